This design comes from an exercise in tuning for small area and a short achievable clock period on the open sky130 flow, not from production work. Where RTL was checked, it was by simulation tests only, not by an equivalence proof against the original. The runs stand in the order in which they began. Some may have run side by side, so a run need not build on the results above it, and the first need not be the original design. The series may have gaps, and a smaller design here may also do less where the tests do not look. Only the layout flow was run in run 22; the RTL was not checked for function there. Power figures rest on the tool's default switching activity, not on a simulated workload.

==> design.v <==
`timescale 1ns / 1ps
module ALU(
	input [3:0] opcode,
	input [15:0] operandA,
	input [15:0] operandB,
	output reg [15:0] ALUo,
	output reg [2:0] flags
);
	always @(opcode or operandA or operandB) begin
		case(opcode)
			4'b0001: begin ALUo = operandA & operandB; flags[0] = 0; end
			4'b0000: begin ALUo = operandA | operandB; flags[0] = 0; end
			4'b0010: begin ALUo = ~operandA; flags[0]= 0; end
			4'b0011: begin ALUo = operandA ^ operandB; flags[0] = 0; end
			4'b0100: {flags[0], ALUo} = operandA + operandB;
			4'b0101: {flags[0], ALUo} = operandA + operandB + 1'b1;
			4'b0110: {flags[0], ALUo} = operandA - operandB;
			4'b0111: {flags[0], ALUo} = operandA - operandB - 1'b1;
			4'b1000: begin ALUo = operandA << operandB[4:0]; flags[0] = 0; end
			4'b1010: begin ALUo = {operandA[15], operandA[14:0] <<< operandB[3:0]}; flags[0] = 0; end
			4'b1001: begin ALUo = operandA >> operandB[4:0]; flags[0] = 0; end
			4'b1011: begin ALUo = $signed(operandA) >>> operandB[4:0]; flags[0] = 0; end
			default: begin ALUo = operandA & operandB; flags[0] = 0; end
		endcase
	end
	always @(ALUo) begin
		flags[2] = ALUo[15];
		flags[1] = ALUo == 16'd0;
	end
endmodule
`timescale 1ns / 1ps
module PCPU(
	input clock,
	input [15:0] d_datain,
	input enable,
	input [15:0] i_datain,
	input reset,
	input [3:0] select_y,
	input start,
	output [7:0] d_addr,
	output [15:0] d_dataout,
	output d_we,
	output [7:0] i_addr,
	output reg [15:0] y,
	input show_gr
);
	reg [7:0] pc;
	reg [15:0] id_ir, ex_ir, mem_ir, wb_ir;
	reg [15:0] reg_A, reg_B, reg_C, reg_C1;
	reg [15:0] smdr, smdr1;
	reg [2:0] flags;  
	reg dw;
	wire [15:0] w_ALUo;
	wire [2:0] w_flags;
	assign d_dataout = smdr1;
	assign d_we = dw;
	assign d_addr = reg_C[7:0];
	assign i_addr = pc;
	reg state, next_state;
	always @(posedge clock) begin
		if (reset)
			state <= 1'b0;
		else
			state <= next_state;
	end
	always @(*) begin
		case (state)
			1'b0 : 
				if ((enable == 1'b1) 
				&& (start == 1'b1))
					next_state = 1'b1;
				else    
					next_state = 1'b0;
			1'b1 :
				if ((enable == 1'b0)
				|| wb_ir[15:11] == 5'b00001)
					next_state = 1'b0;
				else
					next_state = 1'b1;
		endcase
	end
	reg [15:0] gr[0:7];
	always @(posedge clock or posedge reset) begin
		if (reset) begin
			gr[0] <= 0; gr[1] <= 0; gr[2] <= 0; gr[3] <= 0;
			gr[4] <= 0; gr[5] <= 0; gr[6] <= 0; gr[7] <= 0;
		end else if (state ==1'b1) begin
			case(wb_ir[15:11])
				5'b00010, 5'b10000, 5'b10100,
				5'b01000, 5'b01001, 5'b10001,
				5'b01010, 5'b01011, 5'b10010, 
				5'b10011, 5'b01101, 5'b01110, 5'b01111,
				5'b00100, 5'b00110, 5'b00101, 5'b00111:
					gr[wb_ir[10:8]] <= reg_C1;
			endcase
		end
	end
	wire w_data_miss;
	DetectLoadDataMiss pcpu_dldm_id(
		.peek_ir(i_datain),
		.prev_ir(id_ir),
		.miss(w_data_miss)
	);
	reg pc_jump;
	always @(*) begin
		case(mem_ir[15:11])
			5'b11000,
			5'b11001: pc_jump = 1'b1;
			5'b11010: pc_jump = (flags[1] == 1'b1) ? 1'b1 : 1'b0;
			5'b11011: pc_jump = (flags[1] == 1'b0) ? 1'b1 : 1'b0;
			5'b11100: pc_jump = (flags[2] == 1'b1) ? 1'b1 : 1'b0;
			5'b11101: pc_jump = (flags[2] == 1'b0) ? 1'b1 : 1'b0;
			5'b11110: pc_jump = (flags[0] == 1'b1) ? 1'b1 : 1'b0;
			5'b11111: pc_jump = (flags[0] == 1'b0) ? 1'b1 : 1'b0;
			default: pc_jump = 1'b0;
		endcase
	end
	always @(posedge clock or posedge reset) begin
		if (reset) begin
			id_ir <= 16'b0000_0000_0000_0000;
			pc <= 8'b0000_0000;
		end else if (state ==1'b1) begin
			id_ir <= (pc_jump || w_data_miss) ? {5'b00000, 11'd0} : i_datain;
			if (pc_jump) begin
				pc <= reg_C[7:0];
			end else begin
				if (wb_ir[15:11] != 5'b00001 && !w_data_miss)
					pc <= pc + 1'b1;
			end
		end
	end
	wire [3:0] w_rgra [1:2];
	wire [2:0] w_dirty [0:2];
	DetectWBData pcpu_dwbd_ex_0(
		.gra(id_ir[10:8]),
		.prev_ir(ex_ir),
		.dirty(w_dirty[0][0])
	);
	DetectWBData pcpu_dwbd_mem_0(
		.gra(id_ir[10:8]),
		.prev_ir(mem_ir),
		.dirty(w_dirty[0][1])
	);
	DetectWBData pcpu_dwbd_wb_0(
		.gra(id_ir[10:8]),
		.prev_ir(wb_ir),
		.dirty(w_dirty[0][2])
	);
	ParseReadGR pcpu_parseRGR(
		.ir(id_ir),
		.gra1(w_rgra[1]),
		.gra2(w_rgra[2])
	);
	DetectWBData pcpu_dwbd_ex_1(
		.gra(w_rgra[1][2:0]),
		.prev_ir(ex_ir),
		.dirty(w_dirty[1][0])
	);
	DetectWBData pcpu_dwbd_mem_1(
		.gra(w_rgra[1][2:0]),
		.prev_ir(mem_ir),
		.dirty(w_dirty[1][1])
	);
	DetectWBData pcpu_dwbd_wb_1(
		.gra(w_rgra[1][2:0]),
		.prev_ir(wb_ir),
		.dirty(w_dirty[1][2])
	);
	DetectWBData pcpu_dwbd_ex_2(
		.gra(w_rgra[2][2:0]),
		.prev_ir(ex_ir),
		.dirty(w_dirty[2][0])
	);
	DetectWBData pcpu_dwbd_mem_2(
		.gra(w_rgra[2][2:0]),
		.prev_ir(mem_ir),
		.dirty(w_dirty[2][1])
	);
	DetectWBData pcpu_dwbd_wb_2(
		.gra(w_rgra[2][2:0]),
		.prev_ir(wb_ir),
		.dirty(w_dirty[2][2])
	);
	always @(posedge clock or posedge reset) begin
		if (reset) begin
			ex_ir <= 16'd0;
			reg_A <= 16'd0;
			reg_B <= 16'd0;
		end else if (state ==1'b1) begin
			ex_ir <= pc_jump ? {5'b00000, 11'd0} : id_ir;
			if (id_ir[15:11] == 5'b00011) begin
			   if (w_dirty[0][0])
					smdr <= w_ALUo;
				else if (w_dirty[0][1])
					smdr <= reg_C;
				else if (w_dirty[0][2])
					smdr <= reg_C1;
				else
					smdr <= gr[id_ir[10:8]];
			end
			if (w_rgra[1][3]) begin
				case(w_rgra[1][2:0])
					3'b000: reg_A <= 16'd0;
					3'b001: reg_A <= id_ir[3:0];
					3'b010: reg_A <= id_ir[7:4];
					3'b011: reg_A <= id_ir[7:0];
					3'b111: reg_A <= {id_ir[7:0], 8'd0};
				endcase
			end else begin
				if (w_dirty[1][0])
					reg_A <= w_ALUo;
				else if (w_dirty[1][1])
					reg_A <= mem_ir[15:11] == 5'b00010 ? d_datain : reg_C;
				else if (w_dirty[1][2])
					reg_A <= reg_C1;
				else
					reg_A <= gr[w_rgra[1][2:0]];
			end
			if (w_rgra[2][3]) begin
				case(w_rgra[2][2:0])
					3'b000: reg_B <= 16'd0;
					3'b001: reg_B <= id_ir[3:0];
					3'b010: reg_B <= id_ir[7:4];
					3'b011: reg_B <= id_ir[7:0];
					3'b111: reg_B <= {id_ir[7:0], 8'd0};
				endcase
			end else begin
				if (w_dirty[2][0])
					reg_B <= w_ALUo;
				else if (w_dirty[2][1])
					reg_B <= mem_ir[15:11] == 5'b00010 ? d_datain : reg_C;
				else if (w_dirty[2][2])
					reg_B <= reg_C1;
				else
					reg_B <= gr[w_rgra[2][2:0]];
			end
		end
	end
	wire strAfterLd =
		ex_ir[15:11] == 5'b00011 &&
		mem_ir[15:11] == 5'b00010 &&
		ex_ir[10:8] == mem_ir[10:8];
	wire updateZFNF =
		!(ex_ir[15:11] == 5'b11100 || ex_ir[15:11] == 5'b11101 ||
			ex_ir[15:11] == 5'b11010 || ex_ir[15:11] == 5'b11011 ||
			ex_ir[15:11] == 5'b11110 || ex_ir[15:11] == 5'b11111);
	wire updateCF = 
		ex_ir[15:11] == 5'b01000  || ex_ir[15:11] == 5'b01010 ||
		ex_ir[15:11] == 5'b01001 || ex_ir[15:11] == 5'b01011 ||
		ex_ir[15:11] == 5'b10001 || ex_ir[15:11] == 5'b10010;
	wire dwCondition =
		mem_ir[15:11] != 5'b00001 &&
		wb_ir[15:11] != 5'b00001 &&
		!pc_jump && ex_ir[15:11] == 5'b00011;
	always @(posedge clock or posedge reset) begin
		if (reset) begin
			mem_ir <= 16'd0;
			reg_C <= 16'd0;
			flags <= 3'd0;
			dw <= 1'b0;
		end else if (state ==1'b1) begin
			mem_ir <= pc_jump ? {5'b00000, 11'd0} : ex_ir;
			reg_C <= w_ALUo;
			if (updateZFNF) begin
				flags[2:1] <= w_flags[2:1];
				if (updateCF)
					flags[0] <= w_flags[0];
			end
			smdr1 <= strAfterLd ? d_datain : smdr;
			if (dwCondition)
				dw <= 1'b1;
			else
				dw <= 1'b0;
		end
	end
	always @(posedge clock or posedge reset) begin
		if (reset) begin
			wb_ir <= 16'd0;
		end else if (state ==1'b1) begin
			if (wb_ir[15:11] != 5'b00001)
				wb_ir <= pc_jump ? {5'b00000, 11'd0} : mem_ir;
			if (mem_ir[15:11] == 5'b00010)
				reg_C1 <= d_datain;
			else
				reg_C1 <= reg_C;
		end
	end
	reg [3:0] ALUop;
	always @(ex_ir or flags) begin
		case(ex_ir[15:11])
			5'b00010,5'b00011,5'b10000,5'b11010,5'b11011,
			5'b11100,5'b11101,5'b11110,5'b11111,5'b01000,
			5'b01001: ALUop = 4'b0100;
			5'b10001: ALUop = flags[0] == 1'b1 ? 4'b0101 : 4'b0100;
			5'b01010, 5'b01011,
			5'b01100: ALUop = 4'b0110;
			5'b10010: ALUop = flags[0] == 1'b1 ? 4'b0111 : 4'b0110;
			5'b01101: ALUop = 4'b0001;
			5'b01111: ALUop = 4'b0011;
			5'b10011: ALUop = 4'b0010;
			5'b00100: ALUop = 4'b1000;
			5'b00110: ALUop = 4'b1010;
			5'b00101: ALUop = 4'b1001;
			5'b00111: ALUop = 4'b1011;
			 default: ALUop = 4'b0000;
		endcase
	end
	ALU alu(
		.opcode(ALUop),
		.operandA(reg_A),
		.operandB(reg_B),
		.ALUo(w_ALUo),
		.flags(w_flags)
	);
	always @(*) begin
		if (show_gr == 1'b1) begin
			case (select_y[2:0])
				3'b000: y = gr[0];
				3'b001: y = gr[1];
				3'b010: y = gr[2];
				3'b011: y = gr[3];
				3'b100: y = gr[4];
				3'b101: y = gr[5];
				3'b110: y = gr[6];
				3'b111: y = gr[7];
			endcase
		end else begin
			case (select_y)
				4'd0: y = pc;     
				4'd1: y = id_ir;
				4'd2: y = ex_ir;
				4'd3: y = mem_ir;
				4'd4: y = wb_ir;
				4'd5: y = reg_A;
				4'd6: y = reg_B;
				4'd7: y = reg_C;
				4'd8: y = flags;
				4'd9: y = dw;
				4'd10: y = smdr;
				4'd11: y = smdr1;
				4'd12: y = reg_C1;
				default: y = pc;
			endcase
		end
	end
endmodule
module ParseReadGR(
	input [15:0] ir,
	output reg [3:0] gra1,
	output reg [3:0] gra2
);
	always @(*) begin
		case(ir[15:11])
			5'b00000,
			5'b00001: {gra1, gra2} = {1'b1, 3'd0, 1'b1, 3'd0};
			5'b10000: {gra1, gra2} = {1'b0, ir[10:8], 1'b1, 3'b111};
			5'b11000,5'b10100: {gra1, gra2} = {1'b1, 3'b000, 1'b1, 3'b011};
			5'b10011: {gra1, gra2} = {1'b0, ir[6:4], 1'b1, 3'b000};
			5'b01000,5'b10001,5'b01010,5'b10010,5'b01100,5'b01101,5'b01110,
			5'b01111: {gra1, gra2} = {1'b0, ir[6:4], 1'b0, ir[2:0]};
			5'b01001,5'b01011,5'b11001,5'b11010,5'b11011,5'b11100,5'b11101,5'b11110,
			5'b11111: {gra1, gra2} = {1'b0, ir[10:8], 1'b1, 3'b011};
			5'b00100, 5'b00110, 5'b00101,5'b00111,5'b00010,
			5'b00011: {gra1, gra2} = {1'b0, ir[6:4], 1'b1, 3'b001};
			default: {gra1, gra2} = {1'b1, 3'b000, 1'b1, 3'b000};
		endcase
	end
endmodule
module ParseWriteGR(
	input [15:0] ir,
	output reg [3:0] gra
);
	always @(*) begin
		case(ir[15:11])
			5'b00010,5'b10000,5'b01000,5'b01001,5'b10001,5'b01010,5'b01011,5'b10010,
			5'b01101,5'b01111,5'b01110,5'b10011,5'b00100,5'b00110,5'b00101,5'b00111:
				gra = {1'b0, ir[10:8]};
			default: gra = 4'b1000;
		endcase
	end
endmodule
module DetectLoadDataMiss(
	input [15:0] peek_ir,
	input [15:0] prev_ir,
	output miss
);
	wire nre1, nre2;
	wire [2:0] rgr1, rgr2;
	ParseReadGR l_parseRGR(
		.ir(peek_ir),
		.gra1({nre1, rgr1}),
		.gra2({nre2, rgr2})
	);
	assign miss = 
	(prev_ir[15:11] == 5'b00010 &&
		((!nre1 && prev_ir[10:8] == rgr1) ||
		 (!nre2 && prev_ir[10:8] == rgr2) 
  ) ) ?
	1'b1 : 1'b0;
endmodule
module DetectWBData(
	input [2:0] gra,
	input [15:0] prev_ir,
	output dirty
);
	wire nwe;
	wire [2:0] wgra;
	assign dirty = !nwe && gra == wgra;
	ParseWriteGR wb_parseWGR(
		.ir(prev_ir),
		.gra({nwe, wgra})
	);
endmodule
==> run.sh <==
#!/bin/bash
# synth_recipe.tcl (not shown) runs the flow's synth.tcl, then flattens the netlist and writes it again
# the make line also repeats each setting of config.mk as NAME=value (left out here)
make -C /OpenROAD-flow-scripts/flow DESIGN_CONFIG=/design/flow/config.mk WORK_HOME=/design/flow/orfs CLKGATE_MAP_FILE= SYNTH_SCRIPT=/design/flow/synth_recipe.tcl finish
==> config.mk <==
export PLATFORM = sky130hd
export DESIGN_NAME = PCPU
export DESIGN_NICKNAME = PCPU
export VERILOG_FILES = /design/flow/design.v
export SDC_FILE = /design/flow/constraint.sdc
export NUM_CORES = 4
export LEC_CHECK = 0
export CAP_MARGIN = 20
export CORE_MARGIN = 2
export CORE_UTILIZATION = 40
export SLEW_MARGIN = 20
==> constraint.sdc <==
create_clock -name core_clock -period 7.5 [get_ports {clock}]
set_input_delay 1.5000 -clock core_clock [delete_from_list [all_inputs] [get_ports {clock}]]
set_output_delay 1.5000 -clock core_clock [all_outputs]
set_load 0.01 [all_outputs]
==> results of run 1 <==
through the flow:
stage	hold slack, ns	setup WS (ns)
final	0.534	1.12
after global routing	0.565	1.17
after CTS	0.533	1.25
after detailed placement	0.522	1.24
after global placement	0.511	1.37
after floorplan	0.449	1.69
area by class of cell:
cell class,instances,area share (%)
multi-input cells,2163,57.3
flip-flops and latches,301,27.8
repair buffers,173,5.41
clock buffers,49,3.84
well taps,837,3.74
inverters,95,1.29
clock inverters,17,0.590
diodes,3,0.0268
power breakdown:
part / internal, mW / total, mW / switching (mW)
Combinational: 2.46 / 7.08 / 4.62
Sequential: 2.07 / 3.03 / 0.968
Clock: 1.09 / 1.88 / 0.792
path summary, 6_finish.rpt:
path	slack [ns]	endpoint	cells after the start	start
min reg2reg	0.53	mem_ir[3]	2	ex_ir[3]
max in group asynchronous	4.28	gr[7][2]	4	reset
max	1.12	y[4]	7	select_y[0]
min in group asynchronous	1.57	id_ir[13]	2	reset
max reg2reg	1.91	reg_B[4]	9	id_ir[13]
min	0.53	mem_ir[3]	2	ex_ir[3]
flip-flops by register name, indices dropped and copies added (netlist names):
register,flops
dw,1
ex_ir,16
flags,3
gr,128
id_ir,16
mem_ir,16
pc,8
reg_A,16
reg_B,16
reg_C,16
reg_C1,16
smdr,16
smdr1,16
state,1
wb_ir,16
layer usage:
layer  global-route usage, %  up-vias  wire length [um]
met4                    19.1        8              7300
met3                    11.2      412             15400
li1                        -    10682                 -
met2                    55.1     1963             51700
met1                    50.9    12707             48900
met5                       0        -                48
cells by family after synthesis:
| kind of cell | after synthesis | share of synthesized area [%] |
|---|---|---|
| compound gates | 887 | 24.3 |
| xor+xnor | 74 | 2.59 |
| fa+ha+maj | 58 | 2.96 |
| buf+inv | 346 | 5.45 |
| flops | 301 | 31.1 |
| mux | 340 | 18.3 |
| simple gates | 804 | 15.4 |
worst max-delay path: cells and delay by family:
family | cells | cell delay (ns)
simple gates | 2 | 0.86
buf+inv | 2 | 0.88
compound gates | 3 | 1.64
layout by cell type (no fill, tap or decap), types with 16 or more instances in the layout:
master / n
a22o_1: 22
nand2b_1: 17
clkdlybuf4s50_1: 85
dfrtp_1: 250
nand3_1: 84
xor2_1: 26
nand2_1: 239
a21o_1: 19
mux2i_1: 73
a2111oi_0: 21
mux2_2: 195
xnor2_1: 48
o2bb2ai_1: 34
a22oi_1: 57
or3_1: 20
nor3_1: 52
a221o_1: 17
edfxtp_1: 48
a221oi_1: 54
mux4_2: 67
o22ai_1: 48
buf_4: 83
o31ai_1: 16
a21oi_1: 169
nor2b_1: 20
nand4_1: 21
a31oi_1: 27
inv_1: 89
o21ai_0: 185
clkbuf_16: 39
nor2_1: 225
ha_1: 56
a211oi_1: 47
o211ai_1: 31
==> impl_results.md, run 1 <==
* Status: no timing/DRC/antenna violations
* Min-Delay Path Class: flop to flop
* TNS Setup at 0 ns
* Slowest cell delay on critical path at 0.89 ns
* Final instance area at 0.0280 mm2
* Ys Warns at 6
* Hold buffer count at CTS at 0
* Final setup vio count at 0
* Number of filler cells placed in the layout at 5991
* Area of the multi-input gates at 0.0160 mm2
* Synth cell count leaders: dfrtp_1, nand2_1, nor2_1
* Grt ovf at 0
* RSZ-0062 raised after global routing: no
* Max Slew Vio Count at 0
* I/O pin count at 90
* Post-CTS Repair Setup Buffers at 0
* Core box area at 0.0617 mm2
* P_leak at 11.0 nW
* Fin crit period at 6.38 ns
* Max cap viols at 0
* Cell count after synthesis at 2810
* Net Count, Synth at 2909
* Maximum VDD drop at 0.000186 V
* DRT iter0 DRCs at 4018
* Antenna viol nets, final at 0
* Tot GR Track Use at 37.9%
* Initial antenna violation count at 8
* Die Area at 0.0645 mm2
* Util after Layout at 45.3%
* Synth top area cells: dfrtp_1, mux2_2, mux4_2, edfxtp_1, o21ai_0
* Setup CP Type: primary input to primary output
* DR vias at 25772
* Most frequent cell after synthesis: dfrtp_1
* FF/Latch Area at 0.00777 mm2
* CP Capture Type: primary output
* Design Power at 12.0 mW
* Post-synthesis area per instance at 8.90 um2
* TritonCTS clock tree: done
* Pwr Density at 429 mW/mm2
* Post-CTS sizing at 0
* Clock transition at path regs at 0.06 ns
* Critical Path RT at 6.00 ns
* Drt wl/cell at 33.9 um
* Async S/R FF share, synth at 83.7%
* Largest net degree at the start of global routing at 140
* Final Hold Viols at 0
* CP Launch Type: primary input
* DR vias/cell at 7.08
* Clock Latency Late Sink at 0.58 ns
* Share of layout cells above drive strength 1 at 16.9%
* Synthesis-to-layout area growth at 11.9%
* Clk root buf: clkbuf_16
* Row count at 91
* Largest area contributor in the netlist: dfrtp_1
* Worst-margin pin slew at 1.25 ns
* Vias in the first global route at 24315
* I/O Buffers at 89
* Synth cell types at 92
* Skew final at 0.0226 ns
* Mapped Area at 0.0250 mm2
* Post-synth EDFFs at 48
* Max Buffers Root-to-Sink at 3
* Non-Filler Instances at 3638
* Final net count at 2870
* WL final at 123 mm
* Max FO, Critical Path at 23
* DR pass1 iterations at 7
* Dpl cells at 3569
* Max-slew headroom at 16.4%
* Crit path DAT at 4.88 ns
* Initial Utilization at 40.5%
* Global-route wire length before repair at 177 mm
* Predominant post-synthesis flop cell: dfrtp_1
* Synth top area share at 25.2%
* H-tree levels at 2
* Sink Count at 301
* Post-synthesis sequential area ratio at 31.1%
* Slowest CP cell: o22ai_1
* Post-DP HPWL at 89.9 mm
* Total CTS buffers at 37
* Placer Congestion at 1.06
* Placed Area at 0.0267 mm2
* Die Ht at 254 um
* Critical path cell sequence: buf_2 -> nor2_1 -> nand2_1 -> o22ai_1 -> a2111oi_0 -> a21oi_1 -> clkdlybuf4s50_1
* Number of synthesized register bits at 301
* Drt drc at 0
* Die width at 254 um
* Fmax at 157 MHz
* Final period util at 85.1%
==> run 2, diff against run 1 <==
==> design.v (replaced) <==
`timescale 1ns / 1ps
module ALU(
	input [4:0] op,
	input cf,
	input [15:0] operandA,
	input [15:0] operandB,
	output reg [15:0] ALUo,
	output cout
);
	wire is_sub  = op == 5'b01010 || op == 5'b01011 || op == 5'b01100 || op == 5'b10010;
	wire is_arith = op == 5'b00010 || op == 5'b00011 || op == 5'b10000 ||
		op == 5'b01000 || op == 5'b01001 || op == 5'b10001 || is_sub ||
		op[4:1] == 4'b1101 || op[4:2] == 3'b111;
	wire cin = op == 5'b10001 ? cf :
		op == 5'b10010 ? !cf : is_sub;
	wire [15:0] bx = operandB ^ {16{is_sub}};
	wire [17:0] s = {1'b0, operandA, 1'b1} + {1'b0, bx, cin};
	wire [15:0] sum = s[16:1];
	assign cout = s[17] ^ is_sub;
	wire [3:0] sh = operandB[3:0];
	wire [15:0] shl = operandA << sh;
	wire [15:0] shr = $signed({op == 5'b00111 && operandA[15], operandA}) >>> sh;
	always @(*) begin
		case (op)
			5'b01101: ALUo = operandA & operandB;
			5'b01111: ALUo = operandA ^ operandB;
			5'b10011: ALUo = ~operandA;
			5'b00100: ALUo = shl;
			5'b00110: ALUo = {operandA[15], shl[14:0]};
			5'b00101, 5'b00111: ALUo = shr;
			default: ALUo = is_arith ? sum : (operandA | operandB);
		endcase
	end
endmodule
`timescale 1ns / 1ps
module PCPU(
	input clock,
	input [15:0] d_datain,
	input enable,
	input [15:0] i_datain,
	input reset,
	input [3:0] select_y,
	input start,
	output [7:0] d_addr,
	output [15:0] d_dataout,
	output d_we,
	output [7:0] i_addr,
	output reg [15:0] y,
	input show_gr
);
	reg [7:0] pc;
	reg [15:0] id_ir;
	reg [4:0] ex_op, mem_op;
	reg [2:0] ex_r1, mem_r1, wb_r1;
	reg wb_halt, wb_we, wb_fw;	 
	reg [15:0] reg_A, reg_B, reg_C, reg_C1;
	reg [15:0] smdr, smdr1;
	reg [2:0] flags;  
	reg dw;
	reg state;
	reg [15:0] gr[0:7];
	wire run = state == 1'b1;
	assign d_dataout = smdr1;
	assign d_we = dw;
	assign d_addr = reg_C[7:0];
	assign i_addr = pc;
	always @(posedge clock) begin
		if (reset)
			state <= 1'b0;
		else if (state == 1'b0)
			state <= enable && start;
		else
			state <= enable && !wb_halt;
	end
	function fwd_op(input [4:0] op);
		fwd_op = op == 5'b00010 || op[4:2] == 3'b001 ||
			(op[4:3] == 2'b01 && op != 5'b01100) || op[4:2] == 3'b100;
	endfunction
	always @(posedge clock or posedge reset) begin
		if (reset) begin
			gr[0] <= 0; gr[1] <= 0; gr[2] <= 0; gr[3] <= 0;
			gr[4] <= 0; gr[5] <= 0; gr[6] <= 0; gr[7] <= 0;
		end else if (run && wb_we) begin
			gr[wb_r1] <= reg_C1;
		end
	end
	wire [4:0] id_op = id_ir[15:11];
	wire [2:0] id_r1 = id_ir[10:8];
	wire [4:0] pk_op = i_datain[15:11];
	wire pk_rr = pk_op == 5'b01000 || pk_op == 5'b10001 || pk_op == 5'b01010 ||
		pk_op == 5'b10010 || pk_op[4:2] == 3'b011;
	wire pk_a_r1 = pk_op == 5'b10000 || pk_op == 5'b01001 || pk_op == 5'b01011 ||
		pk_op == 5'b11001 || pk_op[4:1] == 4'b1101 || pk_op[4:2] == 3'b111;
	wire pk_a_none = pk_op[4:1] == 4'b0000 || pk_op == 5'b11000 ||
		pk_op[4:2] == 3'b101;
	wire [2:0] pk_ra = pk_a_r1 ? i_datain[10:8] : i_datain[6:4];
	wire miss = id_op == 5'b00010 &&
		((!pk_a_none && id_r1 == pk_ra) || (pk_rr && id_r1 == i_datain[2:0]));
	reg pc_jump;
	always @(*) begin
		case (mem_op)
			5'b11000, 5'b11001: pc_jump = 1'b1;
			5'b11010:  pc_jump = flags[1];
			5'b11011: pc_jump = !flags[1];
			5'b11100:  pc_jump = flags[2];
			5'b11101: pc_jump = !flags[2];
			5'b11110:  pc_jump = flags[0];
			5'b11111: pc_jump = !flags[0];
			default: pc_jump = 1'b0;
		endcase
	end
	always @(posedge clock or posedge reset) begin
		if (reset) begin
			id_ir <= 16'd0;
			pc <= 8'd0;
		end else if (run) begin
			id_ir <= (pc_jump || miss) ? 16'd0 : i_datain;
			if (pc_jump)
				pc <= reg_C[7:0];
			else if (!wb_halt && !miss)
				pc <= pc + 8'd1;
		end
	end
	wire [15:0] w_ALUo;
	wire w_cout;
	wire id_store = id_op == 5'b00011;
	wire id_rr = id_op == 5'b01000 || id_op == 5'b10001 || id_op == 5'b01010 ||
		id_op == 5'b10010 || id_op[4:2] == 3'b011;
	wire id_a_r1 = id_op == 5'b10000 || id_op == 5'b01001 || id_op == 5'b01011 ||
		id_op == 5'b11001 || id_op[4:1] == 4'b1101 || id_op[4:2] == 3'b111;
	wire id_a_none = id_op[4:1] == 4'b0000 || id_op == 5'b11000 ||
		id_op[4:2] == 3'b101;
	wire id_b_imm = id_op == 5'b11000 || id_op == 5'b10100 || id_op == 5'b01001 ||
		id_op == 5'b01011 || id_op == 5'b11001 || id_op[4:1] == 4'b1101 ||
		id_op[4:2] == 3'b111;
	wire id_b_himm = id_op == 5'b10000;
	wire id_b_val3 = id_op[4:2] == 3'b001 || id_op[4:1] == 4'b0001;
	wire [2:0] ra = id_a_r1 ? id_r1 : id_ir[6:4];
	wire [2:0] rb = id_store ? id_r1 : id_ir[2:0];
	wire ex_fw = fwd_op(ex_op);
	wire mem_fw = fwd_op(mem_op);
	wire mem_load = mem_op == 5'b00010;
	wire a_ex = ex_fw && ra == ex_r1;
	wire a_mem = mem_fw && ra == mem_r1;
	wire a_wb = wb_fw && ra == wb_r1;
	wire b_ex = ex_fw && rb == ex_r1;
	wire b_mem = mem_fw && rb == mem_r1;
	wire b_wb = wb_fw && rb == wb_r1;
	wire [15:0] fwd_a = a_ex ? w_ALUo :
		a_mem ? (mem_load ? d_datain : reg_C) :
		a_wb ? reg_C1 : gr[ra];
	wire [15:0] fwd_b = b_ex ? w_ALUo :
		b_mem ? ((mem_load && !id_store) ? d_datain : reg_C) :
		b_wb ? reg_C1 : gr[rb];
	always @(posedge clock or posedge reset) begin
		if (reset) begin
			ex_op <= 5'b00000;
			ex_r1 <= 3'd0;
			reg_A <= 16'd0;
			reg_B <= 16'd0;
		end else if (run) begin
			ex_op <= pc_jump ? 5'b00000 : id_op;
			ex_r1 <= id_r1;
			reg_A <= id_a_none ? 16'd0 : fwd_a;
			reg_B <= id_rr ? fwd_b :
				id_b_imm ? {8'd0, id_ir[7:0]} :
				id_b_himm ? {id_ir[7:0], 8'd0} :
				id_b_val3 ? {12'd0, id_ir[3:0]} : 16'd0;
		end
	end
	always @(posedge clock) begin
		if (run)
			smdr <= fwd_b;
	end
	ALU alu(
		.op(ex_op),
		.cf(flags[0]),
		.operandA(reg_A),
		.operandB(reg_B),
		.ALUo(w_ALUo),
		.cout(w_cout)
	);
	wire ex_store = ex_op == 5'b00011;
	wire strAfterLd = ex_store && mem_load && ex_r1 == mem_r1;
	wire updateZFNF = !(ex_op[4:1] == 4'b1101 || ex_op[4:2] == 3'b111);
	wire updateCF = ex_op[4:2] == 3'b010 || ex_op == 5'b10001 || ex_op == 5'b10010;
	wire dwCondition = mem_op != 5'b00001 && !wb_halt && !pc_jump && ex_store;
	always @(posedge clock or posedge reset) begin
		if (reset) begin
			mem_op <= 5'b00000;
			mem_r1 <= 3'd0;
			reg_C <= 16'd0;
			flags <= 3'd0;
			dw <= 1'b0;
		end else if (run) begin
			mem_op <= pc_jump ? 5'b00000 : ex_op;
			mem_r1 <= ex_r1;
			reg_C <= w_ALUo;
			if (updateZFNF) begin
				flags[2] <= w_ALUo[15];
				flags[1] <= w_ALUo == 16'd0;
				if (updateCF)
					flags[0] <= w_cout;
			end
			dw <= dwCondition;
		end
	end
	always @(posedge clock) begin
		if (run)
			smdr1 <= strAfterLd ? d_datain : smdr;
	end
	wire mem_we = fwd_op(mem_op) || mem_op == 5'b10100;
	always @(posedge clock or posedge reset) begin
		if (reset) begin
			wb_halt <= 1'b0;
			wb_we <= 1'b0;
			wb_fw <= 1'b0;
			wb_r1 <= 3'd0;
		end else if (run && !wb_halt) begin
			wb_halt <= !pc_jump && mem_op == 5'b00001;
			wb_we <= !pc_jump && mem_we;
			wb_fw <= !pc_jump && mem_fw;
			wb_r1 <= mem_r1;
		end
	end
	always @(posedge clock) begin
		if (run)
			reg_C1 <= mem_load ? d_datain : reg_C;
	end
	always @(*) begin
		if (show_gr)
			y = gr[select_y[2:0]];
		else
			y = {8'd0, pc};
	end
endmodule
==> impl_results.md, run 2 <==
* Largest net degree at the start of global routing at 137 (was 140)
* Tot GR Track Use at 30.1% (was 37.9%)
* Crit path DAT at 4.53 ns (was 4.88 ns)
* I/O Buffers at 88 (was 89)
* Critical path cell sequence: clkdlybuf4s50_1 -> inv_1 -> nand3_1 -> o211ai_1 -> o21ai_0 -> clkdlybuf4s50_1 (was buf_2 -> nor2_1 -> nand2_1 -> o22ai_1 -> a2111oi_0 -> a21oi_1 -> clkdlybuf4s50_1)
* Max Slew Vio Count at 0 (unchanged)
* Max FO, Critical Path at 14 (was 23)
* Worst-margin pin slew at 1.24 ns (was 1.25 ns)
* Synth top area cells: dfrtp_1, mux2_2, edfxtp_1, mux4_2, o21ai_0 (was dfrtp_1, mux2_2, mux4_2, edfxtp_1, o21ai_0)
* RR Startpoint: ex_op[0] (was id_ir[13])
* Max cap viols at 0 (unchanged)
* WHS Path Cells at 1 (was 2)
* CP Capture Type: primary output (unchanged)
* Pre-CTS setup slack at 1.56 ns (was 1.24 ns)
* Final period util at 80.5% (was 85.1%)
* Total CTS buffers at 30 (was 37)
* Ant diodes at 0 (was 3)
* Hold buffer count at CTS at 0 (unchanged)
* Crit path max-delay family: buffers and inverters (was compound AO/OA/AOI/OAI gates)
* Final worst slack at 1.47 ns (was 1.12 ns)
* Clk root buf: clkbuf_16 (unchanged)
* DRT iter0 DRCs at 2359 (was 4018)
* Post-synth EDFFs at 48 (unchanged)
* I/O pin count at 90 (unchanged)
* Post-DP HPWL at 58.2 mm (was 89.9 mm)
* Antenna viol nets, final at 0 (unchanged)
* Post-CTS Repair Setup Buffers at 0 (unchanged)
* Post-CTS sizing at 0 (unchanged)
* Min-delay src: gr[1][15] (was ex_ir[3])
* TNS Setup at 0 ns (unchanged)
* Synth cell types at 94 (was 92)
* Non-Filler Instances at 2887 (was 3638)
* Fin crit period at 6.03 ns (was 6.38 ns)
* Buffer and inverter count on the worst path at 3 (was 2)
* Slowest CP cell: nand3_1 (was o22ai_1)
* Drt drc at 0 (unchanged)
* Slowest cell delay on critical path at 0.78 ns (was 0.89 ns)
* Cell count after synthesis at 2193 (was 2810)
* CP Launch Type: primary input (unchanged)
* Most frequent cell after synthesis: dfrtp_1 (unchanged)
* Post-synthesis sequential area ratio at 34.7% (was 31.1%)
* Commonest cells after routing, fill and taps aside: dfrtp_1, mux2_2, nand2_1 (was dfrtp_1, nand2_1, nor2_1)
* Number of flip-flops in the largest register at 128 (unchanged)
* Setup CP Type: primary input to primary output (unchanged)
* Skew final at 0.0155 ns (was 0.0226 ns)
* Final setup vio count at 0 (unchanged)
* Fmax at 166 MHz (was 157 MHz)
* Maximum VDD drop at 0.000241 V (was 0.000186 V)
* Largest area contributor in the netlist: dfrtp_1 (unchanged)
* Post-synthesis area per instance at 9.36 um2 (was 8.90 um2)
* Global-route wire length before repair at 122 mm (was 177 mm)
* Synth cell count leaders: dfrtp_1, mux2_2, nand2_1 (was dfrtp_1, nand2_1, nor2_1)
* Reg with most FFs: gr (unchanged)
* Drt wl/cell at 28.2 um (was 33.9 um)
* Critical Path RT at 6.00 ns (about the same)
* RSZ-0062 raised after global routing: no (unchanged)
* Sink Count at 275 (was 301)
* Vias in the first global route at 18309 (was 24315)
* Core box area at 0.0510 mm2 (was 0.0617 mm2)
* H-tree levels at 1 (was 2)
* Die Ht at 230 um (was 254 um)
* Setup crit start: select_y[2] (was select_y[0])
* Min-Delay Path Class: flop to flop (unchanged)
* Die width at 230 um (was 254 um)
* P_leak at 9.17 nW (was 11.0 nW)
* Row count at 83 (was 91)
* Final Hold Viols at 0 (unchanged)
* Pwr Density at 421 mW/mm2 (was 429 mW/mm2)
* Final net count at 2276 (was 2870)
* Dpl cells at 2832 (was 3569)
* Clock transition at path regs at 0.06 ns (about the same)
* Net Count, Synth at 2285 (was 2909)
* Commonest non-fill, non-tap cell in the layout: dfrtp_1 (unchanged)
* Most numerous cell on the critical path: clkdlybuf4s50_1
* Stages on the worst setup path at 6 (was 7)
* Initial Utilization at 40.2% (was 40.5%)
* DR vias at 18915 (was 25772)
* WL final at 81.4 mm (was 123 mm)
* Grt ovf at 0 (unchanged)
* Predominant post-synthesis flop cell: dfrtp_1 (unchanged)
* Status: no timing/DRC/antenna violations (unchanged)
* Ys Warns at 3 (was 6)
* Placer Congestion at 0.992 (was 1.06)
* TritonCTS clock tree: done (unchanged)
* Async S/R FF share, synth at 82.2% (was 83.7%)
* Clock Latency Late Sink at 0.59 ns (was 0.58 ns)
* DR vias/cell at 6.55 (was 7.08)
* FF-to-FF path depth at 16 (was 9)
* Die Area at 0.0531 mm2 (was 0.0645 mm2)
* DR pass1 iterations at 8 (was 7)
* Max Buffers Root-to-Sink at 3 (unchanged)
* Synth top area share at 27.6% (was 25.2%)
* Number of filler cells placed in the layout at 4874 (was 5991)
* Mapped Area at 0.0205 mm2 (was 0.0250 mm2)
* Max-slew headroom at 15.0% (was 16.4%)
* Number of synthesized register bits at 275 (was 301)
* Share of layout cells above drive strength 1 at 17.8% (was 16.9%)
* Initial antenna violation count at 0 (was 8)
* Synthesis-to-layout area growth at 12.5% (was 11.9%)
## run 2: layout make-up
type / instances / area (um2) / area share, %
Multi-Input combinational cell: 1653 / 12400 / 53.6
Sequential cell: 275 / 7120 / 30.9
Timing Repair Buffer: 149 / 1350 / 5.83
Clock buffer: 41 / 896 / 3.88
Tap cell: 680 / 851 / 3.69
Inverter: 75 / 285 / 1.24
Clock inverter: 14 / 205 / 0.889
## run 2: per-stage QoR
| stage | hold WS (ns) | power, mW | area, um2 | utilization, % |
|---|---|---|---|---|
| 3_3_place_gp | 0.479 | 7.86 | 22000 | 43.1 |
| 5_1_grt | 0.513 | 10.2 | 23100 | 45.3 |
| 3_5_place_dp | 0.494 | 7.92 | 22000 | 43.1 |
| 6_report | 0.505 | 9.72 | 23100 | 45.3 |
| 2_1_floorplan | 0.461 | 5.99 | 20500 | - |
| 4_1_cts | 0.507 | 9.59 | 23100 | 45.2 |
## run 2: layer usage
layer  global-route usage (%)  vias to the layer above  share of wire [%]
li1                         -                     8293                  -
met1                     39.3                     9375                 40
met2                     49.2                     1004                 47
met3                     3.61                      243                7.8
met4                     15.2                        0                5.7
met5                        0                        -                  0
## run 2: final timing paths
kind / slack [ns] / endpoint
max reg2reg: 1.97 / flags[1]
max in group asynchronous: 4.81 / reg_B[1]
max: 1.47 / y[1]
min in group asynchronous: 1.33 / id_ir[10]
min reg2reg: 0.50 / gr[1][15]
min: 0.50 / gr[1][15]
## run 2: kinds of logic (layout without fill, tap and decap cells)
group	count (synthesis)	in the layout	synth area share, %
buf+inv	265	279	5.32
mux	297	297	18.0
xor+xnor	48	48	2.05
flops	275	275	34.7
simple gates	583	583	13.8
fa+ha+maj	51	51	3.15
compound gates	674	674	23.1
## run 2: power breakdown
part,total (mW),internal (mW),switching (mW)
clock,1.64,1.01,0.638
sequential,2.79,1.99,0.793
combinational,5.29,2.10,3.19
total,9.72,5.10,4.62
==> run 3, diff against run 2 <==
--- a/config.mk
+++ b/config.mk
@@ -8,4 +8,5 @@
 export CAP_MARGIN = 20
 export CORE_MARGIN = 2
 export CORE_UTILIZATION = 40
+export SETUP_SLACK_MARGIN = 3.5
 export SLEW_MARGIN = 20
==> impl_results.md, run 3 <==
* Synth cell types at 94 (unchanged)
* Drt drc at 0 (unchanged)
* Clock Latency Late Sink at 0.57 ns (was 0.59 ns)
* Max FO, Critical Path at 4 (was 14)
* Initial Utilization at 40.2% (unchanged)
* Die Ht at 230 um (unchanged)
* Most frequent cell after synthesis: dfrtp_1 (unchanged)
* Met3 Use GR at 4.71% (was 3.61%)
* Min-Delay Path Class: flop to flop (unchanged)
* CP Launch Type: primary input (unchanged)
* Status: no timing/DRC/antenna violations (unchanged)
* Total CTS buffers at 35 (was 30)
* H-tree levels at 2 (was 1)
* Max Slew Vio Count at 0 (unchanged)
* Buffer and inverter count on the worst path at 3 (unchanged)
* WHS Path Cells at 1 (unchanged)
* Number of filler cells placed in the layout at 4667 (was 4874)
* Reg2reg end: flags[1] (unchanged)
* Flop pwr share at 26.8% (was 28.7%)
* Predominant post-synthesis flop cell: dfrtp_1 (unchanged)
* Slowest cell delay on critical path at 0.50 ns (was 0.78 ns)
* I/O pin count at 90 (unchanged)
* Pint at 5.53 mW (was 5.10 mW)
* Post-DP HPWL at 60.6 mm (was 58.2 mm)
* Synth top area cells: dfrtp_1, mux2_2, edfxtp_1, mux4_2, o21ai_0 (unchanged)
* RSZ-0062 raised after global routing: yes (was no)
* Final Hold Viols at 0 (unchanged)
* Global-route wire length before repair at 129 mm (was 122 mm)
* Clock transition at path regs at 0.05 ns (was 0.06 ns)
* Util after Layout at 49.3% (was 45.3%)
* Share of layout cells above drive strength 1 at 28.4% (was 17.8%)
* Max Buffers Root-to-Sink at 3 (unchanged)
* DR pass1 iterations at 10 (was 8)
* WL final at 88.9 mm (was 81.4 mm)
* Placed Area at 0.0220 mm2 (about the same)
* Min-delay src: gr[1][15] (unchanged)
* Placer Congestion at 0.991 (was 0.992)
* Drt wl/cell at 29.7 um (was 28.2 um)
* Worst-margin pin slew at 1.06 ns (was 1.24 ns)
* Final period util at 60.8% (was 80.5%)
* Largest net degree at the start of global routing at 137 (unchanged)
* Die Area at 0.0531 mm2 (unchanged)
* Max cap viols at 0 (unchanged)
* Core box area at 0.0510 mm2 (unchanged)
* Final net count at 2382 (was 2276)
* Met1 Use GR at 41.0% (was 39.3%)
* Commonest non-fill, non-tap cell in the layout: dfrtp_1 (unchanged)
* DRT iter0 DRCs at 2322 (was 2359)
* Net Count, Synth at 2285 (unchanged)
* Post-synthesis sequential area ratio at 34.7% (unchanged)
* Crit path DAT at 3.06 ns (was 4.53 ns)
* Critical path cell sequence: buf_12 -> buf_12 -> mux4_2 -> nor2_2 -> a31oi_2 -> a31oi_2 -> o21ai_2 -> mux2_4 -> buf_6 (was clkdlybuf4s50_1 -> inv_1 -> nand3_1 -> o211ai_1 -> o21ai_0 -> clkdlybuf4s50_1)
* Ys Warns at 3 (unchanged)
* Number of flip-flops in the largest register at 128 (unchanged)
* Crit path max-delay family: multiplexers (was buffers and inverters)
* Net Sw Frac at 48.3% (was 47.5%)
* Antenna viol nets, final at 0 (unchanged)
* Final instance area at 0.0251 mm2 (was 0.0231 mm2)
* FF-to-FF path depth at 18 (was 16)
* Fin crit period at 4.56 ns (was 6.03 ns)
* Vias in the first global route at 19236 (was 18309)
* Post-synthesis area per instance at 9.36 um2 (unchanged)
* Slowest CP cell: mux4_2 (was nand3_1)
* Synthesis-to-layout area growth at 22.5% (was 12.5%)
* Synth top area share at 27.6% (unchanged)
* NetSw at 5.17 mW (was 4.62 mW)
* Clk root buf: clkbuf_16 (unchanged)
* CP Capture Type: primary output (unchanged)
* Ant diodes at 0 (unchanged)
* Cell count after synthesis at 2193 (unchanged)
* Comb power frac at 57.9% (was 54.4%)
* Reg with most FFs: gr (unchanged)
* Largest area contributor in the netlist: dfrtp_1 (unchanged)
* GRT Max-Usage Layer: met2 (unchanged)
* Mapped Area at 0.0205 mm2 (unchanged)
* RR Startpoint: ex_op[3] (was ex_op[0])
* Row count at 83 (unchanged)
* Skew final at 0.0338 ns (was 0.0155 ns)
* Number of synthesized register bits at 275 (unchanged)
* DR vias at 19968 (was 18915)
* Async S/R FF share, synth at 82.2% (unchanged)
* I/O Buffers at 88 (unchanged)
* Hold buffer count at CTS at 0 (unchanged)
* Hold EP: gr[1][15] (unchanged)
* Commonest cells after routing, fill and taps aside: dfrtp_1, mux2_2, nand2_1 (unchanged)
* TNS Setup at 0 ns (unchanged)
* Final setup vio count at 0 (unchanged)
* Pwr Density at 426 mW/mm2 (was 421 mW/mm2)
* Critical Path RT at 6.00 ns (about the same)
* Die width at 230 um (unchanged)
* Post-synth EDFFs at 48 (unchanged)
* P_leak at 9.99 nW (was 9.17 nW)
* Fmax at 219 MHz (was 166 MHz)
* Grt ovf at 0 (unchanged)
* Max-slew headroom at 29.6% (was 15.0%)
* Clock power frac at 15.3% (was 16.9%)
* Maximum VDD drop at 0.000181 V (was 0.000241 V)
* Setup CP Type: primary input to primary output (unchanged)
* TritonCTS clock tree: done (unchanged)
* Sink Count at 275 (unchanged)
* DR vias/cell at 6.67 (was 6.55)
* Initial antenna violation count at 0 (unchanged)
* Reg-to-reg slack, setup at 3.44 ns (was 1.97 ns)
* Tot GR Track Use at 32.6% (was 30.1%)
* GR Util met2 at 52.2% (was 49.2%)
* Design Power at 10.7 mW (was 9.72 mW)
* Synth cell count leaders: dfrtp_1, mux2_2, nand2_1 (unchanged)
[run 3: cell type report]
| class | instances | area [um2] | area share [%] |
|---|---|---|---|
| clock buffers | 47 | 981 | 3.90 |
| clock inverters | 15 | 110 | 0.438 |
| flip-flops and latches | 275 | 7140 | 28.4 |
| multi-input cells | 1654 | 13300 | 52.9 |
| inverters | 75 | 294 | 1.17 |
| repair buffers | 249 | 2450 | 9.75 |
| well taps | 680 | 851 | 3.39 |
[run 3: power groups by stage]
stage	Combinational [mW]	Sequential, mW	Clock, mW
floorplan	3.65	2.36	0
global placement	5.06	2.82	0
detailed placement	5.13	2.84	0
CTS	5.66	2.80	1.65
global route	6.53	2.91	1.72
finish	6.20	2.86	1.64
[run 3: logic make-up after synthesis]
logic type	synth area share, %
xor+xnor	2.05
flops	34.7
buf+inv	5.32
simple gates	13.8
fa+ha+maj	3.15
mux	18.0
compound gates	23.1
[run 3: routing by layer]
layer	share of wire, %	vias to the layer above
li1	-	8529
met1	38	9866
met2	46	1207
met3	7.9	366
met4	7.8	0
met5	0	-
[run 3: how the worst max path moves through the flow]
| stage | startpoint | endpoint | slack, ns | cells past startpoint |
|---|---|---|---|---|
| after floorplan | reset | state | 2.09 | 2 |
| after global placement | select_y[2] | y[1] | 1.63 | 6 |
| after detailed placement | select_y[2] | y[1] | 1.62 | 6 |
| after CTS | select_y[0] | y[6] | 2.91 | 9 |
| after global routing | select_y[0] | y[6] | 2.91 | 9 |
| final | select_y[0] | y[6] | 2.94 | 9 |
[run 3: what timing repair did]
item,in CTS,in global routing
cloned,4,0
pin swaps,44,57
gates resized for setup,222,130
buffers inserted,59,38
endpoints found under the setup margin,96,59
[run 3: stage by stage]
stage	hold slack, ns	std cells	setup slack (ns)
floorplan	0.461	2193	2.09
global placement	0.478	2831	1.63
detailed placement	0.496	2832	1.62
CTS	0.509	2957	2.91
global route	0.528	2995	2.91
finish	0.504	2995	2.94
==> run 4, diff against run 3 <==
--- a/config.mk
+++ b/config.mk
@@ -7,6 +7,6 @@
 export LEC_CHECK = 0
 export CAP_MARGIN = 20
 export CORE_MARGIN = 2
-export CORE_UTILIZATION = 40
-export SETUP_SLACK_MARGIN = 3.5
+export CORE_UTILIZATION = 60
+export SETUP_SLACK_MARGIN = 4.0
 export SLEW_MARGIN = 20
==> impl_results.md, run 4 <==
* Crit path DAT at 3.06 ns (about the same)
* H-tree levels at 1 (was 2)
* WL final at 91.1 mm (was 88.9 mm)
* Final Hold Viols at 0 (unchanged)
* Drt wl/cell at 32.0 um (was 29.7 um)
* Die Area at 0.0357 mm2 (was 0.0531 mm2)
* Maximum VDD drop at 0.000368 V (was 0.000181 V)
* Clk root buf: clkbuf_16 (unchanged)
* RSZ-0062 raised after global routing: yes (unchanged)
* Min-Delay Path Class: flop to flop (unchanged)
* Antenna viol nets, final at 0 (unchanged)
* Slowest cell delay on critical path at 0.48 ns (was 0.50 ns)
* TNS Setup at 0 ns (unchanged)
* Clock transition at path regs at 0.06 ns (was 0.05 ns)
* Fmax at 219 MHz (about the same)
* Initial Utilization at 61.0% (was 40.2%)
* Util after Layout at 78.2% (was 49.3%)
* Predominant post-synthesis flop cell: dfrtp_1 (unchanged)
* Synth cell count leaders: dfrtp_1, mux2_2, nand2_1 (unchanged)
* Clock Latency Late Sink at 0.59 ns (was 0.57 ns)
* Mapped Area at 0.0205 mm2 (unchanged)
* RR Startpoint: ex_op[2] (was ex_op[3])
* Reg with most FFs: gr (unchanged)
* WHS Path Cells at 2 (was 1)
* P_leak at 10.6 nW (was 9.99 nW)
* Number of filler cells placed in the layout at 2133 (was 4667)
* Total CTS buffers at 30 (was 35)
* Max Buffers Root-to-Sink at 3 (unchanged)
* Status: no timing/DRC/antenna violations (unchanged)
* Net Count, Synth at 2285 (unchanged)
* Drt drc at 0 (unchanged)
* Buffer and inverter count on the worst path at 3 (unchanged)
* Share of layout cells above drive strength 1 at 34.2% (was 28.4%)
* Max Slew Vio Count at 0 (unchanged)
* DR vias/cell at 7.65 (was 6.67)
* Initial antenna violation count at 4 (was 0)
* Post-synth EDFFs at 48 (unchanged)
* DR pass1 iterations at 9 (was 10)
* CP Capture Type: primary output (unchanged)
* Min-delay src: reg_C[12] (was gr[1][15])
* Commonest cells after routing, fill and taps aside: dfrtp_1, mux2_2, buf_4 (was dfrtp_1, mux2_2, nand2_1)
* I/O pin count at 90 (unchanged)
* Async S/R FF share, synth at 82.2% (unchanged)
* Pwr Density at 455 mW/mm2 (was 426 mW/mm2)
* TritonCTS clock tree: done (unchanged)
* Post-DP HPWL at 56.6 mm (was 60.6 mm)
* Final setup vio count at 0 (unchanged)
* Largest net degree at the start of global routing at 139 (was 137)
* DR vias at 21755 (was 19968)
* Crit path max-delay family: multiplexers (unchanged)
* Final net count at 2460 (was 2382)
* Skew final at 0.0163 ns (was 0.0338 ns)
* Post-synthesis area per instance at 9.36 um2 (unchanged)
* Fin crit period at 4.56 ns (about the same)
* Slowest CP cell: mux4_2 (unchanged)
* Critical path cell sequence: buf_12 -> buf_12 -> mux4_2 -> nor2_1 -> a31oi_1 -> a31oi_1 -> o21ai_2 -> mux2_4 -> buf_6 (was buf_12 -> buf_12 -> mux4_2 -> nor2_2 -> a31oi_2 -> a31oi_2 -> o21ai_2 -> mux2_4 -> buf_6)
* Number of flip-flops in the largest register at 128 (unchanged)
* DRT iter0 DRCs at 3517 (was 2322)
* Die Ht at 189 um (was 230 um)
* Cell count after synthesis at 2193 (unchanged)
* Post-synthesis sequential area ratio at 34.7% (unchanged)
* Reg2reg end: reg_B[14] (was flags[1])
* Synth cell types at 94 (unchanged)
* Largest area contributor in the netlist: dfrtp_1 (unchanged)
* Most frequent cell after synthesis: dfrtp_1 (unchanged)
* Row count at 67 (was 83)
* Synth top area share at 27.6% (unchanged)
* Synthesis-to-layout area growth at 28.2% (was 22.5%)
* Critical Path RT at 6.00 ns (about the same)
* FF-to-FF path depth at 17 (was 18)
* Number of synthesized register bits at 275 (unchanged)
* Grt ovf at 0 (unchanged)
* Final period util at 60.8% (about the same)
* Max-slew headroom at 25.3% (was 29.6%)
* Sink Count at 275 (unchanged)
* CP Launch Type: primary input (unchanged)
* Max FO, Critical Path at 5 (was 4)
* Synth top area cells: dfrtp_1, mux2_2, edfxtp_1, mux4_2, o21ai_0 (unchanged)
* Reg-to-reg slack, setup at 3.15 ns (was 3.44 ns)
* Vias in the first global route at 20222 (was 19236)
* Global-route wire length before repair at 129 mm (about the same)
* I/O Buffers at 88 (unchanged)
* Tot GR Track Use at 47.8% (was 32.6%)
* Core box area at 0.0336 mm2 (was 0.0510 mm2)
* Setup CP Type: primary input to primary output (unchanged)
* Ys Warns at 3 (unchanged)
* Hold EP: reg_C[12] (was gr[1][15])
* Placer Congestion at 1.03 (was 0.991)
* Commonest non-fill, non-tap cell in the layout: dfrtp_1 (unchanged)
* Worst-margin pin slew at 1.12 ns (was 1.06 ns)
* Die width at 189 um (was 230 um)
* Max cap viols at 0 (unchanged)
[run 4: cell counts after synthesis]
No cell type changed its count.
[run 4: layout make-up]
type                            count  area [um2]  area share (%)
Multi-Input combinational cell   1656       14100            53.4
Sequential cell                   275        7140            27.2
Timing Repair Buffer              330        3180            12.1
Clock buffer                       40         830            3.15
Tap cell                          448         561            2.13
Inverter                           75         305            1.16
Clock inverter                     16         223           0.847
Antenna cell                        3        7.51          0.0285
[run 4: kinds of logic after synthesis]
kind of cell	after synthesis	synth area share (%)
simple gates	583	13.8
flops	275	34.7
compound gates	674	23.1
fa+ha+maj	51	3.15
xor+xnor	48	2.05
buf+inv	265	5.32
mux	297	18.0
[run 4: report_power, final]
group	switching, mW	internal (mW)
combinational	4.32	3.27
sequential	0.805	2.00
clock	0.660	0.921
total	5.79	6.19
[run 4: per-stage QoR]
| stage | total power [mW] | hold slack (ns) | area [um2] | std cells | setup WS (ns) |
|---|---|---|---|---|---|
| finish | 12.0 | 0.509 | 26300 | 2843 | 2.94 |
| global route | 12.2 | 0.528 | 26300 | 2840 | 2.86 |
| CTS | 10.7 | 0.508 | 25200 | 2780 | 2.91 |
| global placement | 7.84 | 0.480 | 21800 | 2593 | 1.82 |
| floorplan | 6.13 | 0.461 | 21000 | 2193 | 2.09 |
| detailed placement | 7.95 | 0.493 | 21800 | 2593 | 1.80 |
[run 4: timing repair]
item                                    CTS  global route
resized for setup                       337           164
pin swaps                                78            58
buffers inserted                        126            58
hold buffers                              0             0
cloned                                    5             2
endpoints found under the setup margin  106           101
[run 4: worst max-delay path by stage]
stage | from | end | slack [ns] | cells past startpoint
final | select_y[0] | y[6] | 2.94 | 9
after global routing | ex_op[2] | reg_B[14] | 2.86 | 17
after CTS | select_y[0] | y[6] | 2.91 | 9
after detailed placement | select_y[1] | y[6] | 1.80 | 9
after global placement | select_y[1] | y[6] | 1.82 | 9
after floorplan | reset | state | 2.09 | 2
[run 4: tightest hold or removal path: stages, from the launching register on]
cell     delay [ns]
dfrtp_1        0.36
nand2_1        0.07
o21ai_2        0.05
[run 4: layer usage]
layer	GRT usage, %	part of all wire [%]
met5	0	0.019
met4	35.6	11
met3	13.5	15
met2	72.0	42
met1	58.8	33
==> run 5, diff against run 4 <==
--- a/design.v
+++ b/design.v
@@ -4,33 +4,52 @@
 	input cf,
 	input [15:0] operandA,
 	input [15:0] operandB,
-	output reg [15:0] ALUo,
+	input store,		 
+	input [3:0] offset,
+	output [15:0] ALUo,
 	output cout
 );
-	wire is_sub  = op == 5'b01010 || op == 5'b01011 || op == 5'b01100 || op == 5'b10010;
+	wire is_sub = op == 5'b01010 || op == 5'b01011 || op == 5'b01100 || op == 5'b10010;
 	wire is_arith = op == 5'b00010 || op == 5'b00011 || op == 5'b10000 ||
 		op == 5'b01000 || op == 5'b01001 || op == 5'b10001 || is_sub ||
 		op[4:1] == 4'b1101 || op[4:2] == 3'b111;
+	wire is_and = op == 5'b01101;
+	wire is_xor = op == 5'b01111;
+	wire is_not = op == 5'b10011;
+	wire is_sll = op == 5'b00100;
+	wire is_sla = op == 5'b00110;
+	wire is_shr = op == 5'b00101 || op == 5'b00111;
+	wire is_or = !(is_arith || is_and || is_xor || is_not || is_sll ||
+		is_sla || is_shr);
 	wire cin = op == 5'b10001 ? cf :
 		op == 5'b10010 ? !cf : is_sub;
-	wire [15:0] bx = operandB ^ {16{is_sub}};
+	wire [15:0] badd = store ? {12'd0, offset} : operandB;
+	wire [15:0] bx = badd ^ {16{is_sub}};
 	wire [17:0] s = {1'b0, operandA, 1'b1} + {1'b0, bx, cin};
 	wire [15:0] sum = s[16:1];
 	assign cout = s[17] ^ is_sub;
-	wire [3:0] sh = operandB[3:0];
-	wire [15:0] shl = operandA << sh;
-	wire [15:0] shr = $signed({op == 5'b00111 && operandA[15], operandA}) >>> sh;
-	always @(*) begin
-		case (op)
-			5'b01101: ALUo = operandA & operandB;
-			5'b01111: ALUo = operandA ^ operandB;
-			5'b10011: ALUo = ~operandA;
-			5'b00100: ALUo = shl;
-			5'b00110: ALUo = {operandA[15], shl[14:0]};
-			5'b00101, 5'b00111: ALUo = shr;
-			default: ALUo = is_arith ? sum : (operandA | operandB);
-		endcase
-	end
+	wire left = op[1:0] == 2'b00 || op[1:0] == 2'b10;	 
+	reg [15:0] arev;
+	integer i;
+	always @(*)
+		for (i = 0; i < 16; i = i + 1)
+			arev[i] = operandA[15 - i];
+	wire [15:0] sin = left ? arev : operandA;
+	wire fill = op == 5'b00111 && operandA[15];
+	wire [15:0] sr = $signed({fill, sin}) >>> operandB[3:0];
+	reg [15:0] srrev;
+	always @(*)
+		for (i = 0; i < 16; i = i + 1)
+			srrev[i] = sr[15 - i];
+	wire [15:0] shl = {is_sla ? operandA[15] : srrev[15], srrev[14:0]};
+	assign ALUo =
+		({16{is_arith}} & sum) |
+		({16{is_and}} & (operandA & operandB)) |
+		({16{is_or}} & (operandA | operandB)) |
+		({16{is_xor}} & (operandA ^ operandB)) |
+		({16{is_not}} & ~operandA) |
+		({16{is_sll || is_sla}} & shl) |
+		({16{is_shr}} & sr);
 endmodule
 `timescale 1ns / 1ps
 module PCPU(
@@ -45,7 +64,7 @@
 	output [15:0] d_dataout,
 	output d_we,
 	output [7:0] i_addr,
-	output reg [15:0] y,
+	output [15:0] y,
 	input show_gr
 );
 	reg [7:0] pc;
@@ -54,7 +73,8 @@
 	reg [2:0] ex_r1, mem_r1, wb_r1;
 	reg wb_halt, wb_we, wb_fw;	 
 	reg [15:0] reg_A, reg_B, reg_C, reg_C1;
-	reg [15:0] smdr, smdr1;
+	reg [15:0] smdr1;
+	reg [3:0] ex_off;	 
 	reg [2:0] flags;  
 	reg dw;
 	reg state;
@@ -76,6 +96,18 @@
 		fwd_op = op == 5'b00010 || op[4:2] == 3'b001 ||
 			(op[4:3] == 2'b01 && op != 5'b01100) || op[4:2] == 3'b100;
 	endfunction
+	function [7:0] dec8(input [2:0] r);
+		dec8 = 8'd1 << r;
+	endfunction
+	function [15:0] grsel(input [7:0] s, input [127:0] g);
+		integer k;
+		begin
+			grsel = 16'd0;
+			for (k = 0; k < 8; k = k + 1)
+				grsel = grsel | ({16{s[k]}} & g[16*k +: 16]);
+		end
+	endfunction
+	wire [127:0] grv = {gr[7], gr[6], gr[5], gr[4], gr[3], gr[2], gr[1], gr[0]};
 	always @(posedge clock or posedge reset) begin
 		if (reset) begin
 			gr[0] <= 0; gr[1] <= 0; gr[2] <= 0; gr[3] <= 0;
@@ -134,24 +166,33 @@
 		id_op == 5'b01011 || id_op == 5'b11001 || id_op[4:1] == 4'b1101 ||
 		id_op[4:2] == 3'b111;
 	wire id_b_himm = id_op == 5'b10000;
-	wire id_b_val3 = id_op[4:2] == 3'b001 || id_op[4:1] == 4'b0001;
+	wire id_b_val3 = id_op[4:2] == 3'b001 || id_op == 5'b00010;
 	wire [2:0] ra = id_a_r1 ? id_r1 : id_ir[6:4];
 	wire [2:0] rb = id_store ? id_r1 : id_ir[2:0];
 	wire ex_fw = fwd_op(ex_op);
 	wire mem_fw = fwd_op(mem_op);
 	wire mem_load = mem_op == 5'b00010;
 	wire a_ex = ex_fw && ra == ex_r1;
-	wire a_mem = mem_fw && ra == mem_r1;
-	wire a_wb = wb_fw && ra == wb_r1;
+	wire a_mem = !a_ex && mem_fw && ra == mem_r1;
+	wire a_wb = !a_ex && !(mem_fw && ra == mem_r1) && wb_fw && ra == wb_r1;
+	wire a_gr = !a_ex && !(mem_fw && ra == mem_r1) && !(wb_fw && ra == wb_r1);
 	wire b_ex = ex_fw && rb == ex_r1;
-	wire b_mem = mem_fw && rb == mem_r1;
-	wire b_wb = wb_fw && rb == wb_r1;
-	wire [15:0] fwd_a = a_ex ? w_ALUo :
-		a_mem ? (mem_load ? d_datain : reg_C) :
-		a_wb ? reg_C1 : gr[ra];
-	wire [15:0] fwd_b = b_ex ? w_ALUo :
-		b_mem ? ((mem_load && !id_store) ? d_datain : reg_C) :
-		b_wb ? reg_C1 : gr[rb];
+	wire b_mem = !b_ex && mem_fw && rb == mem_r1;
+	wire b_wb = !b_ex && !(mem_fw && rb == mem_r1) && wb_fw && rb == wb_r1;
+	wire b_gr = !b_ex && !(mem_fw && rb == mem_r1) && !(wb_fw && rb == wb_r1);
+	wire b_memd = b_mem && mem_load && !id_store;
+	wire [15:0] fwd_a =
+		({16{a_ex}} & w_ALUo) |
+		({16{a_mem && mem_load}} & d_datain) |
+		({16{a_mem && !mem_load}} & reg_C) |
+		({16{a_wb}} & reg_C1) |
+		grsel(dec8(ra) & {8{a_gr}}, grv);
+	wire [15:0] fwd_b =
+		({16{b_ex}} & w_ALUo) |
+		({16{b_memd}} & d_datain) |
+		({16{b_mem && !b_memd}} & reg_C) |
+		({16{b_wb}} & reg_C1) |
+		grsel(dec8(rb) & {8{b_gr}}, grv);
 	always @(posedge clock or posedge reset) begin
 		if (reset) begin
 			ex_op <= 5'b00000;
@@ -161,26 +202,28 @@
 		end else if (run) begin
 			ex_op <= pc_jump ? 5'b00000 : id_op;
 			ex_r1 <= id_r1;
-			reg_A <= id_a_none ? 16'd0 : fwd_a;
-			reg_B <= id_rr ? fwd_b :
-				id_b_imm ? {8'd0, id_ir[7:0]} :
-				id_b_himm ? {id_ir[7:0], 8'd0} :
-				id_b_val3 ? {12'd0, id_ir[3:0]} : 16'd0;
+			reg_A <= {16{!id_a_none}} & fwd_a;
+			reg_B <= ({16{id_rr || id_store}} & fwd_b) |
+				({16{id_b_imm}} & {8'd0, id_ir[7:0]}) |
+				({16{id_b_himm}} & {id_ir[7:0], 8'd0}) |
+				({16{id_b_val3}} & {12'd0, id_ir[3:0]});
 		end
 	end
 	always @(posedge clock) begin
 		if (run)
-			smdr <= fwd_b;
-	end
+			ex_off <= id_ir[3:0];
+	end
+	wire ex_store = ex_op == 5'b00011;
 	ALU alu(
 		.op(ex_op),
 		.cf(flags[0]),
 		.operandA(reg_A),
 		.operandB(reg_B),
+		.store(ex_store),
+		.offset(ex_off),
 		.ALUo(w_ALUo),
 		.cout(w_cout)
 	);
-	wire ex_store = ex_op == 5'b00011;
 	wire strAfterLd = ex_store && mem_load && ex_r1 == mem_r1;
 	wire updateZFNF = !(ex_op[4:1] == 4'b1101 || ex_op[4:2] == 3'b111);
 	wire updateCF = ex_op[4:2] == 3'b010 || ex_op == 5'b10001 || ex_op == 5'b10010;
@@ -207,7 +250,7 @@
 	end
 	always @(posedge clock) begin
 		if (run)
-			smdr1 <= strAfterLd ? d_datain : smdr;
+			smdr1 <= strAfterLd ? d_datain : reg_B;
 	end
 	wire mem_we = fwd_op(mem_op) || mem_op == 5'b10100;
 	always @(posedge clock or posedge reset) begin
@@ -227,10 +270,6 @@
 		if (run)
 			reg_C1 <= mem_load ? d_datain : reg_C;
 	end
-	always @(*) begin
-		if (show_gr)
-			y = gr[select_y[2:0]];
-		else
-			y = {8'd0, pc};
-	end
+	assign y = grsel(dec8(select_y[2:0]) & {8{show_gr}}, grv) |
+		{8'd0, pc & {8{!show_gr}}};
 endmodule
--- a/config.mk
+++ b/config.mk
@@ -7,6 +7,6 @@
 export LEC_CHECK = 0
 export CAP_MARGIN = 20
 export CORE_MARGIN = 2
-export CORE_UTILIZATION = 60
-export SETUP_SLACK_MARGIN = 4.0
+export CORE_UTILIZATION = 40
+export SETUP_SLACK_MARGIN = 3.2
 export SLEW_MARGIN = 20
==> impl_results.md, run 5 <==
* Status: no timing/DRC/antenna violations (unchanged)
* Cell count after synthesis at 1980 (was 2193)
* Initial antenna violation count at 2 (was 4)
* Max Slew Vio Count at 0 (unchanged)
* Die Area at 0.0491 mm2 (was 0.0357 mm2)
* DR vias/cell at 6.66 (was 7.65)
* Skew final at 0.0154 ns (was 0.0163 ns)
* Post-DP HPWL at 53.3 mm (was 56.6 mm)
* Comb power frac at 47.0% (was 63.4%)
* DR pass1 iterations at 19 (was 9)
* Post-synth EDFFs at 36 (was 48)
* Net Count, Synth at 2071 (was 2285)
* Placer Congestion at 1.01 (was 1.03)
* Drt drc at 0 (unchanged)
* Row count at 79 (was 67)
* Post-synthesis sequential area ratio at 35.7% (was 34.7%)
* Clock power frac at 20.5% (was 13.2%)
* Post-synthesis area per instance at 9.56 um2 (was 9.36 um2)
* Predominant post-synthesis flop cell: dfrtp_1 (unchanged)
* Util after Layout at 47.8% (was 78.2%)
* Synthesis-to-layout area growth at 17.9% (was 28.2%)
* Grt ovf at 0 (unchanged)
* Drt wl/cell at 27.9 um (was 32.0 um)
* Die width at 222 um (was 189 um)
* CP Capture Type: primary output (unchanged)
* Sink Count at 263 (was 275)
* TNS Setup at 0 ns (unchanged)
* Clock transition at path regs at 0.06 ns (about the same)
* Largest net degree at the start of global routing at 194 (was 139)
* CP Launch Type: primary input (unchanged)
* Core box area at 0.0467 mm2 (was 0.0336 mm2)
* Max cap viols at 0 (unchanged)
* H-tree levels at 1 (unchanged)
* Commonest cells after routing, fill and taps aside: dfrtp_1, nand2_1, mux2_2 (was dfrtp_1, mux2_2, buf_4)
* NetSw at 3.58 mW (was 5.79 mW)
* I/O Buffers at 88 (unchanged)
* Synth top area share at 29.9% (was 27.6%)
* Die Ht at 222 um (was 189 um)
* Final Hold Viols at 0 (unchanged)
* Number of flip-flops in the largest register at 128 (unchanged)
* Total CTS buffers at 30 (unchanged)
* Antenna viol nets, final at 0 (unchanged)
* Worst-margin pin slew at 0.985 ns (was 1.12 ns)
* Area of the multi-input gates at 0.0116 mm2 (was 0.0141 mm2)
* TritonCTS clock tree: done (unchanged)
* Min-Delay Path Class: flop to flop (unchanged)
* I/O pin count at 90 (unchanged)
* Pwr Density at 354 mW/mm2 (was 455 mW/mm2)
* Setup CP Type: primary input to primary output (unchanged)
* Synth cell types at 104 (was 94)
* WL final at 74.4 mm (was 91.1 mm)
* Most frequent cell after synthesis: dfrtp_1 (unchanged)
* Clk root buf: clkbuf_16 (unchanged)
* Number of synthesized register bits at 263 (was 275)
* Net Sw Frac at 45.3% (was 48.3%)
* Mapped Area at 0.0189 mm2 (was 0.0205 mm2)
* Max-slew headroom at 32.4% (was 25.3%)
* Global-route wire length before repair at 112 mm (was 129 mm)
* DRT iter0 DRCs at 2508 (was 3517)
* DR vias at 17762 (was 21755)
* Flop pwr share at 32.5% (was 23.4%)
* Synth cell count leaders: dfrtp_1, nand2_1, mux2_2 (was dfrtp_1, mux2_2, nand2_1)
* FF/Latch Area at 0.00677 mm2 (was 0.00714 mm2)
* Vias in the first global route at 16921 (was 20222)
* Clock Latency Late Sink at 0.60 ns (was 0.59 ns)
* Initial Utilization at 40.6% (was 61.0%)
* Crit path DAT at 2.88 ns (was 3.06 ns)
* Ant diodes at 0 (was 3)
* P_leak at 9.10 nW (was 10.6 nW)
* Synth top area cells: dfrtp_1, mux2_2, edfxtp_1, nand2_1, a22oi_1 (was dfrtp_1, mux2_2, edfxtp_1, mux4_2, o21ai_0)
* RSZ-0062 raised after global routing: yes (unchanged)
* Final setup vio count at 0 (unchanged)
* Max FO, Critical Path at 5 (unchanged)
* Ys Warns at 3 (unchanged)
* Reg with most FFs: gr (unchanged)
* Largest area contributor in the netlist: dfrtp_1 (unchanged)
* Pint at 4.32 mW (was 6.19 mW)
* Async S/R FF share, synth at 85.9% (was 82.2%)
* Max Buffers Root-to-Sink at 3 (unchanged)
* Final period util at 58.4% (was 60.8%)
* Fmax at 228 MHz (was 219 MHz)
* Commonest non-fill, non-tap cell in the layout: dfrtp_1 (unchanged)
* Share of layout cells above drive strength 1 at 23.3% (was 34.2%)
* Critical Path RT at 6.00 ns (about the same)
* Final net count at 2129 (was 2460)
* Number of filler cells placed in the layout at 4366 (was 2133)
* Tot GR Track Use at 29.5% (was 47.8%)
* Maximum VDD drop at 0.000168 V (was 0.000368 V)
* Fin crit period at 4.38 ns (was 4.56 ns)
## run 5: cell types whose count changed after synthesis, sizes merged, moves of 15 or more
cell	before	now
a21oi	115	85
a222oi	17	33
a22oi	36	96
buf	56	79
clkbuf	134	96
mux2	204	162
nand2	172	198
nor2	160	107
o21ai	156	98
o31ai	25	5
xnor2	35	20
xor2	13	31
## run 5: cell type report
type                            instances  area share, %
Clock buffer                           38           3.87
Clock inverter                         17          0.959
Timing Repair Buffer                  201           8.61
Multi-Input combinational cell       1482           51.8
Sequential cell                       263           30.3
Inverter                               60           1.04
Tap cell                              607           3.40
## run 5: cell families (layout without fill, tap and decap cells)
group | Yosys count | count (layout) | share of synthesized area (%)
AOI/OAI and AO/OA | 606 | 606 | 23.7
xor gates and xnor gates | 51 | 51 | 2.36
adders and majority gates | 50 | 50 | 3.34
buffers and inverters | 235 | 316 | 5.47
DFF | 263 | 263 | 35.7
muxes | 232 | 232 | 15.1
and+or+nand+nor | 543 | 543 | 14.3
## run 5: worst max-delay path, cell delays in order
cell and delay, ns:
buf_8 0.09, nand2b_4 0.16, buf_6 0.12, buf_6 0.10, nor2_4 0.05, buf_12 0.14, a22oi_2 0.16, nand3_1 0.09
a221o_1 0.31, buf_2 0.16
## run 5: repair_timing
item	4_1_cts	5_1_grt
pin swaps	21	22
setup endpoints to repair	52	43
endpoints found under the hold margin	0	0
resized for setup	149	41
gates cloned	0	2
setup buffers	42	20
hold buffers	0	0
## run 5: power by group through the flow
stage / Combinational, mW / Clock [mW] / Sequential, mW
2_1_floorplan: 2.50 / 0 / 2.14
3_3_place_gp: 3.32 / 0 / 2.53
3_5_place_dp: 3.34 / 0 / 2.55
4_1_cts: 3.51 / 1.64 / 2.53
5_1_grt: 3.94 / 1.70 / 2.60
6_report: 3.71 / 1.62 / 2.57
## run 5: path summary, 6_finish.rpt
path / start / endpoint / slack, ns / cells after the start
worst max register to register: ex_op[0] / flags[1] / 3.23 / 16
min in group asynchronous: reset / gr[3][14] / 1.39 / 2
worst min-delay path: dw / dw / 0.49 / 1
worst max-delay path: select_y[1] / y[4] / 3.12 / 10
max in group asynchronous: reset / pc[7] / 4.66 / 4
worst min register to register: dw / dw / 0.49 / 1
## run 5: routing by layer
metal	global-route usage, %	up-vias	part of all wire, %
met5	0	-	0.017
met4	10.5	2	4.5
met3	4.68	202	9.6
met2	45.8	1132	44
met1	41.7	8745	42
li1	-	7681	-
## run 5: per-stage QoR
step                cells  worst slack, ns  area (um2)  power, mW  hold WS (ns)
finish               2668             3.12       22300       7.90         0.493
global route         2668             3.04       22300       8.24         0.506
CTS                  2645             3.18       22000       7.67         0.497
detailed placement   2548             1.56       20200       5.90         0.484
global placement     2548             1.58       20200       5.85         0.483
floorplan            1980             2.09       18900       4.64         0.423
==> run 6, diff against run 5 <==
--- a/config.mk
+++ b/config.mk
@@ -10,3 +10,4 @@
 export CORE_UTILIZATION = 40
 export SETUP_SLACK_MARGIN = 3.2
 export SLEW_MARGIN = 20
+export TNS_END_PERCENT = 20
==> impl_results.md, run 6 <==
* Initial Utilization at 40.6% (unchanged)
* Synthesis-to-layout area growth at 15.5% (was 17.9%)
* Setup CP Type: primary input to primary output (unchanged)
* Net Sw Frac at 45.5% (was 45.3%)
* Dpl cells at 2551 (was 2548)
* Post-synthesis sequential area ratio at 35.7% (unchanged)
* Final net count at 2111 (was 2129)
* Predominant post-synthesis flop cell: dfrtp_1 (unchanged)
* Core box area at 0.0467 mm2 (unchanged)
* DR vias/cell at 6.72 (was 6.66)
* Non-Filler Instances at 2651 (was 2668)
* Drt drc at 0 (unchanged)
* Die Area at 0.0491 mm2 (unchanged)
* Tot GR Track Use at 28.7% (was 29.5%)
* Fin crit period at 4.34 ns (was 4.38 ns)
* Max Slew Vio Count at 0 (unchanged)
* Row count at 79 (unchanged)
* DR vias at 17812 (was 17762)
* Reg with most FFs: gr (unchanged)
* Pwr Density at 349 mW/mm2 (was 354 mW/mm2)
* CP Capture Type: primary output (unchanged)
* Sink Count at 263 (unchanged)
* Post-synthesis area per instance at 9.56 um2 (unchanged)
* Final setup vio count at 0 (unchanged)
* Final Hold Viols at 0 (unchanged)
* Global-route wire length before repair at 109 mm (was 112 mm)
* Flop pwr share at 33.9% (was 32.5%)
* Synth cell types at 104 (unchanged)
* NetSw at 3.47 mW (was 3.58 mW)
* Max FO, Critical Path at 16 (was 5)
* Total CTS buffers at 31 (was 30)
* Ys Warns at 3 (unchanged)
* Worst-margin pin slew at 1.03 ns (was 0.985 ns)
* Worst Hold Margin at 0.517 ns (was 0.493 ns)
* Max-slew headroom at 30.7% (was 32.4%)
* I/O pin count at 90 (unchanged)
* TritonCTS clock tree: done (unchanged)
* Number of flip-flops in the largest register at 128 (unchanged)
* Die Ht at 222 um (unchanged)
* Largest net degree at the start of global routing at 76 (was 194)
* Number of synthesized register bits at 263 (unchanged)
* Ant diodes at 0 (unchanged)
* Skew final at 0.0188 ns (was 0.0154 ns)
* Commonest non-fill, non-tap cell in the layout: dfrtp_1 (unchanged)
* Largest area contributor in the netlist: dfrtp_1 (unchanged)
* Max cap viols at 0 (unchanged)
* Clock Latency Late Sink at 0.61 ns (was 0.60 ns)
* Commonest cells after routing, fill and taps aside: dfrtp_1, nand2_1, mux2_2 (unchanged)
* Vias in the first global route at 16589 (was 16921)
* Hold buffer count at CTS at 0 (unchanged)
* Critical Path RT at 6.00 ns (about the same)
* Placer Congestion at 1.01 (about the same)
* Comb power frac at 46.5% (was 47.0%)
* Placed Area at 0.0202 mm2 (about the same)
* Maximum VDD drop at 0.000202 V (was 0.000168 V)
* Async S/R FF share, synth at 85.9% (unchanged)
* Clock power frac at 19.7% (was 20.5%)
* RSZ-0062 raised after global routing: yes (unchanged)
* Final worst slack at 3.16 ns (was 3.12 ns)
* Post-DP HPWL at 52.4 mm (was 53.3 mm)
* CP Launch Type: primary input (unchanged)
* I/O Buffers at 88 (unchanged)
* Clock transition at path regs at 0.06 ns (about the same)
* Post-synth EDFFs at 36 (unchanged)
* Pre-CTS setup slack at 1.66 ns (was 1.56 ns)
* Clk root buf: clkbuf_16 (unchanged)
* Initial antenna violation count at 0 (was 2)
* Pint at 4.16 mW (was 4.32 mW)
* Critical path cell sequence: buf_8 -> nand2b_4 -> nor2_1 -> buf_6 -> a22oi_2 -> nand2_1 -> a221oi_2 -> o21ai_1 -> clkdlybuf4s15_1 (was buf_8 -> nand2b_4 -> buf_6 -> buf_6 -> nor2_4 -> buf_12 -> a22oi_2 -> nand3_1 -> a221o_1 -> buf_2)
* Final instance area at 0.0219 mm2 (was 0.0223 mm2)
* Die width at 222 um (unchanged)
* Synth top area share at 29.9% (unchanged)
* Fmax at 230 MHz (was 228 MHz)
* Drt wl/cell at 27.5 um (was 27.9 um)
* Status: no timing/DRC/antenna violations (unchanged)
* Buffer and inverter count on the worst path at 3 (was 5)
* Design Power at 7.64 mW (was 7.90 mW)
* TNS Setup at 0 ns (unchanged)
* WL final at 72.8 mm (was 74.4 mm)
* H-tree levels at 1 (unchanged)
* Final period util at 57.9% (was 58.4%)
* DR pass1 iterations at 19 (unchanged)
* Antenna viol nets, final at 0 (unchanged)
* Min-Delay Path Class: flop to flop (unchanged)
* Mapped Area at 0.0189 mm2 (unchanged)
* Max Buffers Root-to-Sink at 3 (unchanged)
* Crit path max-delay family: buffers and inverters (unchanged)
* Crit path DAT at 2.84 ns (was 2.88 ns)
* DRT iter0 DRCs at 2443 (was 2508)
* Slowest cell delay on critical path at 0.26 ns (was 0.31 ns)
* Number of filler cells placed in the layout at 4376 (was 4366)
* Cell count after synthesis at 1980 (unchanged)
* Net Count, Synth at 2071 (unchanged)
* P_leak at 8.91 nW (was 9.10 nW)
* Synth top area cells: dfrtp_1, mux2_2, edfxtp_1, nand2_1, a22oi_1 (unchanged)
* Grt ovf at 0 (unchanged)
* Most frequent cell after synthesis: dfrtp_1 (unchanged)
* Share of layout cells above drive strength 1 at 21.5% (was 23.3%)
* Slowest CP cell: clkdlybuf4s15_1 (was a221o_1)
* Synth cell count leaders: dfrtp_1, nand2_1, mux2_2 (unchanged)
* Util after Layout at 46.9% (was 47.8%)
==> run 6: cell counts after synthesis <==
Identical to the previous run, type by type.
==> run 6: repair_timing <==
item                       4_1_cts  5_1_grt
gates resized for setup        112       36
pin swaps                       10       12
buffers inserted                18       22
setup endpoints to repair       52       52
cloned                           3        0
==> run 6: power groups by stage <==
stage	clock, mW	sequential (mW)	combinational, mW
after floorplan	0	2.14	2.50
after global placement	0	2.55	3.22
after detailed placement	0	2.56	3.28
after CTS	1.52	2.55	3.34
after global routing	1.57	2.63	3.79
final	1.50	2.59	3.55
==> run 6: final timing paths <==
check,endpoint,slack [ns],start,cells after the start
worst min register to register,dw,0.52,dw,1
worst max-delay path,y[1],3.16,select_y[0],9
max in group asynchronous,pc[7],4.93,reset,3
min in group asynchronous,gr[5][9],1.29,reset,2
worst min-delay path,dw,0.52,dw,1
worst max register to register,flags[1],3.24,ex_op[3],14
==> run 6: cell families after synthesis <==
kind of cell	Yosys count	synth area share, %
multiplexers	232	15.1
buffers and inverters	235	5.47
flip-flops	263	35.7
adder cells (fa/ha/maj)	50	3.34
AO/OA/AOI/OAI	606	23.7
AND/OR/NAND/NOR	543	14.3
XOR/XNOR	51	2.36
==> run 6: area by class of cell <==
type,count,area [um2],share of cell area [%]
multi-input combinational,1482,11400,52.3
sequential,263,6770,31.0
timing repair buffer,182,1660,7.60
clock buffer,48,900,4.12
tap,607,759,3.47
inverter,60,233,1.06
clock inverter,9,97.6,0.446
==> run 6: per-layer routing <==
| metal | global-route usage (%) | vias up | wire (um) |
|---|---|---|---|
| li1 | - | 7657 | - |
| met2 | 43.5 | 1192 | 31800 |
| met1 | 40.5 | 8797 | 30000 |
| met4 | 10.9 | 0 | 2870 |
| met5 | 0 | - | 0 |
| met3 | 5.67 | 166 | 8070 |
==> run 6: worst reg2reg max path, cell delays in order (launching register included) <==
cell	delay (ns)
dfrtp_4	0.54
nand3b_1	0.23
or3_4	0.41
buf_12	0.16
mux2i_1	0.17
xor2_1	0.18
ha_2	0.33
a21o_1	0.19
a31oi_1	0.18
nand2_1	0.14
or3_1	0.36
a31o_2	0.28
nand2b_1	0.13
or4_1	0.60
o31ai_1	0.27
==> run 7, diff against run 6 <==
--- a/design.v
+++ b/design.v
@@ -78,7 +78,8 @@
 	reg [2:0] flags;  
 	reg dw;
 	reg state;
-	reg [15:0] gr[0:7];
+	reg [15:0] gr[0:7];	 
+	reg [7:0] gr_ok;	 
 	wire run = state == 1'b1;
 	assign d_dataout = smdr1;
 	assign d_we = dw;
@@ -109,12 +110,14 @@
 	endfunction
 	wire [127:0] grv = {gr[7], gr[6], gr[5], gr[4], gr[3], gr[2], gr[1], gr[0]};
 	always @(posedge clock or posedge reset) begin
-		if (reset) begin
-			gr[0] <= 0; gr[1] <= 0; gr[2] <= 0; gr[3] <= 0;
-			gr[4] <= 0; gr[5] <= 0; gr[6] <= 0; gr[7] <= 0;
-		end else if (run && wb_we) begin
+		if (reset)
+			gr_ok <= 8'd0;
+		else if (run && wb_we)
+			gr_ok[wb_r1] <= 1'b1;
+	end
+	always @(posedge clock) begin
+		if (run && wb_we)
 			gr[wb_r1] <= reg_C1;
-		end
 	end
 	wire [4:0] id_op = id_ir[15:11];
 	wire [2:0] id_r1 = id_ir[10:8];
@@ -186,13 +189,13 @@
 		({16{a_mem && mem_load}} & d_datain) |
 		({16{a_mem && !mem_load}} & reg_C) |
 		({16{a_wb}} & reg_C1) |
-		grsel(dec8(ra) & {8{a_gr}}, grv);
+		grsel(dec8(ra) & gr_ok & {8{a_gr}}, grv);
 	wire [15:0] fwd_b =
 		({16{b_ex}} & w_ALUo) |
 		({16{b_memd}} & d_datain) |
 		({16{b_mem && !b_memd}} & reg_C) |
 		({16{b_wb}} & reg_C1) |
-		grsel(dec8(rb) & {8{b_gr}}, grv);
+		grsel(dec8(rb) & gr_ok & {8{b_gr}}, grv);
 	always @(posedge clock or posedge reset) begin
 		if (reset) begin
 			ex_op <= 5'b00000;
@@ -270,6 +273,6 @@
 		if (run)
 			reg_C1 <= mem_load ? d_datain : reg_C;
 	end
-	assign y = grsel(dec8(select_y[2:0]) & {8{show_gr}}, grv) |
+	assign y = grsel(dec8(select_y[2:0]) & gr_ok & {8{show_gr}}, grv) |
 		{8'd0, pc & {8{!show_gr}}};
 endmodule
--- a/config.mk
+++ b/config.mk
@@ -8,6 +8,7 @@
 export CAP_MARGIN = 20
 export CORE_MARGIN = 2
 export CORE_UTILIZATION = 40
+export CTS_BUF_LIST = sky130_fd_sc_hd__clkbuf_4 sky130_fd_sc_hd__clkbuf_8
 export SETUP_SLACK_MARGIN = 3.2
 export SLEW_MARGIN = 20
 export TNS_END_PERCENT = 20
==> impl_results.md, run 7 <==
* Synth cell count leaders: edfxtp_1, nand2_1, nor2_1 (was dfrtp_1, nand2_1, mux2_2)
* Synth cell types at 95 (was 104)
* Final period util at 58.9% (was 57.9%)
* Sink Count at 271 (was 263)
* Commonest cells after routing, fill and taps aside: edfxtp_1, nand2_1, nor2_1 (was dfrtp_1, nand2_1, mux2_2)
* I/O pin count at 90 (unchanged)
* Fin crit period at 4.42 ns (was 4.34 ns)
* Net Count, Synth at 1907 (was 2071)
* Min-Delay Path Class: flop to flop (unchanged)
* WL final at 74.9 mm (was 72.8 mm)
* Global-route wire length before repair at 111 mm (was 109 mm)
* Predominant post-synthesis flop cell: edfxtp_1 (was dfrtp_1)
* Commonest non-fill, non-tap cell in the layout: edfxtp_1 (was dfrtp_1)
* Grt ovf at 0 (unchanged)
* Max FO, Critical Path at 5 (was 16)
* Final instance area at 0.0216 mm2 (was 0.0219 mm2)
* Worst-margin pin slew at 1.16 ns (was 1.03 ns)
* Most frequent cell after synthesis: edfxtp_1 (was dfrtp_1)
* Slowest CP cell: and3_4 (was clkdlybuf4s15_1)
* Status: no timing/DRC/antenna violations (unchanged)
* Reg with most FFs: gr (unchanged)
* Crit path DAT at 2.92 ns (was 2.84 ns)
* DR vias/cell at 6.74 (was 6.72)
* Synth top area share at 27.5% (was 29.9%)
* Number of synthesized register bits at 271 (was 263)
* Die Area at 0.0464 mm2 (was 0.0491 mm2)
* DRT iter0 DRCs at 2791 (was 2443)
* DR pass1 iterations at 11 (was 19)
* Placer Congestion at 1.01 (about the same)
* DR top layer: met5 (was met4)
* Slowest cell delay on critical path at 0.24 ns (was 0.26 ns)
* Ys Warns at 2 (was 3)
* Skew final at 0.0329 ns (was 0.0188 ns)
* Max Slew Vio Count at 0 (unchanged)
* Vias in the first global route at 16761 (was 16589)
* Clock Latency Late Sink at 0.64 ns (was 0.61 ns)
* Most numerous cell on the critical path: buf_6
* Antenna viol nets, final at 0 (unchanged)
* Share of layout cells above drive strength 1 at 19.9% (was 21.5%)
* Drt drc at 0 (unchanged)
* P_leak at 7.80 nW (was 8.91 nW)
* Synthesis-to-layout area growth at 20.8% (was 15.5%)
* Mapped Area at 0.0179 mm2 (was 0.0189 mm2)
* Maximum VDD drop at 0.000141 V (was 0.000202 V)
* RSZ-0062 raised after global routing: yes (unchanged)
* Number of filler cells placed in the layout at 4026 (was 4376)
* Pwr Density at 341 mW/mm2 (was 349 mW/mm2)
* Met2 wire len at 32.4 mm (was 31.8 mm)
* Placed Area at 0.0194 mm2 (was 0.0202 mm2)
* Clock transition at path regs at 0.06 ns (about the same)
* Drt wl/cell at 29.0 um (was 27.5 um)
* Initial Utilization at 40.5% (was 40.6%)
* Setup CP Type: primary input to primary output (unchanged)
* TNS Setup at 0 ns (unchanged)
* Largest area contributor in the netlist: edfxtp_1 (was dfrtp_1)
* Die width at 215 um (was 222 um)
* Tot GR Track Use at 31.8% (was 28.7%)
* Final Hold Viols at 0 (unchanged)
* Die Ht at 215 um (was 222 um)
* Max Buffers Root-to-Sink at 3 (unchanged)
* Initial antenna violation count at 2 (was 0)
* Fmax at 226 MHz (was 230 MHz)
* Critical Path RT at 6.00 ns (about the same)
* Clk root buf: clkbuf_8 (was clkbuf_16)
* Met3 routed WL at 7.92 mm (was 8.07 mm)
* Design Power at 7.36 mW (was 7.64 mW)
* H-tree levels at 2 (was 1)
* Post-synth EDFFs at 164 (was 36)
* Number of flip-flops in the largest register at 128 (unchanged)
* TritonCTS clock tree: done (unchanged)
* CP Capture Type: primary output (unchanged)
* Critical path cell sequence: buf_12 -> and2_4 -> and3_4 -> buf_6 -> a22o_1 -> a221oi_2 -> nand3_2 -> buf_6 (was buf_8 -> nand2b_4 -> nor2_1 -> buf_6 -> a22oi_2 -> nand2_1 -> a221oi_2 -> o21ai_1 -> clkdlybuf4s15_1)
* Post-DP HPWL at 49.8 mm (was 52.4 mm)
* Wl on met1 at 29.3 mm (was 30.0 mm)
* Final setup vio count at 0 (unchanged)
* Core box area at 0.0442 mm2 (was 0.0467 mm2)
* DR vias at 17364 (was 17812)
* CP Launch Type: primary input (unchanged)
* Total CTS buffers at 48 (was 31)
* Post-synthesis sequential area ratio at 42.5% (was 35.7%)
* Async S/R FF share, synth at 39.1% (was 85.9%)
* Final net count at 2039 (was 2111)
* Largest net degree at the start of global routing at 75 (was 76)
* Post-synthesis area per instance at 9.87 um2 (was 9.56 um2)
* Row count at 77 (was 79)
* Cell count after synthesis at 1812 (was 1980)
* I/O Buffers at 88 (unchanged)
* Max cap viols at 0 (unchanged)
* Max-slew headroom at 22.2% (was 30.7%)
* Synth top area cells: edfxtp_1, dfrtp_1, ha_1, a22oi_1, nand2_1 (was dfrtp_1, mux2_2, edfxtp_1, nand2_1, a22oi_1)
==> run 7: per-stage QoR <==
step / cells / worst slack (ns) / hold WS (ns) / utilization (%)
2_1_floorplan: 1812 / 3.19 / 0.423 / -
3_3_place_gp: 2407 / 1.66 / 0.454 / 44.0
3_5_place_dp: 2407 / 1.66 / 0.470 / 44.0
4_1_cts: 2559 / 3.12 / 0.484 / 48.2
5_1_grt: 2577 / 3.04 / 0.512 / 48.9
6_report: 2578 / 3.08 / 0.476 / 48.9
==> run 7: power by group <==
group | total (mW) | switching (mW) | internal [mW]
clock | 1.47 | 0.681 | 0.793
combinational | 3.57 | 2.15 | 1.41
sequential | 2.32 | 0.489 | 1.84
total | 7.36 | 3.32 | 4.04
==> run 7: worst max-delay path, delay by kind of cell <==
kind	cells	cell delay [ns]
AO/OA/AOI/OAI	2	0.41
buffers and inverters	3	0.41
AND/OR/NAND/NOR	3	0.60
==> run 7: final timing paths <==
check / slack, ns / to / startpoint / cells after the start
hold reg to reg: 0.48 / wb_halt / wb_halt / 1
setup / recovery: 3.08 / y[7] / show_gr / 8
max in group asynchronous: 4.83 / reg_A[8] / reset / 3
setup reg to reg: 3.26 / flags[1] / ex_op[4] / 16
hold / removal: 0.48 / wb_halt / wb_halt / 1
min in group asynchronous: 1.31 / id_ir[2] / reset / 2
==> run 7: repair_timing <==
item / CTS / global route
pin swaps: 34 / 13
resized for setup: 164 / 30
hold buffers: 0 / 0
endpoints found under the setup margin: 59 / 45
buffers inserted: 59 / 17
cloned: 3 / 0
==> run 7: logic make-up after synthesis <==
family / share of synthesized area [%]
muxes: 6.62
AOI/OAI and AO/OA: 24.8
DFF: 42.5
xor gates and xnor gates: 2.35
adders and majority gates: 3.82
and+or+nand+nor: 15.4
buffers and inverters: 4.51
==> run 7: layout make-up <==
class                           instances  area (um2)  area share [%]
Clock buffer                           66         833            3.85
Multi-Input combinational cell       1346       10000            46.4
Timing Repair Buffer                  219        2010            9.31
Inverter                               58         220            1.02
Clock inverter                         24         168           0.776
Sequential cell                       271        7610            35.2
Tap cell                              592         741            3.43
Antenna cell                            2        5.00          0.0232
==> run 7: layer usage <==
layer / GRT usage, % / up-vias
met5: 0 / -
met2: 47.9 / 1209
li1: - / 7402
met3: 6.51 / 320
met1: 42.4 / 8431
met4: 18.9 / 2
==> run 8, diff against run 7 <==
--- a/config.mk
+++ b/config.mk
@@ -8,7 +8,6 @@
 export CAP_MARGIN = 20
 export CORE_MARGIN = 2
 export CORE_UTILIZATION = 40
-export CTS_BUF_LIST = sky130_fd_sc_hd__clkbuf_4 sky130_fd_sc_hd__clkbuf_8
 export SETUP_SLACK_MARGIN = 3.2
 export SLEW_MARGIN = 20
 export TNS_END_PERCENT = 20
==> impl_results.md, run 8 <==
* RR Startpoint: id_ir[13] (was ex_op[4])
* Commonest cells after routing, fill and taps aside: edfxtp_1, nand2_1, buf_4 (was edfxtp_1, nand2_1, nor2_1)
* Initial Utilization at 40.5% (unchanged)
* Number of flip-flops in the largest register at 128 (unchanged)
* DR pass1 iterations at 10 (was 11)
* Drt drc at 0 (unchanged)
* TritonCTS clock tree: done (unchanged)
* Most numerous cell on the critical path: buf_4 (was buf_6)
* Skew final at 0.0253 ns (was 0.0329 ns)
* Post-DP HPWL at 49.8 mm (unchanged)
* Antenna viol nets, final at 0 (unchanged)
* Largest net degree at the start of global routing at 75 (unchanged)
* Max Slew Vio Count at 0 (unchanged)
* I/O pin count at 90 (unchanged)
* Slowest CP cell: dlygate4sd2_1 (was and3_4)
* DR vias/cell at 6.82 (was 6.74)
* Vias in the first global route at 16794 (was 16761)
* Final period util at 60.1% (was 58.9%)
* Die Area at 0.0464 mm2 (unchanged)
* Max cap viols at 0 (unchanged)
* Largest area contributor in the netlist: edfxtp_1 (unchanged)
* Status: no timing/DRC/antenna violations (unchanged)
* Post-synthesis sequential area ratio at 42.5% (unchanged)
* WL final at 75.8 mm (was 74.9 mm)
* I/O Buffers at 88 (unchanged)
* Synth top area cells: edfxtp_1, dfrtp_1, ha_1, a22oi_1, nand2_1 (unchanged)
* Net Count, Synth at 1907 (unchanged)
* Non-Filler Instances at 2556 (was 2578)
* Min-delay src: wb_halt (unchanged)
* Tot GR Track Use at 32.1% (was 31.8%)
* Async S/R FF share, synth at 39.1% (unchanged)
* P_leak at 7.86 nW (was 7.80 nW)
* FF-to-FF path depth at 12 (was 16)
* Initial antenna violation count at 0 (was 2)
* Core box area at 0.0442 mm2 (unchanged)
* Min-Delay Path Class: flop to flop (unchanged)
* Final setup vio count at 0 (unchanged)
* Max FO, Critical Path at 5 (unchanged)
* Row count at 77 (unchanged)
* Synth top area share at 27.5% (unchanged)
* Die Ht at 215 um (unchanged)
* Synthesis-to-layout area growth at 21.7% (was 20.8%)
* Total CTS buffers at 34 (was 48)
* Hold buffer count at CTS at 0 (unchanged)
* Ant diodes at 0 (was 2)
* Most frequent cell after synthesis: edfxtp_1 (unchanged)
* Final Hold Viols at 0 (unchanged)
* Placer Congestion at 1.01 (unchanged)
* Setup CP Type: primary input to primary output (unchanged)
* Share of layout cells above drive strength 1 at 19.1% (was 19.9%)
* Mapped Area at 0.0179 mm2 (unchanged)
* CP Launch Type: primary input (unchanged)
* Cell count after synthesis at 1812 (unchanged)
* Buffer and inverter count on the worst path at 4 (was 3)
* Ys Warns at 2 (unchanged)
* Dpl cells at 2407 (unchanged)
* RSZ-0062 raised after global routing: yes (unchanged)
* Reg2reg end: reg_B[10] (was flags[1])
* Hold EP: wb_halt (unchanged)
* Critical Path RT at 6.00 ns (about the same)
* Reg-to-reg slack, setup at 3.18 ns (was 3.26 ns)
* Post-synthesis area per instance at 9.87 um2 (unchanged)
* Slowest cell delay on critical path at 0.34 ns (was 0.24 ns)
* Final net count at 2037 (was 2039)
* Fmax at 222 MHz (was 226 MHz)
* Maximum VDD drop at 0.000144 V (was 0.000141 V)
* Reg with most FFs: gr (unchanged)
* Fin crit period at 4.51 ns (was 4.42 ns)
* Global-route wire length before repair at 112 mm (was 111 mm)
* Synth cell types at 95 (unchanged)
* TNS Setup at 0 ns (unchanged)
* Synth cell count leaders: edfxtp_1, nand2_1, nor2_1 (unchanged)
* Crit path max-delay family: buffers and inverters (was simple AND/OR/NAND/NOR gates)
* Drt wl/cell at 29.6 um (was 29.0 um)
* Commonest non-fill, non-tap cell in the layout: edfxtp_1 (unchanged)
* DR vias at 17443 (was 17364)
* Clk root buf: clkbuf_16 (was clkbuf_8)
* CP Capture Type: primary output (unchanged)
* Post-synth EDFFs at 164 (unchanged)
* Die width at 215 um (unchanged)
* Worst-margin pin slew at 1.12 ns (was 1.16 ns)
* Grt ovf at 0 (unchanged)
* Sink Count at 271 (unchanged)
* Max Buffers Root-to-Sink at 3 (unchanged)
* Predominant post-synthesis flop cell: edfxtp_1 (unchanged)
* Crit path DAT at 3.01 ns (was 2.92 ns)
* Pwr Density at 350 mW/mm2 (was 341 mW/mm2)
* Clock transition at path regs at 0.06 ns (about the same)
* WHS Path Cells at 1 (unchanged)
* Critical path cell sequence: buf_12 -> and2_4 -> buf_4 -> and3_4 -> buf_4 -> a22oi_1 -> nand4_1 -> dlygate4sd2_1 (was buf_12 -> and2_4 -> and3_4 -> buf_6 -> a22o_1 -> a221oi_2 -> nand3_2 -> buf_6)
* Max-slew headroom at 24.8% (was 22.2%)
* Number of synthesized register bits at 271 (unchanged)
* DRT iter0 DRCs at 2752 (was 2791)
* H-tree levels at 2 (unchanged)
* Clock Latency Late Sink at 0.56 ns (was 0.64 ns)
-- run 8: cell counts after synthesis --
Identical to the previous run, type by type.
-- run 8: cell type report --
class                           count  area [um2]
Fill cell                        3979       22500
Multi-Input combinational cell   1347       10000
Sequential cell                   271        7610
Timing Repair Buffer              230        2070
Clock buffer                       43         916
Tap cell                          592         741
Inverter                           58         220
Clock inverter                     15         193
-- run 8: worst max path at each step --
| stage | startpoint | end | slack (ns) | cells after the start |
|---|---|---|---|---|
| floorplan | ex_op[0] | reg_B[15] | 3.19 | 19 |
| global placement | show_gr | y[7] | 1.66 | 7 |
| detailed placement | show_gr | y[7] | 1.66 | 7 |
| CTS | show_gr | y[0] | 3.07 | 9 |
| global route | show_gr | y[0] | 2.96 | 9 |
| finish | show_gr | y[14] | 2.99 | 8 |
-- run 8: layer usage --
layer	track usage, %	up-vias	part of all wire [%]
li1	-	7384	-
met1	42.3	8477	39
met2	48.2	1259	43
met3	6.93	323	11
met4	20.0	0	7.5
met5	0	-	0
-- run 8: kinds of logic after synthesis --
family	share of synthesized area, %
flops	42.5
simple gates	15.4
mux	6.62
compound gates	24.8
fa+ha+maj	3.82
xor+xnor	2.35
buf+inv	4.51
-- run 8: per-stage QoR --
step / worst slack, ns / area (um2) / hold slack, ns / util [%] / power, mW
finish: 2.99 / 21800 / 0.480 / 49.2 / 7.61
global route: 2.96 / 21800 / 0.510 / 49.2 / 7.92
CTS: 3.07 / 21500 / 0.483 / 48.5 / 7.31
detailed placement: 1.66 / 19400 / 0.470 / 44.0 / 5.46
global placement: 1.66 / 19400 / 0.454 / 44.0 / 5.43
floorplan: 3.19 / 17900 / 0.423 / - / 4.25
-- run 8: what timing repair did --
action,CTS,global route
buffers inserted,64,23
resized for setup,156,28
pin swaps,29,22
endpoints found under the setup margin,59,43
cloned,4,0
-- run 8: where the power goes --
| part | switching [mW] | internal [mW] |
|---|---|---|
| Clock | 0.675 | 1.01 |
| Sequential | 0.488 | 1.84 |
| Combinational | 2.16 | 1.44 |
==> run 9, diff against run 8 <==
--- a/design.v
+++ b/design.v
@@ -2,32 +2,34 @@
 module ALU(
 	input [4:0] op,
 	input cf,
+	input sub,		 
+	input cincf,		 
+	input arith,		 
+	input store,		 
+	input [3:0] offset,
 	input [15:0] operandA,
 	input [15:0] operandB,
-	input store,		 
-	input [3:0] offset,
 	output [15:0] ALUo,
+	output zero,
 	output cout
 );
-	wire is_sub = op == 5'b01010 || op == 5'b01011 || op == 5'b01100 || op == 5'b10010;
-	wire is_arith = op == 5'b00010 || op == 5'b00011 || op == 5'b10000 ||
-		op == 5'b01000 || op == 5'b01001 || op == 5'b10001 || is_sub ||
-		op[4:1] == 4'b1101 || op[4:2] == 3'b111;
 	wire is_and = op == 5'b01101;
 	wire is_xor = op == 5'b01111;
 	wire is_not = op == 5'b10011;
 	wire is_sll = op == 5'b00100;
 	wire is_sla = op == 5'b00110;
 	wire is_shr = op == 5'b00101 || op == 5'b00111;
-	wire is_or = !(is_arith || is_and || is_xor || is_not || is_sll ||
+	wire is_or = !(arith || is_and || is_xor || is_not || is_sll ||
 		is_sla || is_shr);
-	wire cin = op == 5'b10001 ? cf :
-		op == 5'b10010 ? !cf : is_sub;
+	wire cin = cincf ? cf ^ sub : sub;
 	wire [15:0] badd = store ? {12'd0, offset} : operandB;
-	wire [15:0] bx = badd ^ {16{is_sub}};
+	wire [15:0] bx = badd ^ {16{sub}};
 	wire [17:0] s = {1'b0, operandA, 1'b1} + {1'b0, bx, cin};
 	wire [15:0] sum = s[16:1];
-	assign cout = s[17] ^ is_sub;
+	assign cout = s[17] ^ sub;
+	wire [15:0] p = operandA ^ bx;
+	wire [15:0] k = operandA | bx;
+	wire sum_zero = &(p ~^ {k[14:0], cin});
 	wire left = op[1:0] == 2'b00 || op[1:0] == 2'b10;	 
 	reg [15:0] arev;
 	integer i;
@@ -42,14 +44,15 @@
 		for (i = 0; i < 16; i = i + 1)
 			srrev[i] = sr[15 - i];
 	wire [15:0] shl = {is_sla ? operandA[15] : srrev[15], srrev[14:0]};
-	assign ALUo =
-		({16{is_arith}} & sum) |
+	wire [15:0] other =
 		({16{is_and}} & (operandA & operandB)) |
 		({16{is_or}} & (operandA | operandB)) |
 		({16{is_xor}} & (operandA ^ operandB)) |
 		({16{is_not}} & ~operandA) |
 		({16{is_sll || is_sla}} & shl) |
 		({16{is_shr}} & sr);
+	assign ALUo = ({16{arith}} & sum) | other;
+	assign zero = ALUo == 16'd0;
 endmodule
 `timescale 1ns / 1ps
 module PCPU(
@@ -75,6 +78,7 @@
 	reg [15:0] reg_A, reg_B, reg_C, reg_C1;
 	reg [15:0] smdr1;
 	reg [3:0] ex_off;	 
+	reg ex_sub, ex_cincf, ex_arith, ex_store;	 
 	reg [2:0] flags;  
 	reg dw;
 	reg state;
@@ -157,7 +161,7 @@
 		end
 	end
 	wire [15:0] w_ALUo;
-	wire w_cout;
+	wire w_cout, w_zero;
 	wire id_store = id_op == 5'b00011;
 	wire id_rr = id_op == 5'b01000 || id_op == 5'b10001 || id_op == 5'b01010 ||
 		id_op == 5'b10010 || id_op[4:2] == 3'b011;
@@ -170,6 +174,12 @@
 		id_op[4:2] == 3'b111;
 	wire id_b_himm = id_op == 5'b10000;
 	wire id_b_val3 = id_op[4:2] == 3'b001 || id_op == 5'b00010;
+	wire id_sub = id_op == 5'b01010 || id_op == 5'b01011 || id_op == 5'b01100 ||
+		id_op == 5'b10010;
+	wire id_cincf = id_op == 5'b10001 || id_op == 5'b10010;
+	wire id_arith = id_op == 5'b00010 || id_op == 5'b00011 || id_op == 5'b10000 ||
+		id_op == 5'b01000 || id_op == 5'b01001 || id_op == 5'b10001 || id_sub ||
+		id_op[4:1] == 4'b1101 || id_op[4:2] == 3'b111;
 	wire [2:0] ra = id_a_r1 ? id_r1 : id_ir[6:4];
 	wire [2:0] rb = id_store ? id_r1 : id_ir[2:0];
 	wire ex_fw = fwd_op(ex_op);
@@ -199,11 +209,19 @@
 	always @(posedge clock or posedge reset) begin
 		if (reset) begin
 			ex_op <= 5'b00000;
+			ex_sub <= 1'b0;
+			ex_cincf <= 1'b0;
+			ex_arith <= 1'b0;
+			ex_store <= 1'b0;
 			ex_r1 <= 3'd0;
 			reg_A <= 16'd0;
 			reg_B <= 16'd0;
 		end else if (run) begin
 			ex_op <= pc_jump ? 5'b00000 : id_op;
+			ex_sub <= !pc_jump && id_sub;
+			ex_cincf <= !pc_jump && id_cincf;
+			ex_arith <= !pc_jump && id_arith;
+			ex_store <= !pc_jump && id_store;
 			ex_r1 <= id_r1;
 			reg_A <= {16{!id_a_none}} & fwd_a;
 			reg_B <= ({16{id_rr || id_store}} & fwd_b) |
@@ -216,15 +234,18 @@
 		if (run)
 			ex_off <= id_ir[3:0];
 	end
-	wire ex_store = ex_op == 5'b00011;
 	ALU alu(
 		.op(ex_op),
 		.cf(flags[0]),
+		.sub(ex_sub),
+		.cincf(ex_cincf),
+		.arith(ex_arith),
+		.store(ex_store),
+		.offset(ex_off),
 		.operandA(reg_A),
 		.operandB(reg_B),
-		.store(ex_store),
-		.offset(ex_off),
 		.ALUo(w_ALUo),
+		.zero(w_zero),
 		.cout(w_cout)
 	);
 	wire strAfterLd = ex_store && mem_load && ex_r1 == mem_r1;
@@ -244,7 +265,7 @@
 			reg_C <= w_ALUo;
 			if (updateZFNF) begin
 				flags[2] <= w_ALUo[15];
-				flags[1] <= w_ALUo == 16'd0;
+				flags[1] <= w_zero;
 				if (updateCF)
 					flags[0] <= w_cout;
 			end
--- a/config.mk
+++ b/config.mk
@@ -8,6 +8,7 @@
 export CAP_MARGIN = 20
 export CORE_MARGIN = 2
 export CORE_UTILIZATION = 40
+export CTS_BUF_LIST = sky130_fd_sc_hd__clkbuf_4 sky130_fd_sc_hd__clkbuf_8
 export SETUP_SLACK_MARGIN = 3.2
 export SLEW_MARGIN = 20
 export TNS_END_PERCENT = 20
==> impl_results.md, run 9 <==
* Status: no timing/DRC/antenna violations (unchanged)
* I/O Buffers at 88 (unchanged)
* Initial Utilization at 40.3% (was 40.5%)
* Post-synthesis area per instance at 9.80 um2 (was 9.87 um2)
* Predominant post-synthesis flop cell: edfxtp_1 (unchanged)
* DR pass1 iterations at 7 (was 10)
* Clock power frac at 20.8% (was 22.1%)
* H-tree levels at 2 (unchanged)
* Final setup vio count at 0 (unchanged)
* Sink Count at 275 (was 271)
* Mapped Area at 0.0182 mm2 (was 0.0179 mm2)
* Drt wl/cell at 28.5 um (was 29.6 um)
* Reg-to-reg slack, setup at 3.25 ns (was 3.18 ns)
* Number of synthesized register bits at 275 (was 271)
* Critical path cell sequence: buf_2 -> nor2b_1 -> and3_4 -> buf_12 -> a222oi_1 -> nand3_1 -> buf_2 (was buf_12 -> and2_4 -> buf_4 -> and3_4 -> buf_4 -> a22oi_1 -> nand4_1 -> dlygate4sd2_1)
* Cell count after synthesis at 1856 (was 1812)
* Clock transition at path regs at 0.06 ns (about the same)
* Die Area at 0.0472 mm2 (was 0.0464 mm2)
* Post-DP HPWL at 49.5 mm (was 49.8 mm)
* Min-Delay Path Class: flop to flop (unchanged)
* Die Ht at 217 um (was 215 um)
* Final instance area at 0.0214 mm2 (was 0.0218 mm2)
* Placer Congestion at 1.04 (was 1.01)
* Initial antenna violation count at 4 (was 0)
* Post-synth EDFFs at 164 (unchanged)
* Antenna viol nets, final at 0 (unchanged)
* Row count at 78 (was 77)
* Largest net degree at the start of global routing at 61 (was 75)
* Final net count at 2036 (was 2037)
* Max-slew headroom at 15.4% (was 24.8%)
* Largest area contributor in the netlist: edfxtp_1 (unchanged)
* Comb power frac at 45.8% (was 47.4%)
* Setup CP Type: primary input to primary output (unchanged)
* RSZ-0062 raised after global routing: yes (unchanged)
* Clk root buf: clkbuf_8 (was clkbuf_16)
* Grt ovf at 0 (unchanged)
* Maximum VDD drop at 0.000171 V (was 0.000144 V)
* Synth cell count leaders: edfxtp_1, nand2_1, nor2_1 (unchanged)
* Synth cell types at 93 (was 95)
* I/O pin count at 90 (unchanged)
* FF-to-FF path depth at 12 (unchanged)
* Max Slew Vio Count at 0 (unchanged)
* Commonest non-fill, non-tap cell in the layout: edfxtp_1 (unchanged)
* Final Hold Viols at 0 (unchanged)
* Ys Warns at 2 (unchanged)
* Non-Filler Instances at 2580 (was 2556)
* Drt drc at 0 (unchanged)
* Pwr Density at 341 mW/mm2 (was 350 mW/mm2)
* Fmax at 224 MHz (was 222 MHz)
* Critical Path RT at 6.00 ns (about the same)
* P_leak at 7.91 nW (was 7.86 nW)
* Post-synthesis sequential area ratio at 42.3% (was 42.5%)
* Slowest CP cell: a222oi_1 (was dlygate4sd2_1)
* Worst Hold Margin at 0.479 ns (was 0.480 ns)
* Net Count, Synth at 1950 (was 1907)
* Max FO, Critical Path at 7 (was 5)
* Synth top area cells: edfxtp_1, dfrtp_1, ha_1, nand2_1, a22oi_1 (was edfxtp_1, dfrtp_1, ha_1, a22oi_1, nand2_1)
* Max Buffers Root-to-Sink at 3 (unchanged)
* Global-route wire length before repair at 108 mm (was 112 mm)
* Number of flip-flops in the largest register at 128 (unchanged)
* Commonest cells after routing, fill and taps aside: edfxtp_1, nand2_1, nor2_1 (was edfxtp_1, nand2_1, buf_4)
* Flop pwr share at 33.4% (was 30.5%)
* Placed Area at 0.0196 mm2 (was 0.0194 mm2)
* Clock Latency Late Sink at 0.66 ns (was 0.56 ns)
* Synth top area share at 27.1% (was 27.5%)
* Async S/R FF share, synth at 40.0% (was 39.1%)
* DR vias/cell at 6.77 (was 6.82)
* NetSw at 3.25 mW (was 3.32 mW)
* Crit path DAT at 2.96 ns (was 3.01 ns)
* Most frequent cell after synthesis: edfxtp_1 (unchanged)
* Die width at 217 um (was 215 um)
* Slowest cell delay on critical path at 0.42 ns (was 0.34 ns)
* Share of layout cells above drive strength 1 at 17.2% (was 19.1%)
* Most numerous cell on the critical path: buf_2 (was buf_4)
* WL final at 73.4 mm (was 75.8 mm)
* DR vias at 17460 (was 17443)
* TritonCTS clock tree: done (unchanged)
* Reg with most FFs: gr (unchanged)
* WHS Path Cells at 1 (unchanged)
* Core box area at 0.0452 mm2 (was 0.0442 mm2)
* CP Capture Type: primary output (unchanged)
* Max cap viols at 0 (unchanged)
* Fin crit period at 4.46 ns (was 4.51 ns)
* Worst-margin pin slew at 1.27 ns (was 1.12 ns)
* Pint at 4.04 mW (was 4.28 mW)
* CP Launch Type: primary input (unchanged)
* Vias in the first global route at 16229 (was 16794)
* TNS Setup at 0 ns (unchanged)
* Synthesis-to-layout area growth at 17.8% (was 21.7%)
* Net Sw Frac at 44.6% (was 43.7%)
* Total CTS buffers at 49 (was 34)
* Skew final at 0.0427 ns (was 0.0253 ns)
* Final period util at 59.5% (was 60.1%)
* Dpl cells at 2436 (was 2407)
* Tot GR Track Use at 30.6% (was 32.1%)
* DRT iter0 DRCs at 2936 (was 2752)
* Util after Layout at 47.4% (was 49.2%)
run 9: critical path: cells and delay by family:
kind	cells	cell delay, ns
buffers and inverters	3	0.48
AO/OA/AOI/OAI	1	0.42
AND/OR/NAND/NOR	3	0.55
run 9: cell type report:
cell class              instances  area (um2)
flip-flops and latches        275        7720
clock buffers                  62         797
diodes                          1        2.50
multi-input cells            1362        9900
fillers                      4199       23800
inverters                      65         248
clock inverters                26         244
repair buffers                189        1760
well taps                     600         751
run 9: power by group through the flow:
| stage | sequential, mW | clock (mW) | combinational [mW] |
|---|---|---|---|
| 2_1_floorplan | 2.09 | 0 | 2.26 |
| 3_3_place_gp | 2.46 | 0 | 2.99 |
| 3_5_place_dp | 2.47 | 0 | 3.01 |
| 4_1_cts | 2.43 | 1.53 | 3.11 |
| 5_1_grt | 2.47 | 1.59 | 3.55 |
| 6_report | 2.44 | 1.51 | 3.34 |
run 9: final timing paths:
kind	start	endpoint
setup reg to reg	reg_B[1]	flags[1]
max in group asynchronous	reset	ex_sub
hold reg to reg	wb_halt	wb_halt
hold / removal	wb_halt	wb_halt
min in group asynchronous	reset	id_ir[11]
setup / recovery	select_y[1]	y[7]
run 9: metal layers:
layer,part of all wire [%],track usage [%]
met5,0.037,0
met4,5.7,15.2
met3,11,6.32
met2,44,47.0
met1,40,41.1
run 9: cell families (layout without fill, tap and decap cells):
group | Yosys count | in the layout | share of synthesized area, %
AND/OR/NAND/NOR | 547 | 548 | 15.0
XOR/XNOR | 51 | 51 | 2.45
AO/OA/AOI/OAI | 613 | 613 | 25.0
buffers and inverters | 220 | 342 | 4.86
multiplexers | 97 | 97 | 6.66
other | 0 | 1 | 0
flip-flops | 275 | 275 | 42.3
adder cells (fa/ha/maj) | 53 | 53 | 3.69
run 9: per-stage QoR:
| step | setup slack [ns] | power (mW) |
|---|---|---|
| floorplan | 3.12 | 4.35 |
| global placement | 1.75 | 5.45 |
| detailed placement | 1.66 | 5.48 |
| CTS | 3.05 | 7.07 |
| global route | 3.00 | 7.61 |
| finish | 3.04 | 7.30 |
run 9: timing repair:
| item | CTS | global route |
|---|---|---|
| buffers inserted | 36 | 17 |
| resized for setup | 119 | 21 |
| cloned | 2 | 0 |
| pin swaps | 21 | 5 |
| hold buffers | 0 | 0 |
| setup endpoints to repair | 46 | 47 |
==> run 10, diff against run 9 <==
==> design.v: back to that of run 7 <==
--- a/config.mk
+++ b/config.mk
@@ -9,6 +9,6 @@
 export CORE_MARGIN = 2
 export CORE_UTILIZATION = 40
 export CTS_BUF_LIST = sky130_fd_sc_hd__clkbuf_4 sky130_fd_sc_hd__clkbuf_8
-export SETUP_SLACK_MARGIN = 3.2
+export SETUP_SLACK_MARGIN = 2.9
 export SLEW_MARGIN = 20
 export TNS_END_PERCENT = 20
==> impl_results.md, run 10 <==
* Reg with most FFs: gr (unchanged)
* Largest net degree at the start of global routing at 82 (was 61)
* Global-route wire length before repair at 107 mm (was 108 mm)
* Post-DP HPWL at 49.1 mm (was 49.5 mm)
* Final Hold Viols at 0 (unchanged)
* Share of layout cells above drive strength 1 at 17.0% (was 17.2%)
* Clk root buf: clkbuf_8 (unchanged)
* Most frequent cell after synthesis: edfxtp_1 (unchanged)
* Max-slew headroom at 23.6% (was 15.4%)
* Commonest cells after routing, fill and taps aside: edfxtp_1, nand2_1, nor2_1 (unchanged)
* Grt ovf at 0 (unchanged)
* Number of synthesized register bits at 271 (was 275)
* Fmax at 211 MHz (was 224 MHz)
* H-tree levels at 2 (unchanged)
* Clock transition at path regs at 0.06 ns (about the same)
* Die width at 215 um (was 217 um)
* CP Launch Type: primary input (unchanged)
* Predominant post-synthesis flop cell: edfxtp_1 (unchanged)
* Buffer and inverter count on the worst path at 4 (was 3)
* Final net count at 2012 (was 2036)
* Initial Utilization at 40.5% (was 40.3%)
* Synth cell types at 95 (was 93)
* Clock Latency Late Sink at 0.66 ns (about the same)
* Final instance area at 0.0212 mm2 (was 0.0214 mm2)
* Async S/R FF share, synth at 39.1% (was 40.0%)
* Critical Path RT at 6.00 ns (about the same)
* Die Ht at 215 um (was 217 um)
* Synth cell count leaders: edfxtp_1, nand2_1, nor2_1 (unchanged)
* Final worst slack at 2.75 ns (was 3.04 ns)
* DRT iter0 DRCs at 2864 (was 2936)
* Largest area contributor in the netlist: edfxtp_1 (unchanged)
* DR vias/cell at 6.70 (was 6.77)
* Cell count after synthesis at 1812 (was 1856)
* Max cap viols at 0 (unchanged)
* Worst-margin pin slew at 1.15 ns (was 1.27 ns)
* Post-synthesis area per instance at 9.87 um2 (was 9.80 um2)
* Total CTS buffers at 46 (was 49)
* Non-Filler Instances at 2547 (was 2580)
* Fin crit period at 4.75 ns (was 4.46 ns)
* Synthesis-to-layout area growth at 18.4% (was 17.8%)
* Skew final at 0.0431 ns (was 0.0427 ns)
* Ys Warns at 2 (unchanged)
* Slowest cell delay on critical path at 0.30 ns (was 0.42 ns)
* Synth top area share at 27.5% (was 27.1%)
* Min-Delay Path Class: flop to flop (unchanged)
* Post-synth EDFFs at 164 (unchanged)
* Worst Hold Margin at 0.474 ns (was 0.479 ns)
* I/O Buffers at 88 (unchanged)
* Mapped Area at 0.0179 mm2 (was 0.0182 mm2)
* Crit path DAT at 3.25 ns (was 2.96 ns)
* Dpl cells at 2412 (was 2436)
* Core box area at 0.0442 mm2 (was 0.0452 mm2)
* TNS Setup at 0 ns (unchanged)
* Row count at 77 (was 78)
* Max FO, Critical Path at 5 (was 7)
* RSZ-0062 raised after global routing: yes (unchanged)
* Util after Layout at 47.9% (was 47.4%)
* Vias in the first global route at 16049 (was 16229)
* Max Slew Vio Count at 0 (unchanged)
* I/O pin count at 90 (unchanged)
* Status: no timing/DRC/antenna violations (unchanged)
* TritonCTS clock tree: done (unchanged)
* Final setup vio count at 0 (unchanged)
* Pre-CTS setup slack at 1.68 ns (was 1.66 ns)
* Number of flip-flops in the largest register at 128 (unchanged)
* Design Power at 7.17 mW (was 7.30 mW)
* Pwr Density at 338 mW/mm2 (was 341 mW/mm2)
* WL final at 72.4 mm (was 73.4 mm)
* Placer Congestion at 0.987 (was 1.04)
* Tot GR Track Use at 30.6% (about the same)
* Drt wl/cell at 28.4 um (was 28.5 um)
* Synth top area cells: edfxtp_1, dfrtp_1, ha_1, a22oi_1, nand2_1 (was edfxtp_1, dfrtp_1, ha_1, nand2_1, a22oi_1)
* Final period util at 63.3% (was 59.5%)
* Placed Area at 0.0195 mm2 (was 0.0196 mm2)
* P_leak at 7.60 nW (was 7.91 nW)
* Die Area at 0.0464 mm2 (was 0.0472 mm2)
* Maximum VDD drop at 0.000142 V (was 0.000171 V)
* Antenna viol nets, final at 0 (unchanged)
* Drt drc at 0 (unchanged)
* CP Capture Type: primary output (unchanged)
* Crit path max-delay family: buffers and inverters (was simple AND/OR/NAND/NOR gates)
* Commonest non-fill, non-tap cell in the layout: edfxtp_1 (unchanged)
* Critical path cell sequence: dlygate4sd2_1 -> nor2b_4 -> and3_4 -> buf_6 -> buf_4 -> a22o_1 -> a221oi_2 -> nand3_2 -> buf_2 (was buf_2 -> nor2b_1 -> and3_4 -> buf_12 -> a222oi_1 -> nand3_1 -> buf_2)
* Net Count, Synth at 1907 (was 1950)
* Initial antenna violation count at 1 (was 4)
* Ant diodes at 0 (was 1)
* DR vias at 17074 (was 17460)
* Max Buffers Root-to-Sink at 3 (unchanged)
* Sink Count at 271 (was 275)
* Slowest CP cell: dlygate4sd2_1 (was a222oi_1)
* Post-synthesis sequential area ratio at 42.5% (was 42.3%)
* Setup CP Type: primary input to primary output (unchanged)
* DR pass1 iterations at 10 (was 7)
## run 10: cell count changes after synthesis, sizes merged, moves of 9 or more
cell,change
nor4b,+9
nand2,-9
a221oi,-16
o221ai,+11
nand3,+24
clkbuf,-17
and3,-17
xnor2,-13
nor3,-14
a22oi,+12
xor2,+10
nand2b,-11
## run 10: worst paths after layout
check / startpoint / endpoint / slack [ns] / cells past startpoint
max: select_y[2] / y[7] / 2.75 / 9
min: wb_halt / wb_halt / 0.47 / 1
max reg2reg: id_ir[14] / reg_A[7] / 3.05 / 12
min reg2reg: wb_halt / wb_halt / 0.47 / 1
max in group asynchronous: reset / ex_op[3] / 4.82 / 3
min in group asynchronous: reset / id_ir[13] / 1.31 / 2
## run 10: worst reg2reg max path, stage by stage, from the launching register on
cell	delay, ns
dfrtp_1	0.59
or4b_4	0.64
a21oi_2	0.35
nor2_1	0.20
a211oi_1	0.44
o221ai_2	0.28
o211ai_4	0.39
buf_4	0.23
nor3b_2	0.05
buf_4	0.24
a22o_1	0.26
o41ai_1	0.41
o221ai_1	0.21
## run 10: layer usage
metal	part of all wire [%]	vias to the layer above	global-route usage [%]
met4	5.4	2	15.3
met3	11	245	6.79
li1	-	7335	-
met1	39	8337	40.7
met2	44	1155	47.0
met5	0.018	-	0
## run 10: cell families (layout without fill, tap and decap cells)
logic type	Yosys count	after routing	synth area share, %
adder cells (fa/ha/maj)	54	54	3.82
multiplexers	95	95	6.62
AO/OA/AOI/OAI	606	606	24.8
AND/OR/NAND/NOR	541	542	15.4
buffers and inverters	197	339	4.51
XOR/XNOR	48	48	2.35
flip-flops	271	271	42.5
## run 10: report_power, final
group,internal (mW),switching (mW)
Combinational,1.33,2.06
Sequential,1.84,0.488
Clock,0.789,0.655
Total,3.96,3.21
## run 10: area by class of cell
class	count	area [um2]
fillers	4041	23000
repair buffers	195	1810
well taps	592	741
clock buffers	67	828
multi-input cells	1345	9820
clock inverters	19	165
inverters	58	220
flip-flops and latches	271	7610
## run 10: timing repair
action | CTS | global route
hold endpoints to repair | 0 | 0
setup buffers | 37 | 11
endpoints found under the setup margin | 47 | 29
gates resized for setup | 91 | 21
cloned | 1 | 0
hold buffers | 0 | 0
pin swaps | 15 | 2
==> run 11, diff against run 10 <==
==> design.v: back to that of run 9 <==
--- a/config.mk
+++ b/config.mk
@@ -9,6 +9,6 @@
 export CORE_MARGIN = 2
 export CORE_UTILIZATION = 40
 export CTS_BUF_LIST = sky130_fd_sc_hd__clkbuf_4 sky130_fd_sc_hd__clkbuf_8
-export SETUP_SLACK_MARGIN = 2.9
+export SETUP_SLACK_MARGIN = 3.5
 export SLEW_MARGIN = 20
 export TNS_END_PERCENT = 20
==> impl_results.md, run 11 <==
* Largest area contributor in the netlist: edfxtp_1 (unchanged)
* Max Buffers Root-to-Sink at 3 (unchanged)
* Slowest CP cell: a222oi_1 (was dlygate4sd2_1)
* Async S/R FF share, synth at 40.0% (was 39.1%)
* Skew final at 0.0379 ns (was 0.0431 ns)
* Post-DP HPWL at 49.5 mm (was 49.1 mm)
* DR vias at 17512 (was 17074)
* Drt wl/cell at 28.8 um (was 28.4 um)
* Synthesis-to-layout area growth at 19.6% (was 18.4%)
* Row count at 78 (was 77)
* TritonCTS clock tree: done (unchanged)
* Worst-margin pin slew at 0.979 ns (was 1.15 ns)
* Setup CP Type: primary input to primary output (unchanged)
* DRT iter0 DRCs at 2943 (was 2864)
* Max FO, Critical Path at 6 (was 5)
* Max Slew Vio Count at 0 (unchanged)
* Initial Utilization at 40.3% (was 40.5%)
* P_leak at 8.03 nW (was 7.60 nW)
* CP Launch Type: primary input (unchanged)
* Synth cell types at 93 (was 95)
* Clock transition at path regs at 0.06 ns (about the same)
* Most frequent cell after synthesis: edfxtp_1 (unchanged)
* Hold buffer count at CTS at 0 (unchanged)
* Initial antenna violation count at 1 (unchanged)
* Antenna viol nets, final at 0 (unchanged)
* Critical Path RT at 6.00 ns (about the same)
* Slowest cell delay on critical path at 0.46 ns (was 0.30 ns)
* Drt drc at 0 (unchanged)
* Dpl cells at 2436 (was 2412)
* Worst Hold Margin at 0.480 ns (was 0.474 ns)
* Predominant post-synthesis flop cell: edfxtp_1 (unchanged)
* Number of synthesized register bits at 275 (was 271)
* Non-Filler Instances at 2592 (was 2547)
* GRT Max-Usage Layer: met2 (unchanged)
* Final net count at 2048 (was 2012)
* Synth top area share at 27.1% (was 27.5%)
* Core box area at 0.0452 mm2 (was 0.0442 mm2)
* Met1 Use GR at 41.1% (was 40.7%)
* WL final at 74.5 mm (was 72.4 mm)
* Status: no timing/DRC/antenna violations (unchanged)
* H-tree levels at 2 (unchanged)
* Pwr Density at 339 mW/mm2 (was 338 mW/mm2)
* Final period util at 58.8% (was 63.3%)
* Post-synthesis area per instance at 9.80 um2 (was 9.87 um2)
* Fmax at 227 MHz (was 211 MHz)
* Vias in the first global route at 16415 (was 16049)
* Maximum VDD drop at 0.000170 V (was 0.000142 V)
* Net Count, Synth at 1950 (was 1907)
* Die width at 217 um (was 215 um)
* CP Capture Type: primary output (unchanged)
* Share of layout cells above drive strength 1 at 19.2% (was 17.0%)
* Reg with most FFs: gr (unchanged)
* Sink Count at 275 (was 271)
* Synth top area cells: edfxtp_1, dfrtp_1, ha_1, nand2_1, a22oi_1 (was edfxtp_1, dfrtp_1, ha_1, a22oi_1, nand2_1)
* Largest net degree at the start of global routing at 61 (was 82)
* Tot GR Track Use at 30.9% (was 30.6%)
* Critical path cell sequence: buf_12 -> and2_4 -> and3_2 -> a222oi_1 -> nand3_1 -> buf_2 (was dlygate4sd2_1 -> nor2b_4 -> and3_4 -> buf_6 -> buf_4 -> a22o_1 -> a221oi_2 -> nand3_2 -> buf_2)
* GR Util met2 at 47.3% (was 47.0%)
* Grt ovf at 0 (unchanged)
* Die Ht at 217 um (was 215 um)
* Final setup vio count at 0 (unchanged)
* Die Area at 0.0472 mm2 (was 0.0464 mm2)
* Min-Delay Path Class: flop to flop (unchanged)
* Commonest cells after routing, fill and taps aside: edfxtp_1, nand2_1, nor2_1 (unchanged)
* Fin crit period at 4.41 ns (was 4.75 ns)
* Synth cell count leaders: edfxtp_1, nand2_1, nor2_1 (unchanged)
* Global-route wire length before repair at 109 mm (was 107 mm)
* TNS Setup at 0 ns (unchanged)
* Crit path DAT at 2.91 ns (was 3.25 ns)
* DR pass1 iterations at 8 (was 10)
* Placer Congestion at 1.04 (was 0.987)
* RSZ-0062 raised after global routing: yes (unchanged)
* I/O Buffers at 88 (unchanged)
* DR vias/cell at 6.76 (was 6.70)
* Cell count after synthesis at 1856 (was 1812)
* Met3 Use GR at 6.75% (was 6.79%)
* Post-synthesis sequential area ratio at 42.3% (was 42.5%)
* Clk root buf: clkbuf_8 (unchanged)
* Commonest non-fill, non-tap cell in the layout: edfxtp_1 (unchanged)
* I/O pin count at 90 (unchanged)
* Clock Latency Late Sink at 0.66 ns (about the same)
* Final Hold Viols at 0 (unchanged)
* Max-slew headroom at 34.5% (was 23.6%)
* Number of flip-flops in the largest register at 128 (unchanged)
* Ys Warns at 2 (unchanged)
* Total CTS buffers at 49 (was 46)
* Mapped Area at 0.0182 mm2 (was 0.0179 mm2)
* Post-synth EDFFs at 164 (unchanged)
* Max cap viols at 0 (unchanged)
[run 11: path summary, 6_finish.rpt]
kind,startpoint,end,slack (ns),cells after the start
worst max-delay path,show_gr,y[7],3.09,6
worst min-delay path,wb_halt,wb_halt,0.48,1
worst max register to register,id_ir[14],reg_A[15],3.49,11
worst min register to register,wb_halt,wb_halt,0.48,1
max in group asynchronous,reset,ex_sub,4.67,4
min in group asynchronous,reset,dw,1.45,3
[run 11: logic make-up after synthesis]
logic type	synth area share (%)
fa+ha+maj	3.69
xor+xnor	2.45
buf+inv	4.86
flops	42.3
mux	6.66
compound gates	25.0
simple gates	15.0
[run 11: timing repair]
item	CTS	global route
setup endpoints to repair	60	61
gates resized for setup	166	47
gates cloned	4	0
setup buffers	42	21
pin swaps	35	17
[run 11: critical path: cells and delay by family]
| kind | cells | cell delay (ns) |
|---|---|---|
| AND/OR/NAND/NOR | 3 | 0.65 |
| buffers and inverters | 2 | 0.28 |
| AO/OA/AOI/OAI | 1 | 0.46 |
[run 11: metal layers]
metal / part of all wire [%] / up-vias
met4: 6.5 / 0
met1: 39 / 8519
met5: 0 / -
met2: 43 / 1240
met3: 11 / 323
li1: - / 7430
[run 11: per-stage QoR]
stage	setup WS [ns]	utilization [%]	total power, mW	cell area, um2
2_1_floorplan	3.12	-	4.35	18200
3_3_place_gp	1.75	43.4	5.45	19600
3_5_place_dp	1.66	43.4	5.48	19600
4_1_cts	3.15	47.4	7.10	21400
5_1_grt	3.09	48.2	7.68	21800
6_report	3.09	48.2	7.37	21800
[run 11: report_power, final]
part           total (mW)  leakage (nW)  internal [mW]  switching (mW)
clock                1.51         0.538          0.838           0.677
combinational        3.42          4.61           1.36            2.06
sequential           2.44          2.89           1.88           0.559
total                7.37          8.03           4.08            3.29
[run 11: cell type report]
type	instances	area (um2)
fill	4170	23400
multi-input combinational	1364	10100
sequential	275	7730
timing repair buffer	199	1880
clock buffer	62	797
tap	600	751
inverter	65	248
clock inverter	26	244
antenna	1	2.50
==> run 12, diff against run 11 <==
==> flow/run.sh (new file) <==
#!/bin/bash
# Layout: the standard flow (standard.sh: standard synthesis, floorplan,
# placement, CTS, routing), unchanged except that the port buffers are
# made from sky130_fd_sc_hd__buf_1 rather than ORFS's default delay-buffer
# cell; every port still gets its buffer, and the resizer upsizes the ones
# timing needs. The make output goes to standard.log here; the tools' own
# logs are under orfs/logs/.
set -euo pipefail
export BUFFER_PORTS_ARGS="-buffer_cell sky130_fd_sc_hd__buf_1"
bash standard.sh > standard.log 2>&1
==> standard.sh (new file) <==
#!/bin/bash
# synth_recipe.tcl (not shown) runs the flow's synth.tcl, then flattens the netlist and writes it again
# the make line also repeats each setting of config.mk as NAME=value (left out here)
make -C /OpenROAD-flow-scripts/flow DESIGN_CONFIG=/design/flow/config.mk WORK_HOME=/design/flow/orfs CLKGATE_MAP_FILE= SYNTH_SCRIPT=/design/flow/synth_recipe.tcl "${@:-finish}"
--- a/config.mk
+++ b/config.mk
@@ -9,6 +9,6 @@
 export CORE_MARGIN = 2
 export CORE_UTILIZATION = 40
 export CTS_BUF_LIST = sky130_fd_sc_hd__clkbuf_4 sky130_fd_sc_hd__clkbuf_8
-export SETUP_SLACK_MARGIN = 3.5
+export SETUP_SLACK_MARGIN = 3.2
 export SLEW_MARGIN = 20
 export TNS_END_PERCENT = 20
removed: run.sh
==> impl_results.md, run 12 <==
* Critical path cell sequence: buf_6 -> and2_4 -> buf_12 -> and3_2 -> a21oi_1 -> nand3_1 -> buf_2 (was buf_12 -> and2_4 -> and3_2 -> a222oi_1 -> nand3_1 -> buf_2)
* Initial Utilization at 40.3% (unchanged)
* Reg-to-reg slack, setup at 3.32 ns (was 3.49 ns)
* Mapped Area at 0.0182 mm2 (unchanged)
* Min-Delay Path Class: flop to flop (unchanged)
* Skew final at 0.0277 ns (was 0.0379 ns)
* Maximum VDD drop at 0.000222 V (was 0.000170 V)
* Grt ovf at 0 (unchanged)
* Final setup vio count at 0 (unchanged)
* Post-synth EDFFs at 164 (unchanged)
* Die width at 217 um (unchanged)
* Fin crit period at 4.36 ns (was 4.41 ns)
* Synth cell count leaders: edfxtp_1, nand2_1, nor2_1 (unchanged)
* Slowest cell delay on critical path at 0.33 ns (was 0.46 ns)
* Core box area at 0.0452 mm2 (unchanged)
* Worst Hold Margin at 0.481 ns (was 0.480 ns)
* Drt drc at 0 (unchanged)
* Total CTS buffers at 50 (was 49)
* Max Slew Vio Count at 0 (unchanged)
* Synth cell types at 93 (unchanged)
* Sink Count at 275 (unchanged)
* Final instance area at 0.0210 mm2 (was 0.0218 mm2)
* Final worst slack at 3.14 ns (was 3.09 ns)
* Commonest cells after routing, fill and taps aside: edfxtp_1, nand2_1, nor2_1 (unchanged)
* Fmax at 229 MHz (was 227 MHz)
* CP Capture Type: primary output (unchanged)
* Antenna viol nets, final at 0 (unchanged)
* DRT iter0 DRCs at 2778 (was 2943)
* TritonCTS clock tree: done (unchanged)
* Initial antenna violation count at 1 (unchanged)
* Async S/R FF share, synth at 40.0% (unchanged)
* DR vias/cell at 6.78 (was 6.76)
* Global-route wire length before repair at 110 mm (was 109 mm)
* Synthesis-to-layout area growth at 15.6% (was 19.6%)
* Die Area at 0.0472 mm2 (unchanged)
* Synth top area cells: edfxtp_1, dfrtp_1, ha_1, nand2_1, a22oi_1 (unchanged)
* Util after Layout at 46.6% (was 48.2%)
* Cell count after synthesis at 1856 (unchanged)
* WL final at 74.8 mm (was 74.5 mm)
* Slowest CP cell: and3_2 (was a222oi_1)
* Area of the multi-input gates at 0.00997 mm2 (was 0.0101 mm2)
* I/O Buffers at 88 (unchanged)
* Die Ht at 217 um (unchanged)
* Row count at 78 (unchanged)
* TNS Setup at 0 ns (unchanged)
* Max FO, Critical Path at 10 (was 6)
* Drt wl/cell at 29.1 um (was 28.8 um)
* Pre-CTS setup slack at 2.33 ns (was 1.66 ns)
* Crit path DAT at 2.86 ns (was 2.91 ns)
* Placer Congestion at 0.987 (was 1.04)
* Vias in the first global route at 16595 (was 16415)
* Synth top area share at 27.1% (unchanged)
* Ant diodes at 0 (was 1)
* Net Count, Synth at 1950 (unchanged)
* Dpl cells at 2437 (was 2436)
* H-tree levels at 2 (unchanged)
* Largest area contributor in the netlist: edfxtp_1 (unchanged)
* Post-synthesis area per instance at 9.80 um2 (unchanged)
* FF/Latch Area at 0.00771 mm2 (was 0.00773 mm2)
* Clock transition at path regs at 0.06 ns (about the same)
* Number of synthesized register bits at 275 (unchanged)
* Most frequent cell after synthesis: edfxtp_1 (unchanged)
* Pwr Density at 353 mW/mm2 (was 339 mW/mm2)
* Max Buffers Root-to-Sink at 3 (unchanged)
* RSZ-0062 raised after global routing: yes (unchanged)
* Commonest non-fill, non-tap cell in the layout: edfxtp_1 (unchanged)
* Placed Area at 0.0191 mm2 (was 0.0196 mm2)
* Critical Path RT at 6.00 ns (about the same)
* Final period util at 58.1% (was 58.8%)
* Reg with most FFs: gr (unchanged)
* Number of flip-flops in the largest register at 128 (unchanged)
* Final net count at 2025 (was 2048)
* Status: no timing/DRC/antenna violations (unchanged)
* I/O pin count at 90 (unchanged)
* Setup CP Type: primary input to primary output (unchanged)
* Max-slew headroom at 25.4% (was 34.5%)
* Design Power at 7.43 mW (was 7.37 mW)
* Non-Filler Instances at 2573 (was 2592)
* Worst-margin pin slew at 1.11 ns (was 0.979 ns)
* Tot GR Track Use at 31.3% (was 30.9%)
* Final Hold Viols at 0 (unchanged)
* Largest net degree at the start of global routing at 68 (was 61)
* DR pass1 iterations at 9 (was 8)
* Clock Latency Late Sink at 0.65 ns (was 0.66 ns)
* Ys Warns at 2 (unchanged)
* Number of filler cells placed in the layout at 4226 (was 4170)
* P_leak at 7.69 nW (was 8.03 nW)
* Post-synthesis sequential area ratio at 42.3% (unchanged)
* Clk root buf: clkbuf_8 (unchanged)
* DR vias at 17436 (was 17512)
* Predominant post-synthesis flop cell: edfxtp_1 (unchanged)
* Share of layout cells above drive strength 1 at 17.1% (was 19.2%)
* CP Launch Type: primary input (unchanged)
* Post-DP HPWL at 50.3 mm (was 49.5 mm)
* Max cap viols at 0 (unchanged)
* Hold buffer count at CTS at 0 (unchanged)
==> run 12: cell counts after synthesis <==
Identical to the previous run, type by type.
==> run 12: cell type report <==
type	count	share of cell area, %
timing repair buffer	175	5.72
clock inverter	24	1.32
inverter	65	1.18
multi-input combinational	1364	47.4
clock buffer	70	4.19
sequential	275	36.7
tap	600	3.57
==> run 12: where the power goes <==
group | internal [mW] | switching, mW | leakage (nW) | total [mW]
clock | 0.974 | 0.689 | 0.613 | 1.66
sequential | 1.87 | 0.554 | 2.89 | 2.43
combinational | 1.27 | 2.07 | 4.18 | 3.34
total | 4.12 | 3.31 | 7.69 | 7.43
==> run 12: worst max-delay path, delay by kind of cell <==
kind / cells / cell delay (ns)
compound gates: 1 / 0.20
simple gates: 3 / 0.71
buf+inv: 3 / 0.45
==> run 12: final timing paths <==
check | from | endpoint | depth (start not counted)
max | show_gr | y[6] | 7
min | wb_halt | wb_halt | 1
max reg2reg | ex_store | flags[1] | 14
min reg2reg | wb_halt | wb_halt | 1
max in group asynchronous | reset | reg_B[0] | 3
min in group asynchronous | reset | id_ir[12] | 2
==> run 12: metal layers <==
| layer | vias to the layer above | track usage [%] | part of all wire, % |
|---|---|---|---|
| met4 | 2 | 17.4 | 5.9 |
| met3 | 269 | 7.70 | 12 |
| met1 | 8520 | 41.7 | 39 |
| met2 | 1248 | 46.4 | 43 |
| met5 | - | 0 | 0.019 |
| li1 | 7397 | - | - |
==> run 12: cells by family (layout without fill, tap and decap cells) <==
group | after synthesis | after routing | share of synthesized area, %
flip-flops | 275 | 275 | 42.3
XOR/XNOR | 51 | 51 | 2.45
adder cells (fa/ha/maj) | 53 | 53 | 3.69
AND/OR/NAND/NOR | 547 | 550 | 15.0
multiplexers | 97 | 97 | 6.66
AO/OA/AOI/OAI | 613 | 613 | 25.0
buffers and inverters | 220 | 334 | 4.86
==> run 12: what timing repair did <==
action / in CTS / in global routing
gates cloned: 3 / 0
endpoints found under the setup margin: 48 / 43
setup buffers: 24 / 13
pin swaps: 17 / 6
resized for setup: 57 / 31
==> run 13, diff against run 12 <==
==> run.sh (new file) <==
#!/bin/bash
# synth_recipe.tcl (not shown) runs the flow's synth.tcl, then flattens the netlist and writes it again
# the make line also repeats each setting of config.mk as NAME=value (left out here)
make -C /OpenROAD-flow-scripts/flow DESIGN_CONFIG=/design/flow/config.mk WORK_HOME=/design/flow/orfs CLKGATE_MAP_FILE= SYNTH_SCRIPT=/design/flow/synth_recipe.tcl finish
--- a/config.mk
+++ b/config.mk
@@ -8,7 +8,9 @@
 export CAP_MARGIN = 20
 export CORE_MARGIN = 2
 export CORE_UTILIZATION = 40
-export CTS_BUF_LIST = sky130_fd_sc_hd__clkbuf_4 sky130_fd_sc_hd__clkbuf_8
+export CTS_BUF_LIST = sky130_fd_sc_hd__clkbuf_16
+export CTS_CLUSTER_DIAMETER = 80
+export CTS_CLUSTER_SIZE = 24
 export SETUP_SLACK_MARGIN = 3.2
 export SLEW_MARGIN = 20
 export TNS_END_PERCENT = 20
removed: flow/run.sh
removed: standard.sh
==> impl_results.md, run 13 <==
* Status: no timing/DRC/antenna violations (unchanged)
* Grt ovf at 0 (unchanged)
* Net Count, Synth at 1950 (unchanged)
* Cell count after synthesis at 1856 (unchanged)
* Ant diodes at 0 (unchanged)
* Max cap viols at 0 (unchanged)
* TritonCTS clock tree: done (unchanged)
* Post-synth EDFFs at 164 (unchanged)
* Post-DP HPWL at 49.5 mm (was 50.3 mm)
* Synth cell count leaders: edfxtp_1, nand2_1, nor2_1 (unchanged)
* Skew final at 0.0387 ns (was 0.0277 ns)
* Largest area contributor in the netlist: edfxtp_1 (unchanged)
* RR Startpoint: ex_store (unchanged)
* Met2 wire len at 31.6 mm (was 32.1 mm)
* Die Ht at 217 um (unchanged)
* Mapped Area at 0.0182 mm2 (unchanged)
* Min-Delay Path Class: flop to flop (unchanged)
* I/O pin count at 90 (unchanged)
* Fmax at 228 MHz (was 229 MHz)
* NetSw at 3.24 mW (was 3.31 mW)
* Stages on the worst setup path at 8 (was 7)
* CP Capture Type: primary output (unchanged)
* CP Launch Type: primary input (unchanged)
* Initial Utilization at 40.3% (unchanged)
* Reg-to-reg slack, setup at 3.26 ns (was 3.32 ns)
* Predominant post-synthesis flop cell: edfxtp_1 (unchanged)
* Final Hold Viols at 0 (unchanged)
* Crit path max-delay family: buffers and inverters (was simple AND/OR/NAND/NOR gates)
* Final period util at 58.4% (was 58.1%)
* Clock power frac at 18.1% (was 22.4%)
* Final net count at 2003 (was 2025)
* Post-synthesis area per instance at 9.80 um2 (unchanged)
* Max FO, Critical Path at 6 (was 10)
* Slowest CP cell: clkdlybuf4s15_1 (was and3_2)
* Critical path cell sequence: buf_2 -> nor2_1 -> and3_4 -> buf_4 -> buf_12 -> a22oi_1 -> nand4_1 -> clkdlybuf4s15_1 (was buf_6 -> and2_4 -> buf_12 -> and3_2 -> a21oi_1 -> nand3_1 -> buf_2)
* Commonest cells after routing, fill and taps aside: edfxtp_1, nand2_1, nor2_1 (unchanged)
* Wl on met1 at 28.5 mm (was 29.4 mm)
* Placed Area at 0.0196 mm2 (was 0.0191 mm2)
* Slowest cell delay on critical path at 0.27 ns (was 0.33 ns)
* Final setup vio count at 0 (unchanged)
* Largest net degree at the start of global routing at 61 (was 68)
* Share of layout cells above drive strength 1 at 15.4% (was 17.1%)
* Die width at 217 um (unchanged)
* Critical Path RT at 6.00 ns (about the same)
* Post-synthesis sequential area ratio at 42.3% (unchanged)
* DR pass1 iterations at 6 (was 9)
* Reg2reg end: reg_B[7] (was flags[1])
* TNS Setup at 0 ns (unchanged)
* Max-slew headroom at 16.1% (was 25.4%)
* Drt wl/cell at 28.6 um (was 29.1 um)
* WL final at 72.3 mm (was 74.8 mm)
* Number of flip-flops in the largest register at 128 (unchanged)
* Net Sw Frac at 46.0% (was 44.5%)
* Maximum VDD drop at 0.000176 V (was 0.000222 V)
* Pwr Density at 334 mW/mm2 (was 353 mW/mm2)
* Synth top area share at 27.1% (unchanged)
* Clk root buf: clkbuf_16 (was clkbuf_8)
* Setup CP Type: primary input to primary output (unchanged)
* Fin crit period at 4.38 ns (was 4.36 ns)
* Util after Layout at 46.7% (was 46.6%)
* Comb power frac at 47.2% (was 44.9%)
* Max Slew Vio Count at 0 (unchanged)
* Most frequent cell after synthesis: edfxtp_1 (unchanged)
* Global-route wire length before repair at 107 mm (was 110 mm)
* Sink Count at 275 (unchanged)
* Number of synthesized register bits at 275 (unchanged)
* Max Buffers Root-to-Sink at 3 (unchanged)
* Synth top area cells: edfxtp_1, dfrtp_1, ha_1, nand2_1, a22oi_1 (unchanged)
* Worst-margin pin slew at 1.26 ns (was 1.11 ns)
* DR top layer: met4 (was met5)
* Row count at 78 (unchanged)
* Crit path DAT at 2.88 ns (was 2.86 ns)
* Met3 routed WL at 8.17 mm (was 8.85 mm)
* DRT iter0 DRCs at 3073 (was 2778)
* Reg with most FFs: gr (unchanged)
* Core box area at 0.0452 mm2 (unchanged)
* FF-to-FF path depth at 13 (was 14)
* Final instance area at 0.0211 mm2 (was 0.0210 mm2)
* Commonest non-fill, non-tap cell in the layout: edfxtp_1 (unchanged)
* Antenna viol nets, final at 0 (unchanged)
* H-tree levels at 1 (was 2)
* Area of the multi-input gates at 0.00991 mm2 (was 0.00997 mm2)
* Flop pwr share at 34.6% (was 32.7%)
* Total CTS buffers at 22 (was 50)
* Clock transition at path regs at 0.08 ns (was 0.06 ns)
* DR vias at 17185 (was 17436)
* I/O Buffers at 88 (unchanged)
* DR vias/cell at 6.81 (was 6.78)
* Async S/R FF share, synth at 40.0% (unchanged)
* Vias in the first global route at 15962 (was 16595)
* Drt drc at 0 (unchanged)
* P_leak at 7.72 nW (was 7.69 nW)
* Min-delay src: wb_halt (unchanged)
* Final worst slack at 3.12 ns (was 3.14 ns)
* Number of filler cells placed in the layout at 4203 (was 4226)
* Initial antenna violation count at 1 (unchanged)
* RSZ-0062 raised after global routing: yes (unchanged)
* Clock Latency Late Sink at 0.58 ns (was 0.65 ns)
* Placer Congestion at 1.04 (was 0.987)
* Die Area at 0.0472 mm2 (unchanged)
* FF/Latch Area at 0.00772 mm2 (was 0.00771 mm2)
* Tot GR Track Use at 30.2% (was 31.3%)
* WHS Path Cells at 1 (unchanged)
* Pint at 3.80 mW (was 4.12 mW)
* Synthesis-to-layout area growth at 15.9% (was 15.6%)
* Pre-CTS setup slack at 1.66 ns (was 2.33 ns)
* Hold EP: wb_halt (unchanged)
* Synth cell types at 93 (unchanged)
* Buffer and inverter count on the worst path at 4 (was 3)
* Ys Warns at 2 (unchanged)
run 13: cell count changes in the layout (fill, tap and decap cells not counted), moves of 4 or more:
cell and delta:
nor3_4 -4, clkinv_1 -6, buf_1 -77, clkinv_2 -8, clkbuf_16 +23, buf_4 +10, buf_12 -4, clkdlybuf4s50_1 +68
clkbuf_4 -13, bufinv_16 -6, nor3_2 +5, clkbuf_8 -57
run 13: cell families (layout without fill, tap and decap cells):
kind of cell | after synthesis | after routing | synth area share, %
AOI/OAI and AO/OA | 613 | 613 | 25.0
buffers and inverters | 220 | 288 | 4.86
and+or+nand+nor | 547 | 548 | 15.0
muxes | 97 | 97 | 6.66
DFF | 275 | 275 | 42.3
adders and majority gates | 53 | 53 | 3.69
xor gates and xnor gates | 51 | 51 | 2.45
run 13: worst max-delay path by stage:
stage,start,to,slack (ns)
2_1_floorplan,reg_B[1],flags[1],3.12
3_3_place_gp,show_gr,y[6],1.75
3_5_place_dp,show_gr,y[6],1.66
4_1_cts,ex_sub,flags[1],2.95
5_1_grt,select_y[0],y[7],3.07
6_report,select_y[1],y[13],3.12
run 13: worst register-to-register path, stage by stage, from the launching register on:
cell and delay (ns):
dfrtp_4 0.51, buf_4 0.18, mux2i_1 0.18, xnor2_1 0.15
ha_1 0.30, o21ai_0 0.24, nor2_1 0.09, or4b_2 0.71
nand2_1 0.14, xnor2_1 0.07, a211oi_1 0.69, o21ai_0 0.15
a2111oi_0 0.49, a32oi_1 0.20
run 13: through the flow:
step	instances	power, mW	hold WS, ns
4_1_cts	2509	6.82	0.486
3_5_place_dp	2436	5.48	0.471
6_report	2525	7.04	0.487
2_1_floorplan	1856	4.35	0.423
3_3_place_gp	2436	5.45	0.451
5_1_grt	2525	7.36	0.517
run 13: power by group through the flow:
stage          Combinational [mW]  Clock (mW)  Sequential [mW]
5_1_grt                      3.54        1.35             2.47
6_report                     3.33        1.28             2.44
3_3_place_gp                 2.99           0             2.46
2_1_floorplan                2.26           0             2.09
3_5_place_dp                 3.01           0             2.47
4_1_cts                      3.10        1.29             2.43
run 13: what timing repair did:
action | CTS | global route
hold endpoints to repair | 0 | 0
gates cloned | 1 | 0
pin swaps | 19 | 8
setup endpoints to repair | 46 | 49
hold buffers | 0 | 0
gates resized for setup | 108 | 32
setup buffers | 32 | 16
run 13: layer usage:
layer	GRT usage, %	vias to the layer above
met5	0	-
met4	13.5	0
met3	5.65	235
met2	46.7	1254
met1	41.1	8363
li1	-	7333
run 13: cell type report:
| class | instances | area share [%] |
|---|---|---|
| Multi-Input combinational cell | 1362 | 47.0 |
| Inverter | 65 | 1.17 |
| Sequential cell | 275 | 36.6 |
| Tap cell | 600 | 3.56 |
| Timing Repair Buffer | 183 | 7.93 |
| Clock buffer | 23 | 2.73 |
| Clock inverter | 17 | 0.991 |
==> run 14, diff against run 13 <==
--- a/config.mk
+++ b/config.mk
@@ -8,9 +8,9 @@
 export CAP_MARGIN = 20
 export CORE_MARGIN = 2
 export CORE_UTILIZATION = 40
-export CTS_BUF_LIST = sky130_fd_sc_hd__clkbuf_16
-export CTS_CLUSTER_DIAMETER = 80
-export CTS_CLUSTER_SIZE = 24
+export CTS_BUF_LIST = sky130_fd_sc_hd__clkbuf_8
+export CTS_CLUSTER_DIAMETER = 50
+export CTS_CLUSTER_SIZE = 16
 export SETUP_SLACK_MARGIN = 3.2
 export SLEW_MARGIN = 20
 export TNS_END_PERCENT = 20
==> impl_results.md, run 14 <==
* Status: no timing/DRC/antenna violations (unchanged)
* Max FO, Critical Path at 6 (unchanged)
* TritonCTS clock tree: done (unchanged)
* Post-synthesis adder-cell area fraction at 3.69% (unchanged)
* Final setup vio count at 0 (unchanged)
* Max-slew headroom at 15.9% (was 16.1%)
* Worst-margin pin slew at 1.26 ns (about the same)
* H-tree levels at 1 (unchanged)
* CP Capture Type: primary output (unchanged)
* Clock transition at path regs at 0.08 ns (about the same)
* DR vias at 17232 (was 17185)
* Flop pwr share at 35.0% (was 34.6%)
* Synth top area cells: edfxtp_1, dfrtp_1, ha_1, nand2_1, a22oi_1 (unchanged)
* Initial Utilization at 40.3% (unchanged)
* Clk root buf: clkbuf_8 (was clkbuf_16)
* Vias in the first global route at 16016 (was 15962)
* Pwr Density at 332 mW/mm2 (was 334 mW/mm2)
* DR pass1 iterations at 7 (was 6)
* Hold buffer count at CTS at 0 (unchanged)
* Number of synthesized register bits at 275 (unchanged)
* TNS Setup at 0 ns (unchanged)
* Min-delay src: wb_halt (unchanged)
* Max cap viols at 0 (unchanged)
* RSZ-0062 raised after global routing: yes (unchanged)
* DRT iter0 DRCs at 2802 (was 3073)
* Clock Latency Late Sink at 0.69 ns (was 0.58 ns)
* CP Launch Type: primary input (unchanged)
* NetSw at 3.20 mW (was 3.24 mW)
* RR Startpoint: reg_B[1] (was ex_store)
* Async S/R FF share, synth at 40.0% (unchanged)
* Global-route wire length before repair at 107 mm (about the same)
* Reg with most FFs: gr (unchanged)
* Die Area at 0.0472 mm2 (unchanged)
* Die width at 217 um (unchanged)
* Combinational family with the most area after synthesis: compound AO/OA/AOI/OAI gates (unchanged)
* Setup crit start: select_y[1] (unchanged)
* Commonest cells after routing, fill and taps aside: edfxtp_1, nand2_1, nor2_1 (unchanged)
* Drt drc at 0 (unchanged)
* Core box area at 0.0452 mm2 (unchanged)
* Antenna viol nets, final at 0 (unchanged)
* Final Hold Viols at 0 (unchanged)
* Row count at 78 (unchanged)
* FF-to-FF path depth at 12 (was 13)
* Net Count, Synth at 1950 (unchanged)
* Drt wl/cell at 28.5 um (was 28.6 um)
* Mux contribution to synthesized area at 6.66% (unchanged)
* Final period util at 58.2% (was 58.4%)
* Share of layout cells above drive strength 1 at 15.8% (was 15.4%)
* Clock power frac at 17.3% (was 18.1%)
* Post-Synth XOR/XNOR Area at 2.45% (unchanged)
* Cell count after synthesis at 1856 (unchanged)
* Grt ovf at 0 (unchanged)
* Number of filler cells placed in the layout at 4247 (was 4203)
* Maximum VDD drop at 0.000146 V (was 0.000176 V)
* Number of flip-flops in the largest register at 128 (unchanged)
* Tot GR Track Use at 30.1% (was 30.2%)
* Post-synth EDFFs at 164 (unchanged)
* Initial antenna violation count at 2 (was 1)
* Final net count at 2006 (was 2003)
* Total CTS buffers at 31 (was 22)
* Post-synthesis area per instance at 9.80 um2 (unchanged)
* Synth cell count leaders: edfxtp_1, nand2_1, nor2_1 (unchanged)
* WL final at 72.4 mm (was 72.3 mm)
* Net Sw Frac at 46.0% (about the same)
* Post-DP HPWL at 49.5 mm (unchanged)
* Commonest non-fill, non-tap cell in the layout: edfxtp_1 (unchanged)
* Pre-CTS setup slack at 1.66 ns (unchanged)
* Post-synthesis sequential area ratio at 42.3% (unchanged)
* Fmax at 229 MHz (was 228 MHz)
* Placer Congestion at 1.04 (unchanged)
* P_leak at 7.66 nW (was 7.72 nW)
* Pint at 3.75 mW (was 3.80 mW)
* Skew final at 0.0590 ns (was 0.0387 ns)
* Synthesis-to-layout area growth at 15.2% (was 15.9%)
* Die Ht at 217 um (unchanged)
* Mapped Area at 0.0182 mm2 (unchanged)
* DR vias/cell at 6.79 (was 6.81)
* WHS Path Cells at 1 (unchanged)
* Setup CP Type: primary input to primary output (unchanged)
* Post-synthesis compound-gate area fraction at 25.0% (unchanged)
* Fin crit period at 4.37 ns (was 4.38 ns)
* I/O pin count at 90 (unchanged)
* Synth top area share at 27.1% (unchanged)
* Final worst slack at 3.13 ns (was 3.12 ns)
* Ys Warns at 2 (unchanged)
* Critical Path RT at 6.00 ns (about the same)
* Largest area contributor in the netlist: edfxtp_1 (unchanged)
* Area share of and/or/nand/nor cells after synthesis at 15.0% (unchanged)
* Max Buffers Root-to-Sink at 3 (unchanged)
* Most frequent cell after synthesis: edfxtp_1 (unchanged)
* Predominant post-synthesis flop cell: edfxtp_1 (unchanged)
* Crit path DAT at 2.87 ns (was 2.88 ns)
* Comb power frac at 47.7% (was 47.2%)
* I/O Buffers at 88 (unchanged)
* Max Slew Vio Count at 0 (unchanged)
* Largest net degree at the start of global routing at 61 (unchanged)
* Min-Delay Path Class: flop to flop (unchanged)
* Sink Count at 275 (unchanged)
* Synth cell types at 93 (unchanged)
run 14: power groups by stage:
stage / sequential [mW] / clock [mW] / combinational (mW)
after detailed placement: 2.47 / 0 / 3.01
after floorplan: 2.09 / 0 / 2.26
after CTS: 2.42 / 1.23 / 3.11
after global routing: 2.46 / 1.28 / 3.53
final: 2.43 / 1.21 / 3.32
after global placement: 2.46 / 0 / 2.99
run 14: critical path, stage by stage:
cell and delay [ns]:
buf_2 0.14, nor2b_2 0.17, and3_4 0.21, buf_6 0.14
a222oi_1 0.38, nand3_1 0.15, buf_2 0.17
run 14: repair_timing:
item	4_1_cts	5_1_grt
gates resized for setup	119	23
pin swaps	24	9
setup endpoints to repair	46	46
setup buffers	28	14
cloned	0	1
endpoints found under the hold margin	0	0
run 14: logic make-up (layout without fill, tap and decap cells):
group,count (synthesis),after routing
buf+inv,220,298
other cells,0,1
compound gates,613,613
xor+xnor,51,51
fa+ha+maj,53,53
mux,97,97
flops,275,275
simple gates,547,548
run 14: per-stage QoR:
stage / hold slack, ns / area [um2] / total power, mW / cells / util, %
final: 0.482 / 21000 / 6.95 / 2536 / 46.4
after global routing: 0.515 / 21000 / 7.27 / 2536 / 46.4
after CTS: 0.485 / 20800 / 6.76 / 2520 / 46.0
after detailed placement: 0.471 / 19600 / 5.48 / 2436 / 43.4
after global placement: 0.451 / 19600 / 5.45 / 2436 / 43.4
after floorplan: 0.423 / 18200 / 4.35 / 1856 / -
run 14: path summary, 6_finish.rpt:
path	endpoint	slack, ns
max reg2reg	flags[1]	3.26
max in group asynchronous	reg_B[0]	4.67
min	wb_halt	0.48
min in group asynchronous	pc[1]	1.42
min reg2reg	wb_halt	0.48
max	y[7]	3.13
run 14: layer usage:
layer / track usage [%] / up-vias / wire length (um)
met5: 0 / - / 12
met4: 12.1 / 2 / 4020
met3: 5.95 / 274 / 7790
met2: 46.9 / 1191 / 31500
met1: 41.1 / 8425 / 29000
li1: - / 7340 / -
run 14: area by class of cell:
class	count	area, um2	share of cell area [%]
diodes	1	2.50	0.0119
clock buffers	32	440	2.10
clock inverters	24	292	1.39
inverters	65	248	1.18
multi-input cells	1362	9910	47.3
flip-flops and latches	275	7720	36.8
well taps	600	751	3.58
repair buffers	177	1610	7.66
==> run 15, diff against run 14 <==
==> flow/run.sh (new file) <==
#!/bin/bash
# Layout: the standard flow (standard.sh: standard synthesis, floorplan,
# placement, CTS, routing), unchanged except that the port buffers are
# made from sky130_fd_sc_hd__buf_1 rather than ORFS's default delay-buffer
# cell; every port still gets its buffer, and the resizer upsizes the ones
# timing needs. The make output goes to standard.log here; the tools' own
# logs are under orfs/logs/.
set -euo pipefail
export BUFFER_PORTS_ARGS="-buffer_cell sky130_fd_sc_hd__buf_1"
bash standard.sh > standard.log 2>&1
==> standard.sh (new file) <==
#!/bin/bash
# synth_recipe.tcl (not shown) runs the flow's synth.tcl, then flattens the netlist and writes it again
# the make line also repeats each setting of config.mk as NAME=value (left out here)
make -C /OpenROAD-flow-scripts/flow DESIGN_CONFIG=/design/flow/config.mk WORK_HOME=/design/flow/orfs CLKGATE_MAP_FILE= SYNTH_SCRIPT=/design/flow/synth_recipe.tcl "${@:-finish}"
--- a/config.mk
+++ b/config.mk
@@ -8,9 +8,9 @@
 export CAP_MARGIN = 20
 export CORE_MARGIN = 2
 export CORE_UTILIZATION = 40
-export CTS_BUF_LIST = sky130_fd_sc_hd__clkbuf_8
-export CTS_CLUSTER_DIAMETER = 50
-export CTS_CLUSTER_SIZE = 16
+export CTS_BUF_LIST = sky130_fd_sc_hd__clkbuf_16
+export CTS_CLUSTER_DIAMETER = 80
+export CTS_CLUSTER_SIZE = 24
 export SETUP_SLACK_MARGIN = 3.2
 export SLEW_MARGIN = 20
 export TNS_END_PERCENT = 20
removed: run.sh
==> impl_results.md, run 15 <==
* Number of filler cells placed in the layout at 4279 (was 4247)
* Setup CP Type: primary input to primary output (unchanged)
* Fin crit period at 4.36 ns (was 4.37 ns)
* Synth top area share at 27.1% (unchanged)
* Maximum VDD drop at 0.000179 V (was 0.000146 V)
* Final Hold Viols at 0 (unchanged)
* Skew final at 0.0522 ns (was 0.0590 ns)
* Antenna viol nets, final at 0 (unchanged)
* Most frequent cell after synthesis: edfxtp_1 (unchanged)
* Total CTS buffers at 20 (was 31)
* Sink Count at 275 (unchanged)
* Largest net degree at the start of global routing at 68 (was 61)
* TritonCTS clock tree: done (unchanged)
* DRT iter0 DRCs at 2970 (was 2802)
* Hold EP: wb_halt (unchanged)
* I/O pin count at 90 (unchanged)
* DR pass1 iterations at 9 (was 7)
* Cell count after synthesis at 1856 (unchanged)
* Clock Latency Late Sink at 0.58 ns (was 0.69 ns)
* Tot GR Track Use at 30.8% (was 30.1%)
* Max Slew Vio Count at 0 (unchanged)
* Row count at 78 (unchanged)
* Reg with most FFs: gr (unchanged)
* Buffer and inverter count on the worst path at 2 (was 3)
* Drt wl/cell at 29.5 um (was 28.5 um)
* CP Launch Type: primary input (unchanged)
* Predominant post-synthesis flop cell: edfxtp_1 (unchanged)
* I/O Buffers at 88 (unchanged)
* Post-synth EDFFs at 164 (unchanged)
* Clk root buf: clkbuf_16 (was clkbuf_8)
* Crit path max-delay family: simple AND/OR/NAND/NOR gates (unchanged)
* Worst-margin pin slew at 1.24 ns (was 1.26 ns)
* Final net count at 1997 (was 2006)
* RSZ-0062 raised after global routing: yes (unchanged)
* Share of layout cells above drive strength 1 at 15.0% (was 15.8%)
* Comb power frac at 48.4% (was 47.7%)
* Drt drc at 0 (unchanged)
* Max cap viols at 0 (unchanged)
* Core box area at 0.0452 mm2 (unchanged)
* Max-slew headroom at 17.0% (was 15.9%)
* Synthesis-to-layout area growth at 12.8% (was 15.2%)
* Placer Congestion at 0.987 (was 1.04)
* Flop pwr share at 35.2% (was 35.0%)
* CP Capture Type: primary output (unchanged)
* Post-DP HPWL at 50.3 mm (was 49.5 mm)
* TNS Setup at 0 ns (unchanged)
* Reg-to-reg slack, setup at 3.30 ns (was 3.26 ns)
* Clock power frac at 16.4% (was 17.3%)
* Hold buffer count at CTS at 0 (unchanged)
* H-tree levels at 1 (unchanged)
* DR vias at 17233 (was 17232)
* Die Area at 0.0472 mm2 (unchanged)
* Ant diodes at 0 (was 1)
* Commonest non-fill, non-tap cell in the layout: edfxtp_1 (unchanged)
* Max Buffers Root-to-Sink at 3 (unchanged)
* Die Ht at 217 um (unchanged)
* Net Count, Synth at 1950 (unchanged)
* Slowest CP cell: and3_2 (was a222oi_1)
* Critical path cell sequence: buf_4 -> nor2_2 -> and3_2 -> a22oi_1 -> nand4_1 -> buf_1 (was buf_2 -> nor2b_2 -> and3_4 -> buf_6 -> a222oi_1 -> nand3_1 -> buf_2)
* Util after Layout at 45.4% (was 46.4%)
* Mapped Area at 0.0182 mm2 (unchanged)
* Min-Delay Path Class: flop to flop (unchanged)
* Async S/R FF share, synth at 40.0% (unchanged)
* Stages on the worst setup path at 6 (was 7)
* Pint at 3.65 mW (was 3.75 mW)
* P_leak at 7.39 nW (was 7.66 nW)
* Number of synthesized register bits at 275 (unchanged)
* Pwr Density at 336 mW/mm2 (was 332 mW/mm2)
* Final period util at 58.1% (was 58.2%)
* Initial antenna violation count at 2 (unchanged)
* Die width at 217 um (unchanged)
* Initial Utilization at 40.3% (unchanged)
* Min-delay src: wb_halt (unchanged)
* Status: no timing/DRC/antenna violations (unchanged)
* Synth cell count leaders: edfxtp_1, nand2_1, nor2_1 (unchanged)
* Max FO, Critical Path at 7 (was 6)
* Reg2reg end: reg_B[5] (was flags[1])
* RR Startpoint: id_ir[13] (was reg_B[1])
* DR vias/cell at 6.85 (was 6.79)
* Post-synthesis area per instance at 9.80 um2 (unchanged)
* Synth cell types at 93 (unchanged)
* Number of flip-flops in the largest register at 128 (unchanged)
* Ys Warns at 2 (unchanged)
* Post-synthesis sequential area ratio at 42.3% (unchanged)
* Slowest cell delay on critical path at 0.44 ns (was 0.38 ns)
* Synth top area cells: edfxtp_1, dfrtp_1, ha_1, nand2_1, a22oi_1 (unchanged)
* Final setup vio count at 0 (unchanged)
* Net Sw Frac at 47.1% (was 46.0%)
* Global-route wire length before repair at 109 mm (was 107 mm)
* Largest area contributor in the netlist: edfxtp_1 (unchanged)
* Critical Path RT at 6.00 ns (about the same)
* Fmax at 229 MHz (about the same)
* Clock transition at path regs at 0.09 ns (was 0.08 ns)
* NetSw at 3.25 mW (was 3.20 mW)
* Commonest cells after routing, fill and taps aside: edfxtp_1, nand2_1, nor2_1 (unchanged)
* Grt ovf at 0 (unchanged)
* WHS Path Cells at 1 (unchanged)
* Vias in the first global route at 16283 (was 16016)
* WL final at 74.3 mm (was 72.4 mm)
* Crit path DAT at 2.86 ns (was 2.87 ns)
* FF-to-FF path depth at 13 (was 12)
-- run 15: cell counts after synthesis --
No cell type changed its count.
-- run 15: cell families after synthesis --
logic type / Yosys count / synth area share, %
xor+xnor: 51 / 2.45
fa+ha+maj: 53 / 3.69
buf+inv: 220 / 4.86
flops: 275 / 42.3
simple gates: 547 / 15.0
mux: 97 / 6.66
compound gates: 613 / 25.0
-- run 15: per-stage QoR --
stage	cells	power, mW	instance area [um2]	worst slack, ns	hold WS [ns]
after floorplan	1856	4.35	18200	3.12	0.423
after global placement	2437	5.39	19100	2.38	0.452
after detailed placement	2437	5.43	19100	2.33	0.464
after CTS	2493	6.62	20200	2.91	0.483
after global routing	2515	7.21	20500	3.12	0.505
final	2515	6.90	20500	3.14	0.480
-- run 15: worst max-delay path by stage --
stage,start,to,slack [ns]
global route,show_gr,y[4],3.12
CTS,ex_store,flags[1],2.91
global placement,reg_B[0],flags[1],2.38
finish,select_y[1],y[14],3.14
detailed placement,reg_B[0],flags[1],2.33
floorplan,reg_B[1],flags[1],3.12
-- run 15: routing by layer --
metal,wire length (um),part of all wire (%),track usage (%),vias to the layer above
met4,4880,6.6,16.3,4
li1,-,-,-,7320
met5,24,0.032,0,-
met2,31500,42,46.2,1286
met1,29200,39,41.3,8346
met3,8670,12,7.21,277
-- run 15: power by group through the flow --
stage               Sequential (mW)  Combinational, mW  Clock [mW]
floorplan                      2.09               2.26           0
global placement               2.43               2.95           0
detailed placement             2.44               2.99           0
CTS                            2.41               3.07        1.15
global route                   2.45               3.56        1.19
finish                         2.43               3.34        1.13
-- run 15: final cells by class --
type                    instances  area (um2)  area share (%)
inverters                      65         248            1.21
multi-input cells            1366       10000            48.8
clock inverters                14         144           0.701
clock buffers                  20         500            2.44
repair buffers                175        1160            5.64
well taps                     600         751            3.66
flip-flops and latches        275        7710            37.6
-- run 15: repair_timing --
item                                    CTS  global route
cloned                                    4             1
pin swaps                                15             8
endpoints found under the setup margin   47            50
setup buffers                            18            20
gates resized for setup                  53            34
==> run 16, diff against run 15 <==
==> config.mk (replaced) <==
export PLATFORM = sky130hd
export DESIGN_NAME = PCPU
export DESIGN_NICKNAME = PCPU
export VERILOG_FILES = /design/flow/design.v
export SDC_FILE = /design/flow/constraint.sdc
export NUM_CORES = 4
export LEC_CHECK = 0
export CAP_MARGIN = 20
export CORE_MARGIN = 2
export CORE_UTILIZATION = 55
export CTS_BUF_LIST = sky130_fd_sc_hd__clkbuf_8
export CTS_CLUSTER_DIAMETER = 50
export CTS_CLUSTER_SIZE = 16
export SETUP_SLACK_MARGIN = 3.2
export SLEW_MARGIN = 20
export TNS_END_PERCENT = 20
==> impl_results.md, run 16 <==
* RSZ-0062 raised after global routing: yes (unchanged)
* Setup CP Type: primary input to primary output (unchanged)
* Drt drc at 0 (unchanged)
* Max Slew Vio Count at 0 (unchanged)
* Reg-to-reg slack, setup at 3.26 ns (was 3.30 ns)
* Die Area at 0.0346 mm2 (was 0.0472 mm2)
* Placer Congestion at 0.974 (was 0.987)
* FF/Latch Area at 0.00772 mm2 (was 0.00771 mm2)
* Predominant post-synthesis flop cell: edfxtp_1 (unchanged)
* Min-delay src: dw (was wb_halt)
* Cell count after synthesis at 1856 (unchanged)
* Min-Delay Path Class: flop to flop (unchanged)
* Post-synthesis sequential area ratio at 42.3% (unchanged)
* Reg2reg end: reg_A[3] (was reg_B[5])
* CP Capture Type: primary output (unchanged)
* Net Count, Synth at 1950 (unchanged)
* Synthesis-to-layout area growth at 13.0% (was 12.8%)
* Number of flip-flops in the largest register at 128 (unchanged)
* Synth cell types at 93 (unchanged)
* Post-synth EDFFs at 164 (unchanged)
* Crit path DAT at 2.83 ns (was 2.86 ns)
* Mapped Area at 0.0182 mm2 (unchanged)
* Fmax at 231 MHz (was 229 MHz)
* TNS Setup at 0 ns (unchanged)
* Die width at 186 um (was 217 um)
* P_leak at 7.50 nW (was 7.39 nW)
* TritonCTS clock tree: done (unchanged)
* Critical Path RT at 6.00 ns (about the same)
* Fin crit period at 4.33 ns (was 4.36 ns)
* Clk root buf: clkbuf_8 (was clkbuf_16)
* Reg with most FFs: gr (unchanged)
* Worst-margin pin slew at 1.17 ns (was 1.24 ns)
* Vias in the first global route at 16291 (was 16283)
* I/O Buffers at 88 (unchanged)
* Max-slew headroom at 22.1% (was 17.0%)
* Share of layout cells above drive strength 1 at 16.4% (was 15.0%)
* Final period util at 57.8% (was 58.1%)
* Final Hold Viols at 0 (unchanged)
* DRT iter0 DRCs at 2983 (was 2970)
* Skew final at 0.0461 ns (was 0.0522 ns)
* Final setup vio count at 0 (unchanged)
* Number of synthesized register bits at 275 (unchanged)
* Hold EP: dw (was wb_halt)
* WHS Path Cells at 2 (was 1)
* Tot GR Track Use at 42.4% (was 30.8%)
* DR vias/cell at 7.36 (was 6.85)
* Core box area at 0.0325 mm2 (was 0.0452 mm2)
* Post-DP HPWL at 49.5 mm (was 50.3 mm)
* Die Ht at 186 um (was 217 um)
* Commonest non-fill, non-tap cell in the layout: edfxtp_1 (unchanged)
* Drt wl/cell at 30.8 um (was 29.5 um)
* Placed Area at 0.0189 mm2 (was 0.0191 mm2)
* CP Launch Type: primary input (unchanged)
* H-tree levels at 2 (was 1)
* Max cap viols at 0 (unchanged)
* Antenna viol nets, final at 0 (unchanged)
* Maximum VDD drop at 0.000209 V (was 0.000179 V)
* DR vias at 17583 (was 17233)
* Status: no timing/DRC/antenna violations (unchanged)
* I/O pin count at 90 (unchanged)
* Total CTS buffers at 35 (was 20)
* Final net count at 2013 (was 1997)
* Sink Count at 275 (unchanged)
* Area of the multi-input gates at 0.0100 mm2 (about the same)
* Initial antenna violation count at 1 (was 2)
* Grt ovf at 0 (unchanged)
* Final instance area at 0.0206 mm2 (was 0.0205 mm2)
* Largest net degree at the start of global routing at 72 (was 68)
* Max Buffers Root-to-Sink at 3 (unchanged)
* Hold buffer count at CTS at 0 (unchanged)
* Commonest cells after routing, fill and taps aside: edfxtp_1, nand2_1, nor2_1 (unchanged)
* Largest area contributor in the netlist: edfxtp_1 (unchanged)
* Async S/R FF share, synth at 40.0% (unchanged)
* Global-route wire length before repair at 107 mm (was 109 mm)
* Synth top area cells: edfxtp_1, dfrtp_1, ha_1, nand2_1, a22oi_1 (unchanged)
* Most frequent cell after synthesis: edfxtp_1 (unchanged)
* Clock transition at path regs at 0.08 ns (was 0.09 ns)
* Max FO, Critical Path at 8 (was 7)
* Clock Latency Late Sink at 0.61 ns (was 0.58 ns)
* Post-synthesis area per instance at 9.80 um2 (unchanged)
* Synth top area share at 27.1% (unchanged)
* Pwr Density at 347 mW/mm2 (was 336 mW/mm2)
* Number of filler cells placed in the layout at 2794 (was 4279)
* WL final at 73.6 mm (was 74.3 mm)
* DR pass1 iterations at 13 (was 9)
* Synth cell count leaders: edfxtp_1, nand2_1, nor2_1 (unchanged)
* Ys Warns at 2 (unchanged)
* Initial Utilization at 55.9% (was 40.3%)
* RR Startpoint: id_ir[14] (was id_ir[13])
* Row count at 66 (was 78)
* FF-to-FF path depth at 11 (was 13)
run 16: how the worst max path moves through the flow:
| stage | start | endpoint | slack (ns) | depth (start not counted) |
|---|---|---|---|---|
| 6_report | select_y[0] | y[2] | 3.17 | 6 |
| 5_1_grt | show_gr | y[5] | 3.16 | 8 |
| 3_3_place_gp | reg_B[0] | flags[1] | 2.37 | 13 |
| 4_1_cts | id_ir[11] | reg_A[3] | 3.07 | 11 |
| 3_5_place_dp | reg_B[0] | flags[1] | 2.39 | 13 |
| 2_1_floorplan | reg_B[1] | flags[1] | 3.12 | 16 |
run 16: what timing repair did:
action | 4_1_cts | 5_1_grt
endpoints found under the setup margin | 52 | 49
gates cloned | 2 | 1
setup buffers | 24 | 22
gates resized for setup | 63 | 32
pin swaps | 20 | 15
run 16: per-layer routing:
layer,global-route usage (%),part of all wire [%]
met4,20.2,6.1
met2,64.1,43
met1,56.9,38
met5,0,0
met3,10.9,13
run 16: power breakdown:
group          internal, mW  total [mW]  switching [mW]
Combinational          1.28        3.36            2.08
Sequential             1.87        2.46           0.591
Clock                 0.618        1.30           0.684
Total                  3.77        7.13            3.36
run 16: layout make-up:
type	instances	share of cell area, %
clock buffer	35	2.34
tap	442	2.69
inverter	65	1.22
multi-input combinational	1364	48.7
antenna	1	0.0122
timing repair buffer	178	5.87
clock inverter	29	1.63
sequential	275	37.6
run 16: kinds of logic after synthesis:
family / after synthesis / share of synthesized area (%)
XOR/XNOR: 51 / 2.45
AO/OA/AOI/OAI: 613 / 25.0
adder cells (fa/ha/maj): 53 / 3.69
flip-flops: 275 / 42.3
multiplexers: 97 / 6.66
buffers and inverters: 220 / 4.86
AND/OR/NAND/NOR: 547 / 15.0
run 16: per-stage QoR:
| step | setup slack [ns] | hold slack (ns) | total power [mW] | std cells | util, % |
|---|---|---|---|---|---|
| 2_1_floorplan | 3.12 | 0.423 | 4.35 | 1856 | - |
| 3_3_place_gp | 2.37 | 0.466 | 5.39 | 2275 | 58.0 |
| 3_5_place_dp | 2.39 | 0.470 | 5.44 | 2275 | 58.0 |
| 4_1_cts | 3.07 | 0.491 | 6.85 | 2365 | 62.2 |
| 5_1_grt | 3.16 | 0.519 | 7.38 | 2388 | 63.2 |
| 6_report | 3.17 | 0.492 | 7.13 | 2389 | 63.2 |
run 16: worst max-delay path, cell delays in order:
cell      delay (ns)
clkbuf_2        0.11
and2_4          0.21
and3_4          0.26
a222oi_1        0.35
nand3_1         0.20
buf_2           0.19
==> run 17, diff against run 16 <==
--- a/config.mk
+++ b/config.mk
@@ -7,10 +7,10 @@
 export LEC_CHECK = 0
 export CAP_MARGIN = 20
 export CORE_MARGIN = 2
-export CORE_UTILIZATION = 55
+export CORE_UTILIZATION = 40
 export CTS_BUF_LIST = sky130_fd_sc_hd__clkbuf_8
-export CTS_CLUSTER_DIAMETER = 50
-export CTS_CLUSTER_SIZE = 16
+export CTS_CLUSTER_DIAMETER = 60
+export CTS_CLUSTER_SIZE = 20
 export SETUP_SLACK_MARGIN = 3.2
 export SLEW_MARGIN = 20
 export TNS_END_PERCENT = 20
==> impl_results.md, run 17 <==
* Status: no timing/DRC/antenna violations (unchanged)
* Mapped Area at 0.0182 mm2 (unchanged)
* Commonest non-fill, non-tap cell in the layout: edfxtp_1 (unchanged)
* Maximum VDD drop at 0.000156 V (was 0.000209 V)
* Drt wl/cell at 29.5 um (was 30.8 um)
* Antenna viol nets, final at 0 (unchanged)
* Hold buffer count at CTS at 0 (unchanged)
* CP Launch Type: primary input (unchanged)
* Critical Path RT at 6.00 ns (about the same)
* CP Capture Type: primary output (unchanged)
* Initial Utilization at 40.3% (was 55.9%)
* Async S/R FF share, synth at 40.0% (unchanged)
* Max Buffers Root-to-Sink at 3 (unchanged)
* Synth cell types at 93 (unchanged)
* Final setup vio count at 0 (unchanged)
* Clock Latency Late Sink at 0.68 ns (was 0.61 ns)
* Drt drc at 0 (unchanged)
* DR vias at 17391 (was 17583)
* H-tree levels at 1 (was 2)
* Synth cell count leaders: edfxtp_1, nand2_1, nor2_1 (unchanged)
* DR vias/cell at 6.86 (was 7.36)
* TNS Setup at 0 ns (unchanged)
* TritonCTS clock tree: done (unchanged)
* Post-DP HPWL at 50.3 mm (was 49.5 mm)
* Hold EP: wb_halt (was dw)
* Final period util at 58.7% (was 57.8%)
* WHS Path Cells at 1 (was 2)
* Ys Warns at 2 (unchanged)
* Number of filler cells placed in the layout at 4286 (was 2794)
* Skew final at 0.0650 ns (was 0.0461 ns)
* Reg-to-reg slack, setup at 3.30 ns (was 3.26 ns)
* Number of synthesized register bits at 275 (unchanged)
* Fin crit period at 4.40 ns (was 4.33 ns)
* DR pass1 iterations at 8 (was 13)
* FF-to-FF path depth at 11 (unchanged)
* Cell count after synthesis at 1856 (unchanged)
* Largest net degree at the start of global routing at 68 (was 72)
* DRT iter0 DRCs at 3053 (was 2983)
* Max cap viols at 0 (unchanged)
* Max FO, Critical Path at 7 (was 8)
* Post-synthesis sequential area ratio at 42.3% (unchanged)
* Post-synth EDFFs at 164 (unchanged)
* Most frequent cell after synthesis: edfxtp_1 (unchanged)
* Net Count, Synth at 1950 (unchanged)
* Synthesis-to-layout area growth at 13.1% (was 13.0%)
* Reg with most FFs: gr (unchanged)
* Commonest cells after routing, fill and taps aside: edfxtp_1, nand2_1, nor2_1 (unchanged)
* Placer Congestion at 0.987 (was 0.974)
* I/O Buffers at 88 (unchanged)
* Post-synthesis area per instance at 9.80 um2 (unchanged)
* Sink Count at 275 (unchanged)
* Initial antenna violation count at 3 (was 1)
* Vias in the first global route at 16348 (was 16291)
* Grt ovf at 0 (unchanged)
* Die width at 217 um (was 186 um)
* P_leak at 7.43 nW (was 7.50 nW)
* Pwr Density at 335 mW/mm2 (was 347 mW/mm2)
* Max Slew Vio Count at 0 (unchanged)
* Die Ht at 217 um (was 186 um)
* Die Area at 0.0472 mm2 (was 0.0346 mm2)
* WL final at 74.9 mm (was 73.6 mm)
* Fmax at 227 MHz (was 231 MHz)
* Clock transition at path regs at 0.08 ns (about the same)
* RSZ-0062 raised after global routing: yes (unchanged)
* Final worst slack at 3.10 ns (was 3.17 ns)
* Max-slew headroom at 16.8% (was 22.1%)
* Synth top area share at 27.1% (unchanged)
* Setup CP Type: primary input to primary output (unchanged)
* Share of layout cells above drive strength 1 at 16.0% (was 16.4%)
* Pre-CTS setup slack at 2.33 ns (was 2.39 ns)
* Global-route wire length before repair at 109 mm (was 107 mm)
* Synth top area cells: edfxtp_1, dfrtp_1, ha_1, nand2_1, a22oi_1 (unchanged)
* Crit path DAT at 2.90 ns (was 2.83 ns)
* Core box area at 0.0452 mm2 (was 0.0325 mm2)
* Tot GR Track Use at 30.9% (was 42.4%)
* Final Hold Viols at 0 (unchanged)
* RR Startpoint: id_ir[13] (was id_ir[14])
* Min-Delay Path Class: flop to flop (unchanged)
* Number of flip-flops in the largest register at 128 (unchanged)
* Setup crit start: select_y[1] (was select_y[0])
* Predominant post-synthesis flop cell: edfxtp_1 (unchanged)
* Final net count at 2006 (was 2013)
* Clk root buf: clkbuf_8 (unchanged)
* Total CTS buffers at 28 (was 35)
* Worst-margin pin slew at 1.25 ns (was 1.17 ns)
* Largest area contributor in the netlist: edfxtp_1 (unchanged)
* I/O pin count at 90 (unchanged)
* Reg2reg end: reg_B[10] (was reg_A[3])
* Min-delay src: wb_halt (was dw)
* Row count at 78 (was 66)
-- run 17: kinds of logic (layout without fill, tap and decap cells) --
logic type               count (synthesis)  in the layout  share of synthesized area, %
AND/OR/NAND/NOR                        547            552                          15.0
other                                    0              2                             0
multiplexers                            97             97                          6.66
flip-flops                             275            275                          42.3
buffers and inverters                  220            292                          4.86
adder cells (fa/ha/maj)                 53             53                          3.69
AO/OA/AOI/OAI                          613            614                          25.0
XOR/XNOR                                51             51                          2.45
-- run 17: worst max path at each step --
stage	cells past startpoint	end
global route	6	y[7]
finish	6	y[7]
floorplan	16	flags[1]
detailed placement	13	flags[1]
global placement	13	flags[1]
CTS	11	reg_A[7]
-- run 17: worst max-delay path, stage by stage --
cell and delay (ns):
clkbuf_4 0.18, nor2b_4 0.18, and3_4 0.24, a222oi_1 0.37
nand3_1 0.23, buf_2 0.20
-- run 17: report_power, final --
group | switching (mW) | total [mW] | internal [mW]
combinational | 2.08 | 3.35 | 1.27
clock | 0.661 | 1.11 | 0.445
sequential | 0.560 | 2.43 | 1.87
-- run 17: final cells by class --
type	instances	area [um2]	area share (%)
Antenna cell	2	5.00	0.0243
Clock buffer	29	399	1.94
Clock inverter	23	259	1.26
Inverter	65	248	1.20
Multi-Input combinational cell	1367	10000	48.8
Sequential cell	275	7710	37.5
Tap cell	600	751	3.65
Timing Repair Buffer	175	1160	5.66
-- run 17: routing by layer --
metal	track usage, %	vias to the layer above	share of wire [%]
li1	-	7353	-
met1	41.5	8431	39
met2	46.4	1298	43
met3	6.54	303	12
met4	17.4	6	6.7
met5	0	-	0.035
-- run 17: repair_timing --
action / in CTS / in global routing
gates resized for setup: 51 / 43
cloned: 5 / 1
pin swaps: 18 / 13
setup buffers: 18 / 20
endpoints found under the setup margin: 47 / 52
-- run 17: metrics by stage --
stage               hold WS, ns  instances  utilization, %  cell area, um2  power, mW
floorplan                 0.423       1856               -           18200       4.35
global placement          0.452       2437            42.3           19100       5.39
detailed placement        0.464       2437            42.3           19100       5.43
CTS                       0.484       2512            44.7           20200       6.60
global route              0.505       2534            45.5           20600       7.19
finish                    0.487       2536            45.5           20600       6.89
==> run 18, diff against run 17 <==
--- a/config.mk
+++ b/config.mk
@@ -9,8 +9,8 @@
 export CORE_MARGIN = 2
 export CORE_UTILIZATION = 40
 export CTS_BUF_LIST = sky130_fd_sc_hd__clkbuf_8
-export CTS_CLUSTER_DIAMETER = 60
-export CTS_CLUSTER_SIZE = 20
-export SETUP_SLACK_MARGIN = 3.2
+export CTS_CLUSTER_DIAMETER = 50
+export CTS_CLUSTER_SIZE = 16
+export SETUP_SLACK_MARGIN = 3.1
 export SLEW_MARGIN = 20
 export TNS_END_PERCENT = 20
==> impl_results.md, run 18 <==
* Status: no timing/DRC/antenna violations (unchanged)
* Die width at 217 um (unchanged)
* Number of synthesized register bits at 275 (unchanged)
* Drt wl/cell at 29.2 um (was 29.5 um)
* Met1 Use GR at 41.5% (about the same)
* Fin crit period at 4.48 ns (was 4.40 ns)
* Initial antenna violation count at 2 (was 3)
* Final instance area at 0.0206 mm2 (about the same)
* Min-Delay Path Class: flop to flop (unchanged)
* Tot GR Track Use at 31.0% (was 30.9%)
* H-tree levels at 2 (was 1)
* Largest net degree at the start of global routing at 68 (unchanged)
* Synth top area cells: edfxtp_1, dfrtp_1, ha_1, nand2_1, a22oi_1 (unchanged)
* DR vias at 17276 (was 17391)
* Met3 Use GR at 6.99% (was 6.54%)
* Post-DP HPWL at 50.3 mm (unchanged)
* Clock Latency Late Sink at 0.66 ns (was 0.68 ns)
* Comb power frac at 46.8% (was 48.6%)
* Max Buffers Root-to-Sink at 3 (unchanged)
* RSZ-0062 raised after global routing: yes (unchanged)
* Row count at 78 (unchanged)
* Clk root buf: clkbuf_8 (unchanged)
* Fmax at 223 MHz (was 227 MHz)
* Initial Utilization at 40.3% (unchanged)
* Pwr Density at 344 mW/mm2 (was 335 mW/mm2)
* CP Capture Type: primary output (unchanged)
* Antenna viol nets, final at 0 (unchanged)
* DR pass1 iterations at 8 (unchanged)
* Die Ht at 217 um (unchanged)
* Max FO, Critical Path at 8 (was 7)
* Net Sw Frac at 46.6% (was 47.9%)
* GR Util met2 at 45.6% (was 46.4%)
* Number of flip-flops in the largest register at 128 (unchanged)
* Ys Warns at 2 (unchanged)
* DR vias/cell at 6.80 (was 6.86)
* FF/Latch Area at 0.00771 mm2 (about the same)
* Post-synthesis area per instance at 9.80 um2 (unchanged)
* Maximum VDD drop at 0.000162 V (was 0.000156 V)
* GRT Max-Usage Layer: met2 (unchanged)
* Hold buffer count at CTS at 0 (unchanged)
* I/O Buffers at 88 (unchanged)
* Sink Count at 275 (unchanged)
* Global-route wire length before repair at 109 mm (about the same)
* Setup CP Type: primary input to primary output (unchanged)
* Pint at 3.77 mW (was 3.59 mW)
* Flop pwr share at 34.3% (was 35.3%)
* Async S/R FF share, synth at 40.0% (unchanged)
* Vias in the first global route at 16400 (was 16348)
* I/O pin count at 90 (unchanged)
* Post-synth EDFFs at 164 (unchanged)
* Max-slew headroom at 20.7% (was 16.8%)
* Share of layout cells above drive strength 1 at 15.2% (was 16.0%)
* Most frequent cell after synthesis: edfxtp_1 (unchanged)
* Area of the multi-input gates at 0.00991 mm2 (was 0.0100 mm2)
* Commonest non-fill, non-tap cell in the layout: edfxtp_1 (unchanged)
* Critical Path RT at 6.00 ns (about the same)
* Final Hold Viols at 0 (unchanged)
* Post-synthesis sequential area ratio at 42.3% (unchanged)
* Worst-margin pin slew at 1.19 ns (was 1.25 ns)
* Number of filler cells placed in the layout at 4299 (was 4286)
* Core box area at 0.0452 mm2 (unchanged)
* Clock transition at path regs at 0.08 ns (about the same)
* Reg with most FFs: gr (unchanged)
* Slowest CP cell: and3_2 (was a222oi_1)
* WL final at 74.3 mm (was 74.9 mm)
* Final period util at 59.8% (was 58.7%)
* Mapped Area at 0.0182 mm2 (unchanged)
* Grt ovf at 0 (unchanged)
* Ant diodes at 0 (was 2)
* Synthesis-to-layout area growth at 13.0% (was 13.1%)
* Critical path cell sequence: buf_2 -> nor2b_2 -> and3_2 -> a22oi_1 -> nand4_1 -> buf_1 (was clkbuf_4 -> nor2b_4 -> and3_4 -> a222oi_1 -> nand3_1 -> buf_2)
* Placed Area at 0.0191 mm2 (unchanged)
* WHS Path Cells at 1 (unchanged)
* Total CTS buffers at 34 (was 28)
* NetSw at 3.30 mW (about the same)
* Max Slew Vio Count at 0 (unchanged)
* Synth cell types at 93 (unchanged)
* Drt drc at 0 (unchanged)
* Clock power frac at 18.9% (was 16.1%)
* DRT iter0 DRCs at 2866 (was 3053)
* Max cap viols at 0 (unchanged)
* Commonest cells after routing, fill and taps aside: edfxtp_1, nand2_1, nor2_1 (unchanged)
* Predominant post-synthesis flop cell: edfxtp_1 (unchanged)
* Largest area contributor in the netlist: edfxtp_1 (unchanged)
* Slowest cell delay on critical path at 0.43 ns (was 0.37 ns)
* Cell count after synthesis at 1856 (unchanged)
* Net Count, Synth at 1950 (unchanged)
* Synth cell count leaders: edfxtp_1, nand2_1, nor2_1 (unchanged)
* Final setup vio count at 0 (unchanged)
* P_leak at 7.43 nW (about the same)
* Placer Congestion at 0.987 (unchanged)
* Die Area at 0.0472 mm2 (unchanged)
* FF-to-FF path depth at 12 (was 11)
* CP Launch Type: primary input (unchanged)
* Crit path DAT at 2.98 ns (was 2.90 ns)
* Skew final at 0.0703 ns (was 0.0650 ns)
* Final net count at 2010 (was 2006)
* Reg-to-reg slack, setup at 3.26 ns (was 3.30 ns)
* TNS Setup at 0 ns (unchanged)
* Synth top area share at 27.1% (unchanged)
* TritonCTS clock tree: done (unchanged)
[run 18: final cells by class]
cell class                 instances  area share, %
clock buffer                      34           2.28
clock inverter                    28           1.74
inverter                          65           1.21
multi-input combinational       1364           48.2
sequential                       275           37.5
tap                              600           3.65
timing repair buffer             176           5.38
[run 18: power groups by stage]
stage | registers [mW] | logic (mW) | clock network [mW]
after floorplan | 2.09 | 2.26 | 0
after CTS | 2.41 | 3.06 | 1.35
after global placement | 2.43 | 2.95 | 0
final | 2.42 | 3.31 | 1.34
after detailed placement | 2.44 | 2.99 | 0
after global routing | 2.45 | 3.53 | 1.40
[run 18: worst paths after layout]
path | from | end
min in group asynchronous | reset | mem_r1[2]
min | wb_halt | wb_halt
max | select_y[1] | y[15]
max in group asynchronous | reset | reg_B[0]
max reg2reg | id_ir[12] | reg_A[1]
min reg2reg | wb_halt | wb_halt
[run 18: metal layers]
layer	vias up	wire, um
li1	7346	-
met1	8450	29700
met2	1204	31700
met3	274	8160
met4	2	4790
met5	-	12
[run 18: timing repair]
| item | CTS | global route |
|---|---|---|
| hold endpoints to repair | 0 | 0 |
| setup buffers | 13 | 26 |
| gates resized for setup | 33 | 29 |
| gates cloned | 3 | 0 |
| pin swaps | 5 | 7 |
| setup endpoints to repair | 41 | 48 |
[run 18: worst max-delay path: cells and delay by family]
kind	cells	cell delay [ns]
AO/OA/AOI/OAI	1	0.14
buffers and inverters	2	0.36
AND/OR/NAND/NOR	3	0.97
[run 18: logic make-up after synthesis]
group	count (synthesis)	synth area share, %
AND/OR/NAND/NOR	547	15.0
adder cells (fa/ha/maj)	53	3.69
multiplexers	97	6.66
buffers and inverters	220	4.86
XOR/XNOR	51	2.45
flip-flops	275	42.3
AO/OA/AOI/OAI	613	25.0
[run 18: metrics by stage]
stage / util [%] / instances / setup WS (ns) / hold slack [ns] / total power [mW]
after floorplan: - / 1856 / 3.12 / 0.423 / 4.35
after global placement: 42.3 / 2437 / 2.38 / 0.452 / 5.39
after detailed placement: 42.3 / 2437 / 2.33 / 0.464 / 5.43
after CTS: 44.7 / 2515 / 2.89 / 0.484 / 6.82
after global routing: 45.5 / 2542 / 3.04 / 0.505 / 7.39
final: 45.5 / 2542 / 3.02 / 0.484 / 7.07
==> run 19, diff against run 18 <==
--- a/config.mk
+++ b/config.mk
@@ -11,6 +11,6 @@
 export CTS_BUF_LIST = sky130_fd_sc_hd__clkbuf_8
 export CTS_CLUSTER_DIAMETER = 50
 export CTS_CLUSTER_SIZE = 16
-export SETUP_SLACK_MARGIN = 3.1
+export SETUP_SLACK_MARGIN = 3.2
 export SLEW_MARGIN = 20
-export TNS_END_PERCENT = 20
+export TNS_END_PERCENT = 5
==> impl_results.md, run 19 <==
* Fmax at 228 MHz (was 223 MHz)
* Synthesis-to-layout area growth at 13.7% (was 13.0%)
* Sink Count at 275 (unchanged)
* Number of filler cells placed in the layout at 4280 (was 4299)
* Max-slew headroom at 17.5% (was 20.7%)
* Post-DP HPWL at 50.3 mm (unchanged)
* Async S/R FF share, synth at 40.0% (unchanged)
* Pre-CTS setup slack at 2.33 ns (unchanged)
* Combinational family with the most area after synthesis: compound AO/OA/AOI/OAI gates (unchanged)
* Cell count after synthesis at 1856 (unchanged)
* Number of synthesized register bits at 275 (unchanged)
* Most frequent cell after synthesis: edfxtp_1 (unchanged)
* Max Slew Vio Count at 0 (unchanged)
* Reg-to-reg slack, setup at 3.22 ns (was 3.26 ns)
* Post-synthesis adder-cell area fraction at 3.69% (unchanged)
* Max cap viols at 0 (unchanged)
* Status: no timing/DRC/antenna violations (unchanged)
* Post-synthesis area per instance at 9.80 um2 (unchanged)
* Largest net degree at the start of global routing at 68 (unchanged)
* Post-synthesis compound-gate area fraction at 25.0% (unchanged)
* Worst-margin pin slew at 1.24 ns (was 1.19 ns)
* Core box area at 0.0452 mm2 (unchanged)
* Slowest cell delay on critical path at 0.34 ns (was 0.43 ns)
* Crit path max-delay family: simple AND/OR/NAND/NOR gates (unchanged)
* Post-Synth XOR/XNOR Area at 2.45% (unchanged)
* Crit path DAT at 2.89 ns (was 2.98 ns)
* DR vias/cell at 6.84 (was 6.80)
* TritonCTS clock tree: done (unchanged)
* Pwr Density at 344 mW/mm2 (about the same)
* Die width at 217 um (unchanged)
* Pint at 3.80 mW (was 3.77 mW)
* H-tree levels at 2 (unchanged)
* Drt wl/cell at 29.3 um (was 29.2 um)
* Dpl cells at 2437 (unchanged)
* Reg2reg end: reg_B[5] (was reg_A[1])
* Clock transition at path regs at 0.08 ns (about the same)
* Synth top area cells: edfxtp_1, dfrtp_1, ha_1, nand2_1, a22oi_1 (unchanged)
* FF-to-FF path depth at 12 (unchanged)
* Hold EP: wb_halt (unchanged)
* Design Power at 7.11 mW (was 7.07 mW)
* Mux contribution to synthesized area at 6.66% (unchanged)
* Min-Delay Path Class: flop to flop (unchanged)
* Die Area at 0.0472 mm2 (unchanged)
* Initial antenna violation count at 1 (was 2)
* Area share of and/or/nand/nor cells after synthesis at 15.0% (unchanged)
* Grt ovf at 0 (unchanged)
* Final instance area at 0.0207 mm2 (was 0.0206 mm2)
* Min-delay src: wb_halt (unchanged)
* WHS Path Cells at 1 (unchanged)
* Net Count, Synth at 1950 (unchanged)
* DR pass1 iterations at 10 (was 8)
* Buffer and inverter count on the worst path at 4 (was 2)
* Final Hold Viols at 0 (unchanged)
* Comb power frac at 47.0% (was 46.8%)
* Final setup vio count at 0 (unchanged)
* NetSw at 3.31 mW (was 3.30 mW)
* Critical path cell sequence: buf_4 -> nor2_2 -> and3_4 -> buf_4 -> buf_4 -> a22oi_1 -> nand4_1 -> buf_1 (was buf_2 -> nor2b_2 -> and3_2 -> a22oi_1 -> nand4_1 -> buf_1)
* Flop pwr share at 34.1% (was 34.3%)
* Critical Path RT at 6.00 ns (about the same)
* P_leak at 7.50 nW (was 7.43 nW)
* Commonest cells after routing, fill and taps aside: edfxtp_1, nand2_1, nor2_1 (unchanged)
* Synth cell types at 93 (unchanged)
* Most numerous cell on the critical path: buf_4
* Ys Warns at 2 (unchanged)
* I/O Buffers at 88 (unchanged)
* Commonest non-fill, non-tap cell in the layout: edfxtp_1 (unchanged)
* Setup CP Type: primary input to primary output (unchanged)
* Max FO, Critical Path at 7 (was 8)
* Placed Area at 0.0191 mm2 (unchanged)
* Net Sw Frac at 46.6% (about the same)
* Tot GR Track Use at 31.0% (about the same)
* Vias in the first global route at 16424 (was 16400)
* Final worst slack at 3.11 ns (was 3.02 ns)
* Clock power frac at 18.8% (was 18.9%)
* Row count at 78 (unchanged)
* Die Ht at 217 um (unchanged)
* Drt drc at 0 (unchanged)
* RSZ-0062 raised after global routing: yes (unchanged)
* Slowest CP cell: and3_4 (was and3_2)
* Number of flip-flops in the largest register at 128 (unchanged)
* Predominant post-synthesis flop cell: edfxtp_1 (unchanged)
* Antenna viol nets, final at 0 (unchanged)
* Initial Utilization at 40.3% (unchanged)
* Share of layout cells above drive strength 1 at 16.0% (was 15.2%)
* TNS Setup at 0 ns (unchanged)
* WL final at 74.7 mm (was 74.3 mm)
* Global-route wire length before repair at 109 mm (about the same)
* Clk root buf: clkbuf_8 (unchanged)
* Placer Congestion at 0.987 (unchanged)
* DR vias at 17423 (was 17276)
* Non-Filler Instances at 2549 (was 2542)
* CP Capture Type: primary output (unchanged)
* Mapped Area at 0.0182 mm2 (unchanged)
* Reg with most FFs: gr (unchanged)
* Total CTS buffers at 34 (unchanged)
* CP Launch Type: primary input (unchanged)
* Final period util at 58.5% (was 59.8%)
* I/O pin count at 90 (unchanged)
* Post-synthesis sequential area ratio at 42.3% (unchanged)
* Maximum VDD drop at 0.000162 V (about the same)
* Largest area contributor in the netlist: edfxtp_1 (unchanged)
* Post-synth EDFFs at 164 (unchanged)
* Synth top area share at 27.1% (unchanged)
* Fin crit period at 4.39 ns (was 4.48 ns)
* Clock Latency Late Sink at 0.66 ns (about the same)
* Synth cell count leaders: edfxtp_1, nand2_1, nor2_1 (unchanged)
* Skew final at 0.0686 ns (was 0.0703 ns)
* RR Startpoint: id_ir[13] (was id_ir[12])
* Final net count at 2016 (was 2010)
* Max Buffers Root-to-Sink at 3 (unchanged)
* DRT iter0 DRCs at 2806 (was 2866)
==> run 19: cell type report <==
type	count	area (um2)	share of cell area, %
sequential	275	7710	37.3
tap	600	751	3.63
multi-input combinational	1365	9960	48.2
clock inverter	28	358	1.73
clock buffer	34	468	2.26
inverter	65	248	1.20
timing repair buffer	181	1180	5.71
antenna	1	2.50	0.0121
==> run 19: worst max path at each step <==
| stage | startpoint | to | slack (ns) | cells past startpoint |
|---|---|---|---|---|
| after detailed placement | reg_B[0] | flags[1] | 2.33 | 13 |
| after global placement | reg_B[0] | flags[1] | 2.38 | 13 |
| final | select_y[1] | y[13] | 3.11 | 8 |
| after global routing | select_y[1] | y[13] | 3.15 | 8 |
| after floorplan | reg_B[1] | flags[1] | 3.12 | 16 |
| after CTS | ex_store | flags[1] | 2.89 | 13 |
==> run 19: cell families (layout without fill, tap and decap cells) <==
family / count (synthesis) / in the layout
compound gates: 613 / 613
simple gates: 547 / 551
flops: 275 / 275
buf+inv: 220 / 308
mux: 97 / 97
fa+ha+maj: 53 / 53
xor+xnor: 51 / 51
other cells: 0 / 1
==> run 19: per-stage QoR <==
| step | hold slack, ns | util, % |
|---|---|---|
| global placement | 0.452 | 42.3 |
| CTS | 0.484 | 44.7 |
| detailed placement | 0.464 | 42.3 |
| finish | 0.483 | 45.8 |
| floorplan | 0.423 | - |
| global route | 0.505 | 45.8 |
==> run 19: power by group through the flow <==
stage / logic (mW) / registers [mW] / clock network, mW
after floorplan: 2.26 / 2.09 / 0
after global placement: 2.95 / 2.43 / 0
after detailed placement: 2.99 / 2.44 / 0
after CTS: 3.06 / 2.41 / 1.35
after global routing: 3.57 / 2.45 / 1.40
final: 3.34 / 2.42 / 1.34
==> run 19: repair_timing <==
action | in CTS | in global routing
buffers inserted | 13 | 31
gates resized for setup | 40 | 44
endpoints found under the setup margin | 47 | 52
gates cloned | 3 | 1
hold buffers | 0 | 0
pin swaps | 7 | 14
==> run 19: routing by layer <==
metal  track usage, %  vias up  wire, um
met3             6.81      318      8390
met5                0        -         0
li1                 -     7365         -
met4             18.5        0      5390
met2             45.7     1270     31500
met1             41.7     8470     29400
==> run 20, diff against run 19 <==
==> config.mk (replaced) <==
export PLATFORM = sky130hd
export DESIGN_NAME = PCPU
export DESIGN_NICKNAME = PCPU
export VERILOG_FILES = /design/flow/design.v
export SDC_FILE = /design/flow/constraint.sdc
export NUM_CORES = 4
export LEC_CHECK = 0
export CAP_MARGIN = 5
export CORE_MARGIN = 2
export CORE_UTILIZATION = 40
export CTS_BUF_LIST = sky130_fd_sc_hd__clkbuf_8
export CTS_CLUSTER_DIAMETER = 50
export CTS_CLUSTER_SIZE = 16
export SETUP_SLACK_MARGIN = 3.2
export SLEW_MARGIN = 5
export TNS_END_PERCENT = 20
==> impl_results.md, run 20 <==
* Worst-margin pin slew at 1.26 ns (was 1.24 ns)
* Final net count at 2013 (was 2016)
* Area share of and/or/nand/nor cells after synthesis at 15.0% (unchanged)
* RSZ-0062 raised after global routing: yes (unchanged)
* TritonCTS clock tree: done (unchanged)
* Max Buffers Root-to-Sink at 3 (unchanged)
* Reg with most FFs: gr (unchanged)
* Setup CP Type: primary input to primary output (unchanged)
* DR vias at 17314 (was 17423)
* Drt drc at 0 (unchanged)
* Async S/R FF share, synth at 40.0% (unchanged)
* Largest area contributor in the netlist: edfxtp_1 (unchanged)
* Clock transition at path regs at 0.09 ns (was 0.08 ns)
* Critical Path RT at 6.00 ns (about the same)
* Placed Area at 0.0191 mm2 (unchanged)
* RR Startpoint: id_ir[13] (unchanged)
* Commonest non-fill, non-tap cell in the layout: edfxtp_1 (unchanged)
* Number of filler cells placed in the layout at 4275 (was 4280)
* Drt wl/cell at 29.4 um (was 29.3 um)
* Synth cell types at 93 (unchanged)
* Die width at 217 um (unchanged)
* Vias in the first global route at 16455 (was 16424)
* Tot GR Track Use at 31.1% (was 31.0%)
* I/O Buffers at 88 (unchanged)
* Stages on the worst setup path at 6 (was 8)
* FF-to-FF path depth at 12 (unchanged)
* Combinational family with the most area after synthesis: compound AO/OA/AOI/OAI gates (unchanged)
* Synth top area share at 27.1% (unchanged)
* Global-route wire length before repair at 109 mm (about the same)
* Post-synthesis adder-cell area fraction at 3.69% (unchanged)
* Number of synthesized register bits at 275 (unchanged)
* Largest net degree at the start of global routing at 68 (unchanged)
* Dpl cells at 2437 (unchanged)
* Buffer and inverter count on the worst path at 2 (was 4)
* Core box area at 0.0452 mm2 (unchanged)
* Synthesis-to-layout area growth at 13.8% (was 13.7%)
* Final Hold Viols at 0 (unchanged)
* Max cap viols at 0 (unchanged)
* Ant diodes at 0 (was 1)
* Hold buffer count at CTS at 0 (unchanged)
* Die Area at 0.0472 mm2 (unchanged)
* Placer Congestion at 0.987 (unchanged)
* Synth top area cells: edfxtp_1, dfrtp_1, ha_1, nand2_1, a22oi_1 (unchanged)
* Share of layout cells above drive strength 1 at 16.3% (was 16.0%)
* Min-Delay Path Class: flop to flop (unchanged)
* Non-Filler Instances at 2545 (was 2549)
* Max-slew headroom at 16.2% (was 17.5%)
* Commonest cells after routing, fill and taps aside: edfxtp_1, nand2_1, nor2_1 (unchanged)
* H-tree levels at 2 (unchanged)
* Skew final at 0.0724 ns (was 0.0686 ns)
* Pwr Density at 343 mW/mm2 (was 344 mW/mm2)
* Grt ovf at 0 (unchanged)
* WL final at 74.8 mm (was 74.7 mm)
* CP Capture Type: primary output (unchanged)
* Post-DP HPWL at 50.3 mm (unchanged)
* Status: no timing/DRC/antenna violations (unchanged)
* Crit path max-delay family: simple AND/OR/NAND/NOR gates (unchanged)
* CP endpoint: y[6] (was y[13])
* Final setup vio count at 0 (unchanged)
* Clock Latency Late Sink at 0.67 ns (was 0.66 ns)
* Mux contribution to synthesized area at 6.66% (unchanged)
* Final worst slack at 3.10 ns (was 3.11 ns)
* Reg-to-reg slack, setup at 3.23 ns (was 3.22 ns)
* DRT iter0 DRCs at 2859 (was 2806)
* Post-synthesis compound-gate area fraction at 25.0% (unchanged)
* Post-synthesis area per instance at 9.80 um2 (unchanged)
* Max Slew Vio Count at 0 (unchanged)
* CP Launch Type: primary input (unchanged)
* Util after Layout at 45.8% (about the same)
* Clk root buf: clkbuf_8 (unchanged)
* Cell count after synthesis at 1856 (unchanged)
* Setup crit start: show_gr (was select_y[1])
* Predominant post-synthesis flop cell: edfxtp_1 (unchanged)
* Number of flip-flops in the largest register at 128 (unchanged)
* Ys Warns at 2 (unchanged)
* Worst Hold Margin at 0.484 ns (was 0.483 ns)
* Post-synthesis sequential area ratio at 42.3% (unchanged)
* Post-synth EDFFs at 164 (unchanged)
* TNS Setup at 0 ns (unchanged)
* Final period util at 58.7% (was 58.5%)
* Die Ht at 217 um (unchanged)
* Reg2reg end: reg_B[5] (unchanged)
* Final instance area at 0.0207 mm2 (about the same)
* Most frequent cell after synthesis: edfxtp_1 (unchanged)
* Pre-CTS setup slack at 2.33 ns (unchanged)
* Crit path DAT at 2.90 ns (was 2.89 ns)
* Initial antenna violation count at 0 (was 1)
* P_leak at 7.51 nW (was 7.50 nW)
* I/O pin count at 90 (unchanged)
* DR pass1 iterations at 10 (unchanged)
* Sink Count at 275 (unchanged)
* DR vias/cell at 6.80 (was 6.84)
* Net Count, Synth at 1950 (unchanged)
* Design Power at 7.11 mW (about the same)
* Max FO, Critical Path at 10 (was 7)
* Synth cell count leaders: edfxtp_1, nand2_1, nor2_1 (unchanged)
* Critical path cell sequence: buf_6 -> and2_4 -> and3_4 -> a222oi_1 -> nand3_1 -> buf_2 (was buf_4 -> nor2_2 -> and3_4 -> buf_4 -> buf_4 -> a22oi_1 -> nand4_1 -> buf_1)
* Fmax at 227 MHz (was 228 MHz)
* Slowest cell delay on critical path at 0.39 ns (was 0.34 ns)
* Post-Synth XOR/XNOR Area at 2.45% (unchanged)
* Antenna viol nets, final at 0 (unchanged)
* Slowest CP cell: a222oi_1 (was and3_4)
* Initial Utilization at 40.3% (unchanged)
* Maximum VDD drop at 0.000162 V (about the same)
* Total CTS buffers at 34 (unchanged)
* Fin crit period at 4.40 ns (was 4.39 ns)
* Mapped Area at 0.0182 mm2 (unchanged)
* Row count at 78 (unchanged)
==> run 20: cells by family (layout without fill, tap and decap cells) <==
group | after synthesis | after routing
muxes | 97 | 97
and+or+nand+nor | 547 | 551
xor gates and xnor gates | 51 | 51
DFF | 275 | 275
buffers and inverters | 220 | 304
adders and majority gates | 53 | 53
AOI/OAI and AO/OA | 613 | 614
==> run 20: per-layer routing <==
metal | global-route usage, % | part of all wire, % | up-vias
met5 | 0 | 0 | -
met4 | 18.2 | 6.7 | 0
met3 | 7.11 | 12 | 297
met2 | 46.1 | 43 | 1273
met1 | 41.5 | 39 | 8379
li1 | - | - | 7365
==> run 20: power by group <==
group          total, mW  internal [mW]  switching (mW)
sequential          2.43           1.87           0.559
clock               1.34          0.643           0.694
combinational       3.34           1.27            2.07
total               7.11           3.78            3.33
==> run 20: how the worst min path moves through the flow <==
stage / start / endpoint / slack (ns) / cells past startpoint
after floorplan: id_ir[0] / ex_off[0] / 0.42 / 0
after global placement: wb_halt / wb_halt / 0.45 / 1
after detailed placement: wb_halt / wb_halt / 0.46 / 1
after CTS: wb_halt / wb_halt / 0.48 / 1
after global routing: wb_halt / wb_halt / 0.50 / 1
final: wb_halt / wb_halt / 0.48 / 1
==> run 20: worst reg2reg max path, stage by stage (launching register included) <==
cell      delay [ns]
dfrtp_2         0.55
or4b_4          0.67
nor2_4          0.26
a21oi_1         0.17
or4_4           0.68
o31ai_4         0.12
buf_12          0.16
buf_4           0.11
nor3_1          0.04
buf_4           0.25
a221o_1         0.37
a221oi_1        0.55
a221oi_1        0.18
==> run 20: layout make-up <==
class | count | area [um2] | share of cell area [%]
flip-flops and latches | 275 | 7710 | 37.3
well taps | 600 | 751 | 3.63
inverters | 65 | 248 | 1.20
clock buffers | 34 | 468 | 2.26
clock inverters | 28 | 358 | 1.73
multi-input cells | 1366 | 10000 | 48.3
repair buffers | 177 | 1150 | 5.57
==> run 20: timing repair <==
action,CTS,global route
gates resized for setup,52,37
gates cloned,4,1
buffers inserted,18,23
pin swaps,16,12
endpoints found under the setup margin,47,50
==> run 21, diff against run 20 <==
==> config.mk (replaced) <==
export PLATFORM = sky130hd
export DESIGN_NAME = PCPU
export DESIGN_NICKNAME = PCPU
export VERILOG_FILES = /design/flow/design.v
export SDC_FILE = /design/flow/constraint.sdc
export NUM_CORES = 4
export LEC_CHECK = 0
export CAP_MARGIN = 20
export CORE_MARGIN = 2
export CORE_UTILIZATION = 50
export CTS_BUF_LIST = sky130_fd_sc_hd__clkbuf_16
export CTS_CLUSTER_DIAMETER = 80
export CTS_CLUSTER_SIZE = 24
export SETUP_SLACK_MARGIN = 3.2
export SLEW_MARGIN = 20
export TNS_END_PERCENT = 20
==> impl_results.md, run 21 <==
* Status: no timing/DRC/antenna violations (unchanged)
* Sink Count at 275 (unchanged)
* RR Startpoint: ex_op[2] (was id_ir[13])
* Share of layout cells above drive strength 1 at 14.3% (was 16.3%)
* Synth cell count leaders: edfxtp_1, nand2_1, nor2_1 (unchanged)
* Ant diodes at 0 (unchanged)
* Vias in the first global route at 15818 (was 16455)
* Maximum VDD drop at 0.000165 V (was 0.000162 V)
* Largest net degree at the start of global routing at 63 (was 68)
* TritonCTS clock tree: done (unchanged)
* RSZ-0062 raised after global routing: yes (unchanged)
* Max FO, Critical Path at 7 (was 10)
* Commonest cells after routing, fill and taps aside: edfxtp_1, nand2_1, nor2_1 (unchanged)
* Drt wl/cell at 31.3 um (was 29.4 um)
* Net Count, Synth at 1950 (unchanged)
* Clock Latency Late Sink at 0.55 ns (was 0.67 ns)
* H-tree levels at 1 (was 2)
* Pwr Density at 339 mW/mm2 (was 343 mW/mm2)
* Synth top area share at 27.1% (unchanged)
* Worst-margin pin slew at 1.14 ns (was 1.26 ns)
* Placer Congestion at 1.02 (was 0.987)
* Critical Path RT at 6.00 ns (about the same)
* Setup CP Type: primary input to primary output (unchanged)
* Number of synthesized register bits at 275 (unchanged)
* CP Launch Type: primary input (unchanged)
* Post-synthesis area per instance at 9.80 um2 (unchanged)
* Final period util at 58.2% (was 58.7%)
* Synth top area cells: edfxtp_1, dfrtp_1, ha_1, nand2_1, a22oi_1 (unchanged)
* Post-DP HPWL at 50.3 mm (about the same)
* Max cap viols at 0 (unchanged)
* Crit path DAT at 2.86 ns (was 2.90 ns)
* Commonest non-fill, non-tap cell in the layout: edfxtp_1 (unchanged)
* Largest area contributor in the netlist: edfxtp_1 (unchanged)
* Synthesis-to-layout area growth at 10.8% (was 13.8%)
* DRT iter0 DRCs at 2831 (was 2859)
* Design Power at 6.84 mW (was 7.11 mW)
* Row count at 69 (was 78)
* Initial antenna violation count at 0 (unchanged)
* Max Buffers Root-to-Sink at 3 (unchanged)
* Die width at 195 um (was 217 um)
* Number of flip-flops in the largest register at 128 (unchanged)
* Predominant post-synthesis flop cell: edfxtp_1 (unchanged)
* Post-synthesis sequential area ratio at 42.3% (unchanged)
* Reg2reg end: flags[1] (was reg_B[5])
* Initial Utilization at 50.9% (was 40.3%)
* Mapped Area at 0.0182 mm2 (unchanged)
* Post-synth EDFFs at 164 (unchanged)
* DR vias at 17313 (was 17314)
* WL final at 74.0 mm (was 74.8 mm)
* Max-slew headroom at 23.7% (was 16.2%)
* Final setup vio count at 0 (unchanged)
* Reg with most FFs: gr (unchanged)
* Min-delay src: wb_halt (unchanged)
* Fin crit period at 4.36 ns (was 4.40 ns)
* Drt drc at 0 (unchanged)
* Die Area at 0.0379 mm2 (was 0.0472 mm2)
* Hold EP: wb_halt (unchanged)
* Core box area at 0.0357 mm2 (was 0.0452 mm2)
* Total CTS buffers at 18 (was 34)
* Async S/R FF share, synth at 40.0% (unchanged)
* Final net count at 1983 (was 2013)
* Clock transition at path regs at 0.10 ns (was 0.09 ns)
* P_leak at 7.31 nW (was 7.51 nW)
* CP Capture Type: primary output (unchanged)
* Max Slew Vio Count at 0 (unchanged)
* Cell count after synthesis at 1856 (unchanged)
* Final Hold Viols at 0 (unchanged)
* Reg-to-reg slack, setup at 3.30 ns (was 3.23 ns)
* Skew final at 0.0347 ns (was 0.0724 ns)
* DR vias/cell at 7.33 (was 6.80)
* I/O pin count at 90 (unchanged)
* Clk root buf: clkbuf_16 (was clkbuf_8)
* TNS Setup at 0 ns (unchanged)
* Most frequent cell after synthesis: edfxtp_1 (unchanged)
* WHS Path Cells at 1 (unchanged)
* Global-route wire length before repair at 107 mm (was 109 mm)
* Fmax at 229 MHz (was 227 MHz)
* Die Ht at 195 um (was 217 um)
* Min-Delay Path Class: flop to flop (unchanged)
* Tot GR Track Use at 37.9% (was 31.1%)
* FF-to-FF path depth at 10 (was 12)
* Antenna viol nets, final at 0 (unchanged)
* I/O Buffers at 88 (unchanged)
* Ys Warns at 2 (unchanged)
* DR pass1 iterations at 8 (was 10)
* Synth cell types at 93 (unchanged)
* Grt ovf at 0 (unchanged)
run 21: cell counts after synthesis:
No cell type changed its count.
run 21: layer usage:
layer  up-vias  part of all wire [%]  wire [um]  global-route usage [%]
li1       7284                     -          -                       -
met1      8408                    40      29400                    54.4
met2      1398                    42      31400                    56.4
met3       223                    13       9460                    7.50
met4         0                   5.0       3680                    15.3
met5         -                     0          0                       0
run 21: how the worst max path moves through the flow:
stage / from / endpoint / slack (ns) / cells past startpoint
floorplan: reg_B[1] / flags[1] / 3.12 / 16
global placement: reg_B[0] / flags[1] / 2.29 / 13
detailed placement: reg_B[0] / flags[1] / 2.28 / 13
CTS: id_ir[11] / reg_A[3] / 3.15 / 10
global route: select_y[0] / y[2] / 3.08 / 6
finish: select_y[0] / y[14] / 3.14 / 7
run 21: cell families (layout without fill, tap and decap cells):
kind of cell               after synthesis  after routing  share of synthesized area [%]
AOI/OAI and AO/OA                      613            614                           25.0
muxes                                   97             97                           6.66
buffers and inverters                  220            260                           4.86
xor gates and xnor gates                51             51                           2.45
and+or+nand+nor                        547            551                           15.0
adders and majority gates               53             53                           3.69
DFF                                    275            275                           42.3
run 21: timing repair:
action | CTS | global route
buffers inserted | 24 | 8
resized for setup | 70 | 18
gates cloned | 4 | 1
endpoints found under the setup margin | 55 | 42
hold buffers | 0 | 0
endpoints found under the hold margin | 0 | 0
pin swaps | 18 | 7
run 21: layout make-up:
class / count / area, um2
Clock inverter: 12 / 115
Timing Repair Buffer: 163 / 997
Sequential cell: 275 / 7720
Tap cell: 461 / 577
Inverter: 65 / 248
Multi-Input combinational cell: 1366 / 10000
Fill cell: 3155 / 15600
Clock buffer: 20 / 500
run 21: critical path, stage by stage:
cell and delay, ns:
buf_1 0.17, and2_4 0.25, and4_4 0.36, buf_4 0.15, a22oi_1 0.07, nand4_1 0.18, buf_1 0.17
run 21: per-stage QoR:
stage	std cells	area, um2	util (%)	hold WS (ns)	setup WS [ns]
6_report	2362	20200	56.4	0.492	3.14
5_1_grt	2362	20200	56.4	0.509	3.08
4_1_cts	2353	20000	56.0	0.488	3.15
3_5_place_dp	2293	18900	52.9	0.461	2.28
3_3_place_gp	2293	18900	52.9	0.458	2.29
2_1_floorplan	1856	18200	-	0.423	3.12
run 21: power by group:
part | internal, mW | switching [mW] | total (mW)
logic | 1.23 | 2.05 | 3.27
registers | 1.87 | 0.592 | 2.46
clock network | 0.509 | 0.596 | 1.11
==> run 22, diff against run 21 <==
--- a/design.v
+++ b/design.v
@@ -27,9 +27,6 @@
 	wire [17:0] s = {1'b0, operandA, 1'b1} + {1'b0, bx, cin};
 	wire [15:0] sum = s[16:1];
 	assign cout = s[17] ^ sub;
-	wire [15:0] p = operandA ^ bx;
-	wire [15:0] k = operandA | bx;
-	wire sum_zero = &(p ~^ {k[14:0], cin});
 	wire left = op[1:0] == 2'b00 || op[1:0] == 2'b10;	 
 	reg [15:0] arev;
 	integer i;
@@ -294,6 +291,6 @@
 		if (run)
 			reg_C1 <= mem_load ? d_datain : reg_C;
 	end
-	assign y = grsel(dec8(select_y[2:0]) & gr_ok & {8{show_gr}}, grv) |
-		{8'd0, pc & {8{!show_gr}}};
+	wire [15:0] y_gr = grsel(dec8(select_y[2:0]) & gr_ok, grv);
+	assign y = show_gr ? y_gr : {8'd0, pc};
 endmodule
--- a/config.mk
+++ b/config.mk
@@ -7,7 +7,7 @@
 export LEC_CHECK = 0
 export CAP_MARGIN = 20
 export CORE_MARGIN = 2
-export CORE_UTILIZATION = 50
+export CORE_UTILIZATION = 40
 export CTS_BUF_LIST = sky130_fd_sc_hd__clkbuf_16
 export CTS_CLUSTER_DIAMETER = 80
 export CTS_CLUSTER_SIZE = 24
==> impl_results.md, run 22 <==
* TNS Setup at 0 ns (unchanged)
* Flop pwr share at 34.1% (was 36.0%)
* Synth cell types at 104 (was 93)
* Cell count after synthesis at 1931 (was 1856)
* Synth top area cells: edfxtp_1, dfrtp_1, nand2_1, ha_1, mux4_2 (was edfxtp_1, dfrtp_1, ha_1, nand2_1, a22oi_1)
* Final period util at 58.7% (was 58.2%)
* I/O pin count at 90 (unchanged)
* Drt wl/cell at 29.1 um (was 31.3 um)
* Initial Utilization at 40.6% (was 50.9%)
* Max Buffers Root-to-Sink at 3 (unchanged)
* Placer Congestion at 0.989 (was 1.02)
* Final net count at 2072 (was 1983)
* Synthesis-to-layout area growth at 11.6% (was 10.8%)
* Maximum VDD drop at 0.000188 V (was 0.000165 V)
* Vias in the first global route at 16353 (was 15818)
* Reg with most FFs: gr (unchanged)
* Share of layout cells above drive strength 1 at 14.1% (was 14.3%)
* Die Ht at 222 um (was 195 um)
* Core box area at 0.0467 mm2 (was 0.0357 mm2)
* Fin crit period at 4.40 ns (was 4.36 ns)
* Die width at 222 um (was 195 um)
* Commonest cells after routing, fill and taps aside: nand2_1, edfxtp_1, nor2_1 (was edfxtp_1, nand2_1, nor2_1)
* Hold buffer count at CTS at 0 (unchanged)
* Critical Path RT at 6.00 ns (about the same)
* Setup CP Type: primary input to primary output (unchanged)
* Post-synth EDFFs at 164 (unchanged)
* Tot GR Track Use at 30.0% (was 37.9%)
* Total CTS buffers at 22 (was 18)
* Max FO, Critical Path at 7 (unchanged)
* DR pass1 iterations at 19 (was 8)
* Clock transition at path regs at 0.07 ns (was 0.10 ns)
* Predominant post-synthesis flop cell: edfxtp_1 (unchanged)
* Crit path DAT at 2.90 ns (was 2.86 ns)
* RSZ-0062 raised after global routing: yes (unchanged)
* Row count at 79 (was 69)
* Ys Warns at 2 (unchanged)
* NetSw at 3.28 mW (was 3.23 mW)
* Initial antenna violation count at 0 (unchanged)
* Drt drc at 0 (unchanged)
* Dpl cells at 2530 (was 2293)
* Skew final at 0.0660 ns (was 0.0347 ns)
* WL final at 75.5 mm (was 74.0 mm)
* Post-synthesis area per instance at 9.82 um2 (was 9.80 um2)
* Sink Count at 275 (unchanged)
* CP Capture Type: primary output (unchanged)
* Max cap viols at 0 (unchanged)
* Number of flip-flops in the largest register at 128 (unchanged)
* Pwr Density at 334 mW/mm2 (was 339 mW/mm2)
* Post-synthesis sequential area ratio at 40.6% (was 42.3%)
* Post-DP HPWL at 55.2 mm (was 50.3 mm)
* Fmax at 227 MHz (was 229 MHz)
* Status: no timing/DRC/antenna violations (unchanged)
* Clock Latency Late Sink at 0.59 ns (was 0.55 ns)
* Commonest non-fill, non-tap cell in the layout: nand2_1 (was edfxtp_1)
* Net Count, Synth at 2025 (was 1950)
* Largest area contributor in the netlist: edfxtp_1 (unchanged)
* TritonCTS clock tree: done (unchanged)
* DR vias/cell at 6.79 (was 7.33)
* Largest net degree at the start of global routing at 92 (was 63)
* Mapped Area at 0.0190 mm2 (was 0.0182 mm2)
* Pint at 3.80 mW (was 3.61 mW)
* P_leak at 7.65 nW (was 7.31 nW)
* Min-Delay Path Class: flop to flop (unchanged)
* DR vias at 17638 (was 17313)
* Number of synthesized register bits at 275 (unchanged)
* H-tree levels at 1 (unchanged)
* Final setup vio count at 0 (unchanged)
* Global-route wire length before repair at 112 mm (was 107 mm)
* Grt ovf at 0 (unchanged)
* Die Area at 0.0492 mm2 (was 0.0379 mm2)
* Clk root buf: clkbuf_16 (unchanged)
* DRT iter0 DRCs at 3116 (was 2831)
* Non-Filler Instances at 2599 (was 2362)
* I/O Buffers at 88 (unchanged)
* Comb power frac at 47.5% (was 47.8%)
* Antenna viol nets, final at 0 (unchanged)
* Final Hold Viols at 0 (unchanged)
* Synth cell count leaders: nand2_1, edfxtp_1, nor2_1 (was edfxtp_1, nand2_1, nor2_1)
* Number of filler cells placed in the layout at 4467 (was 3155)
* Most frequent cell after synthesis: nand2_1 (was edfxtp_1)
* Async S/R FF share, synth at 40.0% (unchanged)
* Clock power frac at 18.4% (was 16.2%)
* Worst-margin pin slew at 1.22 ns (was 1.14 ns)
* Synth top area share at 26.0% (was 27.1%)
* Max Slew Vio Count at 0 (unchanged)
* Net Sw Frac at 46.3% (was 47.3%)
* Max-slew headroom at 18.7% (was 23.7%)
* CP Launch Type: primary input (unchanged)
==> run 22: logic make-up after synthesis <==
kind of cell,share of synthesized area [%]
buffers and inverters,5.20
adder cells (fa/ha/maj),3.54
flip-flops,40.6
AND/OR/NAND/NOR,16.0
XOR/XNOR,2.22
AO/OA/AOI/OAI,25.4
multiplexers,7.06
==> run 22: final cells by class <==
cell class | count | area [um2] | area share (%)
Clock buffer | 23 | 576 | 2.72
Antenna cell | 1 | 2.50 | 0.0118
Inverter | 81 | 308 | 1.45
Sequential cell | 275 | 7700 | 36.4
Multi-Input combinational cell | 1425 | 10500 | 49.6
Clock inverter | 14 | 198 | 0.934
Tap cell | 607 | 759 | 3.59
Timing Repair Buffer | 173 | 1110 | 5.26
==> run 22: what timing repair did <==
action,4_1_cts,5_1_grt
buffers inserted,20,8
gates cloned,3,0
resized for setup,56,9
hold endpoints to repair,0,0
pin swaps,16,3
endpoints found under the setup margin,39,40
==> run 22: final timing paths <==
| kind | endpoint | slack, ns | depth (start not counted) | from |
|---|---|---|---|---|
| max | y[0] | 3.10 | 7 | select_y[1] |
| min | wb_halt | 0.49 | 1 | wb_halt |
| max reg2reg | reg_A[13] | 3.29 | 9 | id_ir[14] |
| min reg2reg | wb_halt | 0.49 | 1 | wb_halt |
| max in group asynchronous | reg_B[10] | 5.05 | 4 | reset |
| min in group asynchronous | id_ir[0] | 1.08 | 3 | reset |
==> run 22: critical path, stage by stage <==
cell,delay (ns)
buf_12,0.11
nor4bb_4,0.34
buf_6,0.21
a22o_1,0.15
a221oi_1,0.05
a31oi_1,0.33
buf_2,0.20
==> run 22: per-stage QoR <==
stage	power [mW]	cell area [um2]	hold slack (ns)	setup WS (ns)	util [%]
2_1_floorplan	4.45	19000	0.423	3.09	-
3_3_place_gp	5.51	19900	0.453	2.61	42.5
3_5_place_dp	5.55	19900	0.474	2.46	42.5
4_1_cts	6.91	21100	0.490	3.07	45.1
5_1_grt	7.40	21200	0.511	3.01	45.4
6_report	7.08	21200	0.486	3.10	45.4
==> run 22: per-layer routing <==
| layer | vias to the layer above | global-route usage [%] | wire length (um) |
|---|---|---|---|
| li1 | 7619 | - | - |
| met1 | 8641 | 43.1 | 31200 |
| met2 | 1198 | 45.5 | 33100 |
| met3 | 180 | 4.57 | 7790 |
| met4 | 0 | 11.5 | 3380 |
| met5 | - | 0 | 0 |
==> run 22: power groups by stage <==
stage	registers [mW]	logic, mW	clock network [mW]
after floorplan	2.08	2.37	0
after global placement	2.41	3.10	0
after detailed placement	2.42	3.13	0
after CTS	2.39	3.20	1.32
after global routing	2.44	3.59	1.37
final	2.41	3.36	1.30
==> run 23, diff against run 22 <==
--- a/design.v
+++ b/design.v
@@ -291,6 +291,6 @@
 		if (run)
 			reg_C1 <= mem_load ? d_datain : reg_C;
 	end
-	wire [15:0] y_gr = grsel(dec8(select_y[2:0]) & gr_ok, grv);
-	assign y = show_gr ? y_gr : {8'd0, pc};
+	assign y = grsel(dec8(select_y[2:0]) & gr_ok & {8{show_gr}}, grv) |
+		{8'd0, pc & {8{!show_gr}}};
 endmodule
--- a/config.mk
+++ b/config.mk
@@ -7,7 +7,7 @@
 export LEC_CHECK = 0
 export CAP_MARGIN = 20
 export CORE_MARGIN = 2
-export CORE_UTILIZATION = 40
+export CORE_UTILIZATION = 60
 export CTS_BUF_LIST = sky130_fd_sc_hd__clkbuf_16
 export CTS_CLUSTER_DIAMETER = 80
 export CTS_CLUSTER_SIZE = 24
==> impl_results.md, run 23 <==
* Final Hold Viols at 0 (unchanged)
* Flop pwr share at 35.9% (was 34.1%)
* Worst Hold Margin at 0.488 ns (was 0.486 ns)
* DR vias at 17609 (was 17638)
* Post-synthesis sequential area ratio at 42.3% (was 40.6%)
* Global-route wire length before repair at 106 mm (was 112 mm)
* Drt wl/cell at 31.5 um (was 29.1 um)
* Worst-margin pin slew at 1.16 ns (was 1.22 ns)
* Final instance area at 0.0201 mm2 (was 0.0212 mm2)
* Ys Warns at 2 (unchanged)
* Drt drc at 0 (unchanged)
* Largest area contributor in the netlist: edfxtp_1 (unchanged)
* Clock transition at path regs at 0.10 ns (was 0.07 ns)
* Synth cell count leaders: edfxtp_1, nand2_1, nor2_1 (was nand2_1, edfxtp_1, nor2_1)
* Die width at 178 um (was 222 um)
* Wl on met1 at 25.6 mm (was 31.2 mm)
* Async S/R FF share, synth at 40.0% (unchanged)
* WL final at 72.0 mm (was 75.5 mm)
* Setup CP Type: primary input to primary output (unchanged)
* Fmax at 230 MHz (was 227 MHz)
* Final setup vio count at 0 (unchanged)
* Reg with most FFs: gr (unchanged)
* DR top layer: met5 (was met4)
* Net Count, Synth at 1950 (was 2025)
* Commonest non-fill, non-tap cell in the layout: edfxtp_1 (was nand2_1)
* Commonest cells after routing, fill and taps aside: edfxtp_1, nand2_1, nor2_1 (was nand2_1, edfxtp_1, nor2_1)
* Crit path DAT at 2.85 ns (was 2.90 ns)
* Critical Path RT at 6.00 ns (about the same)
* Min-Delay Path Class: flop to flop (unchanged)
* DRT iter0 DRCs at 3601 (was 3116)
* Reg-to-reg slack, setup at 3.19 ns (was 3.29 ns)
* TritonCTS clock tree: done (unchanged)
* Pwr Density at 341 mW/mm2 (was 334 mW/mm2)
* Met2 wire len at 30.8 mm (was 33.1 mm)
* Design Power at 6.87 mW (was 7.08 mW)
* Max Slew Vio Count at 0 (unchanged)
* Initial Utilization at 61.2% (was 40.6%)
* Die Area at 0.0317 mm2 (was 0.0492 mm2)
* Initial antenna violation count at 3 (was 0)
* NetSw at 3.28 mW (about the same)
* Met3 routed WL at 11.0 mm (was 7.79 mm)
* Max FO, Critical Path at 10 (was 7)
* Clock power frac at 16.3% (was 18.4%)
* Placed Area at 0.0188 mm2 (was 0.0199 mm2)
* Number of filler cells placed in the layout at 2290 (was 4467)
* Post-synth EDFFs at 164 (unchanged)
* Status: no timing/DRC/antenna violations (unchanged)
* Cell count after synthesis at 1856 (was 1931)
* Final period util at 58.0% (was 58.7%)
* Max Buffers Root-to-Sink at 3 (unchanged)
* Post-synthesis area per instance at 9.80 um2 (was 9.82 um2)
* TNS Setup at 0 ns (unchanged)
* I/O pin count at 90 (unchanged)
* Largest net degree at the start of global routing at 67 (was 92)
* Max-slew headroom at 23.0% (was 18.7%)
* Mapped Area at 0.0182 mm2 (was 0.0190 mm2)
* Total CTS buffers at 19 (was 22)
* Antenna viol nets, final at 0 (unchanged)
* Grt ovf at 0 (unchanged)
* Synth top area cells: edfxtp_1, dfrtp_1, ha_1, nand2_1, a22oi_1 (was edfxtp_1, dfrtp_1, nand2_1, ha_1, mux4_2)
* Max cap viols at 0 (unchanged)
* Share of layout cells above drive strength 1 at 13.9% (was 14.1%)
* Pint at 3.59 mW (was 3.80 mW)
* Tot GR Track Use at 45.2% (was 30.0%)
* CP Launch Type: primary input (unchanged)
* Net Sw Frac at 47.8% (was 46.3%)
* Hold buffer count at CTS at 0 (unchanged)
* Post-DP HPWL at 48.2 mm (was 55.2 mm)
* Final net count at 1977 (was 2072)
* Synth cell types at 93 (was 104)
* Number of synthesized register bits at 275 (unchanged)
* Number of flip-flops in the largest register at 128 (unchanged)
* Die Ht at 178 um (was 222 um)
* I/O Buffers at 88 (unchanged)
* DR vias/cell at 7.70 (was 6.79)
* Clock Latency Late Sink at 0.54 ns (was 0.59 ns)
* Core box area at 0.0297 mm2 (was 0.0467 mm2)
* Comb power frac at 47.9% (was 47.5%)
* Pre-CTS setup slack at 2.23 ns (was 2.46 ns)
* P_leak at 7.32 nW (was 7.65 nW)
* Sink Count at 275 (unchanged)
* Synthesis-to-layout area growth at 10.7% (was 11.6%)
* Final worst slack at 3.15 ns (was 3.10 ns)
* Fin crit period at 4.35 ns (was 4.40 ns)
* Predominant post-synthesis flop cell: edfxtp_1 (unchanged)
* Vias in the first global route at 16390 (was 16353)
* H-tree levels at 1 (unchanged)
* Maximum VDD drop at 0.000245 V (was 0.000188 V)
* Clk root buf: clkbuf_16 (unchanged)
* Row count at 63 (was 79)
* DR pass1 iterations at 10 (was 19)
* Skew final at 0.0364 ns (was 0.0660 ns)
* Synth top area share at 27.1% (was 26.0%)
* CP Capture Type: primary output (unchanged)
* Most frequent cell after synthesis: edfxtp_1 (was nand2_1)
* RSZ-0062 raised after global routing: yes (unchanged)
* Placer Congestion at 1.01 (was 0.989)
run 23: cell count changes after synthesis, moves of 8 or more:
cell	delta
a31oi_1	-16
clkbuf_1	+20
a221o_1	-10
a22oi_1	+8
and3_1	+17
o211ai_1	-8
a222oi_1	+18
inv_1	-15
nor2b_1	-11
nand2_1	-14
a21oi_1	+14
buf_2	-13
o22ai_1	-23
run 23: worst paths after layout:
path / startpoint / endpoint / cells past startpoint
max in group asynchronous: reset / reg_B[0] / 4
max reg2reg: id_ir[13] / reg_B[11] / 12
min reg2reg: wb_halt / wb_halt / 1
min: wb_halt / wb_halt / 1
max: show_gr / y[6] / 6
min in group asynchronous: reset / id_ir[12] / 3
run 23: layout make-up:
class | count | area, um2 | area share, %
clock buffers | 19 | 475 | 2.36
well taps | 390 | 488 | 2.42
diodes | 2 | 5.00 | 0.0248
flip-flops and latches | 275 | 7720 | 38.3
multi-input cells | 1363 | 9990 | 49.6
repair buffers | 159 | 1080 | 5.36
clock inverters | 14 | 141 | 0.702
inverters | 65 | 248 | 1.23
run 23: worst max-delay path, stage by stage:
cell	delay, ns
buf_12	0.11
and2_4	0.18
and3_4	0.24
a222oi_1	0.42
nand3_1	0.20
buf_2	0.18
run 23: routing by layer:
layer	track usage (%)	up-vias
met5	0	-
met4	20.7	2
met3	13.7	357
met2	68.3	1604
met1	59.8	8399
li1	-	7247
run 23: per-stage QoR:
step | cells | utilization [%]
global placement | 2221 | 63.2
global route | 2285 | 67.8
detailed placement | 2221 | 63.2
CTS | 2279 | 67.2
floorplan | 1856 | -
finish | 2287 | 67.8
run 23: what timing repair did:
action,CTS,global route
gates cloned,2,0
gates resized for setup,65,22
pin swaps,14,3
setup buffers,23,5
setup endpoints to repair,48,42
run 23: logic make-up after synthesis:
| logic type | after synthesis | synth area share (%) |
|---|---|---|
| AND/OR/NAND/NOR | 547 | 15.0 |
| adder cells (fa/ha/maj) | 53 | 3.69 |
| XOR/XNOR | 51 | 2.45 |
| buffers and inverters | 220 | 4.86 |
| AO/OA/AOI/OAI | 613 | 25.0 |
| multiplexers | 97 | 6.66 |
| flip-flops | 275 | 42.3 |
run 23: power by group through the flow:
| stage | combinational, mW | sequential (mW) | clock (mW) |
|---|---|---|---|
| 6_report | 3.29 | 2.47 | 1.12 |
| 3_3_place_gp | 2.88 | 2.47 | 0 |
| 5_1_grt | 3.46 | 2.48 | 1.16 |
| 4_1_cts | 3.08 | 2.41 | 1.11 |
| 3_5_place_dp | 2.92 | 2.48 | 0 |
| 2_1_floorplan | 2.26 | 2.09 | 0 |
==> run 24, diff against run 23 <==
--- a/config.mk
+++ b/config.mk
@@ -7,7 +7,7 @@
 export LEC_CHECK = 0
 export CAP_MARGIN = 20
 export CORE_MARGIN = 2
-export CORE_UTILIZATION = 60
+export CORE_UTILIZATION = 50
 export CTS_BUF_LIST = sky130_fd_sc_hd__clkbuf_16
 export CTS_CLUSTER_DIAMETER = 80
 export CTS_CLUSTER_SIZE = 24
==> impl_results.md, run 24 <==
* Synthesis-to-layout area growth at 10.8% (was 10.7%)
* Pwr Density at 339 mW/mm2 (was 341 mW/mm2)
* Net Count, Synth at 1950 (unchanged)
* Clock transition at path regs at 0.10 ns (about the same)
* Number of flip-flops in the largest register at 128 (unchanged)
* Post-synth EDFFs at 164 (unchanged)
* Die width at 195 um (was 178 um)
* CP Capture Type: primary output (unchanged)
* Slowest CP cell: and4_4 (was a222oi_1)
* Async S/R FF share, synth at 40.0% (unchanged)
* Grt ovf at 0 (unchanged)
* Fin crit period at 4.36 ns (was 4.35 ns)
* Status: no timing/DRC/antenna violations (unchanged)
* Clk root buf: clkbuf_16 (unchanged)
* Predominant post-synthesis flop cell: edfxtp_1 (unchanged)
* TritonCTS clock tree: done (unchanged)
* Crit path DAT at 2.86 ns (was 2.85 ns)
* Post-DP HPWL at 50.3 mm (was 48.2 mm)
* Critical Path RT at 6.00 ns (about the same)
* Core box area at 0.0357 mm2 (was 0.0297 mm2)
* P_leak at 7.31 nW (was 7.32 nW)
* WL final at 74.0 mm (was 72.0 mm)
* RR Startpoint: ex_op[2] (was id_ir[13])
* Sink Count at 275 (unchanged)
* Most frequent cell after synthesis: edfxtp_1 (unchanged)
* Placer Congestion at 1.02 (was 1.01)
* Hold buffer count at CTS at 0 (unchanged)
* Ant diodes at 0 (was 2)
* Max Slew Vio Count at 0 (unchanged)
* DR pass1 iterations at 8 (was 10)
* Reg with most FFs: gr (unchanged)
* DRT iter0 DRCs at 2831 (was 3601)
* Util after Layout at 56.4% (was 67.8%)
* DR vias/cell at 7.33 (was 7.70)
* Max cap viols at 0 (unchanged)
* Worst-margin pin slew at 1.14 ns (was 1.16 ns)
* Commonest cells after routing, fill and taps aside: edfxtp_1, nand2_1, nor2_1 (unchanged)
* Initial Utilization at 50.9% (was 61.2%)
* Synth top area cells: edfxtp_1, dfrtp_1, ha_1, nand2_1, a22oi_1 (unchanged)
* Total CTS buffers at 18 (was 19)
* Ys Warns at 2 (unchanged)
* H-tree levels at 1 (unchanged)
* Cell count after synthesis at 1856 (unchanged)
* Final setup vio count at 0 (unchanged)
* Max Buffers Root-to-Sink at 3 (unchanged)
* DR vias at 17313 (was 17609)
* Vias in the first global route at 15818 (was 16390)
* Skew final at 0.0347 ns (was 0.0364 ns)
* Placed Area at 0.0189 mm2 (was 0.0188 mm2)
* Tot GR Track Use at 37.9% (was 45.2%)
* Post-synthesis sequential area ratio at 42.3% (unchanged)
* Most numerous cell on the critical path: buf_1
* Largest area contributor in the netlist: edfxtp_1 (unchanged)
* Row count at 69 (was 63)
* Slowest cell delay on critical path at 0.36 ns (was 0.42 ns)
* Max FO, Critical Path at 7 (was 10)
* Synth cell types at 93 (unchanged)
* Maximum VDD drop at 0.000165 V (was 0.000245 V)
* Die Area at 0.0379 mm2 (was 0.0317 mm2)
* Initial antenna violation count at 0 (was 3)
* Fmax at 229 MHz (was 230 MHz)
* FF-to-FF path depth at 10 (was 12)
* Synth cell count leaders: edfxtp_1, nand2_1, nor2_1 (unchanged)
* Global-route wire length before repair at 107 mm (was 106 mm)
* RSZ-0062 raised after global routing: yes (unchanged)
* I/O pin count at 90 (unchanged)
* Synth top area share at 27.1% (unchanged)
* Setup CP Type: primary input to primary output (unchanged)
* WHS Path Cells at 1 (unchanged)
* TNS Setup at 0 ns (unchanged)
* Largest net degree at the start of global routing at 63 (was 67)
* Final instance area at 0.0202 mm2 (was 0.0201 mm2)
* Min-Delay Path Class: flop to flop (unchanged)
* Die Ht at 195 um (was 178 um)
* Reg2reg end: flags[1] (was reg_B[11])
* Final Hold Viols at 0 (unchanged)
* Post-synthesis area per instance at 9.80 um2 (unchanged)
* Min-delay src: wb_halt (unchanged)
* Drt drc at 0 (unchanged)
* Mapped Area at 0.0182 mm2 (unchanged)
* Share of layout cells above drive strength 1 at 14.3% (was 13.9%)
* Final net count at 1983 (was 1977)
* CP Launch Type: primary input (unchanged)
* Commonest non-fill, non-tap cell in the layout: edfxtp_1 (unchanged)
* Drt wl/cell at 31.3 um (was 31.5 um)
* Clock Latency Late Sink at 0.55 ns (was 0.54 ns)
* Final worst slack at 3.14 ns (was 3.15 ns)
* Final period util at 58.2% (was 58.0%)
* Critical path cell sequence: buf_1 -> and2_4 -> and4_4 -> buf_4 -> a22oi_1 -> nand4_1 -> buf_1 (was buf_12 -> and2_4 -> and3_4 -> a222oi_1 -> nand3_1 -> buf_2)
* Max-slew headroom at 23.7% (was 23.0%)
* I/O Buffers at 88 (unchanged)
* Antenna viol nets, final at 0 (unchanged)
* Reg-to-reg slack, setup at 3.30 ns (was 3.19 ns)
* Pre-CTS setup slack at 2.28 ns (was 2.23 ns)
* Hold EP: wb_halt (unchanged)
* Number of synthesized register bits at 275 (unchanged)
run 24: cell count changes in the layout (fill, tap and decap cells not counted), moves of 2 or more:
| cell | before | now |
|---|---|---|
| and4_2 | 2 | 0 |
| buf_12 | 15 | 5 |
| buf_4 | 55 | 69 |
| buf_6 | 0 | 2 |
| clkinv_4 | 1 | 3 |
| diode_2 | 2 | 0 |
| inv_12 | 3 | 0 |
| mux2i_2 | 1 | 3 |
run 24: per-layer routing:
layer	vias up	GRT usage, %	part of all wire [%]
met5	-	0	0
met4	0	15.3	5.0
met3	223	7.50	13
met2	1398	56.4	42
met1	8408	54.4	40
li1	7284	-	-
run 24: layout make-up:
class | count | area [um2]
fillers | 3155 | 15600
multi-input cells | 1366 | 10000
flip-flops and latches | 275 | 7720
repair buffers | 163 | 997
well taps | 461 | 577
clock buffers | 20 | 500
inverters | 65 | 248
clock inverters | 12 | 115
run 24: kinds of logic (layout without fill, tap and decap cells):
| group | count (synthesis) | in the layout | synth area share (%) |
|---|---|---|---|
| flops | 275 | 275 | 42.3 |
| fa+ha+maj | 53 | 53 | 3.69 |
| mux | 97 | 97 | 6.66 |
| simple gates | 547 | 551 | 15.0 |
| buf+inv | 220 | 260 | 4.86 |
| compound gates | 613 | 614 | 25.0 |
| xor+xnor | 51 | 51 | 2.45 |
run 24: power by group:
part | switching (mW) | internal [mW] | total [mW]
Sequential | 0.592 | 1.87 | 2.46
Clock | 0.596 | 0.509 | 1.11
Combinational | 2.05 | 1.23 | 3.27
Total | 3.23 | 3.61 | 6.84
run 24: through the flow:
stage                     hold WS [ns]  power, mW  cells
after floorplan                  0.423       4.35   1856
after global placement           0.458       5.38   2293
after detailed placement         0.461       5.42   2293
after CTS                        0.488       6.63   2353
after global routing             0.509       7.12   2362
final                            0.492       6.84   2362
run 24: how the worst max path moves through the flow:
stage                      startpoint        to  slack [ns]  cells past startpoint
after floorplan              reg_B[1]  flags[1]        3.12                     16
after global placement       reg_B[0]  flags[1]        2.29                     13
after detailed placement     reg_B[0]  flags[1]        2.28                     13
after global routing      select_y[0]      y[2]        3.08                      6
after CTS                   id_ir[11]  reg_A[3]        3.15                     10
final                     select_y[0]     y[14]        3.14                      7
run 24: worst max-delay path: cells and delay by family:
| family | cells | cell delay [ns] |
|---|---|---|
| AO/OA/AOI/OAI | 1 | 0.07 |
| buffers and inverters | 3 | 0.49 |
| AND/OR/NAND/NOR | 3 | 0.79 |
run 24: timing repair:
action	CTS	global route
cloned	4	1
hold endpoints to repair	0	0
setup buffers	24	8
pin swaps	18	7
resized for setup	70	18
setup endpoints to repair	55	42
==> run 25, diff against run 24 <==
--- a/config.mk
+++ b/config.mk
@@ -8,9 +8,9 @@
 export CAP_MARGIN = 20
 export CORE_MARGIN = 2
 export CORE_UTILIZATION = 50
-export CTS_BUF_LIST = sky130_fd_sc_hd__clkbuf_16
-export CTS_CLUSTER_DIAMETER = 80
-export CTS_CLUSTER_SIZE = 24
+export CTS_BUF_LIST = sky130_fd_sc_hd__clkbuf_8
+export CTS_CLUSTER_DIAMETER = 50
+export CTS_CLUSTER_SIZE = 16
 export SETUP_SLACK_MARGIN = 3.2
 export SLEW_MARGIN = 20
 export TNS_END_PERCENT = 20
==> impl_results.md, run 25 <==
* CP Capture Type: primary output (unchanged)
* Antenna viol nets, final at 0 (unchanged)
* Setup CP Type: primary input to primary output (unchanged)
* Final Hold Viols at 0 (unchanged)
* Most frequent cell after synthesis: edfxtp_1 (unchanged)
* Mapped Area at 0.0182 mm2 (unchanged)
* H-tree levels at 2 (was 1)
* Pint at 3.68 mW (was 3.61 mW)
* Synth top area share at 27.1% (unchanged)
* Critical Path RT at 6.00 ns (about the same)
* Synthesis-to-layout area growth at 11.9% (was 10.8%)
* Grt ovf at 0 (unchanged)
* DR vias at 17389 (was 17313)
* Min-delay src: wb_halt (unchanged)
* Fin crit period at 4.34 ns (was 4.36 ns)
* CP Launch Type: primary input (unchanged)
* Clock Latency Late Sink at 0.61 ns (was 0.55 ns)
* Net Sw Frac at 47.0% (was 47.3%)
* DR vias/cell at 7.25 (was 7.33)
* RR Startpoint: id_ir[13] (was ex_op[2])
* Row count at 69 (unchanged)
* Worst-margin pin slew at 1.12 ns (was 1.14 ns)
* DR pass1 iterations at 10 (was 8)
* Final period util at 57.8% (was 58.2%)
* Final setup vio count at 0 (unchanged)
* Synth top area cells: edfxtp_1, dfrtp_1, ha_1, nand2_1, a22oi_1 (unchanged)
* I/O Buffers at 88 (unchanged)
* Share of layout cells above drive strength 1 at 15.9% (was 14.3%)
* Global-route wire length before repair at 107 mm (about the same)
* Predominant post-synthesis flop cell: edfxtp_1 (unchanged)
* Largest net degree at the start of global routing at 63 (unchanged)
* Maximum VDD drop at 0.000146 V (was 0.000165 V)
* Clock power frac at 17.6% (was 16.2%)
* Cell count after synthesis at 1856 (unchanged)
* Comb power frac at 46.9% (was 47.8%)
* Number of synthesized register bits at 275 (unchanged)
* Post-synthesis area per instance at 9.80 um2 (unchanged)
* Die Ht at 195 um (unchanged)
* Reg-to-reg slack, setup at 3.29 ns (was 3.30 ns)
* Max FO, Critical Path at 8 (was 7)
* Post-DP HPWL at 50.3 mm (unchanged)
* WL final at 73.8 mm (was 74.0 mm)
* RSZ-0062 raised after global routing: yes (unchanged)
* Commonest non-fill, non-tap cell in the layout: edfxtp_1 (unchanged)
* Design Power at 6.95 mW (was 6.84 mW)
* Initial antenna violation count at 0 (unchanged)
* P_leak at 7.43 nW (was 7.31 nW)
* Ys Warns at 2 (unchanged)
* Max Slew Vio Count at 0 (unchanged)
* Post-synthesis sequential area ratio at 42.3% (unchanged)
* Critical path cell sequence: buf_4 -> nor2b_4 -> and3_4 -> a22o_1 -> a221oi_1 -> nand3_1 -> buf_1 (was buf_1 -> and2_4 -> and4_4 -> buf_4 -> a22oi_1 -> nand4_1 -> buf_1)
* Largest area contributor in the netlist: edfxtp_1 (unchanged)
* Max Buffers Root-to-Sink at 3 (unchanged)
* Initial Utilization at 50.9% (unchanged)
* Status: no timing/DRC/antenna violations (unchanged)
* Core box area at 0.0357 mm2 (unchanged)
* NetSw at 3.27 mW (was 3.23 mW)
* I/O pin count at 90 (unchanged)
* Setup crit start: select_y[2] (was select_y[0])
* Commonest cells after routing, fill and taps aside: edfxtp_1, nand2_1, nor2_1 (unchanged)
* TNS Setup at 0 ns (unchanged)
* Max cap viols at 0 (unchanged)
* Drt wl/cell at 30.8 um (was 31.3 um)
* Synth cell types at 93 (unchanged)
* Vias in the first global route at 15912 (was 15818)
* Min-Delay Path Class: flop to flop (unchanged)
* Net Count, Synth at 1950 (unchanged)
* Slowest CP cell: and3_4 (was and4_4)
* Placer Congestion at 1.02 (unchanged)
* Slowest cell delay on critical path at 0.24 ns (was 0.36 ns)
* Drt drc at 0 (unchanged)
* Async S/R FF share, synth at 40.0% (unchanged)
* Flop pwr share at 35.5% (was 36.0%)
* Post-synth EDFFs at 164 (unchanged)
* Hold buffer count at CTS at 0 (unchanged)
* Crit path DAT at 2.84 ns (was 2.86 ns)
* Max-slew headroom at 24.6% (was 23.7%)
* Final net count at 2005 (was 1983)
* Synth cell count leaders: edfxtp_1, nand2_1, nor2_1 (unchanged)
* Pwr Density at 341 mW/mm2 (was 339 mW/mm2)
* Clock transition at path regs at 0.08 ns (was 0.10 ns)
* Number of flip-flops in the largest register at 128 (unchanged)
* Tot GR Track Use at 38.2% (was 37.9%)
* Clk root buf: clkbuf_8 (was clkbuf_16)
* Die width at 195 um (unchanged)
* DRT iter0 DRCs at 2864 (was 2831)
* Die Area at 0.0379 mm2 (unchanged)
* Reg with most FFs: gr (unchanged)
* Fmax at 231 MHz (was 229 MHz)
* Sink Count at 275 (unchanged)
* Skew final at 0.0426 ns (was 0.0347 ns)
* TritonCTS clock tree: done (unchanged)
* Total CTS buffers at 34 (was 18)
run 25: layout make-up:
cell class	instances	area [um2]
fillers	3170	15400
multi-input cells	1366	10000
flip-flops and latches	275	7720
repair buffers	169	1060
well taps	461	577
clock buffers	35	482
clock inverters	26	273
inverters	65	248
diodes	1	2.50
run 25: through the flow:
step / worst slack, ns / hold slack, ns / utilization, % / instance area [um2] / cells
floorplan: 3.12 / 0.423 / - / 18200 / 1856
global placement: 2.29 / 0.458 / 52.9 / 18900 / 2293
detailed placement: 2.28 / 0.461 / 52.9 / 18900 / 2293
CTS: 3.15 / 0.484 / 56.3 / 20100 / 2379
global route: 3.14 / 0.505 / 57.0 / 20400 / 2397
finish: 3.16 / 0.488 / 57.0 / 20400 / 2398
run 25: power by group through the flow:
stage | Sequential [mW] | Combinational [mW] | Clock (mW)
2_1_floorplan | 2.09 | 2.26 | 0
6_report | 2.46 | 3.26 | 1.22
3_5_place_dp | 2.48 | 2.94 | 0
5_1_grt | 2.48 | 3.48 | 1.30
4_1_cts | 2.43 | 3.07 | 1.24
3_3_place_gp | 2.48 | 2.91 | 0
run 25: worst paths after layout:
kind	end	cells past startpoint
max in group asynchronous	reg_B[1]	4
setup / recovery	y[0]	7
min in group asynchronous	id_ir[11]	3
setup reg to reg	reg_B[10]	11
hold reg to reg	wb_halt	1
hold / removal	wb_halt	1
run 25: repair_timing:
| item | 4_1_cts | 5_1_grt |
|---|---|---|
| pin swaps | 18 | 10 |
| gates cloned | 4 | 1 |
| buffers inserted | 21 | 16 |
| setup endpoints to repair | 55 | 40 |
| resized for setup | 68 | 25 |
run 25: layer usage:
layer  GRT usage [%]  share of wire (%)  vias up
met4            17.3                5.3        0
met2            55.8                 43     1332
met1            54.6                 40     8476
met3            7.81                 12      239
li1                -                  -     7342
met5               0                  0        -
run 25: cell families after synthesis:
| family | share of synthesized area (%) |
|---|---|
| compound gates | 25.0 |
| simple gates | 15.0 |
| flops | 42.3 |
| buf+inv | 4.86 |
| mux | 6.66 |
| fa+ha+maj | 3.69 |
| xor+xnor | 2.45 |
run 25: worst max-delay path: cells and delay by family:
family / cells / cell delay (ns)
and+or+nand+nor: 3 / 0.55
AOI/OAI and AO/OA: 2 / 0.47
buffers and inverters: 2 / 0.31
==> run 26, diff against run 25 <==
==> design.v: back to that of run 7 <==
--- a/config.mk
+++ b/config.mk
@@ -8,9 +8,9 @@
 export CAP_MARGIN = 20
 export CORE_MARGIN = 2
 export CORE_UTILIZATION = 50
-export CTS_BUF_LIST = sky130_fd_sc_hd__clkbuf_8
-export CTS_CLUSTER_DIAMETER = 50
-export CTS_CLUSTER_SIZE = 16
+export CTS_BUF_LIST = sky130_fd_sc_hd__clkbuf_16
+export CTS_CLUSTER_DIAMETER = 80
+export CTS_CLUSTER_SIZE = 24
 export SETUP_SLACK_MARGIN = 3.2
 export SLEW_MARGIN = 20
 export TNS_END_PERCENT = 20
==> impl_results.md, run 26 <==
* Comb power frac at 49.4% (was 46.9%)
* Net Sw Frac at 46.5% (was 47.0%)
* RSZ-0062 raised after global routing: yes (unchanged)
* Slowest cell delay on critical path at 0.22 ns (was 0.24 ns)
* Ys Warns at 2 (unchanged)
* Reg with most FFs: gr (unchanged)
* Stages on the worst setup path at 8 (was 7)
* Maximum VDD drop at 0.000310 V (was 0.000146 V)
* Antenna viol nets, final at 0 (unchanged)
* Final Hold Viols at 0 (unchanged)
* Flop pwr share at 32.9% (was 35.5%)
* Clock power frac at 17.7% (was 17.6%)
* Sink Count at 271 (was 275)
* Area of the multi-input gates at 0.0101 mm2 (was 0.0100 mm2)
* Slowest CP cell: a22o_1 (was and3_4)
* CP Capture Type: primary output (unchanged)
* Skew final at 0.0201 ns (was 0.0426 ns)
* FF-to-FF path depth at 14 (was 11)
* Net Count, Synth at 1907 (was 1950)
* Cell count after synthesis at 1812 (was 1856)
* Status: no timing/DRC/antenna violations (unchanged)
* Drt wl/cell at 30.6 um (was 30.8 um)
* Number of flip-flops in the largest register at 128 (unchanged)
* Row count at 69 (unchanged)
* Post-synthesis area per instance at 9.87 um2 (was 9.80 um2)
* Clock Latency Late Sink at 0.55 ns (was 0.61 ns)
* Core box area at 0.0354 mm2 (was 0.0357 mm2)
* CP endpoint: y[4] (was y[0])
* Number of filler cells placed in the layout at 3110 (was 3170)
* Grt ovf at 0 (unchanged)
* Clock transition at path regs at 0.10 ns (was 0.08 ns)
* Mapped Area at 0.0179 mm2 (was 0.0182 mm2)
* CP Launch Type: primary input (unchanged)
* Die Ht at 193 um (was 195 um)
* Max FO, Critical Path at 10 (was 8)
* Share of layout cells above drive strength 1 at 17.0% (was 15.9%)
* Drt drc at 0 (unchanged)
* Synth cell types at 95 (was 93)
* Non-Filler Instances at 2366 (was 2398)
* DR vias at 17131 (was 17389)
* Commonest cells after routing, fill and taps aside: edfxtp_1, nand2_1, nor2_1 (unchanged)
* I/O Buffers at 88 (unchanged)
* Crit path max-delay family: simple AND/OR/NAND/NOR gates (unchanged)
* Number of synthesized register bits at 271 (was 275)
* Vias in the first global route at 15997 (was 15912)
* Most frequent cell after synthesis: edfxtp_1 (unchanged)
* Initial antenna violation count at 1 (was 0)
* Max cap viols at 0 (unchanged)
* DR pass1 iterations at 12 (was 10)
* H-tree levels at 1 (was 2)
* Max Buffers Root-to-Sink at 3 (unchanged)
* Tot GR Track Use at 38.6% (was 38.2%)
* Final setup vio count at 0 (unchanged)
* Post-synth EDFFs at 164 (unchanged)
* I/O pin count at 90 (unchanged)
* Dpl cells at 2274 (was 2293)
* TNS Setup at 0 ns (unchanged)
* Reg-to-reg slack, setup at 3.18 ns (was 3.29 ns)
* WL final at 72.5 mm (was 73.8 mm)
* Worst Hold Margin at 0.509 ns (was 0.488 ns)
* Hold buffer count at CTS at 0 (unchanged)
* Fin crit period at 4.37 ns (was 4.34 ns)
* Largest net degree at the start of global routing at 77 (was 63)
* Setup CP Type: primary input to primary output (unchanged)
* Max Slew Vio Count at 0 (unchanged)
* Final period util at 58.2% (was 57.8%)
* DR vias/cell at 7.24 (was 7.25)
* Worst-margin pin slew at 1.06 ns (was 1.12 ns)
* Pint at 3.76 mW (was 3.68 mW)
* Total CTS buffers at 20 (was 34)
* Synth cell count leaders: edfxtp_1, nand2_1, nor2_1 (unchanged)
* Die Area at 0.0373 mm2 (was 0.0379 mm2)
* Reg2reg end: flags[1] (was reg_B[10])
* Largest area contributor in the netlist: edfxtp_1 (unchanged)
* Initial Utilization at 50.5% (was 50.9%)
* DRT iter0 DRCs at 2825 (was 2864)
* Post-DP HPWL at 48.7 mm (was 50.3 mm)
* RR Startpoint: ex_op[4] (was id_ir[13])
* Async S/R FF share, synth at 39.1% (was 40.0%)
* Commonest non-fill, non-tap cell in the layout: edfxtp_1 (unchanged)
* Clk root buf: clkbuf_16 (was clkbuf_8)
* Synth top area cells: edfxtp_1, dfrtp_1, ha_1, a22oi_1, nand2_1 (was edfxtp_1, dfrtp_1, ha_1, nand2_1, a22oi_1)
* Predominant post-synthesis flop cell: edfxtp_1 (unchanged)
* Synth top area share at 27.5% (was 27.1%)
* Critical Path RT at 6.00 ns (about the same)
* P_leak at 7.23 nW (was 7.43 nW)
* Synthesis-to-layout area growth at 14.5% (was 11.9%)
* Critical path cell sequence: buf_8 -> nor2b_4 -> and3_4 -> buf_12 -> a22o_1 -> a221oi_2 -> nand3_1 -> buf_2 (was buf_4 -> nor2b_4 -> and3_4 -> a22o_1 -> a221oi_1 -> nand3_1 -> buf_1)
* Pwr Density at 343 mW/mm2 (was 341 mW/mm2)
* Post-synthesis sequential area ratio at 42.5% (was 42.3%)
* Final net count at 1985 (was 2005)
* Buffer and inverter count on the worst path at 3 (was 2)
* Min-Delay Path Class: flop to flop (unchanged)
* FF/Latch Area at 0.00761 mm2 (was 0.00772 mm2)
* Global-route wire length before repair at 105 mm (was 107 mm)
* Crit path DAT at 2.87 ns (was 2.84 ns)
* Setup crit start: show_gr (was select_y[2])
* Placer Congestion at 0.984 (was 1.02)
* Fmax at 229 MHz (was 231 MHz)
* Die width at 193 um (was 195 um)
* Max-slew headroom at 29.3% (was 24.6%)
* NetSw at 3.26 mW (was 3.27 mW)
* TritonCTS clock tree: done (unchanged)
[run 26: cell types whose count changed in the layout (fill, tap and decap cells not counted), sizes merged, moves of 11 or more]
| cell | previous run | this run |
|---|---|---|
| nor3 | 40 | 26 |
| nand2b | 28 | 17 |
| buf | 169 | 192 |
| nand3 | 41 | 65 |
| a22oi | 72 | 84 |
| clkbuf | 35 | 21 |
| xnor2 | 38 | 25 |
| o221ai | 9 | 20 |
| a221oi | 56 | 40 |
| and3 | 43 | 25 |
[run 26: worst reg2reg max path: cells and delay by family (launching register included)]
| kind | cells | cell delay, ns |
|---|---|---|
| AO/OA/AOI/OAI | 3 | 0.76 |
| flip-flops | 1 | 0.47 |
| AND/OR/NAND/NOR | 7 | 2.11 |
| XOR/XNOR | 1 | 0.17 |
| adder cells (fa/ha/maj) | 1 | 0.42 |
| multiplexers | 2 | 0.33 |
[run 26: what timing repair did]
item	4_1_cts	5_1_grt
gates cloned	3	0
gates resized for setup	92	33
pin swaps	26	9
setup buffers	42	10
setup endpoints to repair	60	44
[run 26: per-stage QoR]
step	cell area [um2]	power (mW)	worst slack, ns	util, %
after floorplan	17900	4.25	3.19	-
after global placement	18700	5.33	1.77	52.9
after detailed placement	18700	5.37	1.70	52.9
after CTS	20200	6.81	3.18	57.2
after global routing	20500	7.31	3.05	57.9
final	20500	7.02	3.13	57.9
[run 26: how the worst min path moves through the flow]
stage | cells past startpoint | endpoint | slack [ns] | startpoint
3_3_place_gp | 1 | wb_halt | 0.46 | wb_halt
5_1_grt | 2 | dw | 0.53 | dw
6_report | 1 | wb_halt | 0.51 | wb_halt
3_5_place_dp | 1 | wb_halt | 0.48 | wb_halt
4_1_cts | 1 | wb_halt | 0.51 | wb_halt
2_1_floorplan | 0 | ex_off[0] | 0.42 | id_ir[0]
[run 26: kinds of logic (layout without fill, tap and decap cells)]
family	after synthesis	count (layout)	synth area share [%]
AOI/OAI and AO/OA	606	606	24.8
xor gates and xnor gates	48	48	2.35
adders and majority gates	54	54	3.82
buffers and inverters	197	286	4.51
DFF	271	271	42.5
muxes	95	95	6.62
other	0	1	0
and+or+nand+nor	541	544	15.4
[run 26: power groups by stage]
stage | clock [mW] | combinational (mW) | sequential, mW
after floorplan | 0 | 2.19 | 2.07
after global placement | 0 | 3.01 | 2.32
after detailed placement | 0 | 3.04 | 2.32
after CTS | 1.25 | 3.28 | 2.28
after global routing | 1.30 | 3.67 | 2.33
final | 1.24 | 3.47 | 2.31
[run 26: layout make-up]
cell class	instances	share of cell area, %
Clock inverter	15	0.996
Inverter	58	1.08
Antenna cell	1	0.0122
Timing Repair Buffer	192	6.28
Tap cell	461	2.82
Multi-Input combinational cell	1347	49.1
Clock buffer	21	2.57
Sequential cell	271	37.2
[run 26: per-layer routing]
| metal | vias up | GRT usage [%] | share of wire, % |
|---|---|---|---|
| met5 | - | 0 | 0 |
| met4 | 0 | 19.6 | 6.4 |
| met3 | 305 | 8.65 | 12 |
| met2 | 1224 | 58.0 | 43 |
| met1 | 8330 | 52.5 | 38 |
| li1 | 7272 | - | - |
==> run 27, diff against run 26 <==
==> design.v: back to that of run 23 <==
--- a/config.mk
+++ b/config.mk
@@ -11,6 +11,6 @@
 export CTS_BUF_LIST = sky130_fd_sc_hd__clkbuf_16
 export CTS_CLUSTER_DIAMETER = 80
 export CTS_CLUSTER_SIZE = 24
-export SETUP_SLACK_MARGIN = 3.2
+export SETUP_SLACK_MARGIN = 3.3
 export SLEW_MARGIN = 20
 export TNS_END_PERCENT = 20
==> impl_results.md, run 27 <==
* Tot GR Track Use at 38.1% (was 38.6%)
* Die width at 195 um (was 193 um)
* Final net count at 1987 (was 1985)
* CP Launch Type: primary input (unchanged)
* RSZ-0062 raised after global routing: yes (unchanged)
* DR vias at 17309 (was 17131)
* Worst-margin pin slew at 1.16 ns (was 1.06 ns)
* Antenna viol nets, final at 0 (unchanged)
* Number of filler cells placed in the layout at 3144 (was 3110)
* Max cap viols at 0 (unchanged)
* FF/Latch Area at 0.00772 mm2 (was 0.00761 mm2)
* Ant diodes at 0 (was 1)
* Max Buffers Root-to-Sink at 3 (unchanged)
* TNS Setup at 0 ns (unchanged)
* Async S/R FF share, synth at 40.0% (was 39.1%)
* Number of synthesized register bits at 275 (was 271)
* Post-synthesis area per instance at 9.80 um2 (was 9.87 um2)
* CP Capture Type: primary output (unchanged)
* Largest net degree at the start of global routing at 63 (was 77)
* Net Count, Synth at 1950 (was 1907)
* P_leak at 7.38 nW (was 7.23 nW)
* Post-DP HPWL at 50.3 mm (was 48.7 mm)
* Post-synthesis sequential area ratio at 42.3% (was 42.5%)
* Clk root buf: clkbuf_16 (unchanged)
* Fmax at 233 MHz (was 229 MHz)
* Ys Warns at 2 (unchanged)
* Core box area at 0.0357 mm2 (was 0.0354 mm2)
* Hold buffer count at CTS at 0 (unchanged)
* Flop pwr share at 35.9% (was 32.9%)
* Initial Utilization at 50.9% (was 50.5%)
* Net Sw Frac at 47.2% (was 46.5%)
* Clock transition at path regs at 0.10 ns (about the same)
* Number of flip-flops in the largest register at 128 (unchanged)
* Final period util at 57.2% (was 58.2%)
* DRT iter0 DRCs at 2979 (was 2825)
* Pwr Density at 338 mW/mm2 (was 343 mW/mm2)
* I/O pin count at 90 (unchanged)
* Crit path DAT at 2.79 ns (was 2.87 ns)
* DR vias/cell at 7.32 (was 7.24)
* Dpl cells at 2293 (was 2274)
* Maximum VDD drop at 0.000164 V (was 0.000310 V)
* H-tree levels at 1 (unchanged)
* Post-synth EDFFs at 164 (unchanged)
* Final setup vio count at 0 (unchanged)
* Cell count after synthesis at 1856 (was 1812)
* Reg-to-reg slack, setup at 3.30 ns (was 3.18 ns)
* Largest area contributor in the netlist: edfxtp_1 (unchanged)
* Total CTS buffers at 18 (was 20)
* Max FO, Critical Path at 8 (was 10)
* Min-Delay Path Class: flop to flop (unchanged)
* Max-slew headroom at 22.9% (was 29.3%)
* Max Slew Vio Count at 0 (unchanged)
* DR pass1 iterations at 10 (was 12)
* Synth top area share at 27.1% (was 27.5%)
* Sink Count at 275 (was 271)
* WL final at 74.0 mm (was 72.5 mm)
* Die Ht at 195 um (was 193 um)
* Critical Path RT at 6.00 ns (about the same)
* Skew final at 0.0272 ns (was 0.0201 ns)
* TritonCTS clock tree: done (unchanged)
* Final worst slack at 3.21 ns (was 3.13 ns)
* Pre-CTS setup slack at 2.28 ns (was 1.70 ns)
* Reg with most FFs: gr (unchanged)
* Synth cell types at 93 (was 95)
* Area of the multi-input gates at 0.0100 mm2 (was 0.0101 mm2)
* Die Area at 0.0379 mm2 (was 0.0373 mm2)
* Synth top area cells: edfxtp_1, dfrtp_1, ha_1, nand2_1, a22oi_1 (was edfxtp_1, dfrtp_1, ha_1, a22oi_1, nand2_1)
* Placer Congestion at 1.02 (was 0.984)
* Synth cell count leaders: edfxtp_1, nand2_1, nor2_1 (unchanged)
* Commonest cells after routing, fill and taps aside: edfxtp_1, nand2_1, nor2_1 (unchanged)
* Comb power frac at 48.0% (was 49.4%)
* Final Hold Viols at 0 (unchanged)
* Non-Filler Instances at 2366 (unchanged)
* Pint at 3.62 mW (was 3.76 mW)
* I/O Buffers at 88 (unchanged)
* Grt ovf at 0 (unchanged)
* Most frequent cell after synthesis: edfxtp_1 (unchanged)
* Design Power at 6.84 mW (was 7.02 mW)
* NetSw at 3.23 mW (was 3.26 mW)
* Row count at 69 (unchanged)
* Share of layout cells above drive strength 1 at 15.1% (was 17.0%)
* Drt drc at 0 (unchanged)
* Status: no timing/DRC/antenna violations (unchanged)
* Synthesis-to-layout area growth at 11.4% (was 14.5%)
* Global-route wire length before repair at 108 mm (was 105 mm)
* Vias in the first global route at 15854 (was 15997)
* Commonest non-fill, non-tap cell in the layout: edfxtp_1 (unchanged)
* Clock Latency Late Sink at 0.54 ns (was 0.55 ns)
* Fin crit period at 4.29 ns (was 4.37 ns)
* Initial antenna violation count at 0 (was 1)
* Placed Area at 0.0189 mm2 (was 0.0187 mm2)
* Final instance area at 0.0203 mm2 (was 0.0205 mm2)
* Setup CP Type: primary input to primary output (unchanged)
* Predominant post-synthesis flop cell: edfxtp_1 (unchanged)
* Mapped Area at 0.0182 mm2 (was 0.0179 mm2)
* Clock power frac at 16.1% (was 17.7%)
* Drt wl/cell at 31.3 um (was 30.6 um)
==> run 27: final timing paths <==
check                       endpoint  cells after the start  startpoint
max reg2reg                reg_B[12]                     10   id_ir[13]
min reg2reg                  wb_halt                      1     wb_halt
min in group asynchronous    wb_halt                      3       reset
min                          wb_halt                      1     wb_halt
max                             y[2]                      6     show_gr
max in group asynchronous   reg_B[0]                      4       reset
==> run 27: critical path, cell delays in order <==
cell      delay [ns]
buf_12          0.10
and2_4          0.19
and3_4          0.24
a222oi_1        0.36
nand3_1         0.20
buf_2           0.19
==> run 27: area by class of cell <==
class	count	area share, %
Multi-Input combinational cell	1366	49.5
Sequential cell	275	38.1
Timing Repair Buffer	167	5.25
Tap cell	461	2.85
Clock buffer	20	2.47
Inverter	65	1.22
Clock inverter	12	0.568
==> run 27: what timing repair did <==
action                                  CTS  global route
resized for setup                        91            18
cloned                                    5             0
buffers inserted                         31             5
pin swaps                                31             9
endpoints found under the setup margin   56            45
==> run 27: power by group through the flow <==
stage / Sequential, mW / Combinational [mW] / Clock, mW
detailed placement: 2.48 / 2.94 / 0
global route: 2.48 / 3.49 / 1.16
CTS: 2.43 / 3.13 / 1.11
finish: 2.46 / 3.28 / 1.10
floorplan: 2.09 / 2.26 / 0
global placement: 2.48 / 2.91 / 0
==> run 27: logic make-up (layout without fill, tap and decap cells) <==
logic type                 after synthesis  count (layout)  share of synthesized area, %
AOI/OAI and AO/OA                      613             614                          25.0
xor gates and xnor gates                51              51                          2.45
adders and majority gates               53              53                          3.69
buffers and inverters                  220             264                          4.86
DFF                                    275             275                          42.3
muxes                                   97              97                          6.66
and+or+nand+nor                        547             551                          15.0
==> run 27: metrics by stage <==
step	hold slack (ns)	utilization [%]
6_report	0.493	56.7
5_1_grt	0.509	56.7
4_1_cts	0.488	56.4
3_5_place_dp	0.461	52.9
3_3_place_gp	0.458	52.9
2_1_floorplan	0.423	-
==> run 27: layer usage <==
| layer | vias to the layer above | track usage, % | part of all wire (%) |
|---|---|---|---|
| li1 | 7283 | - | - |
| met1 | 8451 | 54.2 | 40 |
| met2 | 1352 | 56.6 | 43 |
| met3 | 223 | 8.07 | 12 |
| met4 | 0 | 15.5 | 5.1 |
| met5 | - | 0 | 0 |
==> run 28, diff against run 27 <==
--- a/config.mk
+++ b/config.mk
@@ -11,6 +11,6 @@
 export CTS_BUF_LIST = sky130_fd_sc_hd__clkbuf_16
 export CTS_CLUSTER_DIAMETER = 80
 export CTS_CLUSTER_SIZE = 24
-export SETUP_SLACK_MARGIN = 3.3
+export SETUP_SLACK_MARGIN = 3.4
 export SLEW_MARGIN = 20
 export TNS_END_PERCENT = 20
==> impl_results.md, run 28 <==
* Ant diodes at 0 (unchanged)
* Number of flip-flops in the largest register at 128 (unchanged)
* Reg-to-reg slack, setup at 3.51 ns (was 3.30 ns)
* Number of filler cells placed in the layout at 3128 (was 3144)
* CP Capture Type: primary output (unchanged)
* Vias in the first global route at 15864 (was 15854)
* Hold EP: wb_halt (unchanged)
* Antenna viol nets, final at 0 (unchanged)
* Post-DP HPWL at 50.3 mm (unchanged)
* Post-synthesis sequential area ratio at 42.3% (unchanged)
* Commonest cells after routing, fill and taps aside: edfxtp_1, nand2_1, nor2_1 (unchanged)
* Cell count after synthesis at 1856 (unchanged)
* Min-Delay Path Class: flop to flop (unchanged)
* Clk root buf: clkbuf_16 (unchanged)
* Ys Warns at 2 (unchanged)
* Clock Latency Late Sink at 0.54 ns (about the same)
* RSZ-0062 raised after global routing: yes (unchanged)
* Grt ovf at 0 (unchanged)
* Fmax at 231 MHz (was 233 MHz)
* DR vias/cell at 7.31 (was 7.32)
* P_leak at 7.45 nW (was 7.38 nW)
* Post-synth EDFFs at 164 (unchanged)
* DR vias at 17386 (was 17309)
* Global-route wire length before repair at 108 mm (about the same)
* Tot GR Track Use at 38.1% (about the same)
* Max cap viols at 0 (unchanged)
* Pwr Density at 339 mW/mm2 (was 338 mW/mm2)
* Die Ht at 195 um (unchanged)
* Reg with most FFs: gr (unchanged)
* Net Count, Synth at 1950 (unchanged)
* Slowest CP cell: and3_4 (was a222oi_1)
* Synth top area cells: edfxtp_1, dfrtp_1, ha_1, nand2_1, a22oi_1 (unchanged)
* Max-slew headroom at 24.5% (was 22.9%)
* Final Hold Viols at 0 (unchanged)
* I/O pin count at 90 (unchanged)
* Predominant post-synthesis flop cell: edfxtp_1 (unchanged)
* Status: no timing/DRC/antenna violations (unchanged)
* TNS Setup at 0 ns (unchanged)
* Slowest cell delay on critical path at 0.32 ns (was 0.36 ns)
* Final period util at 57.6% (was 57.2%)
* Most frequent cell after synthesis: edfxtp_1 (unchanged)
* Max Slew Vio Count at 0 (unchanged)
* Mapped Area at 0.0182 mm2 (unchanged)
* Setup CP Type: primary input to primary output (unchanged)
* Synth top area share at 27.1% (unchanged)
* Final net count at 2001 (was 1987)
* WL final at 74.1 mm (was 74.0 mm)
* Placer Congestion at 1.02 (unchanged)
* Largest area contributor in the netlist: edfxtp_1 (unchanged)
* Number of synthesized register bits at 275 (unchanged)
* Async S/R FF share, synth at 40.0% (unchanged)
* Max FO, Critical Path at 8 (unchanged)
* Fin crit period at 4.32 ns (was 4.29 ns)
* DRT iter0 DRCs at 2839 (was 2979)
* Drt wl/cell at 31.1 um (was 31.3 um)
* Area of the multi-input gates at 0.0101 mm2 (was 0.0100 mm2)
* Critical path cell sequence: buf_8 -> buf_4 -> nor2b_4 -> buf_4 -> and3_4 -> a22oi_1 -> nand4_1 -> buf_1 (was buf_12 -> and2_4 -> and3_4 -> a222oi_1 -> nand3_1 -> buf_2)
* H-tree levels at 1 (unchanged)
* Worst-margin pin slew at 1.13 ns (was 1.16 ns)
* Non-Filler Instances at 2380 (was 2366)
* Synthesis-to-layout area growth at 12.4% (was 11.4%)
* FF-to-FF path depth at 12 (was 10)
* Setup crit start: select_y[0] (was show_gr)
* CP Launch Type: primary input (unchanged)
* WHS Path Cells at 1 (unchanged)
* Largest net degree at the start of global routing at 63 (unchanged)
* Min-delay src: wb_halt (unchanged)
* Synth cell types at 93 (unchanged)
* Initial antenna violation count at 0 (unchanged)
* Initial Utilization at 50.9% (unchanged)
* Total CTS buffers at 18 (unchanged)
* Skew final at 0.0269 ns (was 0.0272 ns)
* Synth cell count leaders: edfxtp_1, nand2_1, nor2_1 (unchanged)
* Hold buffer count at CTS at 0 (unchanged)
* Maximum VDD drop at 0.000165 V (was 0.000164 V)
* FF/Latch Area at 0.00773 mm2 (was 0.00772 mm2)
* Max Buffers Root-to-Sink at 3 (unchanged)
* Die Area at 0.0379 mm2 (unchanged)
* Drt drc at 0 (unchanged)
* RR Startpoint: id_ir[11] (was id_ir[13])
* Design Power at 6.93 mW (was 6.84 mW)
* Most numerous cell on the critical path: buf_4
* Commonest non-fill, non-tap cell in the layout: edfxtp_1 (unchanged)
* Final setup vio count at 0 (unchanged)
* Row count at 69 (unchanged)
* DR pass1 iterations at 12 (was 10)
* Dpl cells at 2293 (unchanged)
* Crit path DAT at 2.82 ns (was 2.79 ns)
* Reg2reg end: reg_A[1] (was reg_B[12])
* Share of layout cells above drive strength 1 at 15.7% (was 15.1%)
* Clock transition at path regs at 0.09 ns (was 0.10 ns)
* Post-synthesis area per instance at 9.80 um2 (unchanged)
* Core box area at 0.0357 mm2 (unchanged)
* Sink Count at 275 (unchanged)
* TritonCTS clock tree: done (unchanged)
* Die width at 195 um (unchanged)
* I/O Buffers at 88 (unchanged)
* Critical Path RT at 6.00 ns (about the same)
[run 28: changes by cell type in the layout (fill, tap and decap cells not counted), sizes merged]
cell,before,now
buf,167,181
[run 28: how the worst max path moves through the flow]
stage / endpoint / slack, ns / cells past startpoint
final: y[10] / 3.18 / 8
after global routing: y[2] / 3.14 / 6
after CTS: y[2] / 3.25 / 6
after detailed placement: flags[1] / 2.28 / 13
after global placement: flags[1] / 2.29 / 13
after floorplan: flags[1] / 3.12 / 16
[run 28: kinds of logic (layout without fill, tap and decap cells)]
logic type               Yosys count  after routing  synth area share (%)
AND/OR/NAND/NOR                  547            551                  15.0
AO/OA/AOI/OAI                    613            614                  25.0
adder cells (fa/ha/maj)           53             53                  3.69
XOR/XNOR                          51             51                  2.45
flip-flops                       275            275                  42.3
buffers and inverters            220            278                  4.86
multiplexers                      97             97                  6.66
[run 28: per-layer routing]
layer | share of wire (%) | global-route usage, % | routed length (um) | vias to the layer above
met5 | 0 | 0 | 0 | -
met4 | 5.2 | 15.5 | 3840 | 0
met3 | 12 | 8.14 | 9110 | 238
met2 | 43 | 56.5 | 31600 | 1371
met1 | 40 | 54.2 | 29600 | 8465
li1 | - | - | - | 7312
[run 28: where the power goes]
group	switching, mW	internal, mW	total [mW]
clock network	0.592	0.509	1.10
registers	0.590	1.87	2.46
logic	2.07	1.30	3.37
total	3.25	3.68	6.93
[run 28: layout make-up]
type,count,area share [%]
clock buffer,20,2.45
tap,461,2.82
timing repair buffer,181,5.86
inverter,65,1.21
sequential,275,37.8
clock inverter,12,0.563
multi-input combinational,1366,49.3
[run 28: what timing repair did]
item                                    in CTS  in global routing
endpoints found under the setup margin      58                 51
gates cloned                                 5                  0
pin swaps                                   32                 21
buffers inserted                            31                 19
resized for setup                           91                 29
[run 28: through the flow]
stage,hold slack (ns),instance area (um2),util (%),worst slack [ns]
global placement,0.458,18900,52.9,2.29
finish,0.486,20400,57.2,3.18
floorplan,0.423,18200,-,3.12
CTS,0.488,20200,56.4,3.25
global route,0.509,20400,57.2,3.14
detailed placement,0.461,18900,52.9,2.28
[run 28: worst max-delay path, delay by kind of cell]
family / cells / cell delay, ns
buf+inv: 4 / 0.55
compound gates: 1 / 0.12
simple gates: 3 / 0.63

-- what the ideal ports hide --
No port has a modelled driver above. Below, the same layouts with a new extraction and two added sets of constraints.
Step 1 sets driving cells, clkbuf_16 on the clock port and buf_2 on the other inputs (assumed; they add their load-dependent delay and slew).
Step 2 times the ports against the registers' clock, not the clock port: input delays grow and output delays shrink by t, the midpoint of the rising clock arrivals with the driver on.
Slacks: ideal ports / drivers / drivers and shift; pairs: ideal ports / drivers.
| run | shift t [ns] | setup slack, ns | worst hold slack (ns) | worst setup path at the end |
|---|---|---|---|---|
| run 1 | 0.629 | 1.118 / 1.100 / 1.100 | 0.534 / 0.534 / 0.534 | input to output |
| run 2 | 0.639 | 1.465 / 1.439 / 1.439 | 0.505 / 0.505 / 0.505 | input to output |
| run 3 | 0.610 | 2.939 / 2.875 / 2.875 | 0.504 / 0.504 / 0.504 | input to output |
| run 4 | 0.637 | 2.937 / 2.860 / 2.860 | 0.509 / 0.509 / 0.509 | input to output |
| run 5 | 0.651 | 3.117 / 3.044 / 2.899 | 0.493 / 0.493 / 0.493 | input to register |
| run 6 | 0.651 | 3.158 / 3.104 / 2.880 | 0.517 / 0.517 / 0.517 | input to register |
| run 7 | 0.680 | 3.079 / 3.026 / 2.821 | 0.476 / 0.476 / 0.476 | input to register |
| run 8 | 0.601 | 2.995 / 2.941 / 2.851 | 0.480 / 0.480 / 0.480 | input to register |
| run 9 | 0.687 | 3.038 / 3.001 / 2.994 | 0.479 / 0.479 / 0.479 | input to register |
| run 10 | 0.682 | 2.752 / 2.715 / 2.715 | 0.474 / 0.474 / 0.474 | input to output |
| run 11 | 0.694 | 3.092 / 3.045 / 3.030 | 0.480 / 0.480 / 0.480 | input to register |
| run 12 | 0.690 | 3.140 / 3.110 / 3.110 | 0.481 / 0.481 / 0.481 | input to output |
| run 13 | 0.617 | 3.117 / 3.082 / 3.028 | 0.487 / 0.487 / 0.487 | input to register |
| run 14 | 0.707 | 3.133 / 3.111 / 3.021 | 0.482 / 0.482 / 0.482 | input to register |
| run 15 | 0.605 | 3.141 / 3.098 / 3.098 | 0.480 / 0.480 / 0.480 | input to output |
| run 16 | 0.643 | 3.168 / 3.144 / 3.144 | 0.492 / 0.492 / 0.492 | input to output |
| run 17 | 0.698 | 3.096 / 3.053 / 3.053 | 0.487 / 0.487 / 0.487 | input to output |
| run 18 | 0.675 | 3.016 / 2.958 / 2.958 | 0.484 / 0.484 / 0.484 | input to output |
| run 19 | 0.682 | 3.111 / 3.069 / 3.069 | 0.483 / 0.483 / 0.483 | input to output |
| run 20 | 0.689 | 3.097 / 3.066 / 3.066 | 0.484 / 0.484 / 0.484 | input to output |
| run 21 | 0.587 | 3.137 / 3.113 / 3.113 | 0.492 / 0.492 / 0.492 | input to output |
| run 22 | 0.619 | 3.096 / 3.045 / 3.045 | 0.486 / 0.486 / 0.486 | input to output |
| run 23 | 0.579 | 3.151 / 3.103 / 3.103 | 0.488 / 0.488 / 0.488 | input to output |
| run 24 | 0.587 | 3.137 / 3.113 / 3.113 | 0.492 / 0.492 / 0.492 | input to output |
| run 25 | 0.645 | 3.164 / 3.143 / 3.143 | 0.488 / 0.488 / 0.488 | input to output |
| run 26 | 0.596 | 3.131 / 3.092 / 3.092 | 0.509 / 0.509 / 0.509 | input to output |
| run 27 | 0.583 | 3.213 / 3.168 / 3.168 | 0.493 / 0.493 / 0.493 | input to output |
| run 28 | 0.582 | 3.180 / 3.136 / 3.136 | 0.486 / 0.486 / 0.486 | input to output |
After both steps every run listed still meets setup and hold. For run 6, which loses most, drivers alone change the setup slack by -0.054 ns; drivers and shift together by -0.278 ns.
